This is an optimization exercise on Yosys and OpenROAD, whose aim is small area, not a production implementation.
RTL that was checked went through simulation tests only; none was proved equivalent to the original.
The runs stand in the order in which they began. Some may have run side by side, so a run need not build on the results above it, and the first need not be the original design.
The series may have gaps, and a smaller design here may also do less where the tests do not look.
The RTL of runs 3, 4 and 10 was laid out without a check of its function.
Power is estimated from default activity; no workload was simulated.

==> run.sh <==
#!/bin/bash
# synth_recipe.tcl (not shown) runs the flow's synth.tcl, then flattens the netlist and writes it again
# the make line also repeats each setting of config.mk as NAME=value (left out here)
make -C /OpenROAD-flow-scripts/flow DESIGN_CONFIG=/design/flow/config.mk WORK_HOME=/design/flow/orfs CLKGATE_MAP_FILE= SYNTH_SCRIPT=/design/flow/synth_recipe.tcl finish
==> config.mk <==
export PLATFORM = sky130hd
export DESIGN_NAME = video
export DESIGN_NICKNAME = video
export VERILOG_FILES = /design/flow/design.v
export SDC_FILE = /design/flow/constraint.sdc
export NUM_CORES = 4
export LEC_CHECK = 0
export CAP_MARGIN = 20
export CORE_MARGIN = 2
export CORE_UTILIZATION = 40
export SLEW_MARGIN = 20
==> constraint.sdc <==
create_clock -name core_clock -period 10.0 [get_ports {clock}]
set_input_delay 2.0000 -clock core_clock [delete_from_list [all_inputs] [get_ports {clock}]]
set_output_delay 2.0000 -clock core_clock [all_outputs]
set_load 0.01 [all_outputs]
==> design.v <==
typedef struct packed {
    reg [7:0] id;
    reg [11:0] h_total;
    reg [11:0] h_active;
    reg [11:0] h_front_porch;
    reg [11:0] h_sync;
    reg [11:0] h_back_porch;
    reg h_sync_pol;
    reg [11:0] v_active;
    reg [11:0] v_front_porch;
    reg [11:0] v_sync;
    reg [11:0] v_total_1;
    reg [11:0] v_back_porch_1;
    reg [11:0] v_pxl_offset_1;
    reg [11:0] v_total_2;
    reg [11:0] v_back_porch_2;
    reg [11:0] v_pxl_offset_2;
    reg v_sync_pol;
    reg [11:0] h_field_start;
    reg [11:0] h_field_end;
    reg [11:0] v_field1_start;
    reg [11:0] v_field1_end;
    reg [11:0] v_field2_start;
    reg [11:0] v_field2_end;
    reg [11:0] v_field3_start;
    reg [11:0] v_field3_end;
    reg [3:0] h_res_divider;
    reg [3:0] v_res_divider;
    reg [11:0] h_res_start;
    reg [3:0] h_lag_divider;
    reg [3:0] v_lag_divider;
    reg [11:0] h_lag_start;
    reg [11:0] v_lag_start;
} VideoMode;
module char_rom (
    input clock,
    input [7:0] address,
    output [7:0] q
);
reg[7:0] q_reg;
reg[7:0] q_reg_2;
assign q = q_reg_2;
always @(posedge clock) begin
    case (address)
        0000: q_reg <= 8'b00000000;
0001: q_reg <= 8'b00000000;
0002: q_reg <= 8'b00111100;
0003: q_reg <= 8'b01000010;
0004: q_reg <= 8'b01000010;
0005: q_reg <= 8'b01000110;
0006: q_reg <= 8'b01001010;
0007: q_reg <= 8'b01010010;
0008: q_reg <= 8'b01100010;
0009: q_reg <= 8'b01000010;
0010: q_reg <= 8'b01000010;
0011: q_reg <= 8'b01000010;
0012: q_reg <= 8'b00111100;
0013: q_reg <= 8'b00000000;
0014: q_reg <= 8'b00000000;
0015: q_reg <= 8'b00000000;
0016: q_reg <= 8'b00000000;
0017: q_reg <= 8'b00000000;
0018: q_reg <= 8'b00011000;
0019: q_reg <= 8'b00101000;
0020: q_reg <= 8'b00001000;
0021: q_reg <= 8'b00001000;
0022: q_reg <= 8'b00001000;
0023: q_reg <= 8'b00001000;
0024: q_reg <= 8'b00001000;
0025: q_reg <= 8'b00001000;
0026: q_reg <= 8'b00001000;
0027: q_reg <= 8'b00001000;
0028: q_reg <= 8'b00111110;
0029: q_reg <= 8'b00000000;
0030: q_reg <= 8'b00000000;
0031: q_reg <= 8'b00000000;
0032: q_reg <= 8'b00000000;
0033: q_reg <= 8'b00000000;
0034: q_reg <= 8'b00111100;
0035: q_reg <= 8'b01000010;
0036: q_reg <= 8'b00000010;
0037: q_reg <= 8'b00000010;
0038: q_reg <= 8'b00000010;
0039: q_reg <= 8'b00000010;
0040: q_reg <= 8'b00111100;
0041: q_reg <= 8'b01000000;
0042: q_reg <= 8'b01000000;
0043: q_reg <= 8'b01000000;
0044: q_reg <= 8'b01111110;
0045: q_reg <= 8'b00000000;
0046: q_reg <= 8'b00000000;
0047: q_reg <= 8'b00000000;
0048: q_reg <= 8'b00000000;
0049: q_reg <= 8'b00000000;
0050: q_reg <= 8'b00111100;
0051: q_reg <= 8'b01000010;
0052: q_reg <= 8'b00000010;
0053: q_reg <= 8'b00000010;
0054: q_reg <= 8'b00001100;
0055: q_reg <= 8'b00000010;
0056: q_reg <= 8'b00000010;
0057: q_reg <= 8'b00000010;
0058: q_reg <= 8'b00000010;
0059: q_reg <= 8'b01000010;
0060: q_reg <= 8'b00111100;
0061: q_reg <= 8'b00000000;
0062: q_reg <= 8'b00000000;
0063: q_reg <= 8'b00000000;
0064: q_reg <= 8'b00000000;
0065: q_reg <= 8'b00000000;
0066: q_reg <= 8'b00001000;
0067: q_reg <= 8'b00001000;
0068: q_reg <= 8'b00011000;
0069: q_reg <= 8'b00011000;
0070: q_reg <= 8'b00101000;
0071: q_reg <= 8'b00101000;
0072: q_reg <= 8'b01001000;
0073: q_reg <= 8'b01001000;
0074: q_reg <= 8'b01111110;
0075: q_reg <= 8'b00001000;
0076: q_reg <= 8'b00001000;
0077: q_reg <= 8'b00000000;
0078: q_reg <= 8'b00000000;
0079: q_reg <= 8'b00000000;
0080: q_reg <= 8'b00000000;
0081: q_reg <= 8'b00000000;
0082: q_reg <= 8'b01111110;
0083: q_reg <= 8'b01000000;
0084: q_reg <= 8'b01000000;
0085: q_reg <= 8'b01000000;
0086: q_reg <= 8'b01111100;
0087: q_reg <= 8'b00000010;
0088: q_reg <= 8'b00000010;
0089: q_reg <= 8'b00000010;
0090: q_reg <= 8'b00000010;
0091: q_reg <= 8'b01000010;
0092: q_reg <= 8'b00111100;
0093: q_reg <= 8'b00000000;
0094: q_reg <= 8'b00000000;
0095: q_reg <= 8'b00000000;
0096: q_reg <= 8'b00000000;
0097: q_reg <= 8'b00000000;
0098: q_reg <= 8'b00111100;
0099: q_reg <= 8'b01000000;
0100: q_reg <= 8'b01000000;
0101: q_reg <= 8'b01000000;
0102: q_reg <= 8'b01111100;
0103: q_reg <= 8'b01000010;
0104: q_reg <= 8'b01000010;
0105: q_reg <= 8'b01000010;
0106: q_reg <= 8'b01000010;
0107: q_reg <= 8'b01000010;
0108: q_reg <= 8'b00111100;
0109: q_reg <= 8'b00000000;
0110: q_reg <= 8'b00000000;
0111: q_reg <= 8'b00000000;
0112: q_reg <= 8'b00000000;
0113: q_reg <= 8'b00000000;
0114: q_reg <= 8'b01111110;
0115: q_reg <= 8'b00000010;
0116: q_reg <= 8'b00000010;
0117: q_reg <= 8'b00000100;
0118: q_reg <= 8'b00000100;
0119: q_reg <= 8'b00001000;
0120: q_reg <= 8'b00001000;
0121: q_reg <= 8'b00010000;
0122: q_reg <= 8'b00010000;
0123: q_reg <= 8'b00010000;
0124: q_reg <= 8'b00010000;
0125: q_reg <= 8'b00000000;
0126: q_reg <= 8'b00000000;
0127: q_reg <= 8'b00000000;
0128: q_reg <= 8'b00000000;
0129: q_reg <= 8'b00000000;
0130: q_reg <= 8'b00111100;
0131: q_reg <= 8'b01000010;
0132: q_reg <= 8'b01000010;
0133: q_reg <= 8'b01000010;
0134: q_reg <= 8'b00111100;
0135: q_reg <= 8'b01000010;
0136: q_reg <= 8'b01000010;
0137: q_reg <= 8'b01000010;
0138: q_reg <= 8'b01000010;
0139: q_reg <= 8'b01000010;
0140: q_reg <= 8'b00111100;
0141: q_reg <= 8'b00000000;
0142: q_reg <= 8'b00000000;
0143: q_reg <= 8'b00000000;
0144: q_reg <= 8'b00000000;
0145: q_reg <= 8'b00000000;
0146: q_reg <= 8'b00111100;
0147: q_reg <= 8'b01000010;
0148: q_reg <= 8'b01000010;
0149: q_reg <= 8'b01000010;
0150: q_reg <= 8'b01000010;
0151: q_reg <= 8'b01000010;
0152: q_reg <= 8'b00111110;
0153: q_reg <= 8'b00000010;
0154: q_reg <= 8'b00000010;
0155: q_reg <= 8'b00000010;
0156: q_reg <= 8'b00111100;
0157: q_reg <= 8'b00000000;
0158: q_reg <= 8'b00000000;
0159: q_reg <= 8'b00000000;
    endcase
    q_reg_2 <= q_reg;
end
endmodule
module lagdisplay(
    input clock,
    input [3:0] addr,
    output [WIDTH-1:0] q
);
    parameter WIDTH = 512;
    reg [WIDTH-1:0] q_reg;
    reg [WIDTH-1:0] q_reg_2;
    always @(posedge clock) begin
        case (addr)
00: q_reg <= 512'b00000000000000000000000000000000000000000000000000000000000000000000000000000000000000000000000000000000000000000000000000000000000000000000000000000000000000000000000000000000000000000000000000000000000000000000000000000000000000000000000000000000000000000000000000000000000000000000000000000000000000000000000000000000000000000000000000000000000000000000000000000000000000000000000000000000000000000000000000000000000000000000000000000000000000000000000000000000000000000000000000000000000000000000000000000000;
01: q_reg <= 512'b00000000000000000000000000000000000000000000000000000000000000000000000000000000000000000000000000000000000000000000000000000000000000000000000000000000000000000000000000000000000000000000000000000000000000000000000000000000000000000000000000000000000000000000000000000000000000000000000000000000000000000000000000000000000000000000000000000000000000000000000000000000000000000000000000000000000000000000000000000000000000000000000000000000000000000000000000000000000000000000000000000000000000000000000000000000;
02: q_reg <= 512'b01000000000000000000000000000000000100000000000000000000000000000000000000000000000000000000000000000000000000000000000000000000000100000000000000000000000000000000000000000000000000000000000000000000000000000001000000000000000000000000000000000000000000000000000000000000000000000000000000000000000000000000000000000000000000000000000000000000000000000000000000000000000000000000000000000000000000000000000000000000000000000000000000000000000000000000000000000000000000000000000000000000000000000000000000000000;
03: q_reg <= 512'b01000000000000000000000000000000000000000000000000000000000000000000000000000000000000000000000000000000000000000000000000000000000100000000000000000000000000000000000000000000000000000000000000000000000000000000000000000000000000100000000000000000000000000000000000000000000000000000000000000000000000000000000000000000000000000000001000000000000000000000000000000000000000000000000000000000000000000000000000000000000000000000000000000000000000000000000000000000000000000000000000000000000000000000000000000000;
04: q_reg <= 512'b01000000000000000000000000000000000000000000000000000000000000000000000000000000000000000000000000000000000000000000000000000000000100000000000000000000000000000000000000000000000000000000000000000000000000000000000000000000000000100000000000000000000000000000000000000000000000000000000000000000000000000000000000000000000000000000001000000000000000000000000000000000000000000000000000000000000000000000000000000000000000000000000000000000000000000000000000000000000000000000000000000000000000000000000000000000;
05: q_reg <= 512'b01000000001110000011110000000000001100000111100000000000011010000011100000000000000111000100010000011100000111000011100001111000001110000000000000000000000000000000000000000000000000000000000000000000011010000011000001111000000001000110100000111000010001000000000000000000000000000000000000000000000000000000000000000000000000000000010000000000000000000000000000000000000000000000000000000000001110000100010000111000000111000011100000111100001110000000000000000000000000000000000000000000000000000000000000000000;
06: q_reg <= 512'b01000000000001000100010000000000000100000100010000000000010101000100000000010000001000000100010000100000001000000100010001000100000100000001000000000000000000000000000000000000000000000000000000000000010101000001000001000100000001000101010000000100001010000001000000000000000000000000000000000000000000000000000000000000000000000000010000000000000000000000000000000000000000000000000000000000000001000100010001000100001000000000010001000100010001000001000000000000000000000000000000000000000000000000000000000000;
07: q_reg <= 512'b01000000000001000100010000000000000100000100010000000000010101000100000000000000001000000100010000100000001000000100010001000100000100000000000000000000001111100011111000111110000000000011111000111110010101000001000001000100000010000101010000000100001010000000000000000000001111100011111000111110000000000011111000111110000000000000100000000000001111100011111000111110000000000011111000111110000001000100010001000100001000000000010001000100010001000000000000000000001111100011111000111110000000000011111000111110;
08: q_reg <= 512'b01000000001111000100010000000000000100000100010000000000010101000011100000000000001000000100010000100000001000000111100001000100000100000000000000000000000000000000000000000000000000000000000000000000010101000001000001000100000010000101010000111100000100000000000000000000000000000000000000000000000000000000000000000000000000000000100000000000000000000000000000000000000000000000000000000000001111000100010001111000001000000011110001000100011110000000000000000000000000000000000000000000000000000000000000000000;
09: q_reg <= 512'b01000000010001000100010000000000000100000100010000000000010101000000010000000000001000000100010000100000001000000100000001000100000100000000000000000000000000000000000000000000000000000000000000000000010101000001000001000100000100000101010001000100000100000000000000000000000000000000000000000000000000000000000000000000000000000001000000000000000000000000000000000000000000000000000000000000010001000010100001000000001000000100010001000100010000000000000000000000000000000000000000000000000000000000000000000000;
10: q_reg <= 512'b01000000010001000100010000000000000100000100010000000000010101000000010000000000001000000100010000100000001000000100000001000100000100000000000000000000000000000000000000000000000000000000000000000000010101000001000001000100000100000101010001000100001010000000000000000000000000000000000000000000000000000000000000000000000000000001000000000000000000000000000000000000000000000000000000000000010001000010100001000000001000000100010001000100010000000000000000000000000000000000000000000000000000000000000000000000;
11: q_reg <= 512'b01000000010001000100010000000000000100000100010000000000010101000000010000000000001000000100010000100000001000000100000001000100000100000000000000000000000000000000000000000000000000000000000000000000010101000001000001000100001000000101010001000100001010000000000000000000000000000000000000000000000000000000000000000000000000000010000000000000000000000000000000000000000000000000000000000000010001000001000001000000001000000100010001000100010000000000000000000000000000000000000000000000000000000000000000000000;
12: q_reg <= 512'b01111110001111000011110000000000001110000100010000000000010101000111100000010000000111000011100000100000001000000011110001000100000011000001000000000000000000000000000000000000000100000000000000000000010101000011100001000100001000000101010000111100010001000001000000000000000000000000000000000000000100000000000000000000000000000010000000000000000000000000000000000000000100000000000000000000001111000001000000111100001000000011110000111100001111000001000000000000000000000000000000000000000100000000000000000000;
13: q_reg <= 512'b00000000000000000000010000000000000000000000000000000000000000000000000000000000000000000000000000000000000000000000000000000000000000000000000000000000000000000000000000000000000000000000000000000000000000000000000000000000000000000000000000000000000000000000000000000000000000000000000000000000000000000000000000000000000000000000000000000000000000000000000000000000000000000000000000000000000000000000000000000000000000000000000000000100000000000000000000000000000000000000000000000000000000000000000000000000;
14: q_reg <= 512'b00000000000000000000010000000000000000000000000000000000000000000000000000000000000000000000000000000000000000000000000000000000000000000000000000000000000000000000000000000000000000000000000000000000000000000000000000000000000000000000000000000000000000000000000000000000000000000000000000000000000000000000000000000000000000000000000000000000000000000000000000000000000000000000000000000000000000000000000000000000000000000000000000000100000000000000000000000000000000000000000000000000000000000000000000000000;
15: q_reg <= 512'b00000000000000000011100000000000000000000000000000000000000000000000000000000000000000000000000000000000000000000000000000000000000000000000000000000000000000000000000000000000000000000000000000000000000000000000000000000000000000000000000000000000000000000000000000000000000000000000000000000000000000000000000000000000000000000000000000000000000000000000000000000000000000000000000000000000000000000000000000000000000000000000000000111000000000000000000000000000000000000000000000000000000000000000000000000000;
endcase
        q_reg_2 <= q_reg;
    end
    assign q = q_reg_2;
endmodule 
module resolution(
    input clock,
    input VideoMode videoMode,
    input [3:0] addr,
    output [12'd136-1:0] q
);
    reg [12'd136-1:0] q_reg;
    always @(posedge clock) begin
        case (addr)
            00: q_reg <= 0;
            01: q_reg <= 0;
            02: q_reg <= { 96'b111111100001000000000000000000000000000000111100000100000000000000000000000100000100000000000000, (videoMode.id[3] ? 32'b00000000000010000011110000111100 : (videoMode.id[2] ? 32'b00000000011111100011110000111100 : 32'b00011000001111000011110000111100)), (videoMode.id[0] ? 8'b00010000 : 8'b00000000 ) };
            03: q_reg <= { 96'b000100000000000000000000000000000000000001000010000100000000000000000000000100000100000000000000, (videoMode.id[3] ? 32'b00000000000010000100001001000010 : (videoMode.id[2] ? 32'b00000000000000100100001001000010 : 32'b00101000010000100100001001000010)), (videoMode.id[0] ? 8'b00000000 : 8'b00000000 ) };
            04: q_reg <= { 96'b000100000000000000000000000000000000000001000000000100000000000000000000000100000100000000000000, (videoMode.id[3] ? 32'b00000000000110000100001001000010 : (videoMode.id[2] ? 32'b00000000000000100000001001000010 : 32'b00001000010000100100001001000010)), (videoMode.id[0] ? 8'b00000000 : 8'b00000000 ) };
            05: q_reg <= { 96'b000100000011000001101000001110000000000001000000000100000011100001000100001110000111100000000000, (videoMode.id[3] ? 32'b00000000000110000100001001000110 : (videoMode.id[2] ? 32'b00000000000001000000001001000110 : 32'b00001000010001100100001001000110)), (videoMode.id[0] ? 8'b00110000 : 8'b01111000 ) };
            06: q_reg <= { 96'b000100000001000001010100010001000000000000111100000100000100010001000100000100000100010000000000, (videoMode.id[3] ? 32'b00000000001010000011110001001010 : (videoMode.id[2] ? 32'b00000000000001000000001001001010 : 32'b00001000010010100011110001001010)), (videoMode.id[0] ? 8'b00010000 : 8'b01000100 ) };
            07: q_reg <= { 96'b000100000001000001010100010001000000000000000010000100000100010001000100000100000100010000000000, (videoMode.id[3] ? 32'b00000000001010000100001001010010 : (videoMode.id[2] ? 32'b00000000000010000000001001010010 : 32'b00001000010100100100001001010010)), (videoMode.id[0] ? 8'b00010000 : 8'b01000100 ) };
            08: q_reg <= { 96'b000100000001000001010100011110000000000000000010000100000111100001000100000100000100010000000000, (videoMode.id[3] ? 32'b00000000010010000100001001100010 : (videoMode.id[2] ? 32'b00000000000010000011110001100010 : 32'b00001000011000100100001001100010)), (videoMode.id[0] ? 8'b00010000 : 8'b01000100 ) };
            09: q_reg <= { 96'b000100000001000001010100010000000000000000000010000100000100000001000100000100000100010000000000, (videoMode.id[3] ? 32'b00000000010010000100001001000010 : (videoMode.id[2] ? 32'b00000000000100000100000001000010 : 32'b00001000010000100100001001000010)), (videoMode.id[0] ? 8'b00010000 : 8'b01000100 ) };
            10: q_reg <= { 96'b000100000001000001010100010000000000000000000010000100000100000001000100000100000100010000000000, (videoMode.id[3] ? 32'b00000000011111100100001001000010 : (videoMode.id[2] ? 32'b00000000000100000100000001000010 : 32'b00001000010000100100001001000010)), (videoMode.id[0] ? 8'b00010000 : 8'b01000100 ) };
            11: q_reg <= { 96'b000100000001000001010100010000000000000001000010000100000100000001000100000100000100010000000000, (videoMode.id[3] ? 32'b00000000000010000100001001000010 : (videoMode.id[2] ? 32'b00000000000100000100000001000010 : 32'b00001000010000100100001001000010)), (videoMode.id[0] ? 8'b00010000 : 8'b01000100 ) };
            12: q_reg <= { 96'b000100000011100001010100001111000000000000111100000011000011110000111000000011000100010000000000, (videoMode.id[3] ? 32'b00000000000010000011110000111100 : (videoMode.id[2] ? 32'b00000000000100000111111000111100 : 32'b00111110001111000011110000111100)), (videoMode.id[0] ? 8'b00111000 : 8'b01111000 ) };
            13: q_reg <= { 128'b0, (videoMode.id[0] ? 8'b00000000 : 8'b01000000 ) };
            14: q_reg <= { 128'b0, (videoMode.id[0] ? 8'b00000000 : 8'b01000000 ) };
            15: q_reg <= { 128'b0, (videoMode.id[0] ? 8'b00000000 : 8'b01000000 ) };
        endcase
    end
    assign q = q_reg;
endmodule 
module video_config(
    input clock,
    input reset,
    input [7:0] data_in,
    output VideoMode videoMode
);
const VideoMode VIDEO_MODE_480P = {
    8'b0000_1000,  
    12'd858,    
    12'd720,    
    12'd16,     
    12'd62,     
    12'd60,     
    1'b0,       
    12'd480,    
    12'd9,      
    12'd6,      
    12'd525,    
    12'd30,     
    12'd0,      
    12'd525,    
    12'd30,     
    12'd0,      
    1'b0,       
    12'd40,     
    12'd200,    
    12'd0,      
    12'd40,     
    12'd220,    
    12'd260,    
    12'd440,    
    12'd480,    
    4'd0,       
    4'd0,       
    12'd720 - 12'd136,    
    4'd1,       
    4'd1,       
    12'd110,    
    12'd50      
};
const VideoMode VIDEO_MODE_480I = {
    8'b0000_1001,  
    12'd1716,   
    12'd1440,   
    12'd38,     
    12'd124,    
    12'd114,    
    1'b0,       
    12'd240,    
    12'd4,      
    12'd3,      
    12'd262,    
    12'd15,     
    12'd0,      
    12'd263,    
    12'd16,     
    12'd858,    
    1'b0,       
    12'd80,     
    12'd400,    
    12'd0,      
    12'd20,     
    12'd110,    
    12'd130,    
    12'd220,    
    12'd240,    
    4'd1,       
    4'd0,       
    12'd720 - 12'd136,    
    4'd2,       
    4'd0,       
    12'd110,    
    12'd25      
};
const VideoMode VIDEO_MODE_720P = {
    8'b0000_0100,   
    12'd1650,   
    12'd1280,   
    12'd110,    
    12'd40,     
    12'd220,    
    1'b1,       
    12'd720,    
    12'd5,      
    12'd5,      
    12'd750,    
    12'd20,     
    12'd0,      
    12'd750,    
    12'd20,     
    12'd0,      
    1'b1,       
    12'd80,     
    12'd400,    
    12'd0,      
    12'd60,     
    12'd330,    
    12'd390,    
    12'd660,    
    12'd720,    
    4'd1,       
    4'd1,       
    12'd640 - 12'd136,    
    4'd2,       
    4'd2,       
    12'd110,    
    12'd60      
};
const VideoMode VIDEO_MODE_1080P = {
    8'b0000_0010,  
    12'd1100,   
    12'd960,    
    12'd44,     
    12'd22,     
    12'd74,     
    1'b1,       
    12'd1080,   
    12'd4,      
    12'd5,      
    12'd1125,   
    12'd36,     
    12'd0,      
    12'd1125,   
    12'd36,     
    12'd0,      
    1'b1,       
    12'd60,     
    12'd300,    
    12'd0,      
    12'd90,     
    12'd495,    
    12'd585,    
    12'd990,    
    12'd1080,   
    4'd0,       
    4'd1,       
    12'd960 - 12'd136,    
    4'd1,       
    4'd2,       
    12'd180,     
    12'd120     
};
const VideoMode VIDEO_MODE_1080I = {
    8'b0000_0011,  
    12'd2200,   
    12'd1920,   
    12'd88,     
    12'd44,     
    12'd148,    
    1'b1,       
    12'd540,    
    12'd2,      
    12'd5,      
    12'd562,    
    12'd15,     
    12'd0,      
    12'd563,    
    12'd16,     
    12'd1100,   
    1'b1,       
    12'd120,    
    12'd600,    
    12'd0,      
    12'd45,     
    12'd247,    
    12'd292,    
    12'd495,    
    12'd540,   
    4'd1,       
    4'd0,       
    12'd960 - 12'd136,    
    4'd2,       
    4'd1,       
    12'd180,     
    12'd60     
};
    reg [7:0] data_in_reg;
    VideoMode videoMode_reg;
    assign videoMode = videoMode_reg;
    always @(posedge clock) begin
        data_in_reg <= data_in;
        if (reset) begin
            case (data_in)
                8'b0000_0011: videoMode_reg <= VIDEO_MODE_1080I;
                8'b0000_0100: videoMode_reg <= VIDEO_MODE_720P;
                8'b0000_1000: videoMode_reg <= VIDEO_MODE_480P;
                8'b0000_1001: videoMode_reg <= VIDEO_MODE_480I;
                default: videoMode_reg <= VIDEO_MODE_1080P;
            endcase
        end else if (data_in_reg != data_in) begin
            case (data_in)
                8'b0000_0010: videoMode_reg <= VIDEO_MODE_1080P;
                8'b0000_0011: videoMode_reg <= VIDEO_MODE_1080I;
                8'b0000_0100: videoMode_reg <= VIDEO_MODE_720P;
                8'b0000_1000: videoMode_reg <= VIDEO_MODE_480P;
                8'b0000_1001: videoMode_reg <= VIDEO_MODE_480I;
            endcase
        end
    end
endmodule
module timingsgen(
    input clock,
    input reset,
    input VideoMode videoMode,
    output reg [11:0] counterX,
    output reg [11:0] counterY,
    output reg [11:0] visible_counterX,
    output reg [11:0] visible_counterY,
    output reg hsync,
    output reg vsync,
    output reg de,
    output reg state
);
    always @(posedge clock) begin
        if (reset) begin
            counterX <= 0;
            counterY <= 0;
            state <= 0;
        end else if (counterX < videoMode.h_total - 1) begin
            counterX <= counterX + 1'b1;
        end else begin
            counterX <= 0;
            if (counterY < (state ? videoMode.v_total_2 : videoMode.v_total_1) - 1) begin
                counterY <= counterY + 1'b1;
            end else begin
                counterY <= 0;
                state <= ~state;
            end
        end
    end 
    always @(posedge clock) begin
        visible_counterX <= counterX + 1'b1   - (videoMode.h_sync + videoMode.h_back_porch);
        visible_counterY <= counterY - (videoMode.v_sync + (state ? videoMode.v_back_porch_2 : videoMode.v_back_porch_1));
    end
    always @(posedge clock) begin
        if (counterX < videoMode.h_sync) begin
            hsync <= videoMode.h_sync_pol;
        end else begin
            hsync <= ~videoMode.h_sync_pol;
        end
    end
    always @(posedge clock) begin
        if (counterY <= videoMode.v_sync) begin
            if (counterY == 0 && counterX < (state ? videoMode.v_pxl_offset_2 : videoMode.v_pxl_offset_1)
             || counterY == videoMode.v_sync && counterX >= (state ? videoMode.v_pxl_offset_2 : videoMode.v_pxl_offset_1)) begin
                vsync <= ~videoMode.v_sync_pol;
            end else begin
                vsync <= videoMode.v_sync_pol;
            end
        end else begin
            vsync <= ~videoMode.v_sync_pol;
        end
    end
    always @(posedge clock) begin
        if (counterX >= videoMode.h_sync + videoMode.h_back_porch
         && counterY >= videoMode.v_sync + (state ? videoMode.v_back_porch_2 : videoMode.v_back_porch_1)
         && counterX < videoMode.h_sync + videoMode.h_back_porch + videoMode.h_active
         && counterY < videoMode.v_sync + (state ? videoMode.v_back_porch_2 : videoMode.v_back_porch_1) + videoMode.v_active)
        begin
            de <= 1'b1;
        end else begin
            de <= 0;
        end
    end
endmodule
module textgen(
    input clock,
    input VideoMode videoMode,
    input [11:0] counterX,
    input [11:0] visible_counterX,
    input [11:0] visible_counterY,
    input [79:0] bcdcount,
    output [12'd136-1:0] resolution_line,
    output reg [512-1:0] lagdisplay_line_out
);
    wire [512-1:0] lagdisplay_line;
    reg trigger_write_lag;
    reg [5:0] write_lag_counter;
    reg [3:0] resolution_addr;
    reg [3:0] lagdisplay_addr;
    reg [7:0] char_addr;
    wire [7:0] char_data;
    char_rom char_rom_inst(
        .clock(clock),
        .address(char_addr),
        .q(char_data)
    );
    resolution resolution(
        .clock(clock),
        .videoMode(videoMode),
        .addr(resolution_addr),
        .q(resolution_line)
    );
    lagdisplay lagdisplay(
        .clock(clock),
        .addr(lagdisplay_addr),
        .q(lagdisplay_line)
    );
    always @(posedge clock) begin
        case (counterX)
            0: begin
                resolution_addr <= (visible_counterY + 1'b1) >> videoMode.v_res_divider;
                lagdisplay_addr <= (visible_counterY + 1'b1 - videoMode.v_lag_start) >> videoMode.v_lag_divider;
            end
            2: begin
                trigger_write_lag <= 1;
            end
            3: begin
                trigger_write_lag <= 0;
            end
        endcase
    end
    task idwc;
        begin
            write_lag_counter <= write_lag_counter + 1'b1;
        end
    endtask
    always @(posedge clock) begin
        if (trigger_write_lag) begin
            write_lag_counter <= 0;
        end else begin
            case (write_lag_counter)
                0: begin
                    lagdisplay_line_out <= lagdisplay_line;
                    idwc();
                end
                1: begin
                    if (bcdcount[19:0] == 20'h9_99_99) begin
                        write_lag_counter <= write_lag_counter + 6'd9;
                    end else begin
                        idwc();
                    end
                end
                2: begin
                    char_addr <= lagdisplay_addr + (bcdcount[3:0] << 4);
                    idwc();
                end
                3: begin
                    char_addr <= lagdisplay_addr + (bcdcount[7:4] << 4);
                    idwc();
                end
                4: begin
                    char_addr <= lagdisplay_addr + (bcdcount[11:8] << 4);
                    idwc();
                end
                5: begin
                    lagdisplay_line_out[319:312] <= char_data;
                    char_addr <= lagdisplay_addr + (bcdcount[15:12] << 4);
                    idwc();
                end
                6: begin
                    lagdisplay_line_out[327:320] <= char_data;
                    char_addr <= lagdisplay_addr + (bcdcount[19:16] << 4);
                    idwc();
                end
                7: begin
                    lagdisplay_line_out[343:336] <= char_data;
                    idwc();
                end
                8: begin
                    lagdisplay_line_out[351:344] <= char_data;
                    idwc();
                end
                9: begin
                    lagdisplay_line_out[360:352] <= char_data;
                    idwc();
                end
                10: begin
                    if (bcdcount[39:20] == 20'h9_99_99) begin
                        write_lag_counter <= write_lag_counter + 6'd9;
                    end else begin
                        idwc();
                    end
                end
                11: begin
                    char_addr <= lagdisplay_addr + (bcdcount[23:20] << 4);
                    idwc();
                end
                12: begin
                    char_addr <= lagdisplay_addr + (bcdcount[27:24] << 4);
                    idwc();
                end
                13: begin
                    char_addr <= lagdisplay_addr + (bcdcount[31:28] << 4);
                    idwc();
                end
                14: begin
                    lagdisplay_line_out[199:192] <= char_data;
                    char_addr <= lagdisplay_addr + (bcdcount[35:32] << 4);
                    idwc();
                end
                15: begin
                    lagdisplay_line_out[207:200] <= char_data;
                    char_addr <= lagdisplay_addr + (bcdcount[39:36] << 4);
                    idwc();
                end
                16: begin
                    lagdisplay_line_out[223:216] <= char_data;
                    idwc();
                end
                17: begin
                    lagdisplay_line_out[231:224] <= char_data;
                    idwc();
                end
                18: begin
                    lagdisplay_line_out[239:232] <= char_data;
                    idwc();
                end
                19: begin
                    if (bcdcount[59:40] == 0) begin
                        write_lag_counter <= write_lag_counter + 6'd9;
                    end else begin
                        idwc();
                    end
                end
                20: begin
                    char_addr <= lagdisplay_addr + (bcdcount[43:40] << 4);
                    idwc();
                end
                21: begin
                    char_addr <= lagdisplay_addr + (bcdcount[47:44] << 4);
                    idwc();
                end
                22: begin
                    char_addr <= lagdisplay_addr + (bcdcount[51:48] << 4);
                    idwc();
                end
                23: begin
                    lagdisplay_line_out[127:120] <= char_data;
                    char_addr <= lagdisplay_addr + (bcdcount[55:52] << 4);
                    idwc();
                end
                24: begin
                    lagdisplay_line_out[136:128] <= char_data;
                    char_addr <= lagdisplay_addr + (bcdcount[59:56] << 4);
                    idwc();
                end
                25: begin
                    lagdisplay_line_out[151:144] <= char_data;
                    idwc();
                end
                26: begin
                    lagdisplay_line_out[159:152] <= char_data;
                    idwc();
                end
                27: begin
                    lagdisplay_line_out[167:160] <= char_data;
                    idwc();
                end
                28: begin
                    if (bcdcount[79:60] == 20'h9_99_99) begin
                        write_lag_counter <= write_lag_counter + 6'd9;
                    end else begin
                        idwc();
                    end
                end
                29: begin
                    char_addr <= lagdisplay_addr + (bcdcount[63:60] << 4);
                    idwc();
                end
                30: begin
                    char_addr <= lagdisplay_addr + (bcdcount[67:64] << 4);
                    idwc();
                end
                31: begin
                    char_addr <= lagdisplay_addr + (bcdcount[71:68] << 4);
                    idwc();
                end
                32: begin
                    lagdisplay_line_out[7:0] <= char_data;
                    char_addr <= lagdisplay_addr + (bcdcount[75:72] << 4);
                    idwc();
                end
                33: begin
                    lagdisplay_line_out[15:8] <= char_data;
                    char_addr <= lagdisplay_addr + (bcdcount[79:76] << 4);
                    idwc();
                end
                34: begin
                    lagdisplay_line_out[31:24] <= char_data;
                    idwc();
                end
                35: begin
                    lagdisplay_line_out[39:32] <= char_data;
                    idwc();
                end
                36: begin
                    lagdisplay_line_out[47:40] <= char_data;
                    idwc();
                end
            endcase
        end
    end 
endmodule
module videogen(
    input clock,
    input reset,
    input VideoMode videoMode,
    input [11:0] counterX,
    input [11:0] counterY,
    input [11:0] visible_counterX,
    input [11:0] visible_counterY,
    input [12'd136-1:0] resolution_line,
    input [512-1:0] lagdisplay_line,
    input state,
    output reg starttrigger,
    output reg [23:0] data
);
    reg [5:0] frameCounter;
    reg displayFields;
    reg [2:0] metaCounter;
    always @(posedge clock) begin
        if (reset) begin
            frameCounter <= 0;
            displayFields <= 0;
            metaCounter <= 0;
            starttrigger <= 0;
        end else if (counterX == videoMode.h_sync + videoMode.h_back_porch
         && counterY == videoMode.v_sync + (state ? videoMode.v_back_porch_2 : videoMode.v_back_porch_1)) begin
            if (frameCounter < 20 - 1 + metaCounter) begin
                frameCounter <= frameCounter + 1'b1;
            end else begin
                frameCounter <= 0;
            end
            if (frameCounter == 0) begin
                starttrigger <= 1;
                displayFields <= 1;
            end else if (frameCounter > 15 - 1) begin
                displayFields <= 0;
            end
            metaCounter <= metaCounter + 1'b1;
        end else begin
            starttrigger <= 0;
        end
    end
    always @(posedge clock) begin
        doOutputValue(
            visible_counterX,
            visible_counterY,
            (12'd136 - 1) - ((visible_counterX >> videoMode.h_res_divider) - videoMode.h_res_start),
            (512 - 1) - ((visible_counterX >> videoMode.h_lag_divider) - videoMode.h_lag_start)
        );
    end
    task doOutputValue;
        input [11:0] xpos;
        input [11:0] ypos;
        input [11:0] resolution_hpos;
        input [11:0] lagdisplay_hpos;
        begin
            if (displayFields && 
                (xpos >= videoMode.h_field_start && xpos < videoMode.h_field_end && 
                   ((ypos >= videoMode.v_field1_start && ypos < videoMode.v_field1_end)
                 || (ypos >= videoMode.v_field2_start && ypos < videoMode.v_field2_end)
                 || (ypos >= videoMode.v_field3_start && ypos < videoMode.v_field3_end))))
            begin
                data <= 24'hFF_FF_FF;
            end else if (
                    ypos < (12'd16 << videoMode.v_res_divider) 
                && (xpos >> videoMode.h_res_divider) >= videoMode.h_res_start
            ) begin  
                if (resolution_line[resolution_hpos]) begin
                    data <= 24'hFF_FF_FF;
                end else begin
                    data <= 0;
                end
            end else if (
                   ypos >= videoMode.v_lag_start
                && ypos < videoMode.v_lag_start + (12'd16 << videoMode.v_lag_divider)
                && (xpos >> videoMode.h_lag_divider) >= videoMode.h_lag_start
                && (xpos >> videoMode.h_lag_divider) < videoMode.h_lag_start + 80
            ) begin
                if (lagdisplay_line[lagdisplay_hpos]) begin
                    data <= 24'hFF_FF_FF;
                end else begin
                    data <= 0;
                end
            end else if (
                   ypos >= videoMode.v_lag_start + (12'd16 << videoMode.v_lag_divider)
                && ypos < videoMode.v_lag_start + (12'd32 << videoMode.v_lag_divider)
                && (xpos >> videoMode.h_lag_divider) >= videoMode.h_lag_start
                && (xpos >> videoMode.h_lag_divider) < videoMode.h_lag_start + 120
            ) begin
                if (lagdisplay_line[lagdisplay_hpos - 80]) begin
                    data <= 24'hFF_FF_FF;
                end else begin
                    data <= 0;
                end
            end else if (
                   ypos >= videoMode.v_lag_start + (12'd32 << videoMode.v_lag_divider)
                && ypos < videoMode.v_lag_start + (12'd48 << videoMode.v_lag_divider)
                && (xpos >> videoMode.h_lag_divider) >= videoMode.h_lag_start
                && (xpos >> videoMode.h_lag_divider) < videoMode.h_lag_start + 192
            ) begin
                if (lagdisplay_line[lagdisplay_hpos - 200]) begin
                    data <= 24'hFF_FF_FF;
                end else begin
                    data <= 0;
                end
            end else if (
                   ypos >= videoMode.v_lag_start + (12'd48 << videoMode.v_lag_divider)
                && ypos < videoMode.v_lag_start + (12'd64 << videoMode.v_lag_divider)
                && (xpos >> videoMode.h_lag_divider) >= videoMode.h_lag_start
                && (xpos >> videoMode.h_lag_divider) < videoMode.h_lag_start + 120
            ) begin
                if (lagdisplay_line[lagdisplay_hpos - 392]) begin
                    data <= 24'hFF_FF_FF;
                end else begin
                    data <= 0;
                end
            end else begin
                data <= 0;
            end
        end
    endtask
endmodule
module video(
    input clock,
    input reset,
    input [7:0] config_data,
    input [79:0] bcdcount,
    output [7:0] red,
    output [7:0] green,
    output [7:0] blue,
    output de,
    output hsync,
    output vsync,
    output starttrigger
);
    wire [11:0] counterX;
    wire [11:0] counterY;
    wire [11:0] visible_counterX;
    wire [11:0] visible_counterY;
    wire [12'd136-1:0] resolution_line;
    wire [512-1:0] lagdisplay_line;
    wire state;
    VideoMode videoMode;
    video_config video_config(
        .clock(clock),
        .reset(reset),
        .data_in(config_data),
        .videoMode(videoMode)
    );
    timingsgen timingsgen(
        .clock(clock),
        .reset(reset),
        .videoMode(videoMode),
        .counterX(counterX),
        .counterY(counterY),
        .visible_counterX(visible_counterX),
        .visible_counterY(visible_counterY),
        .hsync(hsync),
        .vsync(vsync),
        .de(de),
        .state(state)
    );
    textgen textgen(
        .clock(clock),
        .videoMode(videoMode),
        .counterX(counterX),
        .visible_counterX(visible_counterX),
        .visible_counterY(visible_counterY),
        .bcdcount(bcdcount),
        .resolution_line(resolution_line),
        .lagdisplay_line_out(lagdisplay_line)
    );
    videogen videogen(
        .clock(clock),
        .reset(reset),
        .videoMode(videoMode),
        .counterX(counterX),
        .counterY(counterY),
        .visible_counterX(visible_counterX),
        .visible_counterY(visible_counterY),
        .resolution_line(resolution_line),
        .lagdisplay_line(lagdisplay_line),
        .state(state),
        .starttrigger(starttrigger),
        .data({ red, green, blue })
    );
endmodule
==> metrics.md, run 1 <==
| Metric | Value |
|---|---|
| Most common cell after layout, fill and taps aside | nand2_1 |
| Clock sink count | 368 |
| Syn nets | 3480 |
| Crit path DAT | 7.08 ns |
| Placed cell areas | 0.0295 sq mm |
| HP Class | register to register |
| DRT antenna net count | 0 |
| Distinct cell type count after synthesis | 89 |
| First-pass GRT wire length | 137000 um |
| Initial Util | 0.403 |
| Power per cell area | 274 mW/mm^2 |
| Most frequent cells in the layout | nand2_1, ha_1, nor2_1 |
| Drt first pass iters | 8 |
| Number of global-route vias before repair | 23329 |
| Async S/R FF share, synth | 0 |
| Post-CTS sizing | 0 |
| TritonCTS clock tree | done |
| Synth Area per Inst | 8.87 sq um |
| Main flop type after synthesis | edfxtp_1 |
| R2r endpoint | videogen.data[22]$_SDFF_PP1_ |
| 1st-iter DRT viols | 2584 |
| Via count | 24824 |
| Max reg flops | 144 |
| DR WL/cell | 22.2 um |
| Final net count | 3482 |
| Fin Clk Skew | 0.0162 ns |
| Avg Vias per Cell | 6.08 |
| Crit path max fanout | 42 |
| R2R Setup Slk | 3.40 ns |
| Worst-Margin Slew | 1.21 ns |
| Worst R2R Start | video_config.videoMode_reg[304]$_SDFFCE_PP0P_ |
| Hold bufs inserted after CTS | 0 |
| Fin. max-slew vios | 0 |
| # diodes | 0 |
| Register area share after synthesis | 0.338 |
| Root Buffer | clkbuf_16 |
| Total CTS buffers | 42 |
| Clk Latency, worst-skew pair | 0.59 ns |
| Leakage | 13.0 nW |
| Max_slew headroom | 0.189 |
| PortBufs | 117 |
| Setup WS pre-CTS | 3.55 ns |
| Status | no timing/DRC/antenna violations |
| Crit start category | register |
| DRT Wirelength | 90500 um |
| Filler cell count | 6630 |
| Number of cell rows | 96 |
| CP Capture Type | register |
| RSZ-0062 raised after global routing | no |
| Final period utilization | 0.660 |
| VDD IR max | 0.239 mV |
| Setup tns final | 0 ns |
| Synth-to-layout area growth | 11.4% |
| Synthesized cell area | 0.0277 sq mm |
| Post-CTS Setup Bufs | 0 |
| Die X | 267 um |
| Critical path origin | video_config.videoMode_reg[304]$_SDFFCE_PP0P_ |
| Final min period | 6.60 ns |
| WP data required | 10.47 ns |
| R2R cell count | 17 |
| Die footprint | 0.0713 sq mm |
| H-tree lvl count | 2 |
| Grt total ovfl | 0 |
| Fin. Hold Viols | 0 |
| Post-synth EDFFs | 197 |
| Drc violations | 0 |
| Final instance area | 0.0308 sq mm |
| Share of cells above drive strength 1 | 0.0574 |
| Final setup vio count | 0 |
| GRT Util Overall | 0.246 |
| Post-Synthesis Cells | 3120 |
| Worst setup path endpoint | videogen.data[22]$_SDFF_PP1_ |
| Ports | 118 |
| Final Wtd Congestion | 0.950 |
| Synth warnings | 7 |
| Core area | 0.0686 sq mm |
| Initial antenna violation count | 4 |
| Fmax | 151 MHz |
| Power, Total | 8.46 mW |
| Die Y-Extent | 267 um |
| Clock buffer depth | 3 |
| DP HPWL | 67300 um |
| Max Cap Viol | 0 |
| Worst-path clk slew | 0.07 ns |
| Seq cells post-synth | 368 |
| Worst setup margin | 3.40 ns |
| Critical Setup Path Class | register to register |
| Largest net degree at the start of global routing | 49 |
[how the worst min path moves through the flow]
| stage | from | to | slack [ns] | cells past startpoint |
|---|---|---|---|---|
| after global routing | textgen.lagdisplay.q_reg[509]$_SDFF_PN0_ | textgen.lagdisplay.q_reg_2[509]$_DFF_P_ | 0.33 | 0 |
| final | textgen.lagdisplay.q_reg[282]$_SDFF_PP0_ | textgen.lagdisplay.q_reg_2[282]$_DFF_P_ | 0.33 | 0 |
| after detailed placement | textgen.lagdisplay.q_reg[494]$_DFF_P_ | textgen.lagdisplay.q_reg_2[494]$_DFF_P_ | 0.31 | 0 |
| after CTS | textgen.lagdisplay.q_reg[436]$_DFF_P_ | textgen.lagdisplay.q_reg_2[436]$_DFF_P_ | 0.33 | 0 |
| after global placement | textgen.lagdisplay.q_reg[476]$_DFF_P_ | textgen.lagdisplay.q_reg_2[476]$_DFF_P_ | 0.31 | 0 |
| after floorplan | textgen.lagdisplay.q_reg[110]$_DFF_P_ | textgen.lagdisplay.q_reg_2[110]$_DFF_P_ | 0.31 | 0 |
[power breakdown]
part           internal, mW  switching [mW]
clock                 0.826           0.657
sequential             2.04           0.326
combinational          1.72            2.88
[area by class of cell]
| class | instances | area (sq um) | share of cell area |
|---|---|---|---|
| multi-input combinational | 2388 | 16900 | 0.548 |
| sequential | 368 | 9340 | 0.303 |
| timing repair buffer | 158 | 1480 | 0.0480 |
| tap | 931 | 1160 | 0.0378 |
| clock buffer | 53 | 1150 | 0.0373 |
| inverter | 164 | 616 | 0.0200 |
| clock inverter | 22 | 173 | 0.00560 |
[cell families (layout without fill, tap and decap cells)]
logic type | Yosys count | after routing | share of synthesized area
AND/OR/NAND/NOR | 990 | 990 | 0.177
flip-flops | 368 | 368 | 0.338
XOR/XNOR | 141 | 141 | 0.0459
buffers and inverters | 364 | 397 | 0.0535
multiplexers | 97 | 97 | 0.0404
adder cells (fa/ha/maj) | 270 | 270 | 0.125
AO/OA/AOI/OAI | 890 | 890 | 0.220
[metrics by stage]
stage               std cells  hold WS, ns   util
global placement         4009        0.312  0.430
floorplan                3120        0.310      -
finish                   4084        0.328  0.449
global route             4084        0.333  0.449
CTS                      4084        0.330  0.449
detailed placement       4009        0.313  0.430
[critical path: stages, from the launching register on]
cell,delay (ns)
edfxtp_1,0.46
buf_4,0.42
mux2_2,0.81
o21ai_0,0.19
ha_2,0.73
buf_4,0.52
inv_1,0.43
o21ai_0,0.28
a21o_1,0.16
a21oi_1,0.07
o211ai_1,0.18
o221ai_1,0.19
a2111oi_0,0.72
buf_4,0.25
nand2_1,0.05
or4_1,0.51
a311o_1,0.37
o31a_1,0.10
[cells in the mapped netlist (16+ instances only)]
cell,n,share of area
a211oi_1,27,0.0073
a21o_1,156,0.042
a21oi_1,190,0.034
a22oi_1,20,0.0054
a31oi_1,47,0.011
and2_1,33,0.0075
and3_1,26,0.0059
buf_1,22,0.0030
buf_4,23,0.0062
clkbuf_1,142,0.019
dfxtp_1,171,0.12
edfxtp_1,197,0.21
ha_1,259,0.12
inv_1,159,0.022
mux2_2,23,0.0094
mux2i_1,63,0.023
nand2_1,259,0.035
nand2b_1,43,0.0097
nand3_1,105,0.019
nand4_1,31,0.0070
nor2_1,218,0.030
nor2b_1,61,0.014
nor3_1,86,0.016
nor4_1,37,0.0084
o2111ai_1,16,0.0051
o211ai_1,35,0.0095
o21a_1,26,0.0071
o21ai_0,142,0.026
o21bai_1,17,0.0046
o221ai_1,17,0.0054
o31ai_1,17,0.0046
xnor2_1,97,0.031
xor2_1,41,0.013
[metal layers]
layer	track usage	vias up	share of wire
met4	0.0650	2	0.023
li1	-	11528	-
met3	0.0304	169	0.075
met5	0	-	0.00014
met1	0.365	12004	0.47
met2	0.374	1121	0.43
==> run 2, diff against run 1 <==
==> design.v (replaced) <==
module glyph_rom(input [4:0] g, input [3:0] row, input [2:0] col, output reg q);
    always @(*) begin
        case ({g, row, col})
            12'd18: q = 1'b1;
            12'd19: q = 1'b1;
            12'd20: q = 1'b1;
            12'd21: q = 1'b1;
            12'd25: q = 1'b1;
            12'd30: q = 1'b1;
            12'd33: q = 1'b1;
            12'd38: q = 1'b1;
            12'd41: q = 1'b1;
            12'd45: q = 1'b1;
            12'd46: q = 1'b1;
            12'd49: q = 1'b1;
            12'd52: q = 1'b1;
            12'd54: q = 1'b1;
            12'd57: q = 1'b1;
            12'd59: q = 1'b1;
            12'd62: q = 1'b1;
            12'd65: q = 1'b1;
            12'd66: q = 1'b1;
            12'd70: q = 1'b1;
            12'd73: q = 1'b1;
            12'd78: q = 1'b1;
            12'd81: q = 1'b1;
            12'd86: q = 1'b1;
            12'd89: q = 1'b1;
            12'd94: q = 1'b1;
            12'd98: q = 1'b1;
            12'd99: q = 1'b1;
            12'd100: q = 1'b1;
            12'd101: q = 1'b1;
            12'd147: q = 1'b1;
            12'd148: q = 1'b1;
            12'd154: q = 1'b1;
            12'd156: q = 1'b1;
            12'd164: q = 1'b1;
            12'd172: q = 1'b1;
            12'd180: q = 1'b1;
            12'd188: q = 1'b1;
            12'd196: q = 1'b1;
            12'd204: q = 1'b1;
            12'd212: q = 1'b1;
            12'd220: q = 1'b1;
            12'd226: q = 1'b1;
            12'd227: q = 1'b1;
            12'd228: q = 1'b1;
            12'd229: q = 1'b1;
            12'd230: q = 1'b1;
            12'd274: q = 1'b1;
            12'd275: q = 1'b1;
            12'd276: q = 1'b1;
            12'd277: q = 1'b1;
            12'd281: q = 1'b1;
            12'd286: q = 1'b1;
            12'd294: q = 1'b1;
            12'd302: q = 1'b1;
            12'd310: q = 1'b1;
            12'd318: q = 1'b1;
            12'd322: q = 1'b1;
            12'd323: q = 1'b1;
            12'd324: q = 1'b1;
            12'd325: q = 1'b1;
            12'd329: q = 1'b1;
            12'd337: q = 1'b1;
            12'd345: q = 1'b1;
            12'd353: q = 1'b1;
            12'd354: q = 1'b1;
            12'd355: q = 1'b1;
            12'd356: q = 1'b1;
            12'd357: q = 1'b1;
            12'd358: q = 1'b1;
            12'd402: q = 1'b1;
            12'd403: q = 1'b1;
            12'd404: q = 1'b1;
            12'd405: q = 1'b1;
            12'd409: q = 1'b1;
            12'd414: q = 1'b1;
            12'd422: q = 1'b1;
            12'd430: q = 1'b1;
            12'd436: q = 1'b1;
            12'd437: q = 1'b1;
            12'd446: q = 1'b1;
            12'd454: q = 1'b1;
            12'd462: q = 1'b1;
            12'd470: q = 1'b1;
            12'd473: q = 1'b1;
            12'd478: q = 1'b1;
            12'd482: q = 1'b1;
            12'd483: q = 1'b1;
            12'd484: q = 1'b1;
            12'd485: q = 1'b1;
            12'd532: q = 1'b1;
            12'd540: q = 1'b1;
            12'd547: q = 1'b1;
            12'd548: q = 1'b1;
            12'd555: q = 1'b1;
            12'd556: q = 1'b1;
            12'd562: q = 1'b1;
            12'd564: q = 1'b1;
            12'd570: q = 1'b1;
            12'd572: q = 1'b1;
            12'd577: q = 1'b1;
            12'd580: q = 1'b1;
            12'd585: q = 1'b1;
            12'd588: q = 1'b1;
            12'd593: q = 1'b1;
            12'd594: q = 1'b1;
            12'd595: q = 1'b1;
            12'd596: q = 1'b1;
            12'd597: q = 1'b1;
            12'd598: q = 1'b1;
            12'd604: q = 1'b1;
            12'd612: q = 1'b1;
            12'd657: q = 1'b1;
            12'd658: q = 1'b1;
            12'd659: q = 1'b1;
            12'd660: q = 1'b1;
            12'd661: q = 1'b1;
            12'd662: q = 1'b1;
            12'd665: q = 1'b1;
            12'd673: q = 1'b1;
            12'd681: q = 1'b1;
            12'd689: q = 1'b1;
            12'd690: q = 1'b1;
            12'd691: q = 1'b1;
            12'd692: q = 1'b1;
            12'd693: q = 1'b1;
            12'd702: q = 1'b1;
            12'd710: q = 1'b1;
            12'd718: q = 1'b1;
            12'd726: q = 1'b1;
            12'd729: q = 1'b1;
            12'd734: q = 1'b1;
            12'd738: q = 1'b1;
            12'd739: q = 1'b1;
            12'd740: q = 1'b1;
            12'd741: q = 1'b1;
            12'd786: q = 1'b1;
            12'd787: q = 1'b1;
            12'd788: q = 1'b1;
            12'd789: q = 1'b1;
            12'd793: q = 1'b1;
            12'd801: q = 1'b1;
            12'd809: q = 1'b1;
            12'd817: q = 1'b1;
            12'd818: q = 1'b1;
            12'd819: q = 1'b1;
            12'd820: q = 1'b1;
            12'd821: q = 1'b1;
            12'd825: q = 1'b1;
            12'd830: q = 1'b1;
            12'd833: q = 1'b1;
            12'd838: q = 1'b1;
            12'd841: q = 1'b1;
            12'd846: q = 1'b1;
            12'd849: q = 1'b1;
            12'd854: q = 1'b1;
            12'd857: q = 1'b1;
            12'd862: q = 1'b1;
            12'd866: q = 1'b1;
            12'd867: q = 1'b1;
            12'd868: q = 1'b1;
            12'd869: q = 1'b1;
            12'd913: q = 1'b1;
            12'd914: q = 1'b1;
            12'd915: q = 1'b1;
            12'd916: q = 1'b1;
            12'd917: q = 1'b1;
            12'd918: q = 1'b1;
            12'd926: q = 1'b1;
            12'd934: q = 1'b1;
            12'd941: q = 1'b1;
            12'd949: q = 1'b1;
            12'd956: q = 1'b1;
            12'd964: q = 1'b1;
            12'd971: q = 1'b1;
            12'd979: q = 1'b1;
            12'd987: q = 1'b1;
            12'd995: q = 1'b1;
            12'd1042: q = 1'b1;
            12'd1043: q = 1'b1;
            12'd1044: q = 1'b1;
            12'd1045: q = 1'b1;
            12'd1049: q = 1'b1;
            12'd1054: q = 1'b1;
            12'd1057: q = 1'b1;
            12'd1062: q = 1'b1;
            12'd1065: q = 1'b1;
            12'd1070: q = 1'b1;
            12'd1074: q = 1'b1;
            12'd1075: q = 1'b1;
            12'd1076: q = 1'b1;
            12'd1077: q = 1'b1;
            12'd1081: q = 1'b1;
            12'd1086: q = 1'b1;
            12'd1089: q = 1'b1;
            12'd1094: q = 1'b1;
            12'd1097: q = 1'b1;
            12'd1102: q = 1'b1;
            12'd1105: q = 1'b1;
            12'd1110: q = 1'b1;
            12'd1113: q = 1'b1;
            12'd1118: q = 1'b1;
            12'd1122: q = 1'b1;
            12'd1123: q = 1'b1;
            12'd1124: q = 1'b1;
            12'd1125: q = 1'b1;
            12'd1170: q = 1'b1;
            12'd1171: q = 1'b1;
            12'd1172: q = 1'b1;
            12'd1173: q = 1'b1;
            12'd1177: q = 1'b1;
            12'd1182: q = 1'b1;
            12'd1185: q = 1'b1;
            12'd1190: q = 1'b1;
            12'd1193: q = 1'b1;
            12'd1198: q = 1'b1;
            12'd1201: q = 1'b1;
            12'd1206: q = 1'b1;
            12'd1209: q = 1'b1;
            12'd1214: q = 1'b1;
            12'd1218: q = 1'b1;
            12'd1219: q = 1'b1;
            12'd1220: q = 1'b1;
            12'd1221: q = 1'b1;
            12'd1222: q = 1'b1;
            12'd1230: q = 1'b1;
            12'd1238: q = 1'b1;
            12'd1246: q = 1'b1;
            12'd1250: q = 1'b1;
            12'd1251: q = 1'b1;
            12'd1252: q = 1'b1;
            12'd1253: q = 1'b1;
            12'd1297: q = 1'b1;
            12'd1305: q = 1'b1;
            12'd1313: q = 1'b1;
            12'd1321: q = 1'b1;
            12'd1329: q = 1'b1;
            12'd1337: q = 1'b1;
            12'd1345: q = 1'b1;
            12'd1353: q = 1'b1;
            12'd1361: q = 1'b1;
            12'd1369: q = 1'b1;
            12'd1377: q = 1'b1;
            12'd1378: q = 1'b1;
            12'd1379: q = 1'b1;
            12'd1380: q = 1'b1;
            12'd1381: q = 1'b1;
            12'd1382: q = 1'b1;
            12'd1450: q = 1'b1;
            12'd1451: q = 1'b1;
            12'd1452: q = 1'b1;
            12'd1461: q = 1'b1;
            12'd1469: q = 1'b1;
            12'd1474: q = 1'b1;
            12'd1475: q = 1'b1;
            12'd1476: q = 1'b1;
            12'd1477: q = 1'b1;
            12'd1481: q = 1'b1;
            12'd1485: q = 1'b1;
            12'd1489: q = 1'b1;
            12'd1493: q = 1'b1;
            12'd1497: q = 1'b1;
            12'd1501: q = 1'b1;
            12'd1506: q = 1'b1;
            12'd1507: q = 1'b1;
            12'd1508: q = 1'b1;
            12'd1509: q = 1'b1;
            12'd1578: q = 1'b1;
            12'd1579: q = 1'b1;
            12'd1580: q = 1'b1;
            12'd1581: q = 1'b1;
            12'd1585: q = 1'b1;
            12'd1589: q = 1'b1;
            12'd1593: q = 1'b1;
            12'd1597: q = 1'b1;
            12'd1601: q = 1'b1;
            12'd1605: q = 1'b1;
            12'd1609: q = 1'b1;
            12'd1613: q = 1'b1;
            12'd1617: q = 1'b1;
            12'd1621: q = 1'b1;
            12'd1625: q = 1'b1;
            12'd1629: q = 1'b1;
            12'd1634: q = 1'b1;
            12'd1635: q = 1'b1;
            12'd1636: q = 1'b1;
            12'd1637: q = 1'b1;
            12'd1645: q = 1'b1;
            12'd1653: q = 1'b1;
            12'd1658: q = 1'b1;
            12'd1659: q = 1'b1;
            12'd1660: q = 1'b1;
            12'd1811: q = 1'b1;
            12'd1834: q = 1'b1;
            12'd1835: q = 1'b1;
            12'd1843: q = 1'b1;
            12'd1851: q = 1'b1;
            12'd1859: q = 1'b1;
            12'd1867: q = 1'b1;
            12'd1875: q = 1'b1;
            12'd1883: q = 1'b1;
            12'd1890: q = 1'b1;
            12'd1891: q = 1'b1;
            12'd1892: q = 1'b1;
            12'd1961: q = 1'b1;
            12'd1962: q = 1'b1;
            12'd1963: q = 1'b1;
            12'd1964: q = 1'b1;
            12'd1969: q = 1'b1;
            12'd1973: q = 1'b1;
            12'd1977: q = 1'b1;
            12'd1981: q = 1'b1;
            12'd1985: q = 1'b1;
            12'd1989: q = 1'b1;
            12'd1993: q = 1'b1;
            12'd1997: q = 1'b1;
            12'd2001: q = 1'b1;
            12'd2005: q = 1'b1;
            12'd2009: q = 1'b1;
            12'd2013: q = 1'b1;
            12'd2017: q = 1'b1;
            12'd2021: q = 1'b1;
            12'd2089: q = 1'b1;
            12'd2090: q = 1'b1;
            12'd2092: q = 1'b1;
            12'd2097: q = 1'b1;
            12'd2099: q = 1'b1;
            12'd2101: q = 1'b1;
            12'd2105: q = 1'b1;
            12'd2107: q = 1'b1;
            12'd2109: q = 1'b1;
            12'd2113: q = 1'b1;
            12'd2115: q = 1'b1;
            12'd2117: q = 1'b1;
            12'd2121: q = 1'b1;
            12'd2123: q = 1'b1;
            12'd2125: q = 1'b1;
            12'd2129: q = 1'b1;
            12'd2131: q = 1'b1;
            12'd2133: q = 1'b1;
            12'd2137: q = 1'b1;
            12'd2139: q = 1'b1;
            12'd2141: q = 1'b1;
            12'd2145: q = 1'b1;
            12'd2147: q = 1'b1;
            12'd2149: q = 1'b1;
            12'd2218: q = 1'b1;
            12'd2219: q = 1'b1;
            12'd2220: q = 1'b1;
            12'd2225: q = 1'b1;
            12'd2233: q = 1'b1;
            12'd2242: q = 1'b1;
            12'd2243: q = 1'b1;
            12'd2244: q = 1'b1;
            12'd2253: q = 1'b1;
            12'd2261: q = 1'b1;
            12'd2269: q = 1'b1;
            12'd2273: q = 1'b1;
            12'd2274: q = 1'b1;
            12'd2275: q = 1'b1;
            12'd2276: q = 1'b1;
            12'd2355: q = 1'b1;
            12'd2403: q = 1'b1;
            12'd2475: q = 1'b1;
            12'd2476: q = 1'b1;
            12'd2477: q = 1'b1;
            12'd2482: q = 1'b1;
            12'd2490: q = 1'b1;
            12'd2498: q = 1'b1;
            12'd2506: q = 1'b1;
            12'd2514: q = 1'b1;
            12'd2522: q = 1'b1;
            12'd2531: q = 1'b1;
            12'd2532: q = 1'b1;
            12'd2533: q = 1'b1;
            12'd2601: q = 1'b1;
            12'd2605: q = 1'b1;
            12'd2609: q = 1'b1;
            12'd2613: q = 1'b1;
            12'd2617: q = 1'b1;
            12'd2621: q = 1'b1;
            12'd2625: q = 1'b1;
            12'd2629: q = 1'b1;
            12'd2633: q = 1'b1;
            12'd2637: q = 1'b1;
            12'd2641: q = 1'b1;
            12'd2645: q = 1'b1;
            12'd2649: q = 1'b1;
            12'd2653: q = 1'b1;
            12'd2658: q = 1'b1;
            12'd2659: q = 1'b1;
            12'd2660: q = 1'b1;
            12'd2731: q = 1'b1;
            12'd2732: q = 1'b1;
            12'd2733: q = 1'b1;
            12'd2738: q = 1'b1;
            12'd2746: q = 1'b1;
            12'd2754: q = 1'b1;
            12'd2762: q = 1'b1;
            12'd2770: q = 1'b1;
            12'd2778: q = 1'b1;
            12'd2786: q = 1'b1;
            12'd2858: q = 1'b1;
            12'd2859: q = 1'b1;
            12'd2860: q = 1'b1;
            12'd2865: q = 1'b1;
            12'd2869: q = 1'b1;
            12'd2873: q = 1'b1;
            12'd2877: q = 1'b1;
            12'd2881: q = 1'b1;
            12'd2882: q = 1'b1;
            12'd2883: q = 1'b1;
            12'd2884: q = 1'b1;
            12'd2889: q = 1'b1;
            12'd2897: q = 1'b1;
            12'd2905: q = 1'b1;
            12'd2914: q = 1'b1;
            12'd2915: q = 1'b1;
            12'd2916: q = 1'b1;
            12'd2917: q = 1'b1;
            12'd2963: q = 1'b1;
            12'd2971: q = 1'b1;
            12'd2979: q = 1'b1;
            12'd2986: q = 1'b1;
            12'd2987: q = 1'b1;
            12'd2988: q = 1'b1;
            12'd2995: q = 1'b1;
            12'd3003: q = 1'b1;
            12'd3011: q = 1'b1;
            12'd3019: q = 1'b1;
            12'd3027: q = 1'b1;
            12'd3035: q = 1'b1;
            12'd3044: q = 1'b1;
            12'd3045: q = 1'b1;
            12'd3130: q = 1'b1;
            12'd3131: q = 1'b1;
            12'd3132: q = 1'b1;
            12'd3133: q = 1'b1;
            12'd3134: q = 1'b1;
            12'd3299: q = 1'b1;
            12'd3358: q = 1'b1;
            12'd3366: q = 1'b1;
            12'd3373: q = 1'b1;
            12'd3381: q = 1'b1;
            12'd3388: q = 1'b1;
            12'd3396: q = 1'b1;
            12'd3403: q = 1'b1;
            12'd3411: q = 1'b1;
            12'd3418: q = 1'b1;
            12'd3426: q = 1'b1;
            12'd3497: q = 1'b1;
            12'd3501: q = 1'b1;
            12'd3506: q = 1'b1;
            12'd3508: q = 1'b1;
            12'd3514: q = 1'b1;
            12'd3516: q = 1'b1;
            12'd3523: q = 1'b1;
            12'd3531: q = 1'b1;
            12'd3538: q = 1'b1;
            12'd3540: q = 1'b1;
            12'd3546: q = 1'b1;
            12'd3548: q = 1'b1;
            12'd3553: q = 1'b1;
            12'd3557: q = 1'b1;
            12'd3625: q = 1'b1;
            12'd3629: q = 1'b1;
            12'd3633: q = 1'b1;
            12'd3637: q = 1'b1;
            12'd3641: q = 1'b1;
            12'd3645: q = 1'b1;
            12'd3649: q = 1'b1;
            12'd3653: q = 1'b1;
            12'd3658: q = 1'b1;
            12'd3660: q = 1'b1;
            12'd3666: q = 1'b1;
            12'd3668: q = 1'b1;
            12'd3675: q = 1'b1;
            12'd3683: q = 1'b1;
            default: q = 1'b0;
        endcase
    end
endmodule
module lag_string(input [1:0] line, input [4:0] ch, output reg [4:0] g);
    always @(*) begin
        case ({line, ch})
            7'd0: g = 5'd10;
            7'd1: g = 5'd11;
            7'd2: g = 5'd12;
            7'd4: g = 5'd14;
            7'd5: g = 5'd15;
            7'd7: g = 5'd16;
            7'd8: g = 5'd17;
            7'd9: g = 5'd18;
            7'd32: g = 5'd19;
            7'd33: g = 5'd20;
            7'd34: g = 5'd21;
            7'd35: g = 5'd21;
            7'd36: g = 5'd22;
            7'd37: g = 5'd15;
            7'd38: g = 5'd23;
            7'd39: g = 5'd18;
            7'd41: g = 5'd24;
            7'd42: g = 5'd24;
            7'd43: g = 5'd24;
            7'd44: g = 5'd25;
            7'd45: g = 5'd24;
            7'd46: g = 5'd24;
            7'd64: g = 5'd16;
            7'd65: g = 5'd14;
            7'd66: g = 5'd15;
            7'd67: g = 5'd26;
            7'd68: g = 5'd16;
            7'd69: g = 5'd11;
            7'd70: g = 5'd27;
            7'd71: g = 5'd18;
            7'd73: g = 5'd24;
            7'd74: g = 5'd24;
            7'd75: g = 5'd24;
            7'd76: g = 5'd25;
            7'd77: g = 5'd24;
            7'd78: g = 5'd24;
            7'd80: g = 5'd26;
            7'd82: g = 5'd24;
            7'd83: g = 5'd24;
            7'd84: g = 5'd24;
            7'd85: g = 5'd25;
            7'd86: g = 5'd24;
            7'd87: g = 5'd24;
            7'd96: g = 5'd11;
            7'd97: g = 5'd28;
            7'd98: g = 5'd22;
            7'd99: g = 5'd21;
            7'd100: g = 5'd11;
            7'd101: g = 5'd12;
            7'd102: g = 5'd22;
            7'd103: g = 5'd18;
            7'd105: g = 5'd24;
            7'd106: g = 5'd24;
            7'd107: g = 5'd24;
            7'd108: g = 5'd25;
            7'd109: g = 5'd24;
            7'd110: g = 5'd24;
            default: g = 5'd13;
        endcase
    end
endmodule
module res_rom(input m480, input m720, input inter, input [3:0] row, input [7:0] rcol, output reg q);
    always @(*) begin
        case ({m480, m720, inter, row, rcol})
            15'd512: q = 1'b1;
            15'd513: q = 1'b1;
            15'd514: q = 1'b1;
            15'd515: q = 1'b1;
            15'd516: q = 1'b1;
            15'd517: q = 1'b1;
            15'd518: q = 1'b1;
            15'd523: q = 1'b1;
            15'd554: q = 1'b1;
            15'd555: q = 1'b1;
            15'd556: q = 1'b1;
            15'd557: q = 1'b1;
            15'd563: q = 1'b1;
            15'd587: q = 1'b1;
            15'd593: q = 1'b1;
            15'd611: q = 1'b1;
            15'd612: q = 1'b1;
            15'd618: q = 1'b1;
            15'd619: q = 1'b1;
            15'd620: q = 1'b1;
            15'd621: q = 1'b1;
            15'd626: q = 1'b1;
            15'd627: q = 1'b1;
            15'd628: q = 1'b1;
            15'd629: q = 1'b1;
            15'd634: q = 1'b1;
            15'd635: q = 1'b1;
            15'd636: q = 1'b1;
            15'd637: q = 1'b1;
            15'd771: q = 1'b1;
            15'd809: q = 1'b1;
            15'd814: q = 1'b1;
            15'd819: q = 1'b1;
            15'd843: q = 1'b1;
            15'd849: q = 1'b1;
            15'd866: q = 1'b1;
            15'd868: q = 1'b1;
            15'd873: q = 1'b1;
            15'd878: q = 1'b1;
            15'd881: q = 1'b1;
            15'd886: q = 1'b1;
            15'd889: q = 1'b1;
            15'd894: q = 1'b1;
            15'd1027: q = 1'b1;
            15'd1065: q = 1'b1;
            15'd1075: q = 1'b1;
            15'd1099: q = 1'b1;
            15'd1105: q = 1'b1;
            15'd1124: q = 1'b1;
            15'd1129: q = 1'b1;
            15'd1134: q = 1'b1;
            15'd1137: q = 1'b1;
            15'd1142: q = 1'b1;
            15'd1145: q = 1'b1;
            15'd1150: q = 1'b1;
            15'd1283: q = 1'b1;
            15'd1290: q = 1'b1;
            15'd1291: q = 1'b1;
            15'd1297: q = 1'b1;
            15'd1298: q = 1'b1;
            15'd1300: q = 1'b1;
            15'd1306: q = 1'b1;
            15'd1307: q = 1'b1;
            15'd1308: q = 1'b1;
            15'd1321: q = 1'b1;
            15'd1331: q = 1'b1;
            15'd1338: q = 1'b1;
            15'd1339: q = 1'b1;
            15'd1340: q = 1'b1;
            15'd1345: q = 1'b1;
            15'd1349: q = 1'b1;
            15'd1354: q = 1'b1;
            15'd1355: q = 1'b1;
            15'd1356: q = 1'b1;
            15'd1361: q = 1'b1;
            15'd1362: q = 1'b1;
            15'd1363: q = 1'b1;
            15'd1364: q = 1'b1;
            15'd1380: q = 1'b1;
            15'd1385: q = 1'b1;
            15'd1389: q = 1'b1;
            15'd1390: q = 1'b1;
            15'd1393: q = 1'b1;
            15'd1398: q = 1'b1;
            15'd1401: q = 1'b1;
            15'd1405: q = 1'b1;
            15'd1406: q = 1'b1;
            15'd1409: q = 1'b1;
            15'd1410: q = 1'b1;
            15'd1411: q = 1'b1;
            15'd1412: q = 1'b1;
            15'd1539: q = 1'b1;
            15'd1547: q = 1'b1;
            15'd1553: q = 1'b1;
            15'd1555: q = 1'b1;
            15'd1557: q = 1'b1;
            15'd1561: q = 1'b1;
            15'd1565: q = 1'b1;
            15'd1578: q = 1'b1;
            15'd1579: q = 1'b1;
            15'd1580: q = 1'b1;
            15'd1581: q = 1'b1;
            15'd1587: q = 1'b1;
            15'd1593: q = 1'b1;
            15'd1597: q = 1'b1;
            15'd1601: q = 1'b1;
            15'd1605: q = 1'b1;
            15'd1611: q = 1'b1;
            15'd1617: q = 1'b1;
            15'd1621: q = 1'b1;
            15'd1636: q = 1'b1;
            15'd1641: q = 1'b1;
            15'd1644: q = 1'b1;
            15'd1646: q = 1'b1;
            15'd1650: q = 1'b1;
            15'd1651: q = 1'b1;
            15'd1652: q = 1'b1;
            15'd1653: q = 1'b1;
            15'd1657: q = 1'b1;
            15'd1660: q = 1'b1;
            15'd1662: q = 1'b1;
            15'd1665: q = 1'b1;
            15'd1669: q = 1'b1;
            15'd1795: q = 1'b1;
            15'd1803: q = 1'b1;
            15'd1809: q = 1'b1;
            15'd1811: q = 1'b1;
            15'd1813: q = 1'b1;
            15'd1817: q = 1'b1;
            15'd1821: q = 1'b1;
            15'd1838: q = 1'b1;
            15'd1843: q = 1'b1;
            15'd1849: q = 1'b1;
            15'd1853: q = 1'b1;
            15'd1857: q = 1'b1;
            15'd1861: q = 1'b1;
            15'd1867: q = 1'b1;
            15'd1873: q = 1'b1;
            15'd1877: q = 1'b1;
            15'd1892: q = 1'b1;
            15'd1897: q = 1'b1;
            15'd1899: q = 1'b1;
            15'd1902: q = 1'b1;
            15'd1905: q = 1'b1;
            15'd1910: q = 1'b1;
            15'd1913: q = 1'b1;
            15'd1915: q = 1'b1;
            15'd1918: q = 1'b1;
            15'd1921: q = 1'b1;
            15'd1925: q = 1'b1;
            15'd2051: q = 1'b1;
            15'd2059: q = 1'b1;
            15'd2065: q = 1'b1;
            15'd2067: q = 1'b1;
            15'd2069: q = 1'b1;
            15'd2073: q = 1'b1;
            15'd2074: q = 1'b1;
            15'd2075: q = 1'b1;
            15'd2076: q = 1'b1;
            15'd2094: q = 1'b1;
            15'd2099: q = 1'b1;
            15'd2105: q = 1'b1;
            15'd2106: q = 1'b1;
            15'd2107: q = 1'b1;
            15'd2108: q = 1'b1;
            15'd2113: q = 1'b1;
            15'd2117: q = 1'b1;
            15'd2123: q = 1'b1;
            15'd2129: q = 1'b1;
            15'd2133: q = 1'b1;
            15'd2148: q = 1'b1;
            15'd2153: q = 1'b1;
            15'd2154: q = 1'b1;
            15'd2158: q = 1'b1;
            15'd2161: q = 1'b1;
            15'd2166: q = 1'b1;
            15'd2169: q = 1'b1;
            15'd2170: q = 1'b1;
            15'd2174: q = 1'b1;
            15'd2177: q = 1'b1;
            15'd2181: q = 1'b1;
            15'd2307: q = 1'b1;
            15'd2315: q = 1'b1;
            15'd2321: q = 1'b1;
            15'd2323: q = 1'b1;
            15'd2325: q = 1'b1;
            15'd2329: q = 1'b1;
            15'd2350: q = 1'b1;
            15'd2355: q = 1'b1;
            15'd2361: q = 1'b1;
            15'd2369: q = 1'b1;
            15'd2373: q = 1'b1;
            15'd2379: q = 1'b1;
            15'd2385: q = 1'b1;
            15'd2389: q = 1'b1;
            15'd2404: q = 1'b1;
            15'd2409: q = 1'b1;
            15'd2414: q = 1'b1;
            15'd2417: q = 1'b1;
            15'd2422: q = 1'b1;
            15'd2425: q = 1'b1;
            15'd2430: q = 1'b1;
            15'd2433: q = 1'b1;
            15'd2437: q = 1'b1;
            15'd2563: q = 1'b1;
            15'd2571: q = 1'b1;
            15'd2577: q = 1'b1;
            15'd2579: q = 1'b1;
            15'd2581: q = 1'b1;
            15'd2585: q = 1'b1;
            15'd2606: q = 1'b1;
            15'd2611: q = 1'b1;
            15'd2617: q = 1'b1;
            15'd2625: q = 1'b1;
            15'd2629: q = 1'b1;
            15'd2635: q = 1'b1;
            15'd2641: q = 1'b1;
            15'd2645: q = 1'b1;
            15'd2660: q = 1'b1;
            15'd2665: q = 1'b1;
            15'd2670: q = 1'b1;
            15'd2673: q = 1'b1;
            15'd2678: q = 1'b1;
            15'd2681: q = 1'b1;
            15'd2686: q = 1'b1;
            15'd2689: q = 1'b1;
            15'd2693: q = 1'b1;
            15'd2819: q = 1'b1;
            15'd2827: q = 1'b1;
            15'd2833: q = 1'b1;
            15'd2835: q = 1'b1;
            15'd2837: q = 1'b1;
            15'd2841: q = 1'b1;
            15'd2857: q = 1'b1;
            15'd2862: q = 1'b1;
            15'd2867: q = 1'b1;
            15'd2873: q = 1'b1;
            15'd2881: q = 1'b1;
            15'd2885: q = 1'b1;
            15'd2891: q = 1'b1;
            15'd2897: q = 1'b1;
            15'd2901: q = 1'b1;
            15'd2916: q = 1'b1;
            15'd2921: q = 1'b1;
            15'd2926: q = 1'b1;
            15'd2929: q = 1'b1;
            15'd2934: q = 1'b1;
            15'd2937: q = 1'b1;
            15'd2942: q = 1'b1;
            15'd2945: q = 1'b1;
            15'd2949: q = 1'b1;
            15'd3075: q = 1'b1;
            15'd3082: q = 1'b1;
            15'd3083: q = 1'b1;
            15'd3084: q = 1'b1;
            15'd3089: q = 1'b1;
            15'd3091: q = 1'b1;
            15'd3093: q = 1'b1;
            15'd3098: q = 1'b1;
            15'd3099: q = 1'b1;
            15'd3100: q = 1'b1;
            15'd3101: q = 1'b1;
            15'd3114: q = 1'b1;
            15'd3115: q = 1'b1;
            15'd3116: q = 1'b1;
            15'd3117: q = 1'b1;
            15'd3124: q = 1'b1;
            15'd3125: q = 1'b1;
            15'd3130: q = 1'b1;
            15'd3131: q = 1'b1;
            15'd3132: q = 1'b1;
            15'd3133: q = 1'b1;
            15'd3138: q = 1'b1;
            15'd3139: q = 1'b1;
            15'd3140: q = 1'b1;
            15'd3148: q = 1'b1;
            15'd3149: q = 1'b1;
            15'd3153: q = 1'b1;
            15'd3157: q = 1'b1;
            15'd3170: q = 1'b1;
            15'd3171: q = 1'b1;
            15'd3172: q = 1'b1;
            15'd3173: q = 1'b1;
            15'd3174: q = 1'b1;
            15'd3178: q = 1'b1;
            15'd3179: q = 1'b1;
            15'd3180: q = 1'b1;
            15'd3181: q = 1'b1;
            15'd3186: q = 1'b1;
            15'd3187: q = 1'b1;
            15'd3188: q = 1'b1;
            15'd3189: q = 1'b1;
            15'd3194: q = 1'b1;
            15'd3195: q = 1'b1;
            15'd3196: q = 1'b1;
            15'd3197: q = 1'b1;
            15'd3201: q = 1'b1;
            15'd3202: q = 1'b1;
            15'd3203: q = 1'b1;
            15'd3204: q = 1'b1;
            15'd3457: q = 1'b1;
            15'd3713: q = 1'b1;
            15'd3969: q = 1'b1;
            15'd4608: q = 1'b1;
            15'd4609: q = 1'b1;
            15'd4610: q = 1'b1;
            15'd4611: q = 1'b1;
            15'd4612: q = 1'b1;
            15'd4613: q = 1'b1;
            15'd4614: q = 1'b1;
            15'd4619: q = 1'b1;
            15'd4650: q = 1'b1;
            15'd4651: q = 1'b1;
            15'd4652: q = 1'b1;
            15'd4653: q = 1'b1;
            15'd4659: q = 1'b1;
            15'd4683: q = 1'b1;
            15'd4689: q = 1'b1;
            15'd4707: q = 1'b1;
            15'd4708: q = 1'b1;
            15'd4714: q = 1'b1;
            15'd4715: q = 1'b1;
            15'd4716: q = 1'b1;
            15'd4717: q = 1'b1;
            15'd4722: q = 1'b1;
            15'd4723: q = 1'b1;
            15'd4724: q = 1'b1;
            15'd4725: q = 1'b1;
            15'd4730: q = 1'b1;
            15'd4731: q = 1'b1;
            15'd4732: q = 1'b1;
            15'd4733: q = 1'b1;
            15'd4739: q = 1'b1;
            15'd4867: q = 1'b1;
            15'd4905: q = 1'b1;
            15'd4910: q = 1'b1;
            15'd4915: q = 1'b1;
            15'd4939: q = 1'b1;
            15'd4945: q = 1'b1;
            15'd4962: q = 1'b1;
            15'd4964: q = 1'b1;
            15'd4969: q = 1'b1;
            15'd4974: q = 1'b1;
            15'd4977: q = 1'b1;
            15'd4982: q = 1'b1;
            15'd4985: q = 1'b1;
            15'd4990: q = 1'b1;
            15'd5123: q = 1'b1;
            15'd5161: q = 1'b1;
            15'd5171: q = 1'b1;
            15'd5195: q = 1'b1;
            15'd5201: q = 1'b1;
            15'd5220: q = 1'b1;
            15'd5225: q = 1'b1;
            15'd5230: q = 1'b1;
            15'd5233: q = 1'b1;
            15'd5238: q = 1'b1;
            15'd5241: q = 1'b1;
            15'd5246: q = 1'b1;
            15'd5379: q = 1'b1;
            15'd5386: q = 1'b1;
            15'd5387: q = 1'b1;
            15'd5393: q = 1'b1;
            15'd5394: q = 1'b1;
            15'd5396: q = 1'b1;
            15'd5402: q = 1'b1;
            15'd5403: q = 1'b1;
            15'd5404: q = 1'b1;
            15'd5417: q = 1'b1;
            15'd5427: q = 1'b1;
            15'd5434: q = 1'b1;
            15'd5435: q = 1'b1;
            15'd5436: q = 1'b1;
            15'd5441: q = 1'b1;
            15'd5445: q = 1'b1;
            15'd5450: q = 1'b1;
            15'd5451: q = 1'b1;
            15'd5452: q = 1'b1;
            15'd5457: q = 1'b1;
            15'd5458: q = 1'b1;
            15'd5459: q = 1'b1;
            15'd5460: q = 1'b1;
            15'd5476: q = 1'b1;
            15'd5481: q = 1'b1;
            15'd5485: q = 1'b1;
            15'd5486: q = 1'b1;
            15'd5489: q = 1'b1;
            15'd5494: q = 1'b1;
            15'd5497: q = 1'b1;
            15'd5501: q = 1'b1;
            15'd5502: q = 1'b1;
            15'd5506: q = 1'b1;
            15'd5507: q = 1'b1;
            15'd5635: q = 1'b1;
            15'd5643: q = 1'b1;
            15'd5649: q = 1'b1;
            15'd5651: q = 1'b1;
            15'd5653: q = 1'b1;
            15'd5657: q = 1'b1;
            15'd5661: q = 1'b1;
            15'd5674: q = 1'b1;
            15'd5675: q = 1'b1;
            15'd5676: q = 1'b1;
            15'd5677: q = 1'b1;
            15'd5683: q = 1'b1;
            15'd5689: q = 1'b1;
            15'd5693: q = 1'b1;
            15'd5697: q = 1'b1;
            15'd5701: q = 1'b1;
            15'd5707: q = 1'b1;
            15'd5713: q = 1'b1;
            15'd5717: q = 1'b1;
            15'd5732: q = 1'b1;
            15'd5737: q = 1'b1;
            15'd5740: q = 1'b1;
            15'd5742: q = 1'b1;
            15'd5746: q = 1'b1;
            15'd5747: q = 1'b1;
            15'd5748: q = 1'b1;
            15'd5749: q = 1'b1;
            15'd5753: q = 1'b1;
            15'd5756: q = 1'b1;
            15'd5758: q = 1'b1;
            15'd5763: q = 1'b1;
            15'd5891: q = 1'b1;
            15'd5899: q = 1'b1;
            15'd5905: q = 1'b1;
            15'd5907: q = 1'b1;
            15'd5909: q = 1'b1;
            15'd5913: q = 1'b1;
            15'd5917: q = 1'b1;
            15'd5934: q = 1'b1;
            15'd5939: q = 1'b1;
            15'd5945: q = 1'b1;
            15'd5949: q = 1'b1;
            15'd5953: q = 1'b1;
            15'd5957: q = 1'b1;
            15'd5963: q = 1'b1;
            15'd5969: q = 1'b1;
            15'd5973: q = 1'b1;
            15'd5988: q = 1'b1;
            15'd5993: q = 1'b1;
            15'd5995: q = 1'b1;
            15'd5998: q = 1'b1;
            15'd6001: q = 1'b1;
            15'd6006: q = 1'b1;
            15'd6009: q = 1'b1;
            15'd6011: q = 1'b1;
            15'd6014: q = 1'b1;
            15'd6019: q = 1'b1;
            15'd6147: q = 1'b1;
            15'd6155: q = 1'b1;
            15'd6161: q = 1'b1;
            15'd6163: q = 1'b1;
            15'd6165: q = 1'b1;
            15'd6169: q = 1'b1;
            15'd6170: q = 1'b1;
            15'd6171: q = 1'b1;
            15'd6172: q = 1'b1;
            15'd6190: q = 1'b1;
            15'd6195: q = 1'b1;
            15'd6201: q = 1'b1;
            15'd6202: q = 1'b1;
            15'd6203: q = 1'b1;
            15'd6204: q = 1'b1;
            15'd6209: q = 1'b1;
            15'd6213: q = 1'b1;
            15'd6219: q = 1'b1;
            15'd6225: q = 1'b1;
            15'd6229: q = 1'b1;
            15'd6244: q = 1'b1;
            15'd6249: q = 1'b1;
            15'd6250: q = 1'b1;
            15'd6254: q = 1'b1;
            15'd6257: q = 1'b1;
            15'd6262: q = 1'b1;
            15'd6265: q = 1'b1;
            15'd6266: q = 1'b1;
            15'd6270: q = 1'b1;
            15'd6275: q = 1'b1;
            15'd6403: q = 1'b1;
            15'd6411: q = 1'b1;
            15'd6417: q = 1'b1;
            15'd6419: q = 1'b1;
            15'd6421: q = 1'b1;
            15'd6425: q = 1'b1;
            15'd6446: q = 1'b1;
            15'd6451: q = 1'b1;
            15'd6457: q = 1'b1;
            15'd6465: q = 1'b1;
            15'd6469: q = 1'b1;
            15'd6475: q = 1'b1;
            15'd6481: q = 1'b1;
            15'd6485: q = 1'b1;
            15'd6500: q = 1'b1;
            15'd6505: q = 1'b1;
            15'd6510: q = 1'b1;
            15'd6513: q = 1'b1;
            15'd6518: q = 1'b1;
            15'd6521: q = 1'b1;
            15'd6526: q = 1'b1;
            15'd6531: q = 1'b1;
            15'd6659: q = 1'b1;
            15'd6667: q = 1'b1;
            15'd6673: q = 1'b1;
            15'd6675: q = 1'b1;
            15'd6677: q = 1'b1;
            15'd6681: q = 1'b1;
            15'd6702: q = 1'b1;
            15'd6707: q = 1'b1;
            15'd6713: q = 1'b1;
            15'd6721: q = 1'b1;
            15'd6725: q = 1'b1;
            15'd6731: q = 1'b1;
            15'd6737: q = 1'b1;
            15'd6741: q = 1'b1;
            15'd6756: q = 1'b1;
            15'd6761: q = 1'b1;
            15'd6766: q = 1'b1;
            15'd6769: q = 1'b1;
            15'd6774: q = 1'b1;
            15'd6777: q = 1'b1;
            15'd6782: q = 1'b1;
            15'd6787: q = 1'b1;
            15'd6915: q = 1'b1;
            15'd6923: q = 1'b1;
            15'd6929: q = 1'b1;
            15'd6931: q = 1'b1;
            15'd6933: q = 1'b1;
            15'd6937: q = 1'b1;
            15'd6953: q = 1'b1;
            15'd6958: q = 1'b1;
            15'd6963: q = 1'b1;
            15'd6969: q = 1'b1;
            15'd6977: q = 1'b1;
            15'd6981: q = 1'b1;
            15'd6987: q = 1'b1;
            15'd6993: q = 1'b1;
            15'd6997: q = 1'b1;
            15'd7012: q = 1'b1;
            15'd7017: q = 1'b1;
            15'd7022: q = 1'b1;
            15'd7025: q = 1'b1;
            15'd7030: q = 1'b1;
            15'd7033: q = 1'b1;
            15'd7038: q = 1'b1;
            15'd7043: q = 1'b1;
            15'd7171: q = 1'b1;
            15'd7178: q = 1'b1;
            15'd7179: q = 1'b1;
            15'd7180: q = 1'b1;
            15'd7185: q = 1'b1;
            15'd7187: q = 1'b1;
            15'd7189: q = 1'b1;
            15'd7194: q = 1'b1;
            15'd7195: q = 1'b1;
            15'd7196: q = 1'b1;
            15'd7197: q = 1'b1;
            15'd7210: q = 1'b1;
            15'd7211: q = 1'b1;
            15'd7212: q = 1'b1;
            15'd7213: q = 1'b1;
            15'd7220: q = 1'b1;
            15'd7221: q = 1'b1;
            15'd7226: q = 1'b1;
            15'd7227: q = 1'b1;
            15'd7228: q = 1'b1;
            15'd7229: q = 1'b1;
            15'd7234: q = 1'b1;
            15'd7235: q = 1'b1;
            15'd7236: q = 1'b1;
            15'd7244: q = 1'b1;
            15'd7245: q = 1'b1;
            15'd7249: q = 1'b1;
            15'd7253: q = 1'b1;
            15'd7266: q = 1'b1;
            15'd7267: q = 1'b1;
            15'd7268: q = 1'b1;
            15'd7269: q = 1'b1;
            15'd7270: q = 1'b1;
            15'd7274: q = 1'b1;
            15'd7275: q = 1'b1;
            15'd7276: q = 1'b1;
            15'd7277: q = 1'b1;
            15'd7282: q = 1'b1;
            15'd7283: q = 1'b1;
            15'd7284: q = 1'b1;
            15'd7285: q = 1'b1;
            15'd7290: q = 1'b1;
            15'd7291: q = 1'b1;
            15'd7292: q = 1'b1;
            15'd7293: q = 1'b1;
            15'd7298: q = 1'b1;
            15'd7299: q = 1'b1;
            15'd7300: q = 1'b1;
            15'd8704: q = 1'b1;
            15'd8705: q = 1'b1;
            15'd8706: q = 1'b1;
            15'd8707: q = 1'b1;
            15'd8708: q = 1'b1;
            15'd8709: q = 1'b1;
            15'd8710: q = 1'b1;
            15'd8715: q = 1'b1;
            15'd8746: q = 1'b1;
            15'd8747: q = 1'b1;
            15'd8748: q = 1'b1;
            15'd8749: q = 1'b1;
            15'd8755: q = 1'b1;
            15'd8779: q = 1'b1;
            15'd8785: q = 1'b1;
            15'd8809: q = 1'b1;
            15'd8810: q = 1'b1;
            15'd8811: q = 1'b1;
            15'd8812: q = 1'b1;
            15'd8813: q = 1'b1;
            15'd8814: q = 1'b1;
            15'd8818: q = 1'b1;
            15'd8819: q = 1'b1;
            15'd8820: q = 1'b1;
            15'd8821: q = 1'b1;
            15'd8826: q = 1'b1;
            15'd8827: q = 1'b1;
            15'd8828: q = 1'b1;
            15'd8829: q = 1'b1;
            15'd8963: q = 1'b1;
            15'd9001: q = 1'b1;
            15'd9006: q = 1'b1;
            15'd9011: q = 1'b1;
            15'd9035: q = 1'b1;
            15'd9041: q = 1'b1;
            15'd9070: q = 1'b1;
            15'd9073: q = 1'b1;
            15'd9078: q = 1'b1;
            15'd9081: q = 1'b1;
            15'd9086: q = 1'b1;
            15'd9219: q = 1'b1;
            15'd9257: q = 1'b1;
            15'd9267: q = 1'b1;
            15'd9291: q = 1'b1;
            15'd9297: q = 1'b1;
            15'd9326: q = 1'b1;
            15'd9334: q = 1'b1;
            15'd9337: q = 1'b1;
            15'd9342: q = 1'b1;
            15'd9475: q = 1'b1;
            15'd9482: q = 1'b1;
            15'd9483: q = 1'b1;
            15'd9489: q = 1'b1;
            15'd9490: q = 1'b1;
            15'd9492: q = 1'b1;
            15'd9498: q = 1'b1;
            15'd9499: q = 1'b1;
            15'd9500: q = 1'b1;
            15'd9513: q = 1'b1;
            15'd9523: q = 1'b1;
            15'd9530: q = 1'b1;
            15'd9531: q = 1'b1;
            15'd9532: q = 1'b1;
            15'd9537: q = 1'b1;
            15'd9541: q = 1'b1;
            15'd9546: q = 1'b1;
            15'd9547: q = 1'b1;
            15'd9548: q = 1'b1;
            15'd9553: q = 1'b1;
            15'd9554: q = 1'b1;
            15'd9555: q = 1'b1;
            15'd9556: q = 1'b1;
            15'd9581: q = 1'b1;
            15'd9590: q = 1'b1;
            15'd9593: q = 1'b1;
            15'd9597: q = 1'b1;
            15'd9598: q = 1'b1;
            15'd9601: q = 1'b1;
            15'd9602: q = 1'b1;
            15'd9603: q = 1'b1;
            15'd9604: q = 1'b1;
            15'd9731: q = 1'b1;
            15'd9739: q = 1'b1;
            15'd9745: q = 1'b1;
            15'd9747: q = 1'b1;
            15'd9749: q = 1'b1;
            15'd9753: q = 1'b1;
            15'd9757: q = 1'b1;
            15'd9770: q = 1'b1;
            15'd9771: q = 1'b1;
            15'd9772: q = 1'b1;
            15'd9773: q = 1'b1;
            15'd9779: q = 1'b1;
            15'd9785: q = 1'b1;
            15'd9789: q = 1'b1;
            15'd9793: q = 1'b1;
            15'd9797: q = 1'b1;
            15'd9803: q = 1'b1;
            15'd9809: q = 1'b1;
            15'd9813: q = 1'b1;
            15'd9837: q = 1'b1;
            15'd9846: q = 1'b1;
            15'd9849: q = 1'b1;
            15'd9852: q = 1'b1;
            15'd9854: q = 1'b1;
            15'd9857: q = 1'b1;
            15'd9861: q = 1'b1;
            15'd9987: q = 1'b1;
            15'd9995: q = 1'b1;
            15'd10001: q = 1'b1;
            15'd10003: q = 1'b1;
            15'd10005: q = 1'b1;
            15'd10009: q = 1'b1;
            15'd10013: q = 1'b1;
            15'd10030: q = 1'b1;
            15'd10035: q = 1'b1;
            15'd10041: q = 1'b1;
            15'd10045: q = 1'b1;
            15'd10049: q = 1'b1;
            15'd10053: q = 1'b1;
            15'd10059: q = 1'b1;
            15'd10065: q = 1'b1;
            15'd10069: q = 1'b1;
            15'd10092: q = 1'b1;
            15'd10102: q = 1'b1;
            15'd10105: q = 1'b1;
            15'd10107: q = 1'b1;
            15'd10110: q = 1'b1;
            15'd10113: q = 1'b1;
            15'd10117: q = 1'b1;
            15'd10243: q = 1'b1;
            15'd10251: q = 1'b1;
            15'd10257: q = 1'b1;
            15'd10259: q = 1'b1;
            15'd10261: q = 1'b1;
            15'd10265: q = 1'b1;
            15'd10266: q = 1'b1;
            15'd10267: q = 1'b1;
            15'd10268: q = 1'b1;
            15'd10286: q = 1'b1;
            15'd10291: q = 1'b1;
            15'd10297: q = 1'b1;
            15'd10298: q = 1'b1;
            15'd10299: q = 1'b1;
            15'd10300: q = 1'b1;
            15'd10305: q = 1'b1;
            15'd10309: q = 1'b1;
            15'd10315: q = 1'b1;
            15'd10321: q = 1'b1;
            15'd10325: q = 1'b1;
            15'd10348: q = 1'b1;
            15'd10354: q = 1'b1;
            15'd10355: q = 1'b1;
            15'd10356: q = 1'b1;
            15'd10357: q = 1'b1;
            15'd10361: q = 1'b1;
            15'd10362: q = 1'b1;
            15'd10366: q = 1'b1;
            15'd10369: q = 1'b1;
            15'd10373: q = 1'b1;
            15'd10499: q = 1'b1;
            15'd10507: q = 1'b1;
            15'd10513: q = 1'b1;
            15'd10515: q = 1'b1;
            15'd10517: q = 1'b1;
            15'd10521: q = 1'b1;
            15'd10542: q = 1'b1;
            15'd10547: q = 1'b1;
            15'd10553: q = 1'b1;
            15'd10561: q = 1'b1;
            15'd10565: q = 1'b1;
            15'd10571: q = 1'b1;
            15'd10577: q = 1'b1;
            15'd10581: q = 1'b1;
            15'd10603: q = 1'b1;
            15'd10609: q = 1'b1;
            15'd10617: q = 1'b1;
            15'd10622: q = 1'b1;
            15'd10625: q = 1'b1;
            15'd10629: q = 1'b1;
            15'd10755: q = 1'b1;
            15'd10763: q = 1'b1;
            15'd10769: q = 1'b1;
            15'd10771: q = 1'b1;
            15'd10773: q = 1'b1;
            15'd10777: q = 1'b1;
            15'd10798: q = 1'b1;
            15'd10803: q = 1'b1;
            15'd10809: q = 1'b1;
            15'd10817: q = 1'b1;
            15'd10821: q = 1'b1;
            15'd10827: q = 1'b1;
            15'd10833: q = 1'b1;
            15'd10837: q = 1'b1;
            15'd10859: q = 1'b1;
            15'd10865: q = 1'b1;
            15'd10873: q = 1'b1;
            15'd10878: q = 1'b1;
            15'd10881: q = 1'b1;
            15'd10885: q = 1'b1;
            15'd11011: q = 1'b1;
            15'd11019: q = 1'b1;
            15'd11025: q = 1'b1;
            15'd11027: q = 1'b1;
            15'd11029: q = 1'b1;
            15'd11033: q = 1'b1;
            15'd11049: q = 1'b1;
            15'd11054: q = 1'b1;
            15'd11059: q = 1'b1;
            15'd11065: q = 1'b1;
            15'd11073: q = 1'b1;
            15'd11077: q = 1'b1;
            15'd11083: q = 1'b1;
            15'd11089: q = 1'b1;
            15'd11093: q = 1'b1;
            15'd11115: q = 1'b1;
            15'd11121: q = 1'b1;
            15'd11129: q = 1'b1;
            15'd11134: q = 1'b1;
            15'd11137: q = 1'b1;
            15'd11141: q = 1'b1;
            15'd11267: q = 1'b1;
            15'd11274: q = 1'b1;
            15'd11275: q = 1'b1;
            15'd11276: q = 1'b1;
            15'd11281: q = 1'b1;
            15'd11283: q = 1'b1;
            15'd11285: q = 1'b1;
            15'd11290: q = 1'b1;
            15'd11291: q = 1'b1;
            15'd11292: q = 1'b1;
            15'd11293: q = 1'b1;
            15'd11306: q = 1'b1;
            15'd11307: q = 1'b1;
            15'd11308: q = 1'b1;
            15'd11309: q = 1'b1;
            15'd11316: q = 1'b1;
            15'd11317: q = 1'b1;
            15'd11322: q = 1'b1;
            15'd11323: q = 1'b1;
            15'd11324: q = 1'b1;
            15'd11325: q = 1'b1;
            15'd11330: q = 1'b1;
            15'd11331: q = 1'b1;
            15'd11332: q = 1'b1;
            15'd11340: q = 1'b1;
            15'd11341: q = 1'b1;
            15'd11345: q = 1'b1;
            15'd11349: q = 1'b1;
            15'd11371: q = 1'b1;
            15'd11377: q = 1'b1;
            15'd11378: q = 1'b1;
            15'd11379: q = 1'b1;
            15'd11380: q = 1'b1;
            15'd11381: q = 1'b1;
            15'd11382: q = 1'b1;
            15'd11386: q = 1'b1;
            15'd11387: q = 1'b1;
            15'd11388: q = 1'b1;
            15'd11389: q = 1'b1;
            15'd11393: q = 1'b1;
            15'd11394: q = 1'b1;
            15'd11395: q = 1'b1;
            15'd11396: q = 1'b1;
            15'd11649: q = 1'b1;
            15'd11905: q = 1'b1;
            15'd12161: q = 1'b1;
            15'd16896: q = 1'b1;
            15'd16897: q = 1'b1;
            15'd16898: q = 1'b1;
            15'd16899: q = 1'b1;
            15'd16900: q = 1'b1;
            15'd16901: q = 1'b1;
            15'd16902: q = 1'b1;
            15'd16907: q = 1'b1;
            15'd16938: q = 1'b1;
            15'd16939: q = 1'b1;
            15'd16940: q = 1'b1;
            15'd16941: q = 1'b1;
            15'd16947: q = 1'b1;
            15'd16971: q = 1'b1;
            15'd16977: q = 1'b1;
            15'd17004: q = 1'b1;
            15'd17010: q = 1'b1;
            15'd17011: q = 1'b1;
            15'd17012: q = 1'b1;
            15'd17013: q = 1'b1;
            15'd17018: q = 1'b1;
            15'd17019: q = 1'b1;
            15'd17020: q = 1'b1;
            15'd17021: q = 1'b1;
            15'd17155: q = 1'b1;
            15'd17193: q = 1'b1;
            15'd17198: q = 1'b1;
            15'd17203: q = 1'b1;
            15'd17227: q = 1'b1;
            15'd17233: q = 1'b1;
            15'd17260: q = 1'b1;
            15'd17265: q = 1'b1;
            15'd17270: q = 1'b1;
            15'd17273: q = 1'b1;
            15'd17278: q = 1'b1;
            15'd17411: q = 1'b1;
            15'd17449: q = 1'b1;
            15'd17459: q = 1'b1;
            15'd17483: q = 1'b1;
            15'd17489: q = 1'b1;
            15'd17515: q = 1'b1;
            15'd17516: q = 1'b1;
            15'd17521: q = 1'b1;
            15'd17526: q = 1'b1;
            15'd17529: q = 1'b1;
            15'd17534: q = 1'b1;
            15'd17667: q = 1'b1;
            15'd17674: q = 1'b1;
            15'd17675: q = 1'b1;
            15'd17681: q = 1'b1;
            15'd17682: q = 1'b1;
            15'd17684: q = 1'b1;
            15'd17690: q = 1'b1;
            15'd17691: q = 1'b1;
            15'd17692: q = 1'b1;
            15'd17705: q = 1'b1;
            15'd17715: q = 1'b1;
            15'd17722: q = 1'b1;
            15'd17723: q = 1'b1;
            15'd17724: q = 1'b1;
            15'd17729: q = 1'b1;
            15'd17733: q = 1'b1;
            15'd17738: q = 1'b1;
            15'd17739: q = 1'b1;
            15'd17740: q = 1'b1;
            15'd17745: q = 1'b1;
            15'd17746: q = 1'b1;
            15'd17747: q = 1'b1;
            15'd17748: q = 1'b1;
            15'd17771: q = 1'b1;
            15'd17772: q = 1'b1;
            15'd17777: q = 1'b1;
            15'd17782: q = 1'b1;
            15'd17785: q = 1'b1;
            15'd17789: q = 1'b1;
            15'd17790: q = 1'b1;
            15'd17793: q = 1'b1;
            15'd17794: q = 1'b1;
            15'd17795: q = 1'b1;
            15'd17796: q = 1'b1;
            15'd17923: q = 1'b1;
            15'd17931: q = 1'b1;
            15'd17937: q = 1'b1;
            15'd17939: q = 1'b1;
            15'd17941: q = 1'b1;
            15'd17945: q = 1'b1;
            15'd17949: q = 1'b1;
            15'd17962: q = 1'b1;
            15'd17963: q = 1'b1;
            15'd17964: q = 1'b1;
            15'd17965: q = 1'b1;
            15'd17971: q = 1'b1;
            15'd17977: q = 1'b1;
            15'd17981: q = 1'b1;
            15'd17985: q = 1'b1;
            15'd17989: q = 1'b1;
            15'd17995: q = 1'b1;
            15'd18001: q = 1'b1;
            15'd18005: q = 1'b1;
            15'd18026: q = 1'b1;
            15'd18028: q = 1'b1;
            15'd18034: q = 1'b1;
            15'd18035: q = 1'b1;
            15'd18036: q = 1'b1;
            15'd18037: q = 1'b1;
            15'd18041: q = 1'b1;
            15'd18044: q = 1'b1;
            15'd18046: q = 1'b1;
            15'd18049: q = 1'b1;
            15'd18053: q = 1'b1;
            15'd18179: q = 1'b1;
            15'd18187: q = 1'b1;
            15'd18193: q = 1'b1;
            15'd18195: q = 1'b1;
            15'd18197: q = 1'b1;
            15'd18201: q = 1'b1;
            15'd18205: q = 1'b1;
            15'd18222: q = 1'b1;
            15'd18227: q = 1'b1;
            15'd18233: q = 1'b1;
            15'd18237: q = 1'b1;
            15'd18241: q = 1'b1;
            15'd18245: q = 1'b1;
            15'd18251: q = 1'b1;
            15'd18257: q = 1'b1;
            15'd18261: q = 1'b1;
            15'd18282: q = 1'b1;
            15'd18284: q = 1'b1;
            15'd18289: q = 1'b1;
            15'd18294: q = 1'b1;
            15'd18297: q = 1'b1;
            15'd18299: q = 1'b1;
            15'd18302: q = 1'b1;
            15'd18305: q = 1'b1;
            15'd18309: q = 1'b1;
            15'd18435: q = 1'b1;
            15'd18443: q = 1'b1;
            15'd18449: q = 1'b1;
            15'd18451: q = 1'b1;
            15'd18453: q = 1'b1;
            15'd18457: q = 1'b1;
            15'd18458: q = 1'b1;
            15'd18459: q = 1'b1;
            15'd18460: q = 1'b1;
            15'd18478: q = 1'b1;
            15'd18483: q = 1'b1;
            15'd18489: q = 1'b1;
            15'd18490: q = 1'b1;
            15'd18491: q = 1'b1;
            15'd18492: q = 1'b1;
            15'd18497: q = 1'b1;
            15'd18501: q = 1'b1;
            15'd18507: q = 1'b1;
            15'd18513: q = 1'b1;
            15'd18517: q = 1'b1;
            15'd18537: q = 1'b1;
            15'd18540: q = 1'b1;
            15'd18545: q = 1'b1;
            15'd18550: q = 1'b1;
            15'd18553: q = 1'b1;
            15'd18554: q = 1'b1;
            15'd18558: q = 1'b1;
            15'd18561: q = 1'b1;
            15'd18565: q = 1'b1;
            15'd18691: q = 1'b1;
            15'd18699: q = 1'b1;
            15'd18705: q = 1'b1;
            15'd18707: q = 1'b1;
            15'd18709: q = 1'b1;
            15'd18713: q = 1'b1;
            15'd18734: q = 1'b1;
            15'd18739: q = 1'b1;
            15'd18745: q = 1'b1;
            15'd18753: q = 1'b1;
            15'd18757: q = 1'b1;
            15'd18763: q = 1'b1;
            15'd18769: q = 1'b1;
            15'd18773: q = 1'b1;
            15'd18793: q = 1'b1;
            15'd18796: q = 1'b1;
            15'd18801: q = 1'b1;
            15'd18806: q = 1'b1;
            15'd18809: q = 1'b1;
            15'd18814: q = 1'b1;
            15'd18817: q = 1'b1;
            15'd18821: q = 1'b1;
            15'd18947: q = 1'b1;
            15'd18955: q = 1'b1;
            15'd18961: q = 1'b1;
            15'd18963: q = 1'b1;
            15'd18965: q = 1'b1;
            15'd18969: q = 1'b1;
            15'd18990: q = 1'b1;
            15'd18995: q = 1'b1;
            15'd19001: q = 1'b1;
            15'd19009: q = 1'b1;
            15'd19013: q = 1'b1;
            15'd19019: q = 1'b1;
            15'd19025: q = 1'b1;
            15'd19029: q = 1'b1;
            15'd19049: q = 1'b1;
            15'd19050: q = 1'b1;
            15'd19051: q = 1'b1;
            15'd19052: q = 1'b1;
            15'd19053: q = 1'b1;
            15'd19054: q = 1'b1;
            15'd19057: q = 1'b1;
            15'd19062: q = 1'b1;
            15'd19065: q = 1'b1;
            15'd19070: q = 1'b1;
            15'd19073: q = 1'b1;
            15'd19077: q = 1'b1;
            15'd19203: q = 1'b1;
            15'd19211: q = 1'b1;
            15'd19217: q = 1'b1;
            15'd19219: q = 1'b1;
            15'd19221: q = 1'b1;
            15'd19225: q = 1'b1;
            15'd19241: q = 1'b1;
            15'd19246: q = 1'b1;
            15'd19251: q = 1'b1;
            15'd19257: q = 1'b1;
            15'd19265: q = 1'b1;
            15'd19269: q = 1'b1;
            15'd19275: q = 1'b1;
            15'd19281: q = 1'b1;
            15'd19285: q = 1'b1;
            15'd19308: q = 1'b1;
            15'd19313: q = 1'b1;
            15'd19318: q = 1'b1;
            15'd19321: q = 1'b1;
            15'd19326: q = 1'b1;
            15'd19329: q = 1'b1;
            15'd19333: q = 1'b1;
            15'd19459: q = 1'b1;
            15'd19466: q = 1'b1;
            15'd19467: q = 1'b1;
            15'd19468: q = 1'b1;
            15'd19473: q = 1'b1;
            15'd19475: q = 1'b1;
            15'd19477: q = 1'b1;
            15'd19482: q = 1'b1;
            15'd19483: q = 1'b1;
            15'd19484: q = 1'b1;
            15'd19485: q = 1'b1;
            15'd19498: q = 1'b1;
            15'd19499: q = 1'b1;
            15'd19500: q = 1'b1;
            15'd19501: q = 1'b1;
            15'd19508: q = 1'b1;
            15'd19509: q = 1'b1;
            15'd19514: q = 1'b1;
            15'd19515: q = 1'b1;
            15'd19516: q = 1'b1;
            15'd19517: q = 1'b1;
            15'd19522: q = 1'b1;
            15'd19523: q = 1'b1;
            15'd19524: q = 1'b1;
            15'd19532: q = 1'b1;
            15'd19533: q = 1'b1;
            15'd19537: q = 1'b1;
            15'd19541: q = 1'b1;
            15'd19564: q = 1'b1;
            15'd19570: q = 1'b1;
            15'd19571: q = 1'b1;
            15'd19572: q = 1'b1;
            15'd19573: q = 1'b1;
            15'd19578: q = 1'b1;
            15'd19579: q = 1'b1;
            15'd19580: q = 1'b1;
            15'd19581: q = 1'b1;
            15'd19585: q = 1'b1;
            15'd19586: q = 1'b1;
            15'd19587: q = 1'b1;
            15'd19588: q = 1'b1;
            15'd19841: q = 1'b1;
            15'd20097: q = 1'b1;
            15'd20353: q = 1'b1;
            15'd20992: q = 1'b1;
            15'd20993: q = 1'b1;
            15'd20994: q = 1'b1;
            15'd20995: q = 1'b1;
            15'd20996: q = 1'b1;
            15'd20997: q = 1'b1;
            15'd20998: q = 1'b1;
            15'd21003: q = 1'b1;
            15'd21034: q = 1'b1;
            15'd21035: q = 1'b1;
            15'd21036: q = 1'b1;
            15'd21037: q = 1'b1;
            15'd21043: q = 1'b1;
            15'd21067: q = 1'b1;
            15'd21073: q = 1'b1;
            15'd21100: q = 1'b1;
            15'd21106: q = 1'b1;
            15'd21107: q = 1'b1;
            15'd21108: q = 1'b1;
            15'd21109: q = 1'b1;
            15'd21114: q = 1'b1;
            15'd21115: q = 1'b1;
            15'd21116: q = 1'b1;
            15'd21117: q = 1'b1;
            15'd21123: q = 1'b1;
            15'd21251: q = 1'b1;
            15'd21289: q = 1'b1;
            15'd21294: q = 1'b1;
            15'd21299: q = 1'b1;
            15'd21323: q = 1'b1;
            15'd21329: q = 1'b1;
            15'd21356: q = 1'b1;
            15'd21361: q = 1'b1;
            15'd21366: q = 1'b1;
            15'd21369: q = 1'b1;
            15'd21374: q = 1'b1;
            15'd21507: q = 1'b1;
            15'd21545: q = 1'b1;
            15'd21555: q = 1'b1;
            15'd21579: q = 1'b1;
            15'd21585: q = 1'b1;
            15'd21611: q = 1'b1;
            15'd21612: q = 1'b1;
            15'd21617: q = 1'b1;
            15'd21622: q = 1'b1;
            15'd21625: q = 1'b1;
            15'd21630: q = 1'b1;
            15'd21763: q = 1'b1;
            15'd21770: q = 1'b1;
            15'd21771: q = 1'b1;
            15'd21777: q = 1'b1;
            15'd21778: q = 1'b1;
            15'd21780: q = 1'b1;
            15'd21786: q = 1'b1;
            15'd21787: q = 1'b1;
            15'd21788: q = 1'b1;
            15'd21801: q = 1'b1;
            15'd21811: q = 1'b1;
            15'd21818: q = 1'b1;
            15'd21819: q = 1'b1;
            15'd21820: q = 1'b1;
            15'd21825: q = 1'b1;
            15'd21829: q = 1'b1;
            15'd21834: q = 1'b1;
            15'd21835: q = 1'b1;
            15'd21836: q = 1'b1;
            15'd21841: q = 1'b1;
            15'd21842: q = 1'b1;
            15'd21843: q = 1'b1;
            15'd21844: q = 1'b1;
            15'd21867: q = 1'b1;
            15'd21868: q = 1'b1;
            15'd21873: q = 1'b1;
            15'd21878: q = 1'b1;
            15'd21881: q = 1'b1;
            15'd21885: q = 1'b1;
            15'd21886: q = 1'b1;
            15'd21890: q = 1'b1;
            15'd21891: q = 1'b1;
            15'd22019: q = 1'b1;
            15'd22027: q = 1'b1;
            15'd22033: q = 1'b1;
            15'd22035: q = 1'b1;
            15'd22037: q = 1'b1;
            15'd22041: q = 1'b1;
            15'd22045: q = 1'b1;
            15'd22058: q = 1'b1;
            15'd22059: q = 1'b1;
            15'd22060: q = 1'b1;
            15'd22061: q = 1'b1;
            15'd22067: q = 1'b1;
            15'd22073: q = 1'b1;
            15'd22077: q = 1'b1;
            15'd22081: q = 1'b1;
            15'd22085: q = 1'b1;
            15'd22091: q = 1'b1;
            15'd22097: q = 1'b1;
            15'd22101: q = 1'b1;
            15'd22122: q = 1'b1;
            15'd22124: q = 1'b1;
            15'd22130: q = 1'b1;
            15'd22131: q = 1'b1;
            15'd22132: q = 1'b1;
            15'd22133: q = 1'b1;
            15'd22137: q = 1'b1;
            15'd22140: q = 1'b1;
            15'd22142: q = 1'b1;
            15'd22147: q = 1'b1;
            15'd22275: q = 1'b1;
            15'd22283: q = 1'b1;
            15'd22289: q = 1'b1;
            15'd22291: q = 1'b1;
            15'd22293: q = 1'b1;
            15'd22297: q = 1'b1;
            15'd22301: q = 1'b1;
            15'd22318: q = 1'b1;
            15'd22323: q = 1'b1;
            15'd22329: q = 1'b1;
            15'd22333: q = 1'b1;
            15'd22337: q = 1'b1;
            15'd22341: q = 1'b1;
            15'd22347: q = 1'b1;
            15'd22353: q = 1'b1;
            15'd22357: q = 1'b1;
            15'd22378: q = 1'b1;
            15'd22380: q = 1'b1;
            15'd22385: q = 1'b1;
            15'd22390: q = 1'b1;
            15'd22393: q = 1'b1;
            15'd22395: q = 1'b1;
            15'd22398: q = 1'b1;
            15'd22403: q = 1'b1;
            15'd22531: q = 1'b1;
            15'd22539: q = 1'b1;
            15'd22545: q = 1'b1;
            15'd22547: q = 1'b1;
            15'd22549: q = 1'b1;
            15'd22553: q = 1'b1;
            15'd22554: q = 1'b1;
            15'd22555: q = 1'b1;
            15'd22556: q = 1'b1;
            15'd22574: q = 1'b1;
            15'd22579: q = 1'b1;
            15'd22585: q = 1'b1;
            15'd22586: q = 1'b1;
            15'd22587: q = 1'b1;
            15'd22588: q = 1'b1;
            15'd22593: q = 1'b1;
            15'd22597: q = 1'b1;
            15'd22603: q = 1'b1;
            15'd22609: q = 1'b1;
            15'd22613: q = 1'b1;
            15'd22633: q = 1'b1;
            15'd22636: q = 1'b1;
            15'd22641: q = 1'b1;
            15'd22646: q = 1'b1;
            15'd22649: q = 1'b1;
            15'd22650: q = 1'b1;
            15'd22654: q = 1'b1;
            15'd22659: q = 1'b1;
            15'd22787: q = 1'b1;
            15'd22795: q = 1'b1;
            15'd22801: q = 1'b1;
            15'd22803: q = 1'b1;
            15'd22805: q = 1'b1;
            15'd22809: q = 1'b1;
            15'd22830: q = 1'b1;
            15'd22835: q = 1'b1;
            15'd22841: q = 1'b1;
            15'd22849: q = 1'b1;
            15'd22853: q = 1'b1;
            15'd22859: q = 1'b1;
            15'd22865: q = 1'b1;
            15'd22869: q = 1'b1;
            15'd22889: q = 1'b1;
            15'd22892: q = 1'b1;
            15'd22897: q = 1'b1;
            15'd22902: q = 1'b1;
            15'd22905: q = 1'b1;
            15'd22910: q = 1'b1;
            15'd22915: q = 1'b1;
            15'd23043: q = 1'b1;
            15'd23051: q = 1'b1;
            15'd23057: q = 1'b1;
            15'd23059: q = 1'b1;
            15'd23061: q = 1'b1;
            15'd23065: q = 1'b1;
            15'd23086: q = 1'b1;
            15'd23091: q = 1'b1;
            15'd23097: q = 1'b1;
            15'd23105: q = 1'b1;
            15'd23109: q = 1'b1;
            15'd23115: q = 1'b1;
            15'd23121: q = 1'b1;
            15'd23125: q = 1'b1;
            15'd23145: q = 1'b1;
            15'd23146: q = 1'b1;
            15'd23147: q = 1'b1;
            15'd23148: q = 1'b1;
            15'd23149: q = 1'b1;
            15'd23150: q = 1'b1;
            15'd23153: q = 1'b1;
            15'd23158: q = 1'b1;
            15'd23161: q = 1'b1;
            15'd23166: q = 1'b1;
            15'd23171: q = 1'b1;
            15'd23299: q = 1'b1;
            15'd23307: q = 1'b1;
            15'd23313: q = 1'b1;
            15'd23315: q = 1'b1;
            15'd23317: q = 1'b1;
            15'd23321: q = 1'b1;
            15'd23337: q = 1'b1;
            15'd23342: q = 1'b1;
            15'd23347: q = 1'b1;
            15'd23353: q = 1'b1;
            15'd23361: q = 1'b1;
            15'd23365: q = 1'b1;
            15'd23371: q = 1'b1;
            15'd23377: q = 1'b1;
            15'd23381: q = 1'b1;
            15'd23404: q = 1'b1;
            15'd23409: q = 1'b1;
            15'd23414: q = 1'b1;
            15'd23417: q = 1'b1;
            15'd23422: q = 1'b1;
            15'd23427: q = 1'b1;
            15'd23555: q = 1'b1;
            15'd23562: q = 1'b1;
            15'd23563: q = 1'b1;
            15'd23564: q = 1'b1;
            15'd23569: q = 1'b1;
            15'd23571: q = 1'b1;
            15'd23573: q = 1'b1;
            15'd23578: q = 1'b1;
            15'd23579: q = 1'b1;
            15'd23580: q = 1'b1;
            15'd23581: q = 1'b1;
            15'd23594: q = 1'b1;
            15'd23595: q = 1'b1;
            15'd23596: q = 1'b1;
            15'd23597: q = 1'b1;
            15'd23604: q = 1'b1;
            15'd23605: q = 1'b1;
            15'd23610: q = 1'b1;
            15'd23611: q = 1'b1;
            15'd23612: q = 1'b1;
            15'd23613: q = 1'b1;
            15'd23618: q = 1'b1;
            15'd23619: q = 1'b1;
            15'd23620: q = 1'b1;
            15'd23628: q = 1'b1;
            15'd23629: q = 1'b1;
            15'd23633: q = 1'b1;
            15'd23637: q = 1'b1;
            15'd23660: q = 1'b1;
            15'd23666: q = 1'b1;
            15'd23667: q = 1'b1;
            15'd23668: q = 1'b1;
            15'd23669: q = 1'b1;
            15'd23674: q = 1'b1;
            15'd23675: q = 1'b1;
            15'd23676: q = 1'b1;
            15'd23677: q = 1'b1;
            15'd23682: q = 1'b1;
            15'd23683: q = 1'b1;
            15'd23684: q = 1'b1;
            default: q = 1'b0;
        endcase
    end
endmodule
module video(
    input clock,
    input reset,
    input [7:0] config_data,
    input [79:0] bcdcount,
    output [7:0] red,
    output [7:0] green,
    output [7:0] blue,
    output de,
    output hsync,
    output vsync,
    output starttrigger
);
    wire m1080i = config_data == 8'h03;
    wire m720   = config_data == 8'h04;
    wire m480p  = config_data == 8'h08;
    wire m480i  = config_data == 8'h09;
    wire m480   = m480p | m480i;
    wire inter  = m1080i | m480i;
    reg [11:0] ht, ha, hsw, hs, hfs, hfe, hrs, hls, voff;
    reg [10:0] va, vsw, vt1, vt2, vs1, vs2, vls, vf1e, vf2s, vf2e, vf3s;
    reg hrd, vrd, hld1, vld1, vld2;
    always @(*) begin
        if (m480p) begin
            ht = 858;  ha = 720;  hsw = 62;  hs = 122; hfs = 40;  hfe = 200; hrs = 584; hls = 110; voff = 0;
            va = 480;  vsw = 6; vt1 = 525; vt2 = 525; vs1 = 36; vs2 = 36; vls = 50;
            vf1e = 40; vf2s = 220; vf2e = 260; vf3s = 440;
            hrd = 0; vrd = 0; hld1 = 1; vld1 = 1; vld2 = 0;
        end else if (m480i) begin
            ht = 1716; ha = 1440; hsw = 124; hs = 238; hfs = 80; hfe = 400; hrs = 584; hls = 110; voff = 858;
            va = 240;  vsw = 3; vt1 = 262; vt2 = 263; vs1 = 18; vs2 = 19; vls = 25;
            vf1e = 20; vf2s = 110; vf2e = 130; vf3s = 220;
            hrd = 1; vrd = 0; hld1 = 0; vld1 = 0; vld2 = 0;
        end else if (m720) begin
            ht = 1650; ha = 1280; hsw = 40; hs = 260; hfs = 80; hfe = 400; hrs = 504; hls = 110; voff = 0;
            va = 720;  vsw = 5; vt1 = 750; vt2 = 750; vs1 = 25; vs2 = 25; vls = 60;
            vf1e = 60; vf2s = 330; vf2e = 390; vf3s = 660;
            hrd = 1; vrd = 1; hld1 = 0; vld1 = 0; vld2 = 1;
        end else if (m1080i) begin
            ht = 2200; ha = 1920; hsw = 44; hs = 192; hfs = 120; hfe = 600; hrs = 824; hls = 180; voff = 1100;
            va = 540;  vsw = 5; vt1 = 562; vt2 = 563; vs1 = 20; vs2 = 21; vls = 60;
            vf1e = 45; vf2s = 247; vf2e = 292; vf3s = 495;
            hrd = 1; vrd = 0; hld1 = 0; vld1 = 1; vld2 = 0;
        end else begin
            ht = 1100; ha = 960;  hsw = 22; hs = 96; hfs = 60; hfe = 300; hrs = 824; hls = 180; voff = 0;
            va = 1080; vsw = 5; vt1 = 1125; vt2 = 1125; vs1 = 41; vs2 = 41; vls = 120;
            vf1e = 90; vf2s = 495; vf2e = 585; vf3s = 990;
            hrd = 0; vrd = 1; hld1 = 1; vld1 = 0; vld2 = 1;
        end
    end
    reg [11:0] h;
    reg [10:0] v;
    reg st;
    reg [4:0] fc;
    reg nf;
    wire [10:0] vs = st ? vs2 : vs1;
    wire [10:0] vt = st ? vt2 : vt1;
    wire hlast = h == ht - 1;
    wire vlast = v == vt - 1;
    wire field_start = h == hs && v == vs;
    always @(posedge clock) begin
        if (reset) begin
            h <= ht - 1;
            v <= vt2 - 1;
            st <= 1'b1;
        end else if (hlast) begin
            h <= 0;
            if (vlast) begin
                v <= 0;
                st <= ~st;
            end else begin
                v <= v + 1'b1;
            end
        end else begin
            h <= h + 1'b1;
        end
    end
    always @(posedge clock) begin
        if (reset) begin
            fc <= 0;
            nf <= 0;
        end else if (field_start) begin
            fc <= (fc == (nf ? 5'd23 : 5'd24)) ? 5'd0 : fc + 1'b1;
            if (fc == 5'd24) nf <= 1'b1;
        end
    end
    wire pol = ~m480;
    assign hsync = (h < hsw) ? pol : ~pol;
    wire [11:0] off = (st & inter) ? voff : 12'd0;
    wire vs_act = (v == 0) ? (h >= off) : (v < vsw) ? 1'b1 : (v == vsw) ? (h < off) : 1'b0;
    assign vsync = vs_act ? pol : ~pol;
    assign de = h >= hs && h < hs + ha && v >= vs && v < vs + va;
    assign starttrigger = field_start && fc == 0;
    wire df = fc != 0 && fc <= 15;
    wire [11:0] x = h - hs;
    wire [10:0] y = v - vs;
    wire box = df && x >= hfs && x < hfe &&
        (y < vf1e || (y >= vf2s && y < vf2e) || y >= vf3s);
    wire [11:0] xr = hrd ? x >> 1 : x;
    wire [10:0] yr = vrd ? y >> 1 : y;
    wire res_area = yr < 16 && xr >= hrs;
    wire [11:0] rcol = xr - hrs;
    wire res_bit;
    res_rom res_rom(.m480(m480), .m720(m720), .inter(inter), .row(yr[3:0]), .rcol(rcol[7:0]), .q(res_bit));
    wire [11:0] xl = hld1 ? x >> 1 : x >> 2;
    wire [10:0] yl0 = y - vls;
    wire [10:0] yl = vld2 ? yl0 >> 2 : vld1 ? yl0 >> 1 : yl0;
    wire [11:0] tcol = xl - hls;
    wire [1:0] line = yl[5:4];
    wire [4:0] ch = tcol[7:3];
    wire lag_area = y >= vls && yl < 64 && xl >= hls &&
        tcol < (line == 0 ? 80 : line == 2 ? 192 : 120);
    reg slot;
    reg [2:0] dsel;
    always @(*) begin
        slot = 1'b1;
        dsel = 0;
        case (ch)
            9, 18: dsel = 4;
            10, 19: dsel = 3;
            11, 20: dsel = 2;
            13, 22: dsel = 1;
            14, 23: dsel = 0;
            default: slot = 1'b0;
        endcase
        if (line == 0 || (line != 2 && ch >= 16)) slot = 1'b0;
    end
    wire [1:0] grp = line == 1 ? 2'd0 : line == 3 ? 2'd3 : ch >= 16 ? 2'd2 : 2'd1;
    wire [19:0] val = bcdcount[grp * 20 +: 20];
    wire drawn = grp == 2 ? val != 20'h00000 : val != 20'h99999;
    wire [3:0] digit = val[dsel * 4 +: 4];
    wire [4:0] sg;
    lag_string lag_string(.line(line), .ch(ch), .g(sg));
    wire [4:0] g = (slot && drawn) ? {1'b0, digit} : sg;
    wire lag_bit;
    glyph_rom glyph_rom(.g(g), .row(yl[3:0]), .col(tcol[2:0]), .q(lag_bit));
    wire pixel = box | (res_area ? res_bit : lag_area & lag_bit);
    assign red = {8{pixel}};
    assign green = {8{pixel}};
    assign blue = {8{pixel}};
endmodule
==> run 2 against run 1 <==
Against the previous run:
- the layout now fails its checks (negative setup slack)
- area after synthesis decreased by 52%
- clock power decreased by about 90%
- via count down 22%
- synthesized cell count is 36% lower
- worst setup slack worse by 4.9 ns
==> metrics.md, run 2 <==
| Metric | Value |
|---|---|
| Worst hold start | fc[4]$_SDFFE_PP0P_ (was textgen.lagdisplay.q_reg[282]$_SDFF_PP0_) |
| Largest cells by area after synthesis | ha_1, nand2_1, nor2_1 (was edfxtp_1, dfxtp_1, ha_1) |
| Clock sink count | 30 (was 368) |
| R2R cell count | 10 (was 17) |
| Async S/R FF share, synth | 0 (unchanged) |
| Count leader, synth | nand2_1 |
| Fmax | 87.1 MHz (was 151 MHz) |
| Most frequent cells in the layout | buf_4, nand2_1, nor2_1 (was nand2_1, ha_1, nor2_1) |
| Critical Setup Path Class | primary input to output port (was register to register) |
| Worst-path clk slew | 0.06 ns (was 0.07 ns) |
| Final Wtd Congestion | 1.02 (was 0.950) |
| Biggest register | h |
| Filler cell count | 2960 (was 6630) |
| Leading area contributor after synthesis | ha_1 (was edfxtp_1) |
| Worst path buffer plus inverter count | 14 (was 4) |
| Clk Latency, worst-skew pair | 0.29 ns (was 0.59 ns) |
| RSZ-0062 raised after global routing | yes (was no) |
| TritonCTS clock tree | done (unchanged) |
| Main flop type after synthesis | dfxtp_1 (was edfxtp_1) |
| Number of global-route vias before repair | 18912 (was 23329) |
| Share of cells above drive strength 1 | 0.354 (was 0.0574) |
| Fin. max-slew vios | 0 (unchanged) |
| Root Buffer | clkbuf_16 (unchanged) |
| Most common cell after layout, fill and taps aside | buf_4 (was nand2_1) |
| Seq cells post-synth | 30 (was 368) |
| Synth-to-layout area growth | 57.4% (was 11.4%) |
| Status | failed layout checks (was no timing/DRC/antenna violations) |
| Final net count | 2920 (was 3482) |
| R2R Setup Slk | 7.17 ns (was 3.40 ns) |
| WP data required | 8.00 ns (was 10.47 ns) |
| WHS | 0.500 ns (was 0.328 ns) |
| Hold Path Stages | 2 (was 0) |
| R2r endpoint | fc[2]$_SDFFE_PP0P_ (was videogen.data[22]$_SDFF_PP1_) |
| Worst setup margin | -1.48 ns (was 3.40 ns) |
| Fin. Hold Viols | 0 (unchanged) |
| Multi-input logic area | 0.0125 sq mm (was 0.0169 sq mm) |
| Via count | 19427 (was 24824) |
| Fin Clk Skew | 0.0164 ns (was 0.0162 ns) |
| Initial antenna violation count | 3 (was 4) |
| Setup tns final | -32.96 ns (was 0 ns) |
| Final min period | 11.48 ns (was 6.60 ns) |
| Setup WS pre-CTS | -2.35 ns (was 3.55 ns) |
| Power per cell area | 168 mW/mm^2 (was 274 mW/mm^2) |
| Die Y-Extent | 186 um (was 267 um) |
| Final setup vio count | 24 (was 0) |
| CP peak stage delay | 0.61 ns (was 0.81 ns) |
| Clock buffer depth | 2 (was 3) |
| Compound-cell area share of the yosys netlist | 0.370 (was 0.220) |
| Max_slew headroom | 0.455 (was 0.189) |
| Crit path max fanout | 7 (was 42) |
| VDD IR max | 0.237 mV (was 0.239 mV) |
| Post-synth top area share | 0.118 (was 0.214) |
| Grt total ovfl | 0 (unchanged) |
| GRT Util Overall | 0.367 (was 0.246) |
| Ports | 118 (unchanged) |
| Die X | 186 um (was 267 um) |
| DR WL/cell | 21.5 um (was 22.2 um) |
| Worst R2R Start | h[7]$_DFF_P_ (was video_config.videoMode_reg[304]$_SDFFCE_PP0P_) |
| Distinct cell type count after synthesis | 117 (was 89) |
| Initial Util | 0.408 (was 0.403) |
| Synth Area per Inst | 6.65 sq um (was 8.87 sq um) |
| 1st-iter DRT viols | 2258 (was 2584) |
| Max Cap Viol | 0 (unchanged) |
| Largest net degree at the start of global routing | 42 (was 49) |
| DRT antenna net count | 0 (unchanged) |
| Final core occ | 0.642 (was 0.449) |
| Synth warnings | 4 (was 7) |
| DRT Wirelength | 67600 um (was 90500 um) |
| Sequential standard cell area | 711 sq um (was 0.00934 sq mm) |
| Final period utilization | 1.15 (was 0.660) |
| Die footprint | 0.0347 sq mm (was 0.0713 sq mm) |
| First-pass GRT wire length | 104000 um (was 137000 um) |
| Crit-path slowest cell | or4_4 (was mux2_2) |
| Drc violations | 0 (unchanged) |
| Post-synthesis mux area share | 0.0264 (was 0.0404) |
| Register area share after synthesis | 0.0534 (was 0.338) |
| PortBufs | 117 (unchanged) |
| Core area | 0.0326 sq mm (was 0.0686 sq mm) |
| Worst Hold Path EP | fc[4]$_SDFFE_PP0P_ (was textgen.lagdisplay.q_reg_2[282]$_DFF_P_) |
| Xor and xnor area share after synthesis | 0.0491 (was 0.0459) |
| CP Capture Type | output port (was register) |
| Drt first pass iters | 6 (was 8) |
| Largest family of logic cells by synthesized area | compound AO/OA/AOI/OAI gates (unchanged) |
| Post-synth EDFFs | 11 (was 197) |
| Synthesized cell area | 0.0133 sq mm (was 0.0277 sq mm) |
| Post-Synthesis Cells | 2001 (was 3120) |
| HP Class | register to register (unchanged) |
| Crit-path leading delay family | compound AO/OA/AOI/OAI gates (unchanged) |
| Crit start category | primary input (was register) |
| Crit path DAT | 9.48 ns (was 7.08 ns) |
| Syn nets | 2221 (was 3480) |
| DP HPWL | 54600 um (was 67300 um) |
| H-tree lvl count | 2 (unchanged) |
| Commonest cells post-synth | nand2_1, nor2_1, a21oi_1 (was ha_1, nand2_1, nor2_1) |
| Max reg flops | 12 (was 144) |
| Avg Vias per Cell | 6.18 (was 6.08) |
| Leakage | 9.23 nW (was 13.0 nW) |
| Adder-Cell Fraction of Synth Area | 0.125 (about the same) |
| Post-Synth Simple-Gate Area | 0.297 (was 0.177) |
| Worst-Margin Slew | 0.812 ns (was 1.21 ns) |
| Total CTS buffers | 5 (was 42) |
| Fail Reasons | negative setup slack |
| Number of cell rows | 66 (was 96) |
| Most frequent CP cell | buf_4 (unchanged) |
[run 2: logic make-up after synthesis]
logic type,Yosys count
AOI/OAI and AO/OA,707
xor gates and xnor gates,73
adders and majority gates,130
buffers and inverters,227
DFF,30
muxes,32
and+or+nand+nor,802
[run 2: worst max-delay path by stage]
stage | start | endpoint | slack [ns] | cells after the start
detailed placement | config_data[6] | blue[4] | -2.35 | 32
finish | config_data[4] | red[7] | -1.48 | 37
global placement | config_data[6] | green[6] | -2.28 | 31
global route | config_data[4] | green[3] | -1.71 | 36
CTS | config_data[7] | green[2] | -1.42 | 35
floorplan | config_data[6] | blue[0] | -1.46 | 34
[run 2: worst reg2reg max path, stage by stage, from the launching register on]
cell,delay [ns]
dfxtp_1,0.43
ha_1,0.44
buf_4,0.14
nand4_1,0.12
buf_4,0.16
nor2_1,0.08
nor4b_1,0.52
nand2_1,0.34
nor2_1,0.29
nand3_1,0.11
a21oi_1,0.15
[run 2: what timing repair did]
action	CTS	global route
endpoints found under the setup margin	24	24
pin swaps	36	40
hold buffers	0	0
cloned	2	1
buffers inserted	24	15
gates resized for setup	200	87
[run 2: area by class of cell]
cell class,instances,share of cell area
clock inverter,3,0.000777
antenna,2,0.000239
inverter,90,0.0166
timing repair buffer,828,0.318
clock buffer,5,0.00598
multi-input combinational,1745,0.598
sequential,30,0.0340
tap,442,0.0264
[run 2: metal layers]
layer / vias to the layer above / GRT usage / part of all wire
met1: 9111 / 0.466 / 0.41
met2: 1038 / 0.618 / 0.46
li1: 9018 / - / -
met4: 2 / 0.178 / 0.055
met3: 258 / 0.0434 / 0.074
met5: - / 0 / 0.00019
[run 2: metrics by stage]
step                instance area, sq um  power, mW  instances
floorplan                          13600       1.66       2001
global placement                   19700       3.03       3093
detailed placement                 19700       3.05       3093
CTS                                20500       3.31       3127
global route                       20900       3.73       3144
finish                             20900       3.52       3145
[run 2: power by group]
group          switching (mW)  leakage, nW  total (mW)  internal, mW
Sequential             0.0200        0.265       0.156         0.136
Combinational            1.70         8.90        3.21          1.51
Clock                  0.0589       0.0673       0.150        0.0908
==> run 3, diff against run 2 <==
==> design.v (replaced) <==
module glyph_rom(input [5:0] g, input [3:0] row, input [2:0] col, output q);
    reg [7:0] pat;
    always @(*) begin
        case ({g, row})
            10'd2: pat = 8'b00111100;
            10'd3: pat = 8'b01000010;
            10'd4: pat = 8'b01000010;
            10'd5: pat = 8'b01000110;
            10'd6: pat = 8'b01001010;
            10'd7: pat = 8'b01010010;
            10'd8: pat = 8'b01100010;
            10'd9: pat = 8'b01000010;
            10'd10: pat = 8'b01000010;
            10'd11: pat = 8'b01000010;
            10'd12: pat = 8'b00111100;
            10'd18: pat = 8'b00011000;
            10'd19: pat = 8'b00101000;
            10'd20: pat = 8'b00001000;
            10'd21: pat = 8'b00001000;
            10'd22: pat = 8'b00001000;
            10'd23: pat = 8'b00001000;
            10'd24: pat = 8'b00001000;
            10'd25: pat = 8'b00001000;
            10'd26: pat = 8'b00001000;
            10'd27: pat = 8'b00001000;
            10'd28: pat = 8'b00111110;
            10'd34: pat = 8'b00111100;
            10'd35: pat = 8'b01000010;
            10'd36: pat = 8'b00000010;
            10'd37: pat = 8'b00000010;
            10'd38: pat = 8'b00000010;
            10'd39: pat = 8'b00000010;
            10'd40: pat = 8'b00111100;
            10'd41: pat = 8'b01000000;
            10'd42: pat = 8'b01000000;
            10'd43: pat = 8'b01000000;
            10'd44: pat = 8'b01111110;
            10'd50: pat = 8'b00111100;
            10'd51: pat = 8'b01000010;
            10'd52: pat = 8'b00000010;
            10'd53: pat = 8'b00000010;
            10'd54: pat = 8'b00001100;
            10'd55: pat = 8'b00000010;
            10'd56: pat = 8'b00000010;
            10'd57: pat = 8'b00000010;
            10'd58: pat = 8'b00000010;
            10'd59: pat = 8'b01000010;
            10'd60: pat = 8'b00111100;
            10'd66: pat = 8'b00001000;
            10'd67: pat = 8'b00001000;
            10'd68: pat = 8'b00011000;
            10'd69: pat = 8'b00011000;
            10'd70: pat = 8'b00101000;
            10'd71: pat = 8'b00101000;
            10'd72: pat = 8'b01001000;
            10'd73: pat = 8'b01001000;
            10'd74: pat = 8'b01111110;
            10'd75: pat = 8'b00001000;
            10'd76: pat = 8'b00001000;
            10'd82: pat = 8'b01111110;
            10'd83: pat = 8'b01000000;
            10'd84: pat = 8'b01000000;
            10'd85: pat = 8'b01000000;
            10'd86: pat = 8'b01111100;
            10'd87: pat = 8'b00000010;
            10'd88: pat = 8'b00000010;
            10'd89: pat = 8'b00000010;
            10'd90: pat = 8'b00000010;
            10'd91: pat = 8'b01000010;
            10'd92: pat = 8'b00111100;
            10'd98: pat = 8'b00111100;
            10'd99: pat = 8'b01000000;
            10'd100: pat = 8'b01000000;
            10'd101: pat = 8'b01000000;
            10'd102: pat = 8'b01111100;
            10'd103: pat = 8'b01000010;
            10'd104: pat = 8'b01000010;
            10'd105: pat = 8'b01000010;
            10'd106: pat = 8'b01000010;
            10'd107: pat = 8'b01000010;
            10'd108: pat = 8'b00111100;
            10'd114: pat = 8'b01111110;
            10'd115: pat = 8'b00000010;
            10'd116: pat = 8'b00000010;
            10'd117: pat = 8'b00000100;
            10'd118: pat = 8'b00000100;
            10'd119: pat = 8'b00001000;
            10'd120: pat = 8'b00001000;
            10'd121: pat = 8'b00010000;
            10'd122: pat = 8'b00010000;
            10'd123: pat = 8'b00010000;
            10'd124: pat = 8'b00010000;
            10'd130: pat = 8'b00111100;
            10'd131: pat = 8'b01000010;
            10'd132: pat = 8'b01000010;
            10'd133: pat = 8'b01000010;
            10'd134: pat = 8'b00111100;
            10'd135: pat = 8'b01000010;
            10'd136: pat = 8'b01000010;
            10'd137: pat = 8'b01000010;
            10'd138: pat = 8'b01000010;
            10'd139: pat = 8'b01000010;
            10'd140: pat = 8'b00111100;
            10'd146: pat = 8'b00111100;
            10'd147: pat = 8'b01000010;
            10'd148: pat = 8'b01000010;
            10'd149: pat = 8'b01000010;
            10'd150: pat = 8'b01000010;
            10'd151: pat = 8'b01000010;
            10'd152: pat = 8'b00111110;
            10'd153: pat = 8'b00000010;
            10'd154: pat = 8'b00000010;
            10'd155: pat = 8'b00000010;
            10'd156: pat = 8'b00111100;
            10'd162: pat = 8'b01000000;
            10'd163: pat = 8'b01000000;
            10'd164: pat = 8'b01000000;
            10'd165: pat = 8'b01000000;
            10'd166: pat = 8'b01000000;
            10'd167: pat = 8'b01000000;
            10'd168: pat = 8'b01000000;
            10'd169: pat = 8'b01000000;
            10'd170: pat = 8'b01000000;
            10'd171: pat = 8'b01000000;
            10'd172: pat = 8'b01111110;
            10'd181: pat = 8'b00111000;
            10'd182: pat = 8'b00000100;
            10'd183: pat = 8'b00000100;
            10'd184: pat = 8'b00111100;
            10'd185: pat = 8'b01000100;
            10'd186: pat = 8'b01000100;
            10'd187: pat = 8'b01000100;
            10'd188: pat = 8'b00111100;
            10'd197: pat = 8'b00111100;
            10'd198: pat = 8'b01000100;
            10'd199: pat = 8'b01000100;
            10'd200: pat = 8'b01000100;
            10'd201: pat = 8'b01000100;
            10'd202: pat = 8'b01000100;
            10'd203: pat = 8'b01000100;
            10'd204: pat = 8'b00111100;
            10'd205: pat = 8'b00000100;
            10'd206: pat = 8'b00000100;
            10'd207: pat = 8'b00111000;
            10'd306: pat = 8'b00010000;
            10'd309: pat = 8'b00110000;
            10'd310: pat = 8'b00010000;
            10'd311: pat = 8'b00010000;
            10'd312: pat = 8'b00010000;
            10'd313: pat = 8'b00010000;
            10'd314: pat = 8'b00010000;
            10'd315: pat = 8'b00010000;
            10'd316: pat = 8'b00111000;
            10'd245: pat = 8'b01111000;
            10'd246: pat = 8'b01000100;
            10'd247: pat = 8'b01000100;
            10'd248: pat = 8'b01000100;
            10'd249: pat = 8'b01000100;
            10'd250: pat = 8'b01000100;
            10'd251: pat = 8'b01000100;
            10'd252: pat = 8'b01000100;
            10'd565: pat = 8'b01101000;
            10'd566: pat = 8'b01010100;
            10'd567: pat = 8'b01010100;
            10'd568: pat = 8'b01010100;
            10'd569: pat = 8'b01010100;
            10'd570: pat = 8'b01010100;
            10'd571: pat = 8'b01010100;
            10'd572: pat = 8'b01010100;
            10'd277: pat = 8'b00111000;
            10'd278: pat = 8'b01000000;
            10'd279: pat = 8'b01000000;
            10'd280: pat = 8'b00111000;
            10'd281: pat = 8'b00000100;
            10'd282: pat = 8'b00000100;
            10'd283: pat = 8'b00000100;
            10'd284: pat = 8'b01111000;
            10'd294: pat = 8'b00010000;
            10'd300: pat = 8'b00010000;
            10'd469: pat = 8'b00011100;
            10'd470: pat = 8'b00100000;
            10'd471: pat = 8'b00100000;
            10'd472: pat = 8'b00100000;
            10'd473: pat = 8'b00100000;
            10'd474: pat = 8'b00100000;
            10'd475: pat = 8'b00100000;
            10'd476: pat = 8'b00011100;
            10'd325: pat = 8'b01000100;
            10'd326: pat = 8'b01000100;
            10'd327: pat = 8'b01000100;
            10'd328: pat = 8'b01000100;
            10'd329: pat = 8'b01000100;
            10'd330: pat = 8'b01000100;
            10'd331: pat = 8'b01000100;
            10'd332: pat = 8'b00111000;
            10'd341: pat = 8'b00011100;
            10'd342: pat = 8'b00100000;
            10'd343: pat = 8'b00100000;
            10'd344: pat = 8'b00100000;
            10'd345: pat = 8'b00100000;
            10'd346: pat = 8'b00100000;
            10'd347: pat = 8'b00100000;
            10'd348: pat = 8'b00100000;
            10'd229: pat = 8'b00111000;
            10'd230: pat = 8'b01000100;
            10'd231: pat = 8'b01000100;
            10'd232: pat = 8'b01111000;
            10'd233: pat = 8'b01000000;
            10'd234: pat = 8'b01000000;
            10'd235: pat = 8'b01000000;
            10'd236: pat = 8'b00111100;
            10'd370: pat = 8'b00010000;
            10'd371: pat = 8'b00010000;
            10'd372: pat = 8'b00010000;
            10'd373: pat = 8'b00111000;
            10'd374: pat = 8'b00010000;
            10'd375: pat = 8'b00010000;
            10'd376: pat = 8'b00010000;
            10'd377: pat = 8'b00010000;
            10'd378: pat = 8'b00010000;
            10'd379: pat = 8'b00010000;
            10'd380: pat = 8'b00001100;
            10'd391: pat = 8'b00111110;
            10'd412: pat = 8'b00010000;
            10'd419: pat = 8'b00000010;
            10'd420: pat = 8'b00000010;
            10'd421: pat = 8'b00000100;
            10'd422: pat = 8'b00000100;
            10'd423: pat = 8'b00001000;
            10'd424: pat = 8'b00001000;
            10'd425: pat = 8'b00010000;
            10'd426: pat = 8'b00010000;
            10'd427: pat = 8'b00100000;
            10'd428: pat = 8'b00100000;
            10'd501: pat = 8'b01000100;
            10'd502: pat = 8'b00101000;
            10'd503: pat = 8'b00101000;
            10'd504: pat = 8'b00010000;
            10'd505: pat = 8'b00010000;
            10'd506: pat = 8'b00101000;
            10'd507: pat = 8'b00101000;
            10'd508: pat = 8'b01000100;
            10'd453: pat = 8'b01000100;
            10'd454: pat = 8'b01000100;
            10'd455: pat = 8'b01000100;
            10'd456: pat = 8'b01000100;
            10'd457: pat = 8'b00101000;
            10'd458: pat = 8'b00101000;
            10'd459: pat = 8'b00010000;
            10'd460: pat = 8'b00010000;
            10'd354: pat = 8'b11111110;
            10'd355: pat = 8'b00010000;
            10'd356: pat = 8'b00010000;
            10'd357: pat = 8'b00010000;
            10'd358: pat = 8'b00010000;
            10'd359: pat = 8'b00010000;
            10'd360: pat = 8'b00010000;
            10'd361: pat = 8'b00010000;
            10'd362: pat = 8'b00010000;
            10'd363: pat = 8'b00010000;
            10'd364: pat = 8'b00010000;
            10'd482: pat = 8'b00111100;
            10'd483: pat = 8'b01000010;
            10'd484: pat = 8'b01000000;
            10'd485: pat = 8'b01000000;
            10'd486: pat = 8'b00111100;
            10'd487: pat = 8'b00000010;
            10'd488: pat = 8'b00000010;
            10'd489: pat = 8'b00000010;
            10'd490: pat = 8'b00000010;
            10'd491: pat = 8'b01000010;
            10'd492: pat = 8'b00111100;
            10'd946: pat = 8'b00010000;
            10'd947: pat = 8'b00010000;
            10'd948: pat = 8'b00010000;
            10'd949: pat = 8'b00010000;
            10'd950: pat = 8'b00010000;
            10'd951: pat = 8'b00010000;
            10'd952: pat = 8'b00010000;
            10'd953: pat = 8'b00010000;
            10'd954: pat = 8'b00010000;
            10'd955: pat = 8'b00010000;
            10'd956: pat = 8'b00001100;
            10'd514: pat = 8'b01000000;
            10'd515: pat = 8'b01000000;
            10'd516: pat = 8'b01000000;
            10'd517: pat = 8'b01111000;
            10'd518: pat = 8'b01000100;
            10'd519: pat = 8'b01000100;
            10'd520: pat = 8'b01000100;
            10'd521: pat = 8'b01000100;
            10'd522: pat = 8'b01000100;
            10'd523: pat = 8'b01000100;
            10'd524: pat = 8'b01000100;
            10'd533: pat = 8'b01111000;
            10'd534: pat = 8'b01000100;
            10'd535: pat = 8'b01000100;
            10'd536: pat = 8'b01000100;
            10'd537: pat = 8'b01000100;
            10'd538: pat = 8'b01000100;
            10'd539: pat = 8'b01000100;
            10'd540: pat = 8'b01111000;
            10'd541: pat = 8'b01000000;
            10'd542: pat = 8'b01000000;
            10'd543: pat = 8'b01000000;
            default: pat = 8'd0;
        endcase
    end
    assign q = pat[7 - col];
endmodule
module text_string(input res, input m480, input m720, input inter, input [1:0] line, input [4:0] ch, output reg [5:0] g);
    always @(*) begin
        g = 6'd13;
        if (res) begin
            case ({m480, m720, inter, ch})
                8'd0: g = 6'd22;
                8'd1: g = 6'd19;
                8'd2: g = 6'd35;
                8'd3: g = 6'd14;
                8'd5: g = 6'd30;
                8'd6: g = 6'd59;
                8'd7: g = 6'd14;
                8'd8: g = 6'd20;
                8'd9: g = 6'd23;
                8'd10: g = 6'd32;
                8'd12: g = 6'd1;
                8'd13: g = 6'd0;
                8'd14: g = 6'd8;
                8'd15: g = 6'd0;
                8'd16: g = 6'd33;
                8'd32: g = 6'd22;
                8'd33: g = 6'd19;
                8'd34: g = 6'd35;
                8'd35: g = 6'd14;
                8'd37: g = 6'd30;
                8'd38: g = 6'd59;
                8'd39: g = 6'd14;
                8'd40: g = 6'd20;
                8'd41: g = 6'd23;
                8'd42: g = 6'd32;
                8'd44: g = 6'd1;
                8'd45: g = 6'd0;
                8'd46: g = 6'd8;
                8'd47: g = 6'd0;
                8'd48: g = 6'd19;
                8'd64: g = 6'd22;
                8'd65: g = 6'd19;
                8'd66: g = 6'd35;
                8'd67: g = 6'd14;
                8'd69: g = 6'd30;
                8'd70: g = 6'd59;
                8'd71: g = 6'd14;
                8'd72: g = 6'd20;
                8'd73: g = 6'd23;
                8'd74: g = 6'd32;
                8'd77: g = 6'd7;
                8'd78: g = 6'd2;
                8'd79: g = 6'd0;
                8'd80: g = 6'd33;
                8'd128: g = 6'd22;
                8'd129: g = 6'd19;
                8'd130: g = 6'd35;
                8'd131: g = 6'd14;
                8'd133: g = 6'd30;
                8'd134: g = 6'd59;
                8'd135: g = 6'd14;
                8'd136: g = 6'd20;
                8'd137: g = 6'd23;
                8'd138: g = 6'd32;
                8'd141: g = 6'd4;
                8'd142: g = 6'd8;
                8'd143: g = 6'd0;
                8'd144: g = 6'd33;
                8'd160: g = 6'd22;
                8'd161: g = 6'd19;
                8'd162: g = 6'd35;
                8'd163: g = 6'd14;
                8'd165: g = 6'd30;
                8'd166: g = 6'd59;
                8'd167: g = 6'd14;
                8'd168: g = 6'd20;
                8'd169: g = 6'd23;
                8'd170: g = 6'd32;
                8'd173: g = 6'd4;
                8'd174: g = 6'd8;
                8'd175: g = 6'd0;
                8'd176: g = 6'd19;
            endcase
        end else begin
            case ({line, ch})
                7'd0: g = 6'd10;
                7'd1: g = 6'd11;
                7'd2: g = 6'd12;
                7'd4: g = 6'd19;
                7'd5: g = 6'd15;
                7'd7: g = 6'd35;
                7'd8: g = 6'd17;
                7'd9: g = 6'd18;
                7'd32: g = 6'd29;
                7'd33: g = 6'd20;
                7'd34: g = 6'd21;
                7'd35: g = 6'd21;
                7'd36: g = 6'd14;
                7'd37: g = 6'd15;
                7'd38: g = 6'd23;
                7'd39: g = 6'd18;
                7'd41: g = 6'd24;
                7'd42: g = 6'd24;
                7'd43: g = 6'd24;
                7'd44: g = 6'd25;
                7'd45: g = 6'd24;
                7'd46: g = 6'd24;
                7'd64: g = 6'd35;
                7'd65: g = 6'd19;
                7'd66: g = 6'd15;
                7'd67: g = 6'd26;
                7'd68: g = 6'd35;
                7'd69: g = 6'd11;
                7'd70: g = 6'd31;
                7'd71: g = 6'd18;
                7'd73: g = 6'd24;
                7'd74: g = 6'd24;
                7'd75: g = 6'd24;
                7'd76: g = 6'd25;
                7'd77: g = 6'd24;
                7'd78: g = 6'd24;
                7'd80: g = 6'd26;
                7'd82: g = 6'd24;
                7'd83: g = 6'd24;
                7'd84: g = 6'd24;
                7'd85: g = 6'd25;
                7'd86: g = 6'd24;
                7'd87: g = 6'd24;
                7'd96: g = 6'd11;
                7'd97: g = 6'd28;
                7'd98: g = 6'd14;
                7'd99: g = 6'd21;
                7'd100: g = 6'd11;
                7'd101: g = 6'd12;
                7'd102: g = 6'd14;
                7'd103: g = 6'd18;
                7'd105: g = 6'd24;
                7'd106: g = 6'd24;
                7'd107: g = 6'd24;
                7'd108: g = 6'd25;
                7'd109: g = 6'd24;
                7'd110: g = 6'd24;
            endcase
        end
    end
endmodule
module video(
    input clock,
    input reset,
    input [7:0] config_data,
    input [79:0] bcdcount,
    output [7:0] red,
    output [7:0] green,
    output [7:0] blue,
    output de,
    output hsync,
    output vsync,
    output starttrigger
);
    wire c_i1080 = config_data == 8'h03;
    wire c_p720  = config_data == 8'h04;
    wire c_p480  = config_data == 8'h08;
    wire c_i480  = config_data == 8'h09;
    wire c_p1080 = ~(c_i1080 | c_p720 | c_p480 | c_i480);
    reg i1080, p720, p480, i480;
    always @(posedge clock) {i1080, p720, p480, i480} <= {c_i1080, c_p720, c_p480, c_i480};
    wire p1080 = ~(i1080 | p720 | p480 | i480);
    wire m480 = p480 | i480;
    wire inter = i1080 | i480;
    wire hrd = i1080 | p720 | i480;
    wire vld1 = p480;
    wire vld2 = p1080 | p720;
    reg [11:0] H;
    reg [10:0] V;
    reg st;
    reg [4:0] fc;
    reg nf;
    wire [10:0] Hhi = H[11:1];
    wire [8:0] Vhi = V[10:2];
    wire [1:0] Vlo = V[1:0];
    wire hlast = (p1080 & ($signed(H) == $signed(12'd1286))) | (i1080 & ($signed(H) == $signed(12'd1287))) | (p720 & ($signed(H) == $signed(12'd949))) | (p480 & ($signed(H) == $signed(12'd1030))) | (i480 & ($signed(H) == $signed(12'd1037)));
    wire vlast = (p1080 & ($signed(V) == $signed(11'd963))) | (i1080 & (st ? ($signed(V) == $signed(11'd962)) : ($signed(V) == $signed(11'd962)))) | (p720 & ($signed(V) == $signed(11'd664))) | (p480 & ($signed(V) == $signed(11'd876))) | (i480 & (st ? ($signed(V) == $signed(11'd872)) : ($signed(V) == $signed(11'd872))));
    reg [11:0] h_first;
    always @(*) begin
        if (p1080) h_first = 12'd3184;
        else if (i1080) h_first = 12'd3184;
        else if (p720) h_first = 12'd3396;
        else if (p480) h_first = 12'd3412;
        else if (i480) h_first = 12'd3418;
        else h_first = 12'bx;
    end
    reg [10:0] v_first;
    always @(*) begin
        if (p1080) v_first = 11'd1887;
        else if (i1080) v_first = st ? 11'd1888 : 11'd1886;
        else if (p720) v_first = 11'd1963;
        else if (p480) v_first = 11'd1876;
        else if (i480) v_first = st ? 11'd1876 : 11'd1872;
        else v_first = 11'bx;
    end
    reg [11:0] h_reset;
    always @(*) begin
        if (c_p1080) h_reset = 12'd1286;
        else if (c_i1080) h_reset = 12'd1287;
        else if (c_p720) h_reset = 12'd949;
        else if (c_p480) h_reset = 12'd1030;
        else if (c_i480) h_reset = 12'd1037;
        else h_reset = 12'bx;
    end
    reg [10:0] v_reset;
    always @(*) begin
        if (c_p1080) v_reset = 11'd963;
        else if (c_i1080) v_reset = 11'd962;
        else if (c_p720) v_reset = 11'd664;
        else if (c_p480) v_reset = 11'd876;
        else if (c_i480) v_reset = 11'd872;
        else v_reset = 11'bx;
    end
    wire [11:0] Hn = hlast ? h_first : {Hhi + (hrd ? H[0] : 1'b1), hrd & ~H[0]};
    wire [10:0] HhiN = Hn[11:1];
    wire vcarry = i480 | (p480 & Vlo[0]) | (i1080 & Vlo[1]) | (vld2 & (&Vlo));
    wire [1:0] vlo_inc = i1080 ? {~Vlo[1], 1'b0} : p480 ? {1'b0, ~Vlo[0]} : Vlo + 1'b1;
    always @(posedge clock) begin
        if (reset) begin
            H <= h_reset;
            V <= v_reset;
            st <= 1'b1;
        end else if (hlast) begin
            H <= Hn;
            if (vlast) begin
                V <= v_first;
                st <= ~st;
            end else begin
                V <= {Vhi + vcarry, vcarry ? 2'b00 : vlo_inc};
            end
        end else begin
            H <= Hn;
        end
    end
    wire fstart_h = (p1080 & ($signed(H) == $signed(12'd3376))) | (i1080 & ($signed(H) == $signed(12'd3376))) | (p720 & ($signed(H) == $signed(12'd3656))) | (p480 & ($signed(H) == $signed(12'd3656))) | (i480 & ($signed(H) == $signed(12'd3656)));
    wire fstart_v = (p1080 & ($signed(V) == $signed(11'd1928))) | (i1080 & ($signed(V) == $signed(11'd1928))) | (p720 & ($signed(V) == $signed(11'd1988))) | (p480 & ($signed(V) == $signed(11'd1948))) | (i480 & ($signed(V) == $signed(11'd1948)));
    wire field_start = fstart_h & fstart_v;
    always @(posedge clock) begin
        if (reset) begin
            fc <= 0;
            nf <= 1'b0;
        end else if (field_start) begin
            fc <= (fc == (nf ? 5'd23 : 5'd24)) ? 5'd0 : fc + 1'b1;
            if (fc == 5'd24) nf <= 1'b1;
        end
    end
    assign starttrigger = field_start && fc == 0;
    wire df = fc != 0 && fc <= 15;
    wire pol = ~m480;
    wire hs_act = (p1080 & ($signed(H) < $signed(12'd3228))) | (i1080 & ($signed(H) < $signed(12'd3228))) | (p720 & ($signed(H) < $signed(12'd3436))) | (p480 & ($signed(H) < $signed(12'd3536))) | (i480 & ($signed(H) < $signed(12'd3542)));
    assign hsync = hs_act ? pol : ~pol;
    wire vrow0 = (p1080 & ($signed(V) == $signed(11'd1887))) | (i1080 & (st ? ($signed(V) == $signed(11'd1886)) : ($signed(V) == $signed(11'd1888)))) | (p720 & ($signed(V) == $signed(11'd1963))) | (p480 & ($signed(V) == $signed(11'd1876))) | (i480 & (st ? ($signed(V) == $signed(11'd1872)) : ($signed(V) == $signed(11'd1876))));
    wire vrows = (p1080 & ($signed(V) < $signed(11'd1892))) | (i1080 & (st ? ($signed(V) < $signed(11'd1896)) : ($signed(V) < $signed(11'd1898)))) | (p720 & ($signed(V) < $signed(11'd1968))) | (p480 & ($signed(V) < $signed(11'd1888))) | (i480 & (st ? ($signed(V) < $signed(11'd1884)) : ($signed(V) < $signed(11'd1888))));
    wire vrowe = (p1080 & ($signed(V) == $signed(11'd1892))) | (i1080 & (st ? ($signed(V) == $signed(11'd1896)) : ($signed(V) == $signed(11'd1898)))) | (p720 & ($signed(V) == $signed(11'd1968))) | (p480 & ($signed(V) == $signed(11'd1888))) | (i480 & (st ? ($signed(V) == $signed(11'd1884)) : ($signed(V) == $signed(11'd1888))));
    wire hoff = (p1080 & ($signed(H) < $signed(12'd3184))) | (i1080 & ($signed(H) < $signed(12'd188))) | (p720 & ($signed(H) < $signed(12'd3396))) | (p480 & ($signed(H) < $signed(12'd3412))) | (i480 & ($signed(H) < $signed(12'd180)));
    wire vs_act = (st & inter) ? ((vrow0 & ~hoff) | (vrows & ~vrow0) | (vrowe & hoff)) : vrows;
    assign vsync = vs_act ? pol : ~pol;
    wire de_h0 = (p1080 & ($signed(H) >= $signed(12'd3376))) | (i1080 & ($signed(H) >= $signed(12'd3376))) | (p720 & ($signed(H) >= $signed(12'd3656))) | (p480 & ($signed(H) >= $signed(12'd3656))) | (i480 & ($signed(H) >= $signed(12'd3656)));
    wire de_h1 = (p1080 & ($signed(H) < $signed(12'd1200))) | (i1080 & ($signed(H) < $signed(12'd1200))) | (p720 & ($signed(H) < $signed(12'd840))) | (p480 & ($signed(H) < $signed(12'd1000))) | (i480 & ($signed(H) < $signed(12'd1000)));
    wire de_v0 = (p1080 & ($signed(V) >= $signed(11'd1928))) | (i1080 & ($signed(V) >= $signed(11'd1928))) | (p720 & ($signed(V) >= $signed(11'd1988))) | (p480 & ($signed(V) >= $signed(11'd1948))) | (i480 & ($signed(V) >= $signed(11'd1948)));
    wire de_v1 = (p1080 & ($signed(V) < $signed(11'd960))) | (i1080 & ($signed(V) < $signed(11'd960))) | (p720 & ($signed(V) < $signed(11'd660))) | (p480 & ($signed(V) < $signed(11'd860))) | (i480 & ($signed(V) < $signed(11'd860)));
    assign de = de_h0 & de_h1 & de_v0 & de_v1;
    wire bx0 = (p1080 & ($signed(Hn) >= $signed(12'd3496))) | (i1080 & ($signed(Hn) >= $signed(12'd3496))) | (p720 & ($signed(Hn) >= $signed(12'd3736))) | (p480 & ($signed(Hn) >= $signed(12'd3736))) | (i480 & ($signed(Hn) >= $signed(12'd3736)));
    wire bx1 = (p1080 & ($signed(Hn) < $signed(12'd3976))) | (i1080 & ($signed(Hn) < $signed(12'd3976))) | (p720 & ($signed(Hn) < $signed(12'd4056))) | (p480 & ($signed(Hn) < $signed(12'd4056))) | (i480 & ($signed(Hn) < $signed(12'd4056)));
    wire by1 = (p1080 & ($signed(V) < $signed(11'd2018))) | (i1080 & ($signed(V) < $signed(11'd2018))) | (p720 & ($signed(V) < $signed(11'd0))) | (p480 & ($signed(V) < $signed(11'd2028))) | (i480 & ($signed(V) < $signed(11'd2028)));
    wire by2 = (p1080 & ($signed(V) < $signed(11'd375))) | (i1080 & ($signed(V) < $signed(11'd374))) | (p720 & ($signed(V) < $signed(11'd270))) | (p480 & ($signed(V) < $signed(11'd340))) | (i480 & ($signed(V) < $signed(11'd340)));
    wire by3 = (p1080 & ($signed(V) < $signed(11'd465))) | (i1080 & ($signed(V) < $signed(11'd464))) | (p720 & ($signed(V) < $signed(11'd330))) | (p480 & ($signed(V) < $signed(11'd420))) | (i480 & ($signed(V) < $signed(11'd420)));
    wire by4 = (p1080 & ($signed(V) < $signed(11'd870))) | (i1080 & ($signed(V) < $signed(11'd870))) | (p720 & ($signed(V) < $signed(11'd600))) | (p480 & ($signed(V) < $signed(11'd780))) | (i480 & ($signed(V) < $signed(11'd780)));
    wire box = df & bx0 & bx1 & (by1 | (~by2 & by3) | ~by4);
    wire res_v = (p1080 & ($signed(V) < $signed(11'd1960))) | (i1080 & ($signed(V) < $signed(11'd1960))) | (p720 & ($signed(V) < $signed(11'd2020))) | (p480 & ($signed(V) < $signed(11'd1980))) | (i480 & ($signed(V) < $signed(11'd2012)));
    wire res_h = (p1080 & ($signed(Hn) >= $signed(12'd928))) | (i1080 & ($signed(Hn) >= $signed(12'd928))) | (p720 & ($signed(Hn) >= $signed(12'd568))) | (p480 & ($signed(Hn) >= $signed(12'd728))) | (i480 & ($signed(Hn) >= $signed(12'd728)));
    wire res_area = res_v & res_h;
    reg [7:0] d2;
    always @(*) begin
        if (p1080) d2 = 8'd208;
        else if (i1080) d2 = 8'd208;
        else if (p720) d2 = 8'd28;
        else if (p480) d2 = 8'd108;
        else if (i480) d2 = 8'd108;
        else d2 = 8'bx;
    end
    wire [7:0] rcol = HhiN[7:0] - d2;
    reg [3:0] rrow_c;
    always @(*) begin
        if (p1080) rrow_c = 4'd12;
        else if (i1080) rrow_c = 4'd12;
        else if (p720) rrow_c = 4'd14;
        else if (p480) rrow_c = 4'd2;
        else if (i480) rrow_c = 4'd9;
        else rrow_c = 4'bx;
    end
    wire [3:0] rrow_b = i480 ? Vhi[3:0] : {Vhi[2:0], p480 ? Vlo[0] : Vlo[1]};
    wire [3:0] rrow = rrow_b + rrow_c;
    wire [1:0] line = Vhi[5:4];
    wire [4:0] ch = HhiN[8:4];
    wire lag_area = Vhi[8:6] == 3'd0 && HhiN[10:9] == 2'd0 && !(HhiN[8] & HhiN[7]);
    wire [3:0] drawn;
    assign drawn[0] = ~&{bcdcount[3], bcdcount[0], bcdcount[7], bcdcount[4], bcdcount[11], bcdcount[8], bcdcount[15], bcdcount[12], bcdcount[19], bcdcount[16]};
    assign drawn[1] = ~&{bcdcount[23], bcdcount[20], bcdcount[27], bcdcount[24], bcdcount[31], bcdcount[28], bcdcount[35], bcdcount[32], bcdcount[39], bcdcount[36]};
    assign drawn[2] = |bcdcount[59:40];
    assign drawn[3] = ~&{bcdcount[63], bcdcount[60], bcdcount[67], bcdcount[64], bcdcount[71], bcdcount[68], bcdcount[75], bcdcount[72], bcdcount[79], bcdcount[76]};
    wire [19:0] sel;
    assign sel[0] = drawn[0] & line == 2'd1 & ch == 5'd9;
    assign sel[1] = drawn[0] & line == 2'd1 & ch == 5'd10;
    assign sel[2] = drawn[0] & line == 2'd1 & ch == 5'd11;
    assign sel[3] = drawn[0] & line == 2'd1 & ch == 5'd13;
    assign sel[4] = drawn[0] & line == 2'd1 & ch == 5'd14;
    assign sel[5] = drawn[1] & line == 2'd2 & ch == 5'd9;
    assign sel[6] = drawn[1] & line == 2'd2 & ch == 5'd10;
    assign sel[7] = drawn[1] & line == 2'd2 & ch == 5'd11;
    assign sel[8] = drawn[1] & line == 2'd2 & ch == 5'd13;
    assign sel[9] = drawn[1] & line == 2'd2 & ch == 5'd14;
    assign sel[10] = drawn[2] & line == 2'd2 & ch == 5'd18;
    assign sel[11] = drawn[2] & line == 2'd2 & ch == 5'd19;
    assign sel[12] = drawn[2] & line == 2'd2 & ch == 5'd20;
    assign sel[13] = drawn[2] & line == 2'd2 & ch == 5'd22;
    assign sel[14] = drawn[2] & line == 2'd2 & ch == 5'd23;
    assign sel[15] = drawn[3] & line == 2'd3 & ch == 5'd9;
    assign sel[16] = drawn[3] & line == 2'd3 & ch == 5'd10;
    assign sel[17] = drawn[3] & line == 2'd3 & ch == 5'd11;
    assign sel[18] = drawn[3] & line == 2'd3 & ch == 5'd13;
    assign sel[19] = drawn[3] & line == 2'd3 & ch == 5'd14;
    wire slot = |sel;
    reg [3:0] digit;
    always @(*) begin
        digit = 4'd0;
        digit = digit | ({4{sel[0]}} & bcdcount[19:16]);
        digit = digit | ({4{sel[1]}} & bcdcount[15:12]);
        digit = digit | ({4{sel[2]}} & bcdcount[11:8]);
        digit = digit | ({4{sel[3]}} & bcdcount[7:4]);
        digit = digit | ({4{sel[4]}} & bcdcount[3:0]);
        digit = digit | ({4{sel[5]}} & bcdcount[39:36]);
        digit = digit | ({4{sel[6]}} & bcdcount[35:32]);
        digit = digit | ({4{sel[7]}} & bcdcount[31:28]);
        digit = digit | ({4{sel[8]}} & bcdcount[27:24]);
        digit = digit | ({4{sel[9]}} & bcdcount[23:20]);
        digit = digit | ({4{sel[10]}} & bcdcount[59:56]);
        digit = digit | ({4{sel[11]}} & bcdcount[55:52]);
        digit = digit | ({4{sel[12]}} & bcdcount[51:48]);
        digit = digit | ({4{sel[13]}} & bcdcount[47:44]);
        digit = digit | ({4{sel[14]}} & bcdcount[43:40]);
        digit = digit | ({4{sel[15]}} & bcdcount[79:76]);
        digit = digit | ({4{sel[16]}} & bcdcount[75:72]);
        digit = digit | ({4{sel[17]}} & bcdcount[71:68]);
        digit = digit | ({4{sel[18]}} & bcdcount[67:64]);
        digit = digit | ({4{sel[19]}} & bcdcount[63:60]);
    end
    wire [5:0] scode;
    text_string text_string(.res(res_area), .m480(m480), .m720(p720), .inter(inter), .line(line), .ch(res_area ? rcol[7:3] : ch), .g(scode));
    wire [5:0] code = (!res_area && slot) ? {2'b00, digit} : scode;
    wire text_bit;
    glyph_rom glyph_rom(.g(code), .row(res_area ? rrow : Vhi[3:0]), .col(res_area ? rcol[2:0] : HhiN[3:1]), .q(text_bit));
    reg pixel;
    always @(posedge clock) pixel <= box | ((res_area | lag_area) & text_bit);
    assign red = {8{pixel}};
    assign green = {8{pixel}};
    assign blue = {8{pixel}};
endmodule
--- a/config.mk
+++ b/config.mk
@@ -5,7 +5,9 @@
 export SDC_FILE = /design/flow/constraint.sdc
 export NUM_CORES = 4
 export LEC_CHECK = 0
+export ABC_AREA = 1
 export CAP_MARGIN = 20
 export CORE_MARGIN = 2
 export CORE_UTILIZATION = 40
 export SLEW_MARGIN = 20
+export SYNTH_MEMORY_MAX_BITS = 65536
==> run 3 against run 2 <==
Against the previous run:
- the run now finishes clean
- first-iteration DRC count fell by 38%
- worst hold slack lost 0.0079 ns
- final cell count down 39%
- sequential cell count increased by 5
- cell area decreased by 53%
- global-route usage fell by 5.3 points
- synthesized cell count down 20%
- clock skew is 0.0094 ns lower
- worst setup slack gained 4.4 ns
- highest routed layer is now met4
==> metrics.md, run 3 <==
| Metric | Value |
|---|---|
| Clock sink count | 35 (was 30) |
| Ports | 118 (unchanged) |
| Placed cell areas | 0.00968 sq mm (was 0.0197 sq mm) |
| WP data required | 10.18 ns (was 8.00 ns) |
| Largest cells by area after synthesis | nand2_1, nand3_1, inv_1 (was ha_1, nand2_1, nor2_1) |
| Drc violations | 0 (unchanged) |
| Most frequent cells in the layout | nand2_1, inv_1, nor2_1 (was buf_4, nand2_1, nor2_1) |
| Final net count | 1762 (was 2920) |
| Die X | 151 um (was 186 um) |
| Largest net degree at the start of global routing | 37 (was 42) |
| Avg Vias per Cell | 5.94 (was 6.18) |
| CP Capture Type | register (was output port) |
| Most common cell after layout, fill and taps aside | nand2_1 (was buf_4) |
| Leading area contributor after synthesis | nand2_1 (was ha_1) |
| PortBufs | 117 (unchanged) |
| Placed insts | 1908 (was 3093) |
| Clk Latency, worst-skew pair | 0.29 ns (about the same) |
| Post-Layout Cell Count | 1916 (was 3145) |
| DR WL/cell | 19.1 um (was 21.5 um) |
| Seq cells post-synth | 35 (was 30) |
| Hold bufs inserted after CTS | 0 (unchanged) |
| Crit path max fanout | 36 (was 7) |
| Critical Setup Path Class | register to register (was primary input to output port) |
| Core area | 0.0211 sq mm (was 0.0326 sq mm) |
| DRT antenna net count | 0 (unchanged) |
| Met1 Usage GRT | 0.454 (was 0.466) |
| Fin. max-slew vios | 0 (unchanged) |
| HP Class | register to register (unchanged) |
| Worst-path clk slew | 0.06 ns (about the same) |
| 1st-iter DRT viols | 1391 (was 2258) |
| RSZ-0062 raised after global routing | no (was yes) |
| Biggest register | H (was h) |
| Hold Path Stages | 2 (unchanged) |
| GRT Util Overall | 0.314 (was 0.367) |
| DRT Wirelength | 36600 um (was 67600 um) |
| Synthesized cell area | 0.00864 sq mm (was 0.0133 sq mm) |
| Worst-Margin Slew | 1.05 ns (was 0.812 ns) |
| R2R cell count | 45 (was 10) |
| Async S/R FF share, synth | 0 (unchanged) |
| Fmax | 142 MHz (was 87.1 MHz) |
| Post-CTS sizing | 0 (was 200) |
| # diodes | 0 (was 2) |
| First-pass GRT wire length | 56800 um (was 104000 um) |
| Crit start category | register (was primary input) |
| Via count | 11389 (was 19427) |
| Commonest cells post-synth | nand2_1, inv_1, nor2_1 (was nand2_1, nor2_1, a21oi_1) |
| Count leader, synth | nand2_1 (unchanged) |
| Max_slew headroom | 0.297 (was 0.455) |
| Main flop type after synthesis | dfxtp_1 (unchanged) |
| Register area share after synthesis | 0.0938 (was 0.0534) |
| Final instance area | 0.00984 sq mm (was 0.0209 sq mm) |
| Crit path depth | 45 (was 37) |
| Syn nets | 1713 (was 2221) |
| Synth warnings | 3 (was 4) |
| Die Y-Extent | 151 um (was 186 um) |
| Synth-to-layout area growth | 13.9% (was 57.4%) |
| DP HPWL | 29200 um (was 54600 um) |
| Final period utilization | 0.703 (was 1.15) |
| Total CTS buffers | 5 (unchanged) |
| Status | no timing/DRC/antenna violations (was failed layout checks) |
| Setup tns final | 0 ns (was -32.96 ns) |
| Root Buffer | clkbuf_16 (unchanged) |
| Initial antenna violation count | 0 (was 3) |
| Initial Util | 0.410 (was 0.408) |
| Share of cells above drive strength 1 | 0.0652 (was 0.354) |
| Filler cell count | 2326 (was 2960) |
| Number of global-route vias before repair | 10356 (was 18912) |
| Crit-path slowest cell | dfxtp_1 (was or4_4) |
| Post-synth EDFFs | 11 (unchanged) |
| Max Cap Viol | 0 (unchanged) |
| Max reg flops | 12 (unchanged) |
| Final Wtd Congestion | 1.00 (was 1.02) |
| Synth Area per Inst | 5.43 sq um (was 6.65 sq um) |
| Post-CTS Setup Bufs | 0 (was 24) |
| Distinct cell type count after synthesis | 63 (was 117) |
| Global-route met2 utilization | 0.484 (was 0.618) |
| H-tree lvl count | 2 (unchanged) |
| GRT met3 Usage | 0.0407 (was 0.0434) |
| Crit path DAT | 7.21 ns (was 9.48 ns) |
| Final setup vio count | 0 (was 24) |
| Die footprint | 0.0228 sq mm (was 0.0347 sq mm) |
| Final min period | 7.03 ns (was 11.48 ns) |
| Most Crowded Layer GR | met2 (unchanged) |
| Crit-path leading delay family | simple AND/OR/NAND/NOR gates (was compound AO/OA/AOI/OAI gates) |
| Number of cell rows | 53 (was 66) |
| Post-synth top area share | 0.198 (was 0.118) |
| Fin Clk Skew | 0.00703 ns (was 0.0164 ns) |
| Grt total ovfl | 0 (unchanged) |
| Clock buffer depth | 2 (unchanged) |
| Fin. Hold Viols | 0 (unchanged) |
| Worst path buffer plus inverter count | 4 (was 14) |
| Drt first pass iters | 8 (was 6) |
| Most frequent CP cell | nand2_1 (was buf_4) |
| Post-Synthesis Cells | 1591 (was 2001) |
| CP peak stage delay | 0.54 ns (was 0.61 ns) |
| TritonCTS clock tree | done (unchanged) |
## run 3: layout make-up
| cell class | instances | area (sq um) | share of cell area |
|---|---|---|---|
| Multi-Input combinational cell | 1263 | 6500 | 0.661 |
| Timing Repair Buffer | 125 | 1230 | 0.125 |
| Sequential cell | 35 | 811 | 0.0824 |
| Inverter | 210 | 793 | 0.0806 |
| Tap cell | 275 | 344 | 0.0350 |
| Clock buffer | 6 | 139 | 0.0141 |
| Clock inverter | 2 | 16.3 | 0.00165 |
## run 3: per-stage QoR
step / hold WS [ns] / utilization / setup slack, ns
after floorplan: 0.450 / - / 4.85
after global placement: 0.480 / 0.459 / 2.72
after detailed placement: 0.485 / 0.459 / 2.88
after CTS: 0.495 / 0.467 / 3.13
after global routing: 0.534 / 0.467 / 2.22
final: 0.492 / 0.467 / 2.97
## run 3: logic make-up (layout without fill, tap and decap cells)
| group | after synthesis | count (layout) | share of synthesized area |
|---|---|---|---|
| buffers and inverters | 293 | 343 | 0.154 |
| adders and majority gates | 32 | 32 | 0.0481 |
| xor gates and xnor gates | 21 | 21 | 0.0213 |
| AOI/OAI and AO/OA | 279 | 279 | 0.202 |
| and+or+nand+nor | 931 | 931 | 0.481 |
| DFF | 35 | 35 | 0.0938 |
## run 3: path summary, 6_finish.rpt
kind                                   endpoint             from  slack (ns)
worst min-delay path            nf$_SDFFE_PP0P_  nf$_SDFFE_PP0P_        0.49
worst max register to register    pixel$_DFF_P_    i1080$_DFF_P_        2.97
worst min register to register  nf$_SDFFE_PP0P_  nf$_SDFFE_PP0P_        0.49
worst max-delay path              pixel$_DFF_P_    i1080$_DFF_P_        2.97
## run 3: metal layers
| metal | vias up | routed length (um) |
|---|---|---|
| li1 | 5394 | - |
| met1 | 5144 | 15600 |
| met2 | 750 | 16100 |
| met3 | 101 | 3720 |
| met4 | 0 | 1100 |
| met5 | - | 0 |
## run 3: worst reg2reg max path, delay by kind of cell (launching register included)
kind	cells	cell delay [ns]
buf+inv	4	0.78
compound gates	4	0.57
simple gates	34	4.29
fa+ha+maj	3	0.75
flops	1	0.54
Power of run 3 is not shown: the default activity estimate is doubtful for this run.
==> run 4, diff against run 3 <==
--- a/config.mk
+++ b/config.mk
@@ -8,6 +8,6 @@
 export ABC_AREA = 1
 export CAP_MARGIN = 20
 export CORE_MARGIN = 2
-export CORE_UTILIZATION = 40
+export CORE_UTILIZATION = 70
 export SLEW_MARGIN = 20
 export SYNTH_MEMORY_MAX_BITS = 65536
==> run 4 against run 3 <==
Against the previous run:
- still clean on timing, DRC and antenna
- die area down 42%
- non-clock buffer count down 2
- core utilization up 34 points
- critical path depth down 3
- critical endpoint unchanged
- highest routed layer unchanged
==> metrics.md, run 4 <==
| Metric | Value |
|---|---|
| Clock sink count | 35 (unchanged) |
| Number of global-route vias before repair | 11042 (was 10356) |
| WP data required | 10.18 ns (about the same) |
| Worst hold start | nf$_SDFFE_PP0P_ (unchanged) |
| Max Cap Viol | 0 (unchanged) |
| HP Class | register to register (unchanged) |
| Max_slew headroom | 0.427 (was 0.297) |
| Final net count | 1760 (was 1762) |
| Count leader, synth | nand2_1 (unchanged) |
| Fmax | 136 MHz (was 142 MHz) |
| Share of cells above drive strength 1 | 0.0635 (was 0.0652) |
| Post-CTS sizing | 0 (unchanged) |
| Avg Vias per Cell | 6.83 (was 5.94) |
| DP HPWL | 24900 um (was 29200 um) |
| Largest net degree at the start of global routing | 37 (unchanged) |
| Ports | 118 (unchanged) |
| CP Capture Type | register (unchanged) |
| Final period utilization | 0.737 (was 0.703) |
| Most frequent cells in the layout | nand2_1, inv_1, nor2_1 (unchanged) |
| RSZ-0062 raised after global routing | no (unchanged) |
| Synthesized cell area | 0.00864 sq mm (unchanged) |
| Max reg flops | 12 (unchanged) |
| Setup tns final | 0 ns (unchanged) |
| Fin Clk Skew | 0.0157 ns (was 0.00703 ns) |
| PortBufs | 117 (unchanged) |
| Hold bufs inserted after CTS | 0 (unchanged) |
| Syn nets | 1713 (unchanged) |
| Multi-input logic area | 0.00650 sq mm (unchanged) |
| Most common cell after layout, fill and taps aside | nand2_1 (unchanged) |
| Async S/R FF share, synth | 0 (unchanged) |
| Post-synth top area share | 0.198 (unchanged) |
| Commonest cells post-synth | nand2_1, inv_1, nor2_1 (unchanged) |
| Status | no timing/DRC/antenna violations (unchanged) |
| Via count | 12198 (was 11389) |
| Crit start category | register (unchanged) |
| Worst R2R Start | i480$_DFF_P_ (was i1080$_DFF_P_) |
| Leading area contributor after synthesis | nand2_1 (unchanged) |
| # diodes | 0 (unchanged) |
| 1st-iter DRT viols | 3108 (was 1391) |
| Distinct cell type count after synthesis | 63 (unchanged) |
| First-pass GRT wire length | 53500 um (was 56800 um) |
| DRT Wirelength | 33500 um (was 36600 um) |
| GRT Util Overall | 0.502 (was 0.314) |
| Crit path max fanout | 36 (unchanged) |
| Initial Util | 0.719 (was 0.410) |
| Worst-path clk slew | 0.07 ns (was 0.06 ns) |
| Initial antenna violation count | 1 (was 0) |
| Fin. max-slew vios | 0 (unchanged) |
| Die footprint | 0.0132 sq mm (was 0.0228 sq mm) |
| Post-Synthesis Cells | 1591 (unchanged) |
| Fin. Hold Viols | 0 (unchanged) |
| Largest cells by area after synthesis | nand2_1, nand3_1, inv_1 (unchanged) |
| Filler cell count | 946 (was 2326) |
| CP peak stage delay | 0.84 ns (was 0.54 ns) |
| Clk Latency, worst-skew pair | 0.29 ns (about the same) |
| Root Buffer | clkbuf_16 (unchanged) |
| Total CTS buffers | 5 (unchanged) |
| Clock buffer depth | 2 (unchanged) |
| Core area | 0.0120 sq mm (was 0.0211 sq mm) |
| Synth warnings | 3 (unchanged) |
| Crit-path slowest cell | dfxtp_1 (unchanged) |
| Drt first pass iters | 19 (was 8) |
| H-tree lvl count | 2 (unchanged) |
| Critical path origin | i480$_DFF_P_ (was i1080$_DFF_P_) |
| Sequential standard cell area | 811 sq um (unchanged) |
| Main flop type after synthesis | dfxtp_1 (unchanged) |
| Biggest register | H (unchanged) |
| Number of cell rows | 40 (was 53) |
| Post-CTS Setup Bufs | 0 (unchanged) |
| TritonCTS clock tree | done (unchanged) |
| Setup WS pre-CTS | 3.25 ns (was 2.88 ns) |
| Drc violations | 0 (unchanged) |
| Final setup vio count | 0 (unchanged) |
| Worst-Margin Slew | 0.854 ns (was 1.05 ns) |
| Crit path DAT | 7.55 ns (was 7.21 ns) |
| Grt total ovfl | 0 (unchanged) |
| Die Y-Extent | 115 um (was 151 um) |
| DR WL/cell | 18.7 um (was 19.1 um) |
| Seq cells post-synth | 35 (unchanged) |
| DRT antenna net count | 0 (unchanged) |
| Synth Area per Inst | 5.43 sq um (unchanged) |
| Final Wtd Congestion | 1.11 (was 1.00) |
| Worst setup margin | 2.63 ns (was 2.97 ns) |
| Critical Setup Path Class | register to register (unchanged) |
| Die X | 115 um (was 151 um) |
| Post-synth EDFFs | 11 (unchanged) |
| Synth-to-layout area growth | 12.0% (was 13.9%) |
| Most frequent CP cell | nand2_1 (unchanged) |
| Register area share after synthesis | 0.0938 (unchanged) |
| Final min period | 7.37 ns (was 7.03 ns) |
## run 4: cell families (layout without fill, tap and decap cells)
kind of cell,Yosys count,in the layout,share of synthesized area
adders and majority gates,32,32,0.0481
and+or+nand+nor,931,931,0.481
DFF,35,35,0.0938
AOI/OAI and AO/OA,279,279,0.202
xor gates and xnor gates,21,21,0.0213
buffers and inverters,293,341,0.154
## run 4: final timing paths
path,to,slack [ns],cells after the start
worst min register to register,nf$_SDFFE_PP0P_,0.50,2
worst max-delay path,pixel$_DFF_P_,2.63,42
worst min-delay path,nf$_SDFFE_PP0P_,0.50,2
worst max register to register,pixel$_DFF_P_,2.63,42
## run 4: worst max-delay path, delay by kind of cell (launching register included)
kind | cells | cell delay (ns)
flip-flops | 1 | 0.84
adder cells (fa/ha/maj) | 1 | 0.23
AND/OR/NAND/NOR | 37 | 5.55
buffers and inverters | 3 | 0.48
AO/OA/AOI/OAI | 1 | 0.11
## run 4: metal layers
| metal | GRT usage | part of all wire |
|---|---|---|
| met4 | 0.333 | 0.089 |
| met1 | 0.603 | 0.34 |
| met5 | 0 | 0 |
| met3 | 0.184 | 0.16 |
| met2 | 0.750 | 0.41 |
## run 4: metrics by stage
stage / cells / instance area, sq um / hold slack [ns] / util
2_1_floorplan: 1591 / 8640 / 0.450 / -
3_3_place_gp: 1777 / 9500 / 0.468 / 0.791
3_5_place_dp: 1777 / 9500 / 0.476 / 0.791
4_1_cts: 1785 / 9670 / 0.486 / 0.805
5_1_grt: 1786 / 9680 / 0.532 / 0.806
6_report: 1786 / 9680 / 0.498 / 0.806
## run 4: layout make-up
type                       count  area share
clock buffer                   5      0.0129
clock inverter                 3     0.00401
inverter                     210      0.0820
multi-input combinational   1263       0.672
sequential                    35      0.0838
tap                          147      0.0190
timing repair buffer         123       0.126
Power of run 4 is not shown: the default activity estimate is doubtful for this run.
==> run 5, diff against run 4 <==
--- a/design.v
+++ b/design.v
@@ -483,8 +483,8 @@
     wire [10:0] Hhi = H[11:1];
     wire [8:0] Vhi = V[10:2];
     wire [1:0] Vlo = V[1:0];
-    wire hlast = (p1080 & ($signed(H) == $signed(12'd1286))) | (i1080 & ($signed(H) == $signed(12'd1287))) | (p720 & ($signed(H) == $signed(12'd949))) | (p480 & ($signed(H) == $signed(12'd1030))) | (i480 & ($signed(H) == $signed(12'd1037)));
-    wire vlast = (p1080 & ($signed(V) == $signed(11'd963))) | (i1080 & (st ? ($signed(V) == $signed(11'd962)) : ($signed(V) == $signed(11'd962)))) | (p720 & ($signed(V) == $signed(11'd664))) | (p480 & ($signed(V) == $signed(11'd876))) | (i480 & (st ? ($signed(V) == $signed(11'd872)) : ($signed(V) == $signed(11'd872))));
+    wire hlast = (p1080 & (H_s == 12'sh506)) | (i1080 & (H_s == 12'sh507)) | (p720 & (H_s == 12'sh3b5)) | (p480 & (H_s == 12'sh406)) | (i480 & (H_s == 12'sh40d));
+    wire vlast = (p1080 & (V_s == 11'sh3c3)) | (i1080 & (st ? (V_s == 11'sh3c2) : (V_s == 11'sh3c2))) | (p720 & (V_s == 11'sh298)) | (p480 & (V_s == 11'sh36c)) | (i480 & (st ? (V_s == 11'sh368) : (V_s == 11'sh368)));
     reg [11:0] h_first;
     always @(*) begin
         if (p1080) h_first = 12'd3184;
@@ -523,6 +523,9 @@
     end
     wire [11:0] Hn = hlast ? h_first : {Hhi + (hrd ? H[0] : 1'b1), hrd & ~H[0]};
     wire [10:0] HhiN = Hn[11:1];
+    wire signed [11:0] H_s = H;
+    wire signed [11:0] Hn_s = Hn;
+    wire signed [10:0] V_s = V;
     wire vcarry = i480 | (p480 & Vlo[0]) | (i1080 & Vlo[1]) | (vld2 & (&Vlo));
     wire [1:0] vlo_inc = i1080 ? {~Vlo[1], 1'b0} : p480 ? {1'b0, ~Vlo[0]} : Vlo + 1'b1;
     always @(posedge clock) begin
@@ -542,8 +545,8 @@
             H <= Hn;
         end
     end
-    wire fstart_h = (p1080 & ($signed(H) == $signed(12'd3376))) | (i1080 & ($signed(H) == $signed(12'd3376))) | (p720 & ($signed(H) == $signed(12'd3656))) | (p480 & ($signed(H) == $signed(12'd3656))) | (i480 & ($signed(H) == $signed(12'd3656)));
-    wire fstart_v = (p1080 & ($signed(V) == $signed(11'd1928))) | (i1080 & ($signed(V) == $signed(11'd1928))) | (p720 & ($signed(V) == $signed(11'd1988))) | (p480 & ($signed(V) == $signed(11'd1948))) | (i480 & ($signed(V) == $signed(11'd1948)));
+    wire fstart_h = (p1080 & (H_s == 12'shd30)) | (i1080 & (H_s == 12'shd30)) | (p720 & (H_s == 12'she48)) | (p480 & (H_s == 12'she48)) | (i480 & (H_s == 12'she48));
+    wire fstart_v = (p1080 & (V_s == 11'sh788)) | (i1080 & (V_s == 11'sh788)) | (p720 & (V_s == 11'sh7c4)) | (p480 & (V_s == 11'sh79c)) | (i480 & (V_s == 11'sh79c));
     wire field_start = fstart_h & fstart_v;
     always @(posedge clock) begin
         if (reset) begin
@@ -557,28 +560,28 @@
     assign starttrigger = field_start && fc == 0;
     wire df = fc != 0 && fc <= 15;
     wire pol = ~m480;
-    wire hs_act = (p1080 & ($signed(H) < $signed(12'd3228))) | (i1080 & ($signed(H) < $signed(12'd3228))) | (p720 & ($signed(H) < $signed(12'd3436))) | (p480 & ($signed(H) < $signed(12'd3536))) | (i480 & ($signed(H) < $signed(12'd3542)));
+    wire hs_act = (p1080 & (H_s < 12'shc9c)) | (i1080 & (H_s < 12'shc9c)) | (p720 & (H_s < 12'shd6c)) | (p480 & (H_s < 12'shdd0)) | (i480 & (H_s < 12'shdd6));
     assign hsync = hs_act ? pol : ~pol;
-    wire vrow0 = (p1080 & ($signed(V) == $signed(11'd1887))) | (i1080 & (st ? ($signed(V) == $signed(11'd1886)) : ($signed(V) == $signed(11'd1888)))) | (p720 & ($signed(V) == $signed(11'd1963))) | (p480 & ($signed(V) == $signed(11'd1876))) | (i480 & (st ? ($signed(V) == $signed(11'd1872)) : ($signed(V) == $signed(11'd1876))));
-    wire vrows = (p1080 & ($signed(V) < $signed(11'd1892))) | (i1080 & (st ? ($signed(V) < $signed(11'd1896)) : ($signed(V) < $signed(11'd1898)))) | (p720 & ($signed(V) < $signed(11'd1968))) | (p480 & ($signed(V) < $signed(11'd1888))) | (i480 & (st ? ($signed(V) < $signed(11'd1884)) : ($signed(V) < $signed(11'd1888))));
-    wire vrowe = (p1080 & ($signed(V) == $signed(11'd1892))) | (i1080 & (st ? ($signed(V) == $signed(11'd1896)) : ($signed(V) == $signed(11'd1898)))) | (p720 & ($signed(V) == $signed(11'd1968))) | (p480 & ($signed(V) == $signed(11'd1888))) | (i480 & (st ? ($signed(V) == $signed(11'd1884)) : ($signed(V) == $signed(11'd1888))));
-    wire hoff = (p1080 & ($signed(H) < $signed(12'd3184))) | (i1080 & ($signed(H) < $signed(12'd188))) | (p720 & ($signed(H) < $signed(12'd3396))) | (p480 & ($signed(H) < $signed(12'd3412))) | (i480 & ($signed(H) < $signed(12'd180)));
+    wire vrow0 = (p1080 & (V_s == 11'sh75f)) | (i1080 & (st ? (V_s == 11'sh75e) : (V_s == 11'sh760))) | (p720 & (V_s == 11'sh7ab)) | (p480 & (V_s == 11'sh754)) | (i480 & (st ? (V_s == 11'sh750) : (V_s == 11'sh754)));
+    wire vrows = (p1080 & (V_s < 11'sh764)) | (i1080 & (st ? (V_s < 11'sh768) : (V_s < 11'sh76a))) | (p720 & (V_s < 11'sh7b0)) | (p480 & (V_s < 11'sh760)) | (i480 & (st ? (V_s < 11'sh75c) : (V_s < 11'sh760)));
+    wire vrowe = (p1080 & (V_s == 11'sh764)) | (i1080 & (st ? (V_s == 11'sh768) : (V_s == 11'sh76a))) | (p720 & (V_s == 11'sh7b0)) | (p480 & (V_s == 11'sh760)) | (i480 & (st ? (V_s == 11'sh75c) : (V_s == 11'sh760)));
+    wire hoff = (p1080 & (H_s < 12'shc70)) | (i1080 & (H_s < 12'shbc)) | (p720 & (H_s < 12'shd44)) | (p480 & (H_s < 12'shd54)) | (i480 & (H_s < 12'shb4));
     wire vs_act = (st & inter) ? ((vrow0 & ~hoff) | (vrows & ~vrow0) | (vrowe & hoff)) : vrows;
     assign vsync = vs_act ? pol : ~pol;
-    wire de_h0 = (p1080 & ($signed(H) >= $signed(12'd3376))) | (i1080 & ($signed(H) >= $signed(12'd3376))) | (p720 & ($signed(H) >= $signed(12'd3656))) | (p480 & ($signed(H) >= $signed(12'd3656))) | (i480 & ($signed(H) >= $signed(12'd3656)));
-    wire de_h1 = (p1080 & ($signed(H) < $signed(12'd1200))) | (i1080 & ($signed(H) < $signed(12'd1200))) | (p720 & ($signed(H) < $signed(12'd840))) | (p480 & ($signed(H) < $signed(12'd1000))) | (i480 & ($signed(H) < $signed(12'd1000)));
-    wire de_v0 = (p1080 & ($signed(V) >= $signed(11'd1928))) | (i1080 & ($signed(V) >= $signed(11'd1928))) | (p720 & ($signed(V) >= $signed(11'd1988))) | (p480 & ($signed(V) >= $signed(11'd1948))) | (i480 & ($signed(V) >= $signed(11'd1948)));
-    wire de_v1 = (p1080 & ($signed(V) < $signed(11'd960))) | (i1080 & ($signed(V) < $signed(11'd960))) | (p720 & ($signed(V) < $signed(11'd660))) | (p480 & ($signed(V) < $signed(11'd860))) | (i480 & ($signed(V) < $signed(11'd860)));
+    wire de_h0 = (p1080 & (H_s >= 12'shd30)) | (i1080 & (H_s >= 12'shd30)) | (p720 & (H_s >= 12'she48)) | (p480 & (H_s >= 12'she48)) | (i480 & (H_s >= 12'she48));
+    wire de_h1 = (p1080 & (H_s < 12'sh4b0)) | (i1080 & (H_s < 12'sh4b0)) | (p720 & (H_s < 12'sh348)) | (p480 & (H_s < 12'sh3e8)) | (i480 & (H_s < 12'sh3e8));
+    wire de_v0 = (p1080 & (V_s >= 11'sh788)) | (i1080 & (V_s >= 11'sh788)) | (p720 & (V_s >= 11'sh7c4)) | (p480 & (V_s >= 11'sh79c)) | (i480 & (V_s >= 11'sh79c));
+    wire de_v1 = (p1080 & (V_s < 11'sh3c0)) | (i1080 & (V_s < 11'sh3c0)) | (p720 & (V_s < 11'sh294)) | (p480 & (V_s < 11'sh35c)) | (i480 & (V_s < 11'sh35c));
     assign de = de_h0 & de_h1 & de_v0 & de_v1;
-    wire bx0 = (p1080 & ($signed(Hn) >= $signed(12'd3496))) | (i1080 & ($signed(Hn) >= $signed(12'd3496))) | (p720 & ($signed(Hn) >= $signed(12'd3736))) | (p480 & ($signed(Hn) >= $signed(12'd3736))) | (i480 & ($signed(Hn) >= $signed(12'd3736)));
-    wire bx1 = (p1080 & ($signed(Hn) < $signed(12'd3976))) | (i1080 & ($signed(Hn) < $signed(12'd3976))) | (p720 & ($signed(Hn) < $signed(12'd4056))) | (p480 & ($signed(Hn) < $signed(12'd4056))) | (i480 & ($signed(Hn) < $signed(12'd4056)));
-    wire by1 = (p1080 & ($signed(V) < $signed(11'd2018))) | (i1080 & ($signed(V) < $signed(11'd2018))) | (p720 & ($signed(V) < $signed(11'd0))) | (p480 & ($signed(V) < $signed(11'd2028))) | (i480 & ($signed(V) < $signed(11'd2028)));
-    wire by2 = (p1080 & ($signed(V) < $signed(11'd375))) | (i1080 & ($signed(V) < $signed(11'd374))) | (p720 & ($signed(V) < $signed(11'd270))) | (p480 & ($signed(V) < $signed(11'd340))) | (i480 & ($signed(V) < $signed(11'd340)));
-    wire by3 = (p1080 & ($signed(V) < $signed(11'd465))) | (i1080 & ($signed(V) < $signed(11'd464))) | (p720 & ($signed(V) < $signed(11'd330))) | (p480 & ($signed(V) < $signed(11'd420))) | (i480 & ($signed(V) < $signed(11'd420)));
-    wire by4 = (p1080 & ($signed(V) < $signed(11'd870))) | (i1080 & ($signed(V) < $signed(11'd870))) | (p720 & ($signed(V) < $signed(11'd600))) | (p480 & ($signed(V) < $signed(11'd780))) | (i480 & ($signed(V) < $signed(11'd780)));
+    wire bx0 = (p1080 & (Hn_s >= 12'shda8)) | (i1080 & (Hn_s >= 12'shda8)) | (p720 & (Hn_s >= 12'she98)) | (p480 & (Hn_s >= 12'she98)) | (i480 & (Hn_s >= 12'she98));
+    wire bx1 = (p1080 & (Hn_s < 12'shf88)) | (i1080 & (Hn_s < 12'shf88)) | (p720 & (Hn_s < 12'shfd8)) | (p480 & (Hn_s < 12'shfd8)) | (i480 & (Hn_s < 12'shfd8));
+    wire by1 = (p1080 & (V_s < 11'sh7e2)) | (i1080 & (V_s < 11'sh7e2)) | (p720 & (V_s < 11'sh0)) | (p480 & (V_s < 11'sh7ec)) | (i480 & (V_s < 11'sh7ec));
+    wire by2 = (p1080 & (V_s < 11'sh177)) | (i1080 & (V_s < 11'sh176)) | (p720 & (V_s < 11'sh10e)) | (p480 & (V_s < 11'sh154)) | (i480 & (V_s < 11'sh154));
+    wire by3 = (p1080 & (V_s < 11'sh1d1)) | (i1080 & (V_s < 11'sh1d0)) | (p720 & (V_s < 11'sh14a)) | (p480 & (V_s < 11'sh1a4)) | (i480 & (V_s < 11'sh1a4));
+    wire by4 = (p1080 & (V_s < 11'sh366)) | (i1080 & (V_s < 11'sh366)) | (p720 & (V_s < 11'sh258)) | (p480 & (V_s < 11'sh30c)) | (i480 & (V_s < 11'sh30c));
     wire box = df & bx0 & bx1 & (by1 | (~by2 & by3) | ~by4);
-    wire res_v = (p1080 & ($signed(V) < $signed(11'd1960))) | (i1080 & ($signed(V) < $signed(11'd1960))) | (p720 & ($signed(V) < $signed(11'd2020))) | (p480 & ($signed(V) < $signed(11'd1980))) | (i480 & ($signed(V) < $signed(11'd2012)));
-    wire res_h = (p1080 & ($signed(Hn) >= $signed(12'd928))) | (i1080 & ($signed(Hn) >= $signed(12'd928))) | (p720 & ($signed(Hn) >= $signed(12'd568))) | (p480 & ($signed(Hn) >= $signed(12'd728))) | (i480 & ($signed(Hn) >= $signed(12'd728)));
+    wire res_v = (p1080 & (V_s < 11'sh7a8)) | (i1080 & (V_s < 11'sh7a8)) | (p720 & (V_s < 11'sh7e4)) | (p480 & (V_s < 11'sh7bc)) | (i480 & (V_s < 11'sh7dc));
+    wire res_h = (p1080 & (Hn_s >= 12'sh3a0)) | (i1080 & (Hn_s >= 12'sh3a0)) | (p720 & (Hn_s >= 12'sh238)) | (p480 & (Hn_s >= 12'sh2d8)) | (i480 & (Hn_s >= 12'sh2d8));
     wire res_area = res_v & res_h;
     reg [7:0] d2;
     always @(*) begin
--- a/config.mk
+++ b/config.mk
@@ -8,6 +8,6 @@
 export ABC_AREA = 1
 export CAP_MARGIN = 20
 export CORE_MARGIN = 2
-export CORE_UTILIZATION = 70
+export CORE_UTILIZATION = 40
 export SLEW_MARGIN = 20
 export SYNTH_MEMORY_MAX_BITS = 65536
==> run 5 against run 4 <==
Against the previous run:
- final cell count grew 7.3%
- global-route usage shrank 19 points
- wire length grew 9.4%
- non-clock buffer count grew 2
- area after synthesis is the same
- fmax grew 4.8%
- core utilization shrank 34 points
- sequential share of layout area shrank 0.14 points
- critical path type unchanged
==> metrics.md, run 5 <==
| Metric | Value |
|---|---|
| Status | no timing/DRC/antenna violations (unchanged) |
| Placed cell areas | 0.00968 sq mm (was 0.00950 sq mm) |
| Worst Hold Path EP | nf$_SDFFE_PP0P_ (unchanged) |
| Async S/R FF share, synth | 0 (unchanged) |
| Final min period | 7.03 ns (was 7.37 ns) |
| TritonCTS clock tree | done (unchanged) |
| H-tree lvl count | 2 (unchanged) |
| Final period utilization | 0.703 (was 0.737) |
| Max_slew headroom | 0.297 (was 0.427) |
| 1st-iter DRT viols | 1391 (was 3108) |
| Drt first pass iters | 8 (was 19) |
| Seq cells post-synth | 35 (unchanged) |
| DRT antenna net count | 0 (unchanged) |
| DR WL/cell | 19.1 um (was 18.7 um) |
| Crit-path slowest cell | dfxtp_1 (unchanged) |
| Die X | 151 um (was 115 um) |
| Post-synth top area share | 0.198 (unchanged) |
| Worst-Margin Slew | 1.05 ns (was 0.854 ns) |
| Fin. Hold Viols | 0 (unchanged) |
| Post-synth EDFFs | 11 (unchanged) |
| Post-Synth Simple-Gate Area | 0.481 (unchanged) |
| Distinct cell type count after synthesis | 63 (unchanged) |
| HP Class | register to register (unchanged) |
| Most frequent CP cell | nand2_1 (unchanged) |
| Xor and xnor area share after synthesis | 0.0213 (unchanged) |
| Post-CTS Setup Bufs | 0 (unchanged) |
| Core area | 0.0211 sq mm (was 0.0120 sq mm) |
| Synth-to-layout area growth | 13.9% (was 12.0%) |
| Die footprint | 0.0228 sq mm (was 0.0132 sq mm) |
| Main flop type after synthesis | dfxtp_1 (unchanged) |
| Count leader, synth | nand2_1 (unchanged) |
| Post-Synthesis Cells | 1591 (unchanged) |
| Adder-Cell Fraction of Synth Area | 0.0481 (unchanged) |
| CP peak stage delay | 0.54 ns (was 0.84 ns) |
| Initial antenna violation count | 0 (was 1) |
| Synthesized cell area | 0.00864 sq mm (unchanged) |
| First-pass GRT wire length | 56800 um (was 53500 um) |
| Clock sink count | 35 (unchanged) |
| Worst R2R Start | i1080$_DFF_P_ (was i480$_DFF_P_) |
| Most frequent cells in the layout | nand2_1, inv_1, nor2_1 (unchanged) |
| Hold bufs inserted after CTS | 0 (unchanged) |
| Post-CTS sizing | 0 (unchanged) |
| R2r endpoint | pixel$_DFF_P_ (unchanged) |
| Leading area contributor after synthesis | nand2_1 (unchanged) |
| Final setup vio count | 0 (unchanged) |
| Max Cap Viol | 0 (unchanged) |
| Final Wtd Congestion | 1.00 (was 1.11) |
| Total CTS buffers | 5 (unchanged) |
| Number of cell rows | 53 (was 40) |
| Clk Latency, worst-skew pair | 0.29 ns (about the same) |
| Max reg flops | 12 (unchanged) |
| Synth Area per Inst | 5.43 sq um (unchanged) |
| Setup WS pre-CTS | 2.88 ns (was 3.25 ns) |
| Clock buffer depth | 2 (unchanged) |
| Final net count | 1762 (was 1760) |
| Synth warnings | 3 (unchanged) |
| Worst hold start | nf$_SDFFE_PP0P_ (unchanged) |
| WP data required | 10.18 ns (about the same) |
| Initial Util | 0.410 (was 0.719) |
| Critical Setup Path Class | register to register (unchanged) |
| Crit path DAT | 7.21 ns (was 7.55 ns) |
| Fmax | 142 MHz (was 136 MHz) |
| Largest cells by area after synthesis | nand2_1, nand3_1, inv_1 (unchanged) |
| R2R Setup Slk | 2.97 ns (was 2.63 ns) |
| Largest net degree at the start of global routing | 37 (unchanged) |
| Largest family of logic cells by synthesized area | simple AND/OR/NAND/NOR gates (unchanged) |
| Syn nets | 1713 (unchanged) |
| Compound-cell area share of the yosys netlist | 0.202 (unchanged) |
| Most common cell after layout, fill and taps aside | nand2_1 (unchanged) |
| R2R cell count | 45 (was 42) |
| Worst setup margin | 2.97 ns (was 2.63 ns) |
| Root Buffer | clkbuf_16 (unchanged) |
| Biggest register | H (unchanged) |
| # diodes | 0 (unchanged) |
| Ports | 118 (unchanged) |
| DRT Wirelength | 36600 um (was 33500 um) |
| Share of cells above drive strength 1 | 0.0652 (was 0.0635) |
| Fin. max-slew vios | 0 (unchanged) |
| Via count | 11389 (was 12198) |
| Final instance area | 0.00984 sq mm (was 0.00968 sq mm) |
| CP Capture Type | register (unchanged) |
| Grt total ovfl | 0 (unchanged) |
| Crit path max fanout | 36 (unchanged) |
| Hold Path Stages | 2 (unchanged) |
| Final core occ | 0.467 (was 0.806) |
| Setup tns final | 0 ns (unchanged) |
| Drc violations | 0 (unchanged) |
| Number of global-route vias before repair | 10356 (was 11042) |
| Fin Clk Skew | 0.00703 ns (was 0.0157 ns) |
| Post-synthesis mux area share | 0 (unchanged) |
| DP HPWL | 29200 um (was 24900 um) |
| Avg Vias per Cell | 5.94 (was 6.83) |
| Die Y-Extent | 151 um (was 115 um) |
| GRT Util Overall | 0.314 (was 0.502) |
| Crit start category | register (unchanged) |
| PortBufs | 117 (unchanged) |
| Register area share after synthesis | 0.0938 (unchanged) |
| Commonest cells post-synth | nand2_1, inv_1, nor2_1 (unchanged) |
| RSZ-0062 raised after global routing | no (unchanged) |
| Worst-path clk slew | 0.06 ns (was 0.07 ns) |
==> run 5: cell counts after synthesis <==
Identical to the previous run, type by type.
==> run 5: stage by stage <==
stage | cells | hold WS [ns]
after floorplan | 1591 | 0.450
after global placement | 1908 | 0.480
after detailed placement | 1908 | 0.485
after CTS | 1916 | 0.495
after global routing | 1916 | 0.534
final | 1916 | 0.492
==> run 5: layer usage <==
metal / track usage / vias to the layer above / share of wire / wire [um]
met5: 0 / - / 0 / 0
met4: 0.0991 / 0 / 0.030 / 1100
met3: 0.0407 / 101 / 0.10 / 3720
met2: 0.484 / 750 / 0.44 / 16100
met1: 0.454 / 5144 / 0.43 / 15600
li1: - / 5394 / - / -
==> run 5: area by class of cell <==
cell class                 instances  area (sq um)
clock inverter                     2          16.3
clock buffer                       6           139
timing repair buffer             125          1230
tap                              275           344
sequential                        35           811
fill                            2326         11200
inverter                         210           793
multi-input combinational       1263          6500
==> run 5: logic make-up after synthesis <==
group           count (synthesis)
compound gates                279
xor+xnor                       21
fa+ha+maj                      32
buf+inv                       293
flops                          35
simple gates                  931
==> run 5: worst max-delay path by stage <==
stage             startpoint             to  cells past startpoint
6_report       i1080$_DFF_P_  pixel$_DFF_P_                     45
3_3_place_gp    bcdcount[16]  pixel$_DFF_P_                     23
4_1_cts         bcdcount[16]  pixel$_DFF_P_                     27
5_1_grt        i1080$_DFF_P_  pixel$_DFF_P_                     45
3_5_place_dp    bcdcount[16]  pixel$_DFF_P_                     27
2_1_floorplan   i480$_DFF_P_  pixel$_DFF_P_                     45
==> run 5: worst max-delay path: cells and delay by family, from the launching register on <==
| kind | cells | cell delay [ns] |
|---|---|---|
| flops | 1 | 0.54 |
| fa+ha+maj | 3 | 0.75 |
| compound gates | 4 | 0.57 |
| simple gates | 34 | 4.25 |
| buf+inv | 4 | 0.76 |
Power of run 5 is not shown: the default activity estimate is doubtful for this run.
==> run 6, diff against run 5 <==
==> flow/run.sh (new file) <==
#!/bin/bash
# Layout flow: the standard synthesis; then ABC re-maps the combinational
# logic between the registers (the registers are kept as they are: same
# instances, names and cells) and yosys proves the new netlist equivalent to
# the standard one (if either step fails, the standard netlist is used);
# then the standard layout steps, with the port buffers made of
# sky130_fd_sc_hd__buf_1. Each tool's output goes to a log file here.
set -uo pipefail
R=$PWD/orfs/results/sky130hd/video/base
bash standard.sh $R/1_2_yosys.v > 1_standard_synth.log 2>&1 || exit 1
cp $R/1_2_yosys.v std_synth.v
if yosys -c flow/resyn.tcl > 2_resyn.log 2>&1 && yosys -c flow/equiv.tcl > 3_equiv.log 2>&1; then
  cp resyn.v $R/1_2_yosys.v
  echo "using the re-mapped netlist" > 3_netlist_choice.log
else
  echo "using the standard netlist" > 3_netlist_choice.log
fi
bash standard.sh "BUFFER_PORTS_ARGS=-buffer_cell sky130_fd_sc_hd__buf_1" finish > 4_standard_layout.log 2>&1
==> flow/equiv.tcl (new file) <==
# Prove the re-mapped netlist equivalent to the standard one: registers are
# paired by name, internal nets are not used as cut points.
yosys -import
set lib $::env(FLOW_HOME)/platforms/sky130hd/lib/sky130_fd_sc_hd__tt_025C_1v80.lib
yosys read_liberty -ignore_miss_func $lib
yosys read_verilog std_synth.v
yosys rename video gold
yosys read_verilog resyn.v
yosys rename video gate
yosys hierarchy -check
yosys rename -hide gold/w:_*_ gate/w:_*_ gold/c:_*_ gate/c:_*_
yosys flatten gold gate
yosys opt_clean
yosys equiv_make gold gate equiv
yosys hierarchy -top equiv
yosys equiv_simple
yosys equiv_status -assert
==> flow/resyn.tcl (new file) <==
# Re-map the combinational logic of the standard synthesis netlist with ABC.
yosys -import
set lib $::env(FLOW_HOME)/platforms/sky130hd/lib/sky130_fd_sc_hd__tt_025C_1v80.lib
yosys read_liberty -ignore_miss_func $lib
yosys read_verilog std_synth.v
yosys hierarchy -top video
# registers stay the cells the standard synthesis made
yosys setattr -mod -set blackbox 1 sky130_fd_sc_hd__*df* sky130_fd_sc_hd__*dl*
yosys flatten
yosys opt_clean
yosys abc -liberty $lib -dont_use *lpflow* -dont_use *probe* -script "+strash;&get,-n;&deepsyn,-T,60;&put;dch,-f;map,-a"
yosys opt_clean -purge
yosys hilomap -singleton -hicell sky130_fd_sc_hd__conb_1 HI -locell sky130_fd_sc_hd__conb_1 LO
yosys splitnets
yosys opt_clean -purge
yosys insbuf -buf sky130_fd_sc_hd__buf_4 A X
yosys select video
yosys write_verilog -noattr -nohex -nodec -selected resyn.v
yosys stat -liberty $lib
==> standard.sh (new file) <==
#!/bin/bash
# synth_recipe.tcl (not shown) runs the flow's synth.tcl, then flattens the netlist and writes it again
# the make line also repeats each setting of config.mk as NAME=value (left out here)
make -C /OpenROAD-flow-scripts/flow DESIGN_CONFIG=/design/flow/config.mk WORK_HOME=/design/flow/orfs CLKGATE_MAP_FILE= SYNTH_SCRIPT=/design/flow/synth_recipe.tcl "${@:-finish}"
removed: run.sh
==> run 6 against run 5 <==
Against the previous run:
- still clean on timing, DRC and antenna
- area after synthesis is 32% lower
- non-clock buffer count is 3 lower
- final cell count is 29% lower
- highest routed layer unchanged
==> metrics.md, run 6 <==
| Metric | Value |
|---|---|
| Post-CTS Setup Bufs | 0 (unchanged) |
| Placed insts | 1355 (was 1908) |
| Largest net degree at the start of global routing | 25 (was 37) |
| Most common cell after layout, fill and taps aside | nor2_1 (was nand2_1) |
| Final setup vio count | 0 (unchanged) |
| Clock sink count | 35 (unchanged) |
| Synth warnings | 3 (unchanged) |
| Hold bufs inserted after CTS | 0 (unchanged) |
| DRT Wirelength | 26400 um (was 36600 um) |
| Die Y-Extent | 125 um (was 151 um) |
| Root Buffer | clkbuf_16 (unchanged) |
| Post-CTS sizing | 0 (unchanged) |
| Worst-Margin Slew | 0.973 ns (was 1.05 ns) |
| Number of cell rows | 44 (was 53) |
| Total CTS buffers | 5 (unchanged) |
| Max_slew headroom | 0.344 (was 0.297) |
| Post-Synthesis Cells | 1073 (was 1591) |
| Fin Clk Skew | 0.00983 ns (was 0.00703 ns) |
| Crit start category | register (unchanged) |
| Fin. Hold Viols | 0 (unchanged) |
| Worst-path clk slew | 0.06 ns (about the same) |
| Final period utilization | 0.909 (was 0.703) |
| R2R cell count | 45 (unchanged) |
| H-tree lvl count | 2 (unchanged) |
| Via count | 8688 (was 11389) |
| GRT Util Overall | 0.323 (was 0.314) |
| DRT antenna net count | 0 (unchanged) |
| Multi-input logic area | 0.00417 sq mm (was 0.00650 sq mm) |
| CP peak stage delay | 0.75 ns (was 0.54 ns) |
| HP Class | register to register (unchanged) |
| Crit path DAT | 9.26 ns (was 7.21 ns) |
| Filler cell count | 1588 (was 2326) |
| Initial antenna violation count | 0 (unchanged) |
| Drt first pass iters | 9 (was 8) |
| Clk Latency, worst-skew pair | 0.29 ns (about the same) |
| Most frequent cells in the layout | nor2_1, clkinv_1, nand2_1 (was nand2_1, inv_1, nor2_1) |
| Syn nets | 1163 (was 1713) |
| TritonCTS clock tree | done (unchanged) |
| Core area | 0.0144 sq mm (was 0.0211 sq mm) |
| Final Wtd Congestion | 1.12 (was 1.00) |
| Critical Setup Path Class | register to register (unchanged) |
| Hold Path Stages | 2 (unchanged) |
| CP Capture Type | register (unchanged) |
| Max reg flops | 12 (unchanged) |
| Fin. max-slew vios | 0 (unchanged) |
| Clock buffer depth | 2 (unchanged) |
| Max Cap Viol | 0 (unchanged) |
| 1st-iter DRT viols | 1747 (was 1391) |
| Crit-path slowest cell | o21ai_0 (was dfxtp_1) |
| DP HPWL | 21300 um (was 29200 um) |
| Synthesized cell area | 0.00586 sq mm (was 0.00864 sq mm) |
| Synth-to-layout area growth | 11.5% (was 13.9%) |
| Post-Layout Cell Count | 1363 (was 1916) |
| WP data required | 10.16 ns (was 10.18 ns) |
| DR WL/cell | 19.3 um (was 19.1 um) |
| Number of global-route vias before repair | 7768 (was 10356) |
| PortBufs | 117 (unchanged) |
| # diodes | 0 (unchanged) |
| Synth Area per Inst | 5.46 sq um (was 5.43 sq um) |
| R2R Setup Slk | 0.91 ns (was 2.97 ns) |
| First-pass GRT wire length | 41500 um (was 56800 um) |
| Die footprint | 0.0156 sq mm (was 0.0228 sq mm) |
| Initial Util | 0.406 (was 0.410) |
| Ports | 118 (unchanged) |
| Sequential standard cell area | 811 sq um (unchanged) |
| Final min period | 9.09 ns (was 7.03 ns) |
| RSZ-0062 raised after global routing | no (unchanged) |
| Drc violations | 0 (unchanged) |
| Avg Vias per Cell | 6.37 (was 5.94) |
| Die X | 125 um (was 151 um) |
| Crit path max fanout | 19 (was 36) |
| Grt total ovfl | 0 (unchanged) |
| Setup tns final | 0 ns (unchanged) |
| Share of cells above drive strength 1 | 0.0153 (was 0.0652) |
| Fmax | 110 MHz (was 142 MHz) |
| Biggest register | H (unchanged) |
| Status | no timing/DRC/antenna violations (unchanged) |
| Final net count | 1268 (was 1762) |
-- run 6: area by class of cell --
class                      count  area share
clock buffer                   7      0.0218
clock inverter                 1    0.000575
inverter                     186       0.107
multi-input combinational    828       0.638
sequential                    35       0.124
tap                          184      0.0353
timing repair buffer         122      0.0730
-- run 6: critical path, delay by kind of cell (launching register included) --
kind	cells	cell delay [ns]
and+or+nand+nor	16	3.09
AOI/OAI and AO/OA	13	2.61
buffers and inverters	16	2.78
DFF	1	0.43
-- run 6: path summary, 6_finish.rpt --
kind,start,to
setup / recovery,p720$_DFF_P_,pixel$_DFF_P_
hold / removal,nf$_SDFFE_PP0P_,nf$_SDFFE_PP0P_
setup reg to reg,p720$_DFF_P_,pixel$_DFF_P_
hold reg to reg,nf$_SDFFE_PP0P_,nf$_SDFFE_PP0P_
-- run 6: per-layer routing --
layer | wire [um] | global-route usage | vias to the layer above
met1 | 10200 | 0.433 | 3789
met5 | 0 | 0 | -
met3 | 3640 | 0.0839 | 148
met4 | 1460 | 0.142 | 0
li1 | - | - | 3963
met2 | 11100 | 0.491 | 788
-- run 6: metrics by stage --
stage / hold WS, ns / cell area, sq um / worst slack [ns] / util
floorplan: 0.433 / 5860 / 1.97 / -
global placement: 0.452 / 6380 / 1.31 / 0.442
detailed placement: 0.456 / 6380 / 1.28 / 0.442
CTS: 0.463 / 6530 / 1.27 / 0.453
global route: 0.490 / 6530 / 0.0200 / 0.453
finish: 0.462 / 6530 / 0.909 / 0.453
Power of run 6 is not shown: the default activity estimate is doubtful for this run.
==> run 7, diff against run 6 <==
--- a/design.v
+++ b/design.v
@@ -467,8 +467,7 @@
     wire c_p480  = config_data == 8'h08;
     wire c_i480  = config_data == 8'h09;
     wire c_p1080 = ~(c_i1080 | c_p720 | c_p480 | c_i480);
-    reg i1080, p720, p480, i480;
-    always @(posedge clock) {i1080, p720, p480, i480} <= {c_i1080, c_p720, c_p480, c_i480};
+    wire i1080 = c_i1080, p720 = c_p720, p480 = c_p480, i480 = c_i480;
     wire p1080 = ~(i1080 | p720 | p480 | i480);
     wire m480 = p480 | i480;
     wire inter = i1080 | i480;
==> run 7 against run 6 <==
Against the previous run:
- global-route usage rose by 1.9 points
- fmax decreased by 0.65%
- worst setup slack got worse by 0.059 ns
- clock skew grew 0.0015 ns
- area after synthesis is 5.1% lower
- sequential cell count decreased by 4
- synthesized cell count fell by 3.1%
- first-iteration DRC count fell by 43%
- worst hold slack lost 0.0046 ns
==> metrics.md, run 7 <==
| Metric | Value |
|---|---|
| Status | no timing/DRC/antenna violations (unchanged) |
| Drt first pass iters | 6 (was 9) |
| Setup tns final | 0 ns (unchanged) |
| PortBufs | 117 (unchanged) |
| Crit-path slowest cell | nor3_1 (was o21ai_0) |
| HP Class | register to register (unchanged) |
| CP Capture Type | register (unchanged) |
| Fin. Hold Viols | 0 (unchanged) |
| Most frequent cells in the layout | nor2_1, clkinv_1, nand2_1 (unchanged) |
| Post-Synthesis Cells | 1040 (was 1073) |
| Fmax | 109 MHz (was 110 MHz) |
| Core area | 0.0137 sq mm (was 0.0144 sq mm) |
| Avg Vias per Cell | 6.13 (was 6.37) |
| DP HPWL | 21200 um (was 21300 um) |
| RSZ-0062 raised after global routing | no (unchanged) |
| Max_slew headroom | 0.371 (was 0.344) |
| Filler cell count | 1550 (was 1588) |
| Fin Clk Skew | 0.0113 ns (was 0.00983 ns) |
| CP peak stage delay | 0.38 ns (was 0.75 ns) |
| DRT antenna net count | 0 (unchanged) |
| Critical Setup Path Class | primary input to register (was register to register) |
| Max Cap Viol | 0 (unchanged) |
| Leakage | 2.21 nW |
| Total CTS buffers | 5 (unchanged) |
| Final Wtd Congestion | 1.03 (was 1.12) |
| VDD IR max | 0.0797 mV |
| Final setup vio count | 0 (unchanged) |
| 1st-iter DRT viols | 995 (was 1747) |
| Initial Util | 0.405 (was 0.406) |
| Power per cell area | 202 mW/mm^2 |
| Initial antenna violation count | 0 (unchanged) |
| Share of cells above drive strength 1 | 0.0460 (was 0.0153) |
| Die footprint | 0.0148 sq mm (was 0.0156 sq mm) |
| Biggest register | H (unchanged) |
| Die Y-Extent | 122 um (was 125 um) |
| Worst path buffer plus inverter count | 12 (was 16) |
| Worst-path clk slew | 0.05 ns (was 0.06 ns) |
| Max reg flops | 12 (unchanged) |
| Root Buffer | clkbuf_16 (unchanged) |
| Most frequent CP cell | nor2_1 |
| First-pass GRT wire length | 40000 um (was 41500 um) |
| Final period utilization | 0.915 (was 0.909) |
| Clk Latency, worst-skew pair | 0.29 ns (about the same) |
| Die X | 122 um (was 125 um) |
| Post-CTS Setup Bufs | 0 (unchanged) |
| Clock sink count | 31 (was 35) |
| Syn nets | 1130 (was 1163) |
| DR WL/cell | 19.3 um (about the same) |
| Crit path max fanout | 8 (was 19) |
| H-tree lvl count | 2 (unchanged) |
| Crit start category | primary input (was register) |
| Number of cell rows | 43 (was 44) |
| Crit-path leading delay family | simple AND/OR/NAND/NOR gates (unchanged) |
| Via count | 8300 (was 8688) |
| Synth-to-layout area growth | 16.6% (was 11.5%) |
| DRT Wirelength | 26200 um (was 26400 um) |
| Worst-Margin Slew | 0.931 ns (was 0.973 ns) |
| Fin. max-slew vios | 0 (unchanged) |
| # diodes | 0 (unchanged) |
| Final min period | 9.15 ns (was 9.09 ns) |
| TritonCTS clock tree | done (unchanged) |
| WP data required | 10.15 ns (was 10.16 ns) |
| Hold bufs inserted after CTS | 0 (unchanged) |
| Synth Area per Inst | 5.34 sq um (was 5.46 sq um) |
| Post-CTS sizing | 0 (unchanged) |
| Largest net degree at the start of global routing | 25 (unchanged) |
| Clock buffer depth | 2 (unchanged) |
| Final net count | 1263 (was 1268) |
| Crit path DAT | 9.30 ns (was 9.26 ns) |
| Synth warnings | 3 (unchanged) |
| Synthesized cell area | 0.00556 sq mm (was 0.00586 sq mm) |
| Drc violations | 0 (unchanged) |
| Most common cell after layout, fill and taps aside | nor2_1 (unchanged) |
| Number of global-route vias before repair | 7507 (was 7768) |
| Grt total ovfl | 0 (unchanged) |
| Ports | 118 (unchanged) |
| GRT Util Overall | 0.343 (was 0.323) |
| Power, Total | 1.31 mW |
-- run 7: power by group --
part           internal [mW]  switching, mW  leakage (nW)  total [mW]
combinational          0.297          0.675          1.86       0.972
sequential             0.144         0.0257         0.264       0.170
clock                  0.106         0.0591        0.0772       0.165
-- run 7: metrics by stage --
| stage | hold slack [ns] | cells | utilization | setup WS, ns | cell area [sq um] |
|---|---|---|---|---|---|
| 2_1_floorplan | 0.430 | 1040 | - | 0.264 | 5560 |
| 3_5_place_dp | 0.454 | 1346 | 0.459 | 0.282 | 6300 |
| 4_1_cts | 0.461 | 1354 | 0.470 | 0.532 | 6450 |
| 3_3_place_gp | 0.453 | 1346 | 0.459 | 0.431 | 6300 |
| 5_1_grt | 0.474 | 1354 | 0.472 | 0.00848 | 6480 |
| 6_report | 0.458 | 1354 | 0.472 | 0.849 | 6480 |
-- run 7: layer usage --
metal,routed length (um),GRT usage
met2,11400,0.524
met3,3140,0.0735
met4,915,0.118
met1,10700,0.475
met5,0,0
-- run 7: worst min-delay path, delay by kind of cell, from the launching register on --
kind	cells	cell delay (ns)
flip-flops	1	0.30
buffers and inverters	1	0.05
AO/OA/AOI/OAI	1	0.05
-- run 7: final timing paths --
check,from,endpoint,slack [ns],cells past startpoint
max,config_data[0],pixel$_DFF_P_,0.85,48
min,nf$_SDFFE_PP0P_,nf$_SDFFE_PP0P_,0.46,2
max reg2reg,H[8]$_DFF_P_,pixel$_DFF_P_,2.31,47
min reg2reg,nf$_SDFFE_PP0P_,nf$_SDFFE_PP0P_,0.46,2
-- run 7: final cells by class --
type | count | area (sq um) | area share
inverter | 174 | 653 | 0.101
tap | 180 | 225 | 0.0348
sequential | 31 | 731 | 0.113
clock buffer | 8 | 156 | 0.0241
multi-input combinational | 811 | 4020 | 0.621
timing repair buffer | 150 | 688 | 0.106
==> run 8, diff against run 7 <==
--- a/flow/resyn.tcl
+++ b/flow/resyn.tcl
@@ -8,12 +8,12 @@
 yosys setattr -mod -set blackbox 1 sky130_fd_sc_hd__*df* sky130_fd_sc_hd__*dl*
 yosys flatten
 yosys opt_clean
-yosys abc -liberty $lib -dont_use *lpflow* -dont_use *probe* -script "+strash;&get,-n;&deepsyn,-T,60;&put;dch,-f;map,-a"
+yosys abc -liberty $lib -dont_use *lpflow* -dont_use *probe* -script "+strash;&get,-n;&deepsyn,-T,60;&st;&dch,-f;&nf,-R,5000,-C,32,-F,20,-A,20;&st;&dch,-f;&nf,-R,5000,-C,32,-F,20,-A,20;&st;&dch,-f;&nf,-R,5000,-C,32,-F,20,-A,20;&st;&dch,-f;&nf,-R,5000,-C,32,-F,20,-A,20;&st;&dch,-f;&nf,-R,5000,-C,32,-F,20,-A,20;&put"
 yosys opt_clean -purge
 yosys hilomap -singleton -hicell sky130_fd_sc_hd__conb_1 HI -locell sky130_fd_sc_hd__conb_1 LO
 yosys splitnets
 yosys opt_clean -purge
-yosys insbuf -buf sky130_fd_sc_hd__buf_4 A X
+yosys insbuf -buf sky130_fd_sc_hd__buf_1 A X
 yosys select video
 yosys write_verilog -noattr -nohex -nodec -selected resyn.v
 yosys stat -liberty $lib
==> run 8 against run 7 <==
Against the previous run:
- worst hold slack improved by 0.044 ns
- core utilization rose by 2.8 points
- sequential power rose by 8%
- sequential share of layout area rose by 0.35 points
- die area fell by 7.4%
- critical path depth fell by 2
- global-route usage rose by 1.0 points
- critical path type unchanged
- register-to-register slack got worse by 0.10 ns
- non-clock buffer count rose by 16
- via count fell by 7.0%
- sequential cell count did not move
==> metrics.md, run 8 <==
| Metric | Value |
|---|---|
| Status | no timing/DRC/antenna violations (unchanged) |
| Most frequent cells in the layout | nand2_1, buf_1, nor2_1 (was nor2_1, clkinv_1, nand2_1) |
| Root Buffer | clkbuf_16 (unchanged) |
| Critical path origin | config_data[6] (was config_data[0]) |
| Final net count | 1073 (was 1263) |
| DR WL/cell | 21.0 um (was 19.3 um) |
| Post-Synthesis Cells | 834 (was 1040) |
| Die Y-Extent | 117 um (was 122 um) |
| Clk Latency, worst-skew pair | 0.29 ns (about the same) |
| Fmax | 106 MHz (was 109 MHz) |
| Max Cap Viol | 0 (unchanged) |
| Largest net degree at the start of global routing | 27 (was 25) |
| Biggest register | H (unchanged) |
| Fin Clk Skew | 0.00927 ns (was 0.0113 ns) |
| Share of cells above drive strength 1 | 0.0772 (was 0.0460) |
| First-pass GRT wire length | 38200 um (was 40000 um) |
| H-tree lvl count | 2 (unchanged) |
| Most common cell after layout, fill and taps aside | nand2_1 (was nor2_1) |
| Drt first pass iters | 8 (was 6) |
| 1st-iter DRT viols | 1112 (was 995) |
| Final Wtd Congestion | 1.09 (was 1.03) |
| HP Class | register to register (unchanged) |
| Synthesized cell area | 0.00513 sq mm (was 0.00556 sq mm) |
| Max_slew headroom | 0.364 (was 0.371) |
| Initial antenna violation count | 0 (unchanged) |
| DP HPWL | 18800 um (was 21200 um) |
| Leakage | 2.10 nW (was 2.21 nW) |
| Worst R2R Start | H[5]$_DFF_P_ (was H[8]$_DFF_P_) |
| TritonCTS clock tree | done (unchanged) |
| Synth Area per Inst | 6.15 sq um (was 5.34 sq um) |
| Synth-to-layout area growth | 22.5% (was 16.6%) |
| Worst-path clk slew | 0.06 ns (was 0.05 ns) |
| CP Capture Type | register (unchanged) |
| Crit path DAT | 9.61 ns (was 9.30 ns) |
| Hold Path Stages | 1 (was 2) |
| Die X | 117 um (was 122 um) |
| Number of global-route vias before repair | 6921 (was 7507) |
| Fin. max-slew vios | 0 (unchanged) |
| Clock buffer depth | 2 (unchanged) |
| Via count | 7719 (was 8300) |
| Final instance area | 0.00628 sq mm (was 0.00648 sq mm) |
| Initial Util | 0.408 (was 0.405) |
| Crit start category | primary input (unchanged) |
| Core area | 0.0126 sq mm (was 0.0137 sq mm) |
| Critical Setup Path Class | primary input to register (unchanged) |
| Final period utilization | 0.944 (was 0.915) |
| Die footprint | 0.0137 sq mm (was 0.0148 sq mm) |
| Power per cell area | 213 mW/mm^2 (was 202 mW/mm^2) |
| DRT antenna net count | 0 (unchanged) |
| Grt total ovfl | 0 (unchanged) |
| Number of cell rows | 41 (was 43) |
| Fin. Hold Viols | 0 (unchanged) |
| Synth warnings | 3 (unchanged) |
| PortBufs | 117 (unchanged) |
| VDD IR max | 0.0973 mV (was 0.0797 mV) |
| Met1 Usage GRT | 0.492 (was 0.475) |
| Crit-path slowest cell | or4_4 (was nor3_1) |
| Drc violations | 0 (unchanged) |
| Final min period | 9.44 ns (was 9.15 ns) |
| Worst Hold Path EP | nf$_SDFFE_PP0P_ (unchanged) |
| CP peak stage delay | 0.57 ns (was 0.38 ns) |
| Ports | 118 (unchanged) |
| R2R cell count | 43 (was 47) |
| Crit path max fanout | 14 (was 8) |
| WP data required | 10.17 ns (was 10.15 ns) |
| R2R Setup Slk | 2.21 ns (was 2.31 ns) |
| R2r endpoint | pixel$_DFF_P_ (unchanged) |
| # diodes | 0 (unchanged) |
| Placed cell areas | 0.00607 sq mm (was 0.00630 sq mm) |
| Avg Vias per Cell | 6.68 (was 6.13) |
| Most Crowded Layer GR | met2 (unchanged) |
| Total CTS buffers | 5 (unchanged) |
| Filler cell count | 1371 (was 1550) |
| Worst-Margin Slew | 0.944 ns (was 0.931 ns) |
| Global-route met2 utilization | 0.554 (was 0.524) |
| GRT met3 Usage | 0.0613 (was 0.0735) |
| Power, Total | 1.34 mW (was 1.31 mW) |
| Syn nets | 924 (was 1130) |
| Worst hold start | nf$_SDFFE_PP0P_ (unchanged) |
| Clock sink count | 31 (unchanged) |
| GRT Util Overall | 0.353 (was 0.343) |
| Most frequent CP cell | nand2_1 (was nor2_1) |
| DRT Wirelength | 24300 um (was 26200 um) |
| Final setup vio count | 0 (unchanged) |
| Max reg flops | 12 (unchanged) |
-- run 8: changes by cell type in the layout (fill, tap and decap cells not counted), moves of 10 or more --
cell and delta:
nor2_1 -138, nand2b_1 +11, a222oi_1 +10, a31oi_1 +18, buf_4 +16, o21ai_0 -11, nand4_1 -17, a21oi_1 -14
clkinv_1 -143, nand2_1 -18
-- run 8: cell type report --
| class | instances | area, sq um | share of cell area |
|---|---|---|---|
| clock buffers | 7 | 133 | 0.0211 |
| clock inverters | 1 | 5.00 | 0.000796 |
| inverters | 32 | 120 | 0.0191 |
| multi-input cells | 747 | 4270 | 0.680 |
| flip-flops and latches | 31 | 731 | 0.116 |
| well taps | 172 | 215 | 0.0342 |
| repair buffers | 166 | 807 | 0.128 |
-- run 8: report_power, final --
part | switching (mW) | internal (mW) | total [mW]
Clock | 0.0589 | 0.0920 | 0.151
Combinational | 0.657 | 0.344 | 1.00
Sequential | 0.0393 | 0.144 | 0.183
Total | 0.756 | 0.580 | 1.34
-- run 8: timing repair --
action,4_1_cts,5_1_grt
resized for setup,0,26
buffers inserted,0,2
hold endpoints to repair,0,0
hold buffers,0,0
setup endpoints to repair,0,1
-- run 8: worst max-delay path by stage --
stage | slack [ns] | endpoint | cells after the start
6_report | 0.56 | pixel$_DFF_P_ | 46
5_1_grt | -0.01 | pixel$_DFF_P_ | 41
4_1_cts | 0.29 | pixel$_DFF_P_ | 41
3_5_place_dp | 0.02 | pixel$_DFF_P_ | 41
3_3_place_gp | 0.17 | pixel$_DFF_P_ | 40
2_1_floorplan | 0.009 | pixel$_DFF_P_ | 40
-- run 8: per-stage QoR --
step	hold slack, ns	std cells	setup TNS [ns]	utilization	setup slack, ns
6_report	0.502	1156	0	0.500	0.560
3_5_place_dp	0.490	1146	0	0.483	0.0216
3_3_place_gp	0.484	1146	0	0.483	0.174
4_1_cts	0.501	1154	0	0.494	0.289
5_1_grt	0.539	1156	-0.0125	0.500	-0.0125
2_1_floorplan	0.463	834	0	-	0.00856
-- run 8: layer usage --
layer	share of wire	wire length, um	vias to the layer above
met5	0	0	-
met4	0.030	719	0
met3	0.10	2530	70
met2	0.44	10800	562
met1	0.42	10200	3538
li1	-	-	3549
-- run 8: worst max-delay path: cells and delay by family --
family,cells,cell delay [ns]
simple gates,21,3.19
xor+xnor,1,0.19
buf+inv,4,0.55
compound gates,20,3.65
==> run 9, diff against run 8 <==
--- a/config.mk
+++ b/config.mk
@@ -9,5 +9,6 @@
 export CAP_MARGIN = 20
 export CORE_MARGIN = 2
 export CORE_UTILIZATION = 40
+export CTS_BUF_LIST = sky130_fd_sc_hd__clkbuf_2 sky130_fd_sc_hd__clkbuf_4
 export SLEW_MARGIN = 20
 export SYNTH_MEMORY_MAX_BITS = 65536
==> run 9 against run 8 <==
Against the previous run:
- wire length fell by 0.65%
- total power fell by 5.5%
- still clean on timing, DRC and antenna
- sequential cell count did not move
- critical endpoint unchanged
==> metrics.md, run 9 <==
| Metric | Value |
|---|---|
| Status | no timing/DRC/antenna violations (unchanged) |
| Drc violations | 0 (unchanged) |
| Clk network pwr share | 0.065 (was 0.113) |
| PortBufs | 117 (unchanged) |
| Synth-to-layout area growth | 20.3% (was 22.5%) |
| Final Wtd Congestion | 1.09 (unchanged) |
| Die X | 117 um (unchanged) |
| Switching power of the nets | 0.743 mW (was 0.756 mW) |
| GRT Util Overall | 0.350 (was 0.353) |
| Combinational share of power | 0.790 (was 0.750) |
| Number of global-route vias before repair | 6917 (was 6921) |
| Initial Util | 0.408 (unchanged) |
| Multi-input logic area | 0.00425 sq mm (was 0.00427 sq mm) |
| WP data required | 10.32 ns (was 10.17 ns) |
| Initial antenna violation count | 0 (unchanged) |
| Biggest register | H (unchanged) |
| Total CTS buffers | 5 (unchanged) |
| Crit start category | primary input (unchanged) |
| Sequential share of power | 0.145 (was 0.137) |
| Max_slew headroom | 0.361 (was 0.364) |
| Share of cells above drive strength 1 | 0.0743 (was 0.0772) |
| Worst-Margin Slew | 0.949 ns (was 0.944 ns) |
| Crit-path slowest cell | or4_4 (unchanged) |
| Synthesized cell area | 0.00513 sq mm (unchanged) |
| Final net count | 1071 (was 1073) |
| Sequential standard cell area | 731 sq um (unchanged) |
| DR WL/cell | 20.9 um (was 21.0 um) |
| R2R cell count | 40 (was 43) |
| CP Capture Type | register (unchanged) |
| Switching share of power | 0.589 (was 0.566) |
| Leakage | 2.05 nW (was 2.10 nW) |
| Critical Setup Path Class | primary input to register (unchanged) |
| H-tree lvl count | 2 (unchanged) |
| DRT Wirelength | 24100 um (was 24300 um) |
| Max Cap Viol | 0 (unchanged) |
| Hold bufs inserted after CTS | 0 (unchanged) |
| 1st-iter DRT viols | 985 (was 1112) |
| Worst-path clk slew | 0.12 ns (was 0.06 ns) |
| Final setup vio count | 0 (unchanged) |
| Clk Latency, worst-skew pair | 0.37 ns (was 0.29 ns) |
| WHS | 0.507 ns (was 0.502 ns) |
| Via count | 7661 (was 7719) |
| Ports | 118 (unchanged) |
| P_int | 0.519 mW (was 0.580 mW) |
| Avg Vias per Cell | 6.64 (was 6.68) |
| Most frequent cells in the layout | nand2_1, buf_1, nor2_1 (unchanged) |
| Final period utilization | 0.944 (about the same) |
| Post-CTS sizing | 0 (unchanged) |
| Largest net degree at the start of global routing | 27 (unchanged) |
| DP HPWL | 18800 um (unchanged) |
| Core area | 0.0126 sq mm (unchanged) |
| Post-Synthesis Cells | 834 (unchanged) |
| Grt total ovfl | 0 (unchanged) |
| Crit path DAT | 9.76 ns (was 9.61 ns) |
| Synth Area per Inst | 6.15 sq um (unchanged) |
| Filler cell count | 1386 (was 1371) |
| Die Y-Extent | 117 um (unchanged) |
| Die footprint | 0.0137 sq mm (unchanged) |
| Post-CTS Setup Bufs | 0 (unchanged) |
| CP peak stage delay | 0.57 ns (about the same) |
| Number of cell rows | 41 (unchanged) |
| Final min period | 9.44 ns (about the same) |
| # diodes | 0 (unchanged) |
| Fin Clk Skew | 0.0239 ns (was 0.00927 ns) |
| Fmax | 106 MHz (about the same) |
| Power, Total | 1.26 mW (was 1.34 mW) |
| DRT antenna net count | 0 (unchanged) |
| Max reg flops | 12 (unchanged) |
| Clock buffer depth | 2 (unchanged) |
| TritonCTS clock tree | done (unchanged) |
| Crit path max fanout | 9 (was 14) |
| Power per cell area | 205 mW/mm^2 (was 213 mW/mm^2) |
| Synth warnings | 3 (unchanged) |
| Hold Path Stages | 1 (unchanged) |
| HP Class | register to register (unchanged) |
| Fin. max-slew vios | 0 (unchanged) |
| Most common cell after layout, fill and taps aside | nand2_1 (unchanged) |
| Drt first pass iters | 6 (was 8) |
| Clock sink count | 31 (unchanged) |
| Fin. Hold Viols | 0 (unchanged) |
| First-pass GRT wire length | 37800 um (was 38200 um) |
| Root Buffer | clkbuf_4 (was clkbuf_16) |
| Syn nets | 924 (unchanged) |
| VDD IR max | 0.0951 mV (was 0.0973 mV) |
-- run 9: final cells by class --
class	count	share of cell area
Clock buffer	7	0.00852
Clock inverter	1	0.000811
Inverter	32	0.0195
Multi-Input combinational cell	747	0.690
Sequential cell	31	0.118
Tap cell	172	0.0349
Timing Repair Buffer	164	0.128
-- run 9: critical path: cells and delay by family --
family	cells	cell delay, ns
buffers and inverters	5	0.61
AND/OR/NAND/NOR	23	4.10
AO/OA/AOI/OAI	15	3.02
-- run 9: power by group through the flow --
stage,Combinational (mW),Clock [mW],Sequential [mW]
after global placement,0.987,0,0.184
after global routing,1.08,0.0903,0.187
after CTS,0.954,0.0830,0.181
after floorplan,0.619,0,0.173
final,0.997,0.0821,0.183
after detailed placement,0.950,0,0.184
-- run 9: layer usage --
layer	track usage	routed length [um]	vias up
met3	0.0649	2600	69
met2	0.548	10500	556
met1	0.486	10200	3494
li1	-	-	3542
met4	0.112	747	0
met5	0	0	-
-- run 9: final timing paths --
kind,end,slack [ns],from
max,pixel$_DFF_P_,0.56,config_data[6]
min,nf$_SDFFE_PP0P_,0.51,nf$_SDFFE_PP0P_
max reg2reg,pixel$_DFF_P_,2.13,H[6]$_SDFF_PP0_
min reg2reg,nf$_SDFFE_PP0P_,0.51,nf$_SDFFE_PP0P_
-- run 9: through the flow --
step	utilization	TNS (ns)	instances	instance area [sq um]	setup WS, ns
floorplan	-	0	834	5160	0.00856
global placement	0.483	0	1146	6070	0.174
detailed placement	0.483	0	1146	6070	0.0216
CTS	0.488	0	1154	6130	0.384
global route	0.491	-0.00602	1154	6170	-0.00602
finish	0.491	0	1154	6170	0.563
==> run 10, diff against run 9 <==
--- a/design.v
+++ b/design.v
@@ -123,14 +123,14 @@
             10'd170: pat = 8'b01000000;
             10'd171: pat = 8'b01000000;
             10'd172: pat = 8'b01111110;
-            10'd181: pat = 8'b00111000;
-            10'd182: pat = 8'b00000100;
-            10'd183: pat = 8'b00000100;
-            10'd184: pat = 8'b00111100;
-            10'd185: pat = 8'b01000100;
-            10'd186: pat = 8'b01000100;
-            10'd187: pat = 8'b01000100;
-            10'd188: pat = 8'b00111100;
+            10'd309: pat = 8'b00111000;
+            10'd310: pat = 8'b00000100;
+            10'd311: pat = 8'b00000100;
+            10'd312: pat = 8'b00111100;
+            10'd313: pat = 8'b01000100;
+            10'd314: pat = 8'b01000100;
+            10'd315: pat = 8'b01000100;
+            10'd316: pat = 8'b00111100;
             10'd197: pat = 8'b00111100;
             10'd198: pat = 8'b01000100;
             10'd199: pat = 8'b01000100;
@@ -142,15 +142,15 @@
             10'd205: pat = 8'b00000100;
             10'd206: pat = 8'b00000100;
             10'd207: pat = 8'b00111000;
-            10'd306: pat = 8'b00010000;
-            10'd309: pat = 8'b00110000;
-            10'd310: pat = 8'b00010000;
-            10'd311: pat = 8'b00010000;
-            10'd312: pat = 8'b00010000;
-            10'd313: pat = 8'b00010000;
-            10'd314: pat = 8'b00010000;
-            10'd315: pat = 8'b00010000;
-            10'd316: pat = 8'b00111000;
+            10'd178: pat = 8'b00010000;
+            10'd181: pat = 8'b00110000;
+            10'd182: pat = 8'b00010000;
+            10'd183: pat = 8'b00010000;
+            10'd184: pat = 8'b00010000;
+            10'd185: pat = 8'b00010000;
+            10'd186: pat = 8'b00010000;
+            10'd187: pat = 8'b00010000;
+            10'd188: pat = 8'b00111000;
             10'd245: pat = 8'b01111000;
             10'd246: pat = 8'b01000100;
             10'd247: pat = 8'b01000100;
@@ -159,14 +159,14 @@
             10'd250: pat = 8'b01000100;
             10'd251: pat = 8'b01000100;
             10'd252: pat = 8'b01000100;
-            10'd565: pat = 8'b01101000;
-            10'd566: pat = 8'b01010100;
-            10'd567: pat = 8'b01010100;
-            10'd568: pat = 8'b01010100;
-            10'd569: pat = 8'b01010100;
-            10'd570: pat = 8'b01010100;
-            10'd571: pat = 8'b01010100;
-            10'd572: pat = 8'b01010100;
+            10'd517: pat = 8'b01101000;
+            10'd518: pat = 8'b01010100;
+            10'd519: pat = 8'b01010100;
+            10'd520: pat = 8'b01010100;
+            10'd521: pat = 8'b01010100;
+            10'd522: pat = 8'b01010100;
+            10'd523: pat = 8'b01010100;
+            10'd524: pat = 8'b01010100;
             10'd277: pat = 8'b00111000;
             10'd278: pat = 8'b01000000;
             10'd279: pat = 8'b01000000;
@@ -185,14 +185,14 @@
             10'd474: pat = 8'b00100000;
             10'd475: pat = 8'b00100000;
             10'd476: pat = 8'b00011100;
-            10'd325: pat = 8'b01000100;
-            10'd326: pat = 8'b01000100;
-            10'd327: pat = 8'b01000100;
-            10'd328: pat = 8'b01000100;
-            10'd329: pat = 8'b01000100;
-            10'd330: pat = 8'b01000100;
-            10'd331: pat = 8'b01000100;
-            10'd332: pat = 8'b00111000;
+            10'd453: pat = 8'b01000100;
+            10'd454: pat = 8'b01000100;
+            10'd455: pat = 8'b01000100;
+            10'd456: pat = 8'b01000100;
+            10'd457: pat = 8'b01000100;
+            10'd458: pat = 8'b01000100;
+            10'd459: pat = 8'b01000100;
+            10'd460: pat = 8'b00111000;
             10'd341: pat = 8'b00011100;
             10'd342: pat = 8'b00100000;
             10'd343: pat = 8'b00100000;
@@ -240,14 +240,14 @@
             10'd506: pat = 8'b00101000;
             10'd507: pat = 8'b00101000;
             10'd508: pat = 8'b01000100;
-            10'd453: pat = 8'b01000100;
-            10'd454: pat = 8'b01000100;
-            10'd455: pat = 8'b01000100;
-            10'd456: pat = 8'b01000100;
-            10'd457: pat = 8'b00101000;
-            10'd458: pat = 8'b00101000;
-            10'd459: pat = 8'b00010000;
-            10'd460: pat = 8'b00010000;
+            10'd485: pat = 8'b01000100;
+            10'd486: pat = 8'b01000100;
+            10'd487: pat = 8'b01000100;
+            10'd488: pat = 8'b01000100;
+            10'd489: pat = 8'b00101000;
+            10'd490: pat = 8'b00101000;
+            10'd491: pat = 8'b00010000;
+            10'd492: pat = 8'b00010000;
             10'd354: pat = 8'b11111110;
             10'd355: pat = 8'b00010000;
             10'd356: pat = 8'b00010000;
@@ -259,17 +259,17 @@
             10'd362: pat = 8'b00010000;
             10'd363: pat = 8'b00010000;
             10'd364: pat = 8'b00010000;
-            10'd482: pat = 8'b00111100;
-            10'd483: pat = 8'b01000010;
-            10'd484: pat = 8'b01000000;
-            10'd485: pat = 8'b01000000;
-            10'd486: pat = 8'b00111100;
-            10'd487: pat = 8'b00000010;
-            10'd488: pat = 8'b00000010;
-            10'd489: pat = 8'b00000010;
-            10'd490: pat = 8'b00000010;
-            10'd491: pat = 8'b01000010;
-            10'd492: pat = 8'b00111100;
+            10'd322: pat = 8'b00111100;
+            10'd323: pat = 8'b01000010;
+            10'd324: pat = 8'b01000000;
+            10'd325: pat = 8'b01000000;
+            10'd326: pat = 8'b00111100;
+            10'd327: pat = 8'b00000010;
+            10'd328: pat = 8'b00000010;
+            10'd329: pat = 8'b00000010;
+            10'd330: pat = 8'b00000010;
+            10'd331: pat = 8'b01000010;
+            10'd332: pat = 8'b00111100;
             10'd946: pat = 8'b00010000;
             10'd947: pat = 8'b00010000;
             10'd948: pat = 8'b00010000;
@@ -281,28 +281,28 @@
             10'd954: pat = 8'b00010000;
             10'd955: pat = 8'b00010000;
             10'd956: pat = 8'b00001100;
-            10'd514: pat = 8'b01000000;
-            10'd515: pat = 8'b01000000;
-            10'd516: pat = 8'b01000000;
-            10'd517: pat = 8'b01111000;
-            10'd518: pat = 8'b01000100;
-            10'd519: pat = 8'b01000100;
-            10'd520: pat = 8'b01000100;
-            10'd521: pat = 8'b01000100;
-            10'd522: pat = 8'b01000100;
-            10'd523: pat = 8'b01000100;
-            10'd524: pat = 8'b01000100;
-            10'd533: pat = 8'b01111000;
-            10'd534: pat = 8'b01000100;
-            10'd535: pat = 8'b01000100;
-            10'd536: pat = 8'b01000100;
-            10'd537: pat = 8'b01000100;
-            10'd538: pat = 8'b01000100;
-            10'd539: pat = 8'b01000100;
-            10'd540: pat = 8'b01111000;
-            10'd541: pat = 8'b01000000;
-            10'd542: pat = 8'b01000000;
-            10'd543: pat = 8'b01000000;
+            10'd562: pat = 8'b01000000;
+            10'd563: pat = 8'b01000000;
+            10'd564: pat = 8'b01000000;
+            10'd565: pat = 8'b01111000;
+            10'd566: pat = 8'b01000100;
+            10'd567: pat = 8'b01000100;
+            10'd568: pat = 8'b01000100;
+            10'd569: pat = 8'b01000100;
+            10'd570: pat = 8'b01000100;
+            10'd571: pat = 8'b01000100;
+            10'd572: pat = 8'b01000100;
+            10'd213: pat = 8'b01111000;
+            10'd214: pat = 8'b01000100;
+            10'd215: pat = 8'b01000100;
+            10'd216: pat = 8'b01000100;
+            10'd217: pat = 8'b01000100;
+            10'd218: pat = 8'b01000100;
+            10'd219: pat = 8'b01000100;
+            10'd220: pat = 8'b01111000;
+            10'd221: pat = 8'b01000000;
+            10'd222: pat = 8'b01000000;
+            10'd223: pat = 8'b01000000;
             default: pat = 8'd0;
         endcase
     end
@@ -310,94 +310,94 @@
 endmodule
 module text_string(input res, input m480, input m720, input inter, input [1:0] line, input [4:0] ch, output reg [5:0] g);
     always @(*) begin
-        g = 6'd13;
+        g = 6'd33;
         if (res) begin
             case ({m480, m720, inter, ch})
                 8'd0: g = 6'd22;
-                8'd1: g = 6'd19;
-                8'd2: g = 6'd35;
+                8'd1: g = 6'd11;
+                8'd2: g = 6'd32;
                 8'd3: g = 6'd14;
-                8'd5: g = 6'd30;
+                8'd5: g = 6'd20;
                 8'd6: g = 6'd59;
                 8'd7: g = 6'd14;
-                8'd8: g = 6'd20;
+                8'd8: g = 6'd28;
                 8'd9: g = 6'd23;
-                8'd10: g = 6'd32;
+                8'd10: g = 6'd35;
                 8'd12: g = 6'd1;
                 8'd13: g = 6'd0;
                 8'd14: g = 6'd8;
                 8'd15: g = 6'd0;
-                8'd16: g = 6'd33;
+                8'd16: g = 6'd13;
                 8'd32: g = 6'd22;
-                8'd33: g = 6'd19;
-                8'd34: g = 6'd35;
+                8'd33: g = 6'd11;
+                8'd34: g = 6'd32;
                 8'd35: g = 6'd14;
-                8'd37: g = 6'd30;
+                8'd37: g = 6'd20;
                 8'd38: g = 6'd59;
                 8'd39: g = 6'd14;
-                8'd40: g = 6'd20;
+                8'd40: g = 6'd28;
                 8'd41: g = 6'd23;
-                8'd42: g = 6'd32;
+                8'd42: g = 6'd35;
                 8'd44: g = 6'd1;
                 8'd45: g = 6'd0;
                 8'd46: g = 6'd8;
                 8'd47: g = 6'd0;
-                8'd48: g = 6'd19;
+                8'd48: g = 6'd11;
                 8'd64: g = 6'd22;
-                8'd65: g = 6'd19;
-                8'd66: g = 6'd35;
+                8'd65: g = 6'd11;
+                8'd66: g = 6'd32;
                 8'd67: g = 6'd14;
-                8'd69: g = 6'd30;
+                8'd69: g = 6'd20;
                 8'd70: g = 6'd59;
                 8'd71: g = 6'd14;
-                8'd72: g = 6'd20;
+                8'd72: g = 6'd28;
                 8'd73: g = 6'd23;
-                8'd74: g = 6'd32;
+                8'd74: g = 6'd35;
                 8'd77: g = 6'd7;
                 8'd78: g = 6'd2;
                 8'd79: g = 6'd0;
-                8'd80: g = 6'd33;
+                8'd80: g = 6'd13;
                 8'd128: g = 6'd22;
-                8'd129: g = 6'd19;
-                8'd130: g = 6'd35;
+                8'd129: g = 6'd11;
+                8'd130: g = 6'd32;
                 8'd131: g = 6'd14;
-                8'd133: g = 6'd30;
+                8'd133: g = 6'd20;
                 8'd134: g = 6'd59;
                 8'd135: g = 6'd14;
-                8'd136: g = 6'd20;
+                8'd136: g = 6'd28;
                 8'd137: g = 6'd23;
-                8'd138: g = 6'd32;
+                8'd138: g = 6'd35;
                 8'd141: g = 6'd4;
                 8'd142: g = 6'd8;
                 8'd143: g = 6'd0;
-                8'd144: g = 6'd33;
+                8'd144: g = 6'd13;
                 8'd160: g = 6'd22;
-                8'd161: g = 6'd19;
-                8'd162: g = 6'd35;
+                8'd161: g = 6'd11;
+                8'd162: g = 6'd32;
                 8'd163: g = 6'd14;
-                8'd165: g = 6'd30;
+                8'd165: g = 6'd20;
                 8'd166: g = 6'd59;
                 8'd167: g = 6'd14;
-                8'd168: g = 6'd20;
+                8'd168: g = 6'd28;
                 8'd169: g = 6'd23;
-                8'd170: g = 6'd32;
+                8'd170: g = 6'd35;
                 8'd173: g = 6'd4;
                 8'd174: g = 6'd8;
                 8'd175: g = 6'd0;
-                8'd176: g = 6'd19;
+                8'd176: g = 6'd11;
             endcase
         end else begin
             case ({line, ch})
                 7'd0: g = 6'd10;
-                7'd1: g = 6'd11;
+                7'd1: g = 6'd19;
                 7'd2: g = 6'd12;
-                7'd4: g = 6'd19;
+                7'd4: g = 6'd11;
                 7'd5: g = 6'd15;
-                7'd7: g = 6'd35;
+                7'd7: g = 6'd32;
                 7'd8: g = 6'd17;
                 7'd9: g = 6'd18;
                 7'd32: g = 6'd29;
-                7'd33: g = 6'd20;
+                7'd33: g = 6'd28;
                 7'd34: g = 6'd21;
                 7'd35: g = 6'd21;
                 7'd36: g = 6'd14;
@@ -410,12 +410,12 @@
                 7'd44: g = 6'd25;
                 7'd45: g = 6'd24;
                 7'd46: g = 6'd24;
-                7'd64: g = 6'd35;
-                7'd65: g = 6'd19;
+                7'd64: g = 6'd32;
+                7'd65: g = 6'd11;
                 7'd66: g = 6'd15;
                 7'd67: g = 6'd26;
-                7'd68: g = 6'd35;
-                7'd69: g = 6'd11;
+                7'd68: g = 6'd32;
+                7'd69: g = 6'd19;
                 7'd70: g = 6'd31;
                 7'd71: g = 6'd18;
                 7'd73: g = 6'd24;
@@ -431,11 +431,11 @@
                 7'd85: g = 6'd25;
                 7'd86: g = 6'd24;
                 7'd87: g = 6'd24;
-                7'd96: g = 6'd11;
-                7'd97: g = 6'd28;
+                7'd96: g = 6'd19;
+                7'd97: g = 6'd30;
                 7'd98: g = 6'd14;
                 7'd99: g = 6'd21;
-                7'd100: g = 6'd11;
+                7'd100: g = 6'd19;
                 7'd101: g = 6'd12;
                 7'd102: g = 6'd14;
                 7'd103: g = 6'd18;
--- a/config.mk
+++ b/config.mk
@@ -9,6 +9,6 @@
 export CAP_MARGIN = 20
 export CORE_MARGIN = 2
 export CORE_UTILIZATION = 40
-export CTS_BUF_LIST = sky130_fd_sc_hd__clkbuf_2 sky130_fd_sc_hd__clkbuf_4
+export CTS_BUF_LIST = sky130_fd_sc_hd__clkbuf_4 sky130_fd_sc_hd__clkbuf_8
 export SLEW_MARGIN = 20
 export SYNTH_MEMORY_MAX_BITS = 65536
==> run 10 against run 9 <==
Against the previous run:
- final cell count increased by 0.87%
- synthesized cell count increased by 2.3%
- critical path depth decreased by 4
- highest routed layer unchanged
==> metrics.md, run 10 <==
| Metric | Value |
|---|---|
| Crit-path slowest cell | or4_1 (was or4_4) |
| Final Wtd Congestion | 1.01 (was 1.09) |
| GRT Util Overall | 0.337 (was 0.350) |
| Synth Area per Inst | 6.17 sq um (was 6.15 sq um) |
| Fin. max-slew vios | 0 (unchanged) |
| Leakage | 2.11 nW (was 2.05 nW) |
| VDD IR max | 0.121 mV (was 0.0951 mV) |
| Clock sink count | 31 (unchanged) |
| Worst setup margin | 0.682 ns (was 0.563 ns) |
| 1st-iter DRT viols | 1595 (was 985) |
| WHS | 0.507 ns (about the same) |
| Placed insts | 1153 (was 1146) |
| Final setup vio count | 0 (unchanged) |
| DRT antenna net count | 0 (unchanged) |
| Initial Util | 0.414 (was 0.408) |
| Root Buffer | clkbuf_8 (was clkbuf_4) |
| Die footprint | 0.0141 sq mm (was 0.0137 sq mm) |
| DP HPWL | 19000 um (was 18800 um) |
| Ports | 118 (unchanged) |
| Max Cap Viol | 0 (unchanged) |
| Critical Setup Path Class | primary input to register (unchanged) |
| Drc violations | 0 (unchanged) |
| Synth-to-layout area growth | 19.9% (was 20.3%) |
| Max_slew headroom | 0.289 (was 0.361) |
| Fin. Hold Viols | 0 (unchanged) |
| Most frequent CP cell | buf_4 |
| # diodes | 0 (unchanged) |
| Status | no timing/DRC/antenna violations (unchanged) |
| Crit path DAT | 9.51 ns (was 9.76 ns) |
| WP data required | 10.19 ns (was 10.32 ns) |
| Share of cells above drive strength 1 | 0.0565 (was 0.0743) |
| Worst-path clk slew | 0.07 ns (was 0.12 ns) |
| RSZ-0062 raised after global routing | no |
| DR WL/cell | 21.3 um (was 20.9 um) |
| Final period utilization | 0.932 (was 0.944) |
| Core area | 0.0127 sq mm (was 0.0126 sq mm) |
| TritonCTS clock tree | done (unchanged) |
| CP peak stage delay | 0.64 ns (was 0.57 ns) |
| Synthesized cell area | 0.00527 sq mm (was 0.00513 sq mm) |
| Final min period | 9.32 ns (was 9.44 ns) |
| First-pass GRT wire length | 38800 um (was 37800 um) |
| Number of global-route vias before repair | 7293 (was 6917) |
| Worst-Margin Slew | 1.05 ns (was 0.949 ns) |
| Setup tns final | 0 ns (unchanged) |
| Most common cell after layout, fill and taps aside | nand2_1 (unchanged) |
| Fmax | 107 MHz (was 106 MHz) |
| Most frequent cells in the layout | nand2_1, buf_1, nor2_1 (unchanged) |
| Die X | 119 um (was 117 um) |
| Clk Latency, worst-skew pair | 0.29 ns (was 0.37 ns) |
| Max reg flops | 12 (unchanged) |
| Via count | 7940 (was 7661) |
| R2R cell count | 37 (was 40) |
| Total CTS buffers | 5 (unchanged) |
| Crit path max fanout | 25 (was 9) |
| H-tree lvl count | 2 (unchanged) |
| Hold Path Stages | 2 (was 1) |
| Post-Layout Cell Count | 1164 (was 1154) |
| CP Capture Type | register (unchanged) |
| Power per cell area | 263 mW/mm^2 (was 205 mW/mm^2) |
| DRT Wirelength | 24700 um (was 24100 um) |
| Setup WS pre-CTS | 0.432 ns (was 0.0216 ns) |
| Largest net degree at the start of global routing | 31 (was 27) |
| R2R Setup Slk | 2.12 ns (was 2.13 ns) |
| HP Class | register to register (unchanged) |
| Fin Clk Skew | 0.00707 ns (was 0.0239 ns) |
| Initial antenna violation count | 0 (unchanged) |
| Synth warnings | 3 (unchanged) |
| Post-Synthesis Cells | 853 (was 834) |
| Number of cell rows | 41 (unchanged) |
| PortBufs | 117 (unchanged) |
| Avg Vias per Cell | 6.82 (was 6.64) |
| Final net count | 1081 (was 1071) |
| Clock buffer depth | 2 (unchanged) |
| Syn nets | 943 (was 924) |
| Grt total ovfl | 0 (unchanged) |
| Drt first pass iters | 6 (unchanged) |
| Biggest register | H (unchanged) |
| Power, Total | 1.66 mW (was 1.26 mW) |
| Die Y-Extent | 119 um (was 117 um) |
| Crit start category | primary input (unchanged) |
run 10: path summary, 6_finish.rpt:
check,start,to
worst min register to register,nf$_SDFFE_PP0P_,nf$_SDFFE_PP0P_
worst max register to register,H[6]$_SDFF_PP0_,pixel$_DFF_P_
worst min-delay path,nf$_SDFFE_PP0P_,nf$_SDFFE_PP0P_
worst max-delay path,config_data[6],pixel$_DFF_P_
run 10: metrics by stage:
stage          instance area (sq um)  utilization
2_1_floorplan                   5320            -
3_3_place_gp                    6140        0.483
3_5_place_dp                    6140        0.483
4_1_cts                         6280        0.494
5_1_grt                         6310        0.496
6_report                        6310        0.496
run 10: metal layers:
metal | vias up | GRT usage | wire length, um | part of all wire
li1 | 3581 | - | - | -
met1 | 3567 | 0.464 | 9900 | 0.40
met2 | 692 | 0.527 | 10900 | 0.44
met3 | 100 | 0.0492 | 3040 | 0.12
met4 | 0 | 0.130 | 907 | 0.037
met5 | - | 0 | 0 | 0
run 10: what timing repair did:
item,in CTS,in global routing
setup endpoints to repair,0,1
gates resized for setup,0,5
buffers inserted,0,3
hold buffers,0,0
run 10: worst max-delay path, delay by kind of cell:
family,cells,cell delay (ns)
AOI/OAI and AO/OA,16,2.90
buffers and inverters,9,1.82
muxes,1,0.22
and+or+nand+nor,13,2.58
run 10: final cells by class:
type / instances / area (sq um)
clock buffer: 6 / 76.3
clock inverter: 2 / 60.1
fill: 1401 / 6410
inverter: 27 / 101
multi-input combinational: 771 / 4400
sequential: 31 / 731
tap: 172 / 215
timing repair buffer: 155 / 724
run 10: report_power, final:
group	switching [mW]	internal, mW	total [mW]
Combinational	0.871	0.439	1.31
Clock	0.0489	0.102	0.151
Sequential	0.0498	0.148	0.198
Total	0.970	0.690	1.66
==> run 11, diff against run 10 <==
==> design.v: back to that of run 7 <==
--- a/config.mk
+++ b/config.mk
@@ -9,6 +9,7 @@
 export CAP_MARGIN = 20
 export CORE_MARGIN = 2
 export CORE_UTILIZATION = 40
-export CTS_BUF_LIST = sky130_fd_sc_hd__clkbuf_4 sky130_fd_sc_hd__clkbuf_8
+export CTS_BUF_LIST = sky130_fd_sc_hd__clkbuf_4
+export CTS_CLUSTER_SIZE = 10
 export SLEW_MARGIN = 20
 export SYNTH_MEMORY_MAX_BITS = 65536
==> run 11 against run 10 <==
Against the previous run:
- total power fell by 24%
- sequential share of layout area rose by 0.27 points
- via count fell by 3.5%
- synthesized cell count fell by 2.2%
- global-route usage rose by 1.3 points
- worst hold slack barely moved
- critical path type unchanged
- critical endpoint unchanged
- largest cell class unchanged
==> metrics.md, run 11 <==
| Metric | Value |
|---|---|
| DP HPWL | 18800 um (was 19000 um) |
| Routed met1 length | 10200 um (was 9900 um) |
| Total CTS buffers | 5 (unchanged) |
| Crit start category | primary input (unchanged) |
| Drt first pass iters | 6 (unchanged) |
| Die X | 117 um (was 119 um) |
| Drc violations | 0 (unchanged) |
| Worst-path clk slew | 0.12 ns (was 0.07 ns) |
| Clock buffer depth | 2 (unchanged) |
| Top layer in use | met4 (unchanged) |
| CP peak stage delay | 0.57 ns (was 0.64 ns) |
| Max Cap Viol | 0 (unchanged) |
| DRT Wirelength | 24100 um (was 24700 um) |
| Final instance area | 0.00617 sq mm (was 0.00631 sq mm) |
| DRT antenna net count | 0 (unchanged) |
| Filler cell count | 1386 (was 1401) |
| DR WL/cell | 20.9 um (was 21.3 um) |
| Crit path DAT | 9.76 ns (was 9.51 ns) |
| Hold Path Stages | 1 (was 2) |
| Max_slew headroom | 0.361 (was 0.289) |
| Number of cell rows | 41 (unchanged) |
| Critical Setup Path Class | primary input to register (unchanged) |
| Critical path origin | config_data[6] (unchanged) |
| Number of global-route vias before repair | 6917 (was 7293) |
| Share of cells above drive strength 1 | 0.0743 (was 0.0565) |
| Fmax | 106 MHz (was 107 MHz) |
| R2R cell count | 40 (was 37) |
| Worst path buffer plus inverter count | 5 (was 9) |
| WP data required | 10.32 ns (was 10.19 ns) |
| Worst R2R Start | H[6]$_SDFF_PP0_ (unchanged) |
| PortBufs | 117 (unchanged) |
| Die Y-Extent | 117 um (was 119 um) |
| Initial Util | 0.408 (was 0.414) |
| Synth Area per Inst | 6.15 sq um (was 6.17 sq um) |
| Final period utilization | 0.944 (was 0.932) |
| Final min period | 9.44 ns (was 9.32 ns) |
| DR WL met3 | 2600 um (was 3040 um) |
| Ports | 118 (unchanged) |
| Initial antenna violation count | 0 (unchanged) |
| Post-Synthesis Cells | 834 (was 853) |
| Fin Clk Skew | 0.0239 ns (was 0.00707 ns) |
| Hold bufs inserted after CTS | 0 (unchanged) |
| TritonCTS clock tree | done (unchanged) |
| Clk Latency, worst-skew pair | 0.37 ns (was 0.29 ns) |
| Synth warnings | 3 (unchanged) |
| Core area | 0.0126 sq mm (was 0.0127 sq mm) |
| Crit-path slowest cell | or4_4 (was or4_1) |
| Most common cell after layout, fill and taps aside | nand2_1 (unchanged) |
| VDD IR max | 0.0951 mV (was 0.121 mV) |
| Crit path max fanout | 9 (was 25) |
| Post-Layout Cell Count | 1154 (was 1164) |
| Final net count | 1071 (was 1081) |
| First-pass GRT wire length | 37800 um (was 38800 um) |
| Largest net degree at the start of global routing | 27 (was 31) |
| Worst Hold Path EP | nf$_SDFFE_PP0P_ (unchanged) |
| Worst-Margin Slew | 0.949 ns (was 1.05 ns) |
| Final setup vio count | 0 (unchanged) |
| CP Capture Type | register (unchanged) |
| GRT Util Overall | 0.350 (was 0.337) |
| Power per cell area | 205 mW/mm^2 (was 263 mW/mm^2) |
| Leakage | 2.05 nW (was 2.11 nW) |
| Placed cell areas | 0.00607 sq mm (was 0.00614 sq mm) |
| Die footprint | 0.0137 sq mm (was 0.0141 sq mm) |
| Fin. Hold Viols | 0 (unchanged) |
| Root Buffer | clkbuf_4 (was clkbuf_8) |
| Synthesized cell area | 0.00513 sq mm (was 0.00527 sq mm) |
| H-tree lvl count | 2 (unchanged) |
| R2R Setup Slk | 2.13 ns (was 2.12 ns) |
| Via count | 7661 (was 7940) |
| Worst hold start | nf$_SDFFE_PP0P_ (unchanged) |
| 1st-iter DRT viols | 985 (was 1595) |
| Placed insts | 1146 (was 1153) |
| R2r endpoint | pixel$_DFF_P_ (unchanged) |
| # diodes | 0 (unchanged) |
| Avg Vias per Cell | 6.64 (was 6.82) |
| Status | no timing/DRC/antenna violations (unchanged) |
| WL met2 | 10500 um (was 10900 um) |
| Biggest register | H (unchanged) |
| Clock sink count | 31 (unchanged) |
| Grt total ovfl | 0 (unchanged) |
| Crit-path leading delay family | simple AND/OR/NAND/NOR gates (was compound AO/OA/AOI/OAI gates) |
| Synth-to-layout area growth | 20.3% (was 19.9%) |
| Power, Total | 1.26 mW (was 1.66 mW) |
| Fin. max-slew vios | 0 (unchanged) |
| Most frequent cells in the layout | nand2_1, buf_1, nor2_1 (unchanged) |
| Max reg flops | 12 (unchanged) |
| Syn nets | 924 (was 943) |
| Final Wtd Congestion | 1.09 (was 1.01) |
| HP Class | register to register (unchanged) |
==> run 11: report_power, final <==
group          internal (mW)  total, mW  switching [mW]
clock                 0.0328     0.0821          0.0493
sequential             0.144      0.183          0.0389
combinational          0.342      0.997           0.655
==> run 11: timing repair <==
action / 4_1_cts / 5_1_grt
buffers inserted: 0 / 0
hold endpoints to repair: 0 / 0
endpoints found under the setup margin: 0 / 1
gates resized for setup: 0 / 20
==> run 11: through the flow <==
stage          hold slack, ns  setup slack (ns)  utilization  TNS (ns)
2_1_floorplan           0.463           0.00856            -         0
3_3_place_gp            0.484             0.174        0.483         0
3_5_place_dp            0.490            0.0216        0.483         0
4_1_cts                 0.514             0.384        0.488         0
5_1_grt                 0.555          -0.00602        0.491  -0.00602
6_report                0.507             0.563        0.491         0
==> run 11: how the worst max path moves through the flow <==
| stage | end | cells past startpoint |
|---|---|---|
| finish | pixel$_DFF_P_ | 43 |
| CTS | pixel$_DFF_P_ | 41 |
| floorplan | pixel$_DFF_P_ | 40 |
| detailed placement | pixel$_DFF_P_ | 41 |
| global route | pixel$_DFF_P_ | 43 |
| global placement | pixel$_DFF_P_ | 40 |
==> run 11: area by class of cell <==
type                    instances  area (sq um)  area share
multi-input cells             747          4250       0.690
repair buffers                164           792       0.128
flip-flops and latches         31           731       0.118
well taps                     172           215      0.0349
inverters                      32           120      0.0195
clock buffers                   7          52.6     0.00852
clock inverters                 1          5.00    0.000811
==> run 11: per-layer routing <==
| metal | vias to the layer above | global-route usage |
|---|---|---|
| met5 | - | 0 |
| met4 | 0 | 0.112 |
| met3 | 69 | 0.0649 |
| met2 | 556 | 0.548 |
| met1 | 3494 | 0.486 |
| li1 | 3542 | - |
==> run 11: worst register-to-register path: cells and delay by family, from the launching register on <==
| family | cells | cell delay, ns |
|---|---|---|
| buf+inv | 3 | 0.37 |
| flops | 1 | 0.46 |
| simple gates | 18 | 3.28 |
| compound gates | 19 | 3.73 |
==> run 12, diff against run 11 <==
--- a/config.mk
+++ b/config.mk
@@ -10,6 +10,7 @@
 export CORE_MARGIN = 2
 export CORE_UTILIZATION = 40
 export CTS_BUF_LIST = sky130_fd_sc_hd__clkbuf_4
-export CTS_CLUSTER_SIZE = 10
+export CTS_CLUSTER_DIAMETER = 15
+export CTS_CLUSTER_SIZE = 6
 export SLEW_MARGIN = 20
 export SYNTH_MEMORY_MAX_BITS = 65536
==> run 12 against run 11 <==
Against the previous run:
- clock power is essentially flat
- worst setup slack is the same
- critical path depth is the same
- register-to-register slack is essentially flat
- wire length is the same
- largest power group unchanged
- clock skew is the same
- total power is the same
==> metrics.md, run 12 <==
| Metric | Value |
|---|---|
| Status | no timing/DRC/antenna violations (unchanged) |
| Final period utilization | 0.944 (unchanged) |
| VDD IR max | 0.0951 mV (unchanged) |
| Post-CTS Setup Bufs | 0 (unchanged) |
| R2r endpoint | pixel$_DFF_P_ (unchanged) |
| Power, Total | 1.26 mW (unchanged) |
| Hold Path Stages | 1 (unchanged) |
| Worst-Margin Slew | 0.949 ns (unchanged) |
| Multi-input logic area | 0.00425 sq mm (unchanged) |
| WHS | 0.507 ns (unchanged) |
| Worst-path clk slew | 0.12 ns (about the same) |
| Synth warnings | 3 (unchanged) |
| GRT Util Overall | 0.350 (unchanged) |
| Share of cells above drive strength 1 | 0.0743 (unchanged) |
| Critical Setup Path Class | primary input to register (unchanged) |
| Final setup vio count | 0 (unchanged) |
| Crit start category | primary input (unchanged) |
| H-tree lvl count | 2 (unchanged) |
| Max_slew headroom | 0.361 (unchanged) |
| Fin. Hold Viols | 0 (unchanged) |
| Worst setup margin | 0.563 ns (unchanged) |
| Via count | 7661 (unchanged) |
| Final net count | 1071 (unchanged) |
| DRT Wirelength | 24100 um (unchanged) |
| Power per cell area | 205 mW/mm^2 (unchanged) |
| PortBufs | 117 (unchanged) |
| HP Class | register to register (unchanged) |
| Placed insts | 1146 (unchanged) |
| WP data required | 10.32 ns (about the same) |
| Clock buffer depth | 2 (unchanged) |
| Final core occ | 0.491 (unchanged) |
| Synth Area per Inst | 6.15 sq um (unchanged) |
| 1st-iter DRT viols | 985 (unchanged) |
| Die footprint | 0.0137 sq mm (unchanged) |
| Largest net degree at the start of global routing | 27 (unchanged) |
| Max Cap Viol | 0 (unchanged) |
| DP HPWL | 18800 um (unchanged) |
| Fin. max-slew vios | 0 (unchanged) |
| Core area | 0.0126 sq mm (unchanged) |
| Root Buffer | clkbuf_4 (unchanged) |
| Initial Util | 0.408 (unchanged) |
| Crit path max fanout | 9 (unchanged) |
| Synth-to-layout area growth | 20.3% (unchanged) |
| Worst hold start | nf$_SDFFE_PP0P_ (unchanged) |
| First-pass GRT wire length | 37800 um (unchanged) |
| Final instance area | 0.00617 sq mm (unchanged) |
| Number of cell rows | 41 (unchanged) |
| Die Y-Extent | 117 um (unchanged) |
| Setup tns final | 0 ns (unchanged) |
| Post-Synthesis Cells | 834 (unchanged) |
| Hold bufs inserted after CTS | 0 (unchanged) |
| Setup WS pre-CTS | 0.0216 ns (unchanged) |
| Most frequent cells in the layout | nand2_1, buf_1, nor2_1 (unchanged) |
| Leakage | 2.05 nW (unchanged) |
| Clk Latency, worst-skew pair | 0.37 ns (about the same) |
| Final Wtd Congestion | 1.09 (unchanged) |
| Post-CTS sizing | 0 (unchanged) |
| TritonCTS clock tree | done (unchanged) |
| Clock sink count | 31 (unchanged) |
| CP Capture Type | register (unchanged) |
| Fin Clk Skew | 0.0239 ns (unchanged) |
| Drt first pass iters | 6 (unchanged) |
| # diodes | 0 (unchanged) |
| Synthesized cell area | 0.00513 sq mm (unchanged) |
| Grt total ovfl | 0 (unchanged) |
| Biggest register | H (unchanged) |
| Crit path DAT | 9.76 ns (about the same) |
| Max reg flops | 12 (unchanged) |
| Total CTS buffers | 5 (unchanged) |
| Crit-path slowest cell | or4_4 (unchanged) |
| Syn nets | 924 (unchanged) |
| R2R Setup Slk | 2.13 ns (about the same) |
| Worst R2R Start | H[6]$_SDFF_PP0_ (unchanged) |
| Avg Vias per Cell | 6.64 (unchanged) |
| Sequential standard cell area | 731 sq um (unchanged) |
| R2R cell count | 40 (unchanged) |
| CP peak stage delay | 0.57 ns (about the same) |
| Filler cell count | 1386 (unchanged) |
| DR WL/cell | 20.9 um (unchanged) |
| Initial antenna violation count | 0 (unchanged) |
| Placed cell areas | 0.00607 sq mm (unchanged) |
| Post-Layout Cell Count | 1154 (unchanged) |
| Final min period | 9.44 ns (unchanged) |
| Most common cell after layout, fill and taps aside | nand2_1 (unchanged) |
| Ports | 118 (unchanged) |
| Worst Hold Path EP | nf$_SDFFE_PP0P_ (unchanged) |
| Number of global-route vias before repair | 6917 (unchanged) |
| DRT antenna net count | 0 (unchanged) |
| Drc violations | 0 (unchanged) |
| Fmax | 106 MHz (unchanged) |
| Die X | 117 um (unchanged) |
-- run 12: cell counts in the layout (fill, tap and decap cells not counted) --
No cell type changed its count.
-- run 12: worst max-delay path by stage --
stage,slack (ns),from,to,cells after the start
floorplan,0.009,config_data[6],pixel$_DFF_P_,40
global placement,0.17,config_data[6],pixel$_DFF_P_,40
detailed placement,0.02,config_data[6],pixel$_DFF_P_,41
CTS,0.38,config_data[6],pixel$_DFF_P_,41
global route,-0.006,config_data[3],pixel$_DFF_P_,43
finish,0.56,config_data[6],pixel$_DFF_P_,43
-- run 12: critical path: cells and delay by family --
kind / cells / cell delay [ns]
AO/OA/AOI/OAI: 15 / 3.02
buffers and inverters: 5 / 0.61
AND/OR/NAND/NOR: 23 / 4.10
-- run 12: where the power goes --
| part | internal, mW | switching, mW | total, mW |
|---|---|---|---|
| logic | 0.342 | 0.655 | 0.997 |
| registers | 0.144 | 0.0389 | 0.183 |
| clock network | 0.0328 | 0.0493 | 0.0821 |
-- run 12: final cells by class --
type | count | area share
flip-flops and latches | 31 | 0.118
multi-input cells | 747 | 0.690
repair buffers | 164 | 0.128
clock inverters | 1 | 0.000811
well taps | 172 | 0.0349
inverters | 32 | 0.0195
clock buffers | 7 | 0.00852
-- run 12: per-layer routing --
metal | vias up | track usage | part of all wire
met5 | - | 0 | 0
met2 | 556 | 0.548 | 0.44
met4 | 0 | 0.112 | 0.031
li1 | 3542 | - | -
met1 | 3494 | 0.486 | 0.42
met3 | 69 | 0.0649 | 0.11
==> run 13, diff against run 12 <==
--- a/flow/resyn.tcl
+++ b/flow/resyn.tcl
@@ -8,7 +8,7 @@
 yosys setattr -mod -set blackbox 1 sky130_fd_sc_hd__*df* sky130_fd_sc_hd__*dl*
 yosys flatten
 yosys opt_clean
-yosys abc -liberty $lib -dont_use *lpflow* -dont_use *probe* -script "+strash;&get,-n;&deepsyn,-T,60;&st;&dch,-f;&nf,-R,5000,-C,32,-F,20,-A,20;&st;&dch,-f;&nf,-R,5000,-C,32,-F,20,-A,20;&st;&dch,-f;&nf,-R,5000,-C,32,-F,20,-A,20;&st;&dch,-f;&nf,-R,5000,-C,32,-F,20,-A,20;&st;&dch,-f;&nf,-R,5000,-C,32,-F,20,-A,20;&put"
+yosys abc -liberty $lib -dont_use *lpflow* -dont_use *probe* -script "+strash;&get,-n;&deepsyn,-T,60;&st;&dch,-f;&nf,-R,5000,-C,32,-F,20,-A,20;&st;&dch,-f;&nf,-R,5000,-C,32,-F,20,-A,20;&st;&dch,-f;&nf,-R,5000,-C,32,-F,20,-A,20;&deepsyn,-T,60;&st;&dch,-f;&nf,-R,5000,-C,32,-F,20,-A,20;&st;&dch,-f;&nf,-R,5000,-C,32,-F,20,-A,20;&st;&dch,-f;&nf,-R,5000,-C,32,-F,20,-A,20;&put"
 yosys opt_clean -purge
 yosys hilomap -singleton -hicell sky130_fd_sc_hd__conb_1 HI -locell sky130_fd_sc_hd__conb_1 LO
 yosys splitnets
--- a/config.mk
+++ b/config.mk
@@ -9,8 +9,6 @@
 export CAP_MARGIN = 20
 export CORE_MARGIN = 2
 export CORE_UTILIZATION = 40
-export CTS_BUF_LIST = sky130_fd_sc_hd__clkbuf_4
-export CTS_CLUSTER_DIAMETER = 15
-export CTS_CLUSTER_SIZE = 6
+export CTS_BUF_LIST = sky130_fd_sc_hd__clkbuf_4 sky130_fd_sc_hd__clkbuf_8
 export SLEW_MARGIN = 20
 export SYNTH_MEMORY_MAX_BITS = 65536
==> run 13 against run 12 <==
Against the previous run:
- wire length decreased by 6.8%
- die area fell by 0.71%
- global-route usage fell by 3.6 points
- synthesized cell count fell by 1.2%
- via count shrank 1.0%
- sequential power about the same
- register-to-register slack better by 0.14 ns
==> metrics.md, run 13 <==
| Metric | Value |
|---|---|
| Status | no timing/DRC/antenna violations (unchanged) |
| Post-Synthesis Cells | 824 (was 834) |
| Power, Total | 1.25 mW (was 1.26 mW) |
| Die X | 117 um (about the same) |
| Worst-Margin Slew | 0.852 ns (was 0.949 ns) |
| Die footprint | 0.0136 sq mm (was 0.0137 sq mm) |
| Biggest register | H (unchanged) |
| Crit path max fanout | 11 (was 9) |
| Critical Setup Path Class | primary input to register (unchanged) |
| Synthesized cell area | 0.00509 sq mm (was 0.00513 sq mm) |
| Clock buffer depth | 2 (unchanged) |
| DR WL/cell | 19.9 um (was 20.9 um) |
| GRT Util Overall | 0.314 (was 0.350) |
| Grt total ovfl | 0 (unchanged) |
| Most Crowded Layer GR | met2 (unchanged) |
| DP HPWL | 17100 um (was 18800 um) |
| Max reg flops | 12 (unchanged) |
| Initial Util | 0.407 (was 0.408) |
| Met1 Usage GRT | 0.422 (was 0.486) |
| Global-route met2 utilization | 0.500 (was 0.548) |
| Setup tns final | 0 ns (unchanged) |
| Drt first pass iters | 8 (was 6) |
| TritonCTS clock tree | done (unchanged) |
| Hold bufs inserted after CTS | 0 (unchanged) |
| First-pass GRT wire length | 34300 um (was 37800 um) |
| Core area | 0.0125 sq mm (was 0.0126 sq mm) |
| Power per cell area | 206 mW/mm^2 (was 205 mW/mm^2) |
| H-tree lvl count | 2 (unchanged) |
| Max Cap Viol | 0 (unchanged) |
| VDD IR max | 0.115 mV (was 0.0951 mV) |
| Clk Latency, worst-skew pair | 0.30 ns (was 0.37 ns) |
| Share of cells above drive strength 1 | 0.0542 (was 0.0743) |
| Post-Layout Cell Count | 1132 (was 1154) |
| Multi-input logic area | 0.00426 sq mm (was 0.00425 sq mm) |
| Placed insts | 1122 (was 1146) |
| Die Y-Extent | 117 um (about the same) |
| Worst-path clk slew | 0.07 ns (was 0.12 ns) |
| Synth warnings | 3 (unchanged) |
| # diodes | 0 (unchanged) |
| Total CTS buffers | 5 (unchanged) |
| 1st-iter DRT viols | 1054 (was 985) |
| WP data required | 10.17 ns (was 10.32 ns) |
| Ports | 118 (unchanged) |
| Fmax | 107 MHz (was 106 MHz) |
| Final setup vio count | 0 (unchanged) |
| Worst path buffer plus inverter count | 3 (was 5) |
| PortBufs | 117 (unchanged) |
| DRT Wirelength | 22500 um (was 24100 um) |
| Crit path DAT | 9.54 ns (was 9.76 ns) |
| Initial antenna violation count | 0 (unchanged) |
| Final period utilization | 0.937 (was 0.944) |
| CP peak stage delay | 0.57 ns (about the same) |
| Max_slew headroom | 0.429 (was 0.361) |
| GRT met3 Usage | 0.0469 (was 0.0649) |
| Fin Clk Skew | 0.0147 ns (was 0.0239 ns) |
| Final instance area | 0.00607 sq mm (was 0.00617 sq mm) |
| Fin. Hold Viols | 0 (unchanged) |
| Sequential standard cell area | 731 sq um (unchanged) |
| DRT antenna net count | 0 (unchanged) |
| Largest net degree at the start of global routing | 25 (was 27) |
| CP Capture Type | register (unchanged) |
| Syn nets | 914 (was 924) |
| Placed cell areas | 0.00593 sq mm (was 0.00607 sq mm) |
| Most frequent cells in the layout | nand2_1, buf_1, nor2_1 (unchanged) |
| HP Class | register to register (unchanged) |
| Number of cell rows | 41 (unchanged) |
| Synth-to-layout area growth | 19.3% (was 20.3%) |
| Filler cell count | 1335 (was 1386) |
| Synth Area per Inst | 6.18 sq um (was 6.15 sq um) |
| Via count | 7581 (was 7661) |
| Final net count | 1049 (was 1071) |
| Final core occ | 0.485 (was 0.491) |
| Crit start category | primary input (unchanged) |
| Drc violations | 0 (unchanged) |
| Clock sink count | 31 (unchanged) |
| Crit-path leading delay family | simple AND/OR/NAND/NOR gates (unchanged) |
| Number of global-route vias before repair | 6525 (was 6917) |
| Final Wtd Congestion | 1.06 (was 1.09) |
| Fin. max-slew vios | 0 (unchanged) |
| Crit-path slowest cell | or4_4 (unchanged) |
| Most common cell after layout, fill and taps aside | nand2_1 (unchanged) |
| Root Buffer | clkbuf_8 (was clkbuf_4) |
| Avg Vias per Cell | 6.70 (was 6.64) |
| Leakage | 2.07 nW (was 2.05 nW) |
| Final min period | 9.37 ns (was 9.44 ns) |
==> run 13: worst paths after layout <==
check,depth (start not counted),slack (ns),end,start
setup / recovery,42,0.63,pixel$_DFF_P_,config_data[6]
hold / removal,2,0.49,nf$_SDFFE_PP0P_,nf$_SDFFE_PP0P_
setup reg to reg,36,2.27,pixel$_DFF_P_,H[7]$_DFF_P_
hold reg to reg,2,0.49,nf$_SDFFE_PP0P_,nf$_SDFFE_PP0P_
==> run 13: layout make-up <==
class | count | share of cell area
repair buffers | 152 | 0.116
clock buffers | 6 | 0.0136
well taps | 172 | 0.0354
multi-input cells | 749 | 0.701
flip-flops and latches | 31 | 0.120
inverters | 20 | 0.0124
clock inverters | 2 | 0.00185
==> run 13: repair_timing <==
item,4_1_cts,5_1_grt
setup endpoints to repair,0,1
endpoints found under the hold margin,0,0
setup buffers,0,2
resized for setup,0,11
==> run 13: worst reg2reg max path, delay by kind of cell (launching register included) <==
family                    cells  cell delay (ns)
and+or+nand+nor              17             2.93
AOI/OAI and AO/OA            15             3.04
buffers and inverters         2             0.44
muxes                         1             0.28
DFF                           1             0.74
xor gates and xnor gates      1             0.19
==> run 13: stage by stage <==
stage	hold WS [ns]	worst slack, ns
after detailed placement	0.473	0.223
after global placement	0.472	0.357
after global routing	0.518	-0.00263
after floorplan	0.446	0.0675
final	0.493	0.627
after CTS	0.492	0.483
==> run 13: report_power, final <==
part	leakage, nW	switching, mW	internal (mW)
clock network	0.0449	0.0554	0.0550
logic	1.76	0.620	0.335
registers	0.264	0.0412	0.144
==> run 13: layer usage <==
metal | share of wire | vias to the layer above | wire, um
li1 | - | 3473 | -
met1 | 0.40 | 3375 | 8970
met2 | 0.44 | 608 | 9800
met3 | 0.11 | 125 | 2580
met4 | 0.050 | 0 | 1120
met5 | 0 | - | 0

==> afterwards: timing with drivers on the ports <==
In the flow no input, the clock included, has a driving cell. The finished layouts below were timed again as built, in two steps.
Step 1 assumes that a clkbuf_16 drives the clock port and a buf_2 every other input.
Step 2, shift: input delay + t, output delay - t, t = (earliest + latest rising clock arrival at the registers) / 2. This alone moves slack from input paths to output paths.
Three values: no drivers, after step 1, after step 2; two values: the first two.
| run | t, ns | slack for setup (ns) | hold WS [ns] | clock arrival spread, ns |
|---|---|---|---|---|
| run 1 | 0.637 | 3.397 / 3.397 / 3.397 | 0.328 / 0.328 / 0.328 | 0.018 / 0.018 |
| run 2 | 0.322 | -1.481 / -1.512 / -1.512 | 0.500 / 0.500 / 0.500 | 0.016 / 0.017 |
| run 3 | 0.318 | 2.968 / 2.968 / 2.699 | 0.492 / 0.492 / 0.492 | 0.007 / 0.007 |
| run 4 | 0.323 | 2.632 / 2.632 / 2.632 | 0.498 / 0.498 / 0.498 | 0.015 / 0.016 |
| run 5 | 0.318 | 2.968 / 2.968 / 2.699 | 0.492 / 0.492 / 0.492 | 0.007 / 0.007 |
| run 6 | 0.321 | 0.909 / 0.909 / 0.909 | 0.462 / 0.462 / 0.462 | 0.010 / 0.010 |
| run 7 | 0.315 | 0.849 / 0.862 / 0.548 | 0.458 / 0.458 / 0.458 | 0.011 / 0.011 |
| run 8 | 0.317 | 0.560 / 0.572 / 0.255 | 0.502 / 0.502 / 0.502 | 0.009 / 0.009 |
| run 9 | 0.380 | 0.563 / 0.567 / 0.187 | 0.507 / 0.507 / 0.507 | 0.023 / 0.024 |
| run 10 | 0.315 | 0.682 / 0.689 / 0.374 | 0.507 / 0.507 / 0.507 | 0.007 / 0.007 |
| run 11 | 0.380 | 0.563 / 0.567 / 0.187 | 0.507 / 0.507 / 0.507 | 0.023 / 0.024 |
| run 12 | 0.380 | 0.563 / 0.567 / 0.187 | 0.507 / 0.507 / 0.507 | 0.023 / 0.024 |
| run 13 | 0.324 | 0.627 / 0.637 / 0.313 | 0.493 / 0.493 / 0.493 | 0.014 / 0.014 |
